What follows belongs to an exercise in optimizing a design on an open flow for small area; a production flow would make more cautious choices.
The RTL was checked by simulation tests, not by an equivalence proof against the original design.
Order is by start time. A run may have started before the one above it ended, and the first run may already hold edits.
The series may have gaps, and a smaller design here may also do less where the tests do not look.

**flow/design.v**
```verilog
module Alarm_Clock_EE271 (
	clk, 
	pushBtn, 
	switches, 
	led,
	buzzer,
	ps,
	seg0, seg1, 
	seg2, seg3, 
	seg4, seg5,
	segDecimalPoint
);
input [9:0] switches;
input [1:0] pushBtn;
input clk;
output reg [9:0] led;
output reg buzzer;
output reg [3:0] ps;
output reg [7:0] seg0;
output reg [7:0] seg1;
output reg [7:0] seg2;
output reg [7:0] seg3;
output reg [6:0] seg4;
output reg [7:0] seg5;
output reg segDecimalPoint;
reg [1:0] currentState;
reg [24:0]counter_pressed, counter_not_pressed;
reg button_state;
reg alarmflag;
reg timerFlag;
reg buzzerFlag;
localparam [25:0] TICKS      = 26'd200;
localparam [25:0] HALF_TICKS = 26'd100;
localparam [24:0] DEBOUNCE   = 25'd8;
reg [25:0] count;
reg [7:0] hours;
reg [7:0] seconds;
reg [7:0] minutes;
reg [7:0] alarm_hours;
reg [7:0] alarm_minutes;  
reg [7:0] timer_hours;
reg [7:0] timer_minutes;
reg [7:0] timer_seconds;
reg [7:0] stopwatch_hours;
reg [7:0] stopwatch_minutes;
reg [7:0] stopwatch_seconds;
reg [7:0] display_hours;
reg [7:0] display_seconds;
reg [7:0] display_minutes;
reg switch_old;
always @ (posedge clk) begin
if(!pushBtn[1]) begin
	hours <= 0;
	minutes <= 0;
	seconds <= 0;
	alarm_hours <= 0;
	alarm_minutes <= 0;
	timer_hours <= 0;
	timer_minutes <= 0;
	timer_seconds <= 25'd2;
	stopwatch_hours <= 0;
	stopwatch_minutes <= 0;
	stopwatch_seconds <= 0;
	alarmflag = 0;
	timerFlag = 0;
	segDecimalPoint = 0;
	count <= 0;
	buzzer <= 0;
end
else begin
	if((switches[9] == 1'b0)) begin
		if(count == ( TICKS - 1'b1)) begin  
			count <= 0;  
			if(seconds == 6'd59) begin
				seconds <= 0;  
				if(minutes == 6'd59) begin
					minutes <= 0;  
					if(hours == 6'd23) begin  
						hours <= 0;  
					end
					else begin
						hours <= hours + 1;
					end
				end
				else begin
					minutes <= minutes + 1;
				end
			end
			else begin
				seconds <= seconds + 1;
			end
			if(timer_seconds == 6'd00 && timer_minutes != 0) begin
				timer_seconds <= 6'd59;
				if(timer_minutes == 6'd00) begin
					timer_minutes <= 0;
					if(timer_hours == 6'd00) begin 
						timer_hours <= 0;
					end
					else begin
						timer_hours <= timer_hours - 1;
					end
					end
				else begin
					timer_minutes <= timer_minutes - 1;
				end
			end
			else begin
			if (timer_seconds != 0) begin
				timer_seconds <= timer_seconds - 1;
				end
			end
			if (currentState ==3 && switches[0] == 1) begin
				if(stopwatch_seconds == 6'd00 && stopwatch_minutes != 0) begin
					stopwatch_seconds <= 6'd59;
					if(stopwatch_minutes == 6'd59) begin
						stopwatch_minutes <= 0;
						if(stopwatch_hours == 6'd23) begin 
							stopwatch_hours <= 0;
						end
						else begin
							stopwatch_hours <= stopwatch_hours + 1;
						end
					end
					else begin
						stopwatch_minutes <= stopwatch_minutes + 1;
					end
				end
				else begin
					stopwatch_seconds <= stopwatch_seconds + 1;
				end
			end
		end
		else begin
			count <= count + 1;
			if(count > HALF_TICKS) begin
				segDecimalPoint <= 1;
				if ((buzzerFlag && alarmflag) || (buzzerFlag && timerFlag)) begin
					buzzer <= 1;
				end 
				end
			else begin
				segDecimalPoint <= 0;
				buzzer <= 0;
			end
		end
	end
    if(currentState == 0 && switch_old != pushBtn[0] && !pushBtn[0]) begin
        if(switches[9] == 1'b1)
            if(switches[0] == 0 && switches[1] == 1) begin
                if(hours == 6'd23) begin
						hours <= 0;
					end
					else begin
						hours <= hours + 1;
					end
            end
            else if(switches[0] == 1 && switches[1] == 0) begin
                if(minutes == 6'd23) begin
						minutes <= 0;
					end
					else begin
						minutes <= minutes + 1;
					end
            end
    end
    else if(currentState == 1 && switch_old != pushBtn[0] && !pushBtn[0]) begin
        if(switches[9] == 1'b1)
            if(switches[0] == 0 && switches[1] == 1) begin
                if(alarm_hours == 6'd23) begin
						alarm_hours <= 0;
					end
					else begin
						alarm_hours <= alarm_hours + 1;
						alarmflag <=1;
					end
            end
            else if(switches[0] == 1 && switches[1] == 0) begin
                if(alarm_minutes == 6'd23) begin
						alarm_minutes <= 0;
					end
					else begin
						alarm_minutes <= alarm_minutes + 1;
						alarmflag <=1;
					end
            end
    end
	 else if(currentState == 2 && switch_old != pushBtn[0] && !pushBtn[0]) begin
        if(switches[9] == 1'b1)
            if(switches[0] == 0 && switches[1] == 1) begin
                if(timer_hours == 6'd23) begin
						timer_hours <= 0;
					end
					else begin
						timer_hours <= timer_hours + 1;
						timerFlag <= 1;
					end
            end
            else if(switches[0] == 1 && switches[1] == 0) begin
                if(timer_minutes == 6'd23) begin
						timer_minutes <= 0;
					end
					else begin
						timer_minutes <= timer_minutes + 1;
						timerFlag <= 1;
					end
            end
    end
end
switch_old  <= pushBtn[0];
end
always @ (posedge clk)
begin
	if(!pushBtn[1])
		begin
		currentState <= 2'b0;
		counter_pressed<= 25'b0;
		counter_not_pressed<= 25'b0;
		button_state <= 1'b1;
		end
	else
		begin
		if(!pushBtn[0] & !button_state)
			begin
			counter_pressed <= counter_pressed + 1'b1;
			end
		else
			begin
			counter_pressed <= 25'b0;
			end
		if(counter_pressed == DEBOUNCE)
			begin
			if (switches[9] == 1'b0) begin
				currentState = currentState + 1'b1;
				end
			counter_pressed <= 25'b0;
			button_state = 1'b1;
			end
		if(pushBtn[0] & button_state)
			begin
			counter_not_pressed <= counter_not_pressed + 1'b1;		
			end
		else
			begin
			counter_not_pressed <= 25'b0;
			end
		if(counter_not_pressed == DEBOUNCE)
			begin
			counter_not_pressed <= 25'b0;
			button_state = 1'b0;
			end
		end
end
always @ (posedge clk) begin
		if((hours == alarm_hours) && (minutes == alarm_minutes) && (alarmflag == 1) || (0 == timer_minutes) && (0 == timer_seconds) && (timerFlag == 1)) begin
			led = 10'b1111111111;
			buzzerFlag <= 1;
		end
		else begin
			led = 10'b0000000000;
			buzzerFlag <= 0; 
		end
end
always @ (*) begin
	case(currentState)
		0: begin 
			display_hours = hours;
			display_minutes = minutes;
			display_seconds = seconds;
			if (switches[9] == 1'b1) begin
				ps = {switches[0],switches[1], 1'b0,1'b0};
			end
			else begin
				ps = 4'b0000;
			end
			end
		1: begin 
			display_hours = alarm_hours;
			display_minutes = alarm_minutes;
			display_seconds = 0;
			if (switches[9] == 1'b1) begin
				ps = {switches[0],switches[1], 1'b0,1'b1};
			end
			else begin
				ps = 4'b0001;
			end
			end
		2: begin 
			display_hours = timer_hours;
			display_minutes = timer_minutes;
			display_seconds = timer_seconds;
			if (switches[9] == 1'b1) begin
				ps = {switches[0],switches[1], 1'b1,1'b0};
			end
			else begin
				ps = 4'b0010;
			end
			end
		3: begin 
			display_hours = stopwatch_hours;
			display_seconds = stopwatch_seconds;
			display_minutes = stopwatch_minutes;
			if (switches[0] == 1'b1) begin
				ps = {switches[0],switches[1], 1'b1,1'b1};
			end
			else begin
				ps = 4'b0011;
			end
			end
	endcase
end
always @ (*) begin
  case(display_hours)
		0: {seg5,seg4} =  {8'b11_00_00_00,7'b1_00_00_00};
		1: {seg5,seg4} =  {8'b11_00_00_00,7'b1_11_10_01};
		2: {seg5,seg4} =  {8'b11_00_00_00,7'b0_10_01_00};
		3: {seg5,seg4} =  {8'b11_00_00_00,7'b0_11_00_00};
		4: {seg5,seg4} =  {8'b11_00_00_00,7'b0_01_10_01};
		5: {seg5,seg4} =  {8'b11_00_00_00,7'b0_01_00_10};
		6: {seg5,seg4} =  {8'b11_00_00_00,7'b0_00_00_10};
		7: {seg5,seg4} =  {8'b11_00_00_00,7'b1_11_10_00};
		8: {seg5,seg4} =  {8'b11_00_00_00,7'b0_00_00_00};
		9: {seg5,seg4} =  {8'b11_00_00_00,7'b0_01_00_00};
		10: {seg5,seg4} = {8'b11_11_10_01,7'b1_00_00_00};
		11: {seg5,seg4} = {8'b11_11_10_01,7'b1_11_10_01};
		12: {seg5,seg4} = {8'b11_11_10_01,7'b0_10_01_00};
		13: {seg5,seg4} = {8'b11_11_10_01,7'b0_11_00_00};
		14: {seg5,seg4} = {8'b11_11_10_01,7'b0_01_10_01};
		15: {seg5,seg4} = {8'b11_11_10_01,7'b0_01_00_10};
		16: {seg5,seg4} = {8'b11_11_10_01,7'b0_00_00_10};
		17: {seg5,seg4} = {8'b11_11_10_01,7'b1_11_10_00};
		18: {seg5,seg4} = {8'b11_11_10_01,7'b0_00_00_00};
		19: {seg5,seg4} = {8'b11_11_10_01,7'b0_01_00_00};
		20: {seg5,seg4} = {8'b10_10_01_00,7'b1_00_00_00};
		21: {seg5,seg4} = {8'b10_10_01_00,7'b1_11_10_01};
		22: {seg5,seg4} = {8'b10_10_01_00,7'b0_10_01_00};
		23: {seg5,seg4} = {8'b10_10_01_00,7'b0_11_00_00};
		24: {seg5,seg4} = {8'b10_10_01_00,7'b0_01_10_01};
		default: {seg5,seg4} = {8'b11_11_11_11,7'b1_11_11_11};  
  endcase
  case(display_minutes)
		0: {seg3,seg2} =  {8'b11_00_00_00,8'b11_00_00_00};
		1: {seg3,seg2} =  {8'b11_00_00_00,8'b11_11_10_01};
		2: {seg3,seg2} =  {8'b11_00_00_00,8'b10_10_01_00};
		3: {seg3,seg2} =  {8'b11_00_00_00,8'b10_11_00_00};
		4: {seg3,seg2} =  {8'b11_00_00_00,8'b10_01_10_01};
		5: {seg3,seg2} =  {8'b11_00_00_00,8'b10_01_00_10};
		6: {seg3,seg2} =  {8'b11_00_00_00,8'b10_00_00_10};
		7: {seg3,seg2} =  {8'b11_00_00_00,8'b11_11_10_00};
		8: {seg3,seg2} =  {8'b11_00_00_00,8'b10_00_00_00};
		9: {seg3,seg2} =  {8'b11_00_00_00,8'b10_01_00_00};
		10: {seg3,seg2} = {8'b11_11_10_01,8'b11_00_00_00};
		11: {seg3,seg2} = {8'b11_11_10_01,8'b11_11_10_01};
		12: {seg3,seg2} = {8'b11_11_10_01,8'b10_10_01_00};
		13: {seg3,seg2} = {8'b11_11_10_01,8'b10_11_00_00};
		14: {seg3,seg2} = {8'b11_11_10_01,8'b10_01_10_01};
		15: {seg3,seg2} = {8'b11_11_10_01,8'b10_01_00_10};
		16: {seg3,seg2} = {8'b11_11_10_01,8'b10_00_00_10};
		17: {seg3,seg2} = {8'b11_11_10_01,8'b11_11_10_00};
		18: {seg3,seg2} = {8'b11_11_10_01,8'b10_00_00_00};
		19: {seg3,seg2} = {8'b11_11_10_01,8'b10_01_00_00};
		20: {seg3,seg2} = {8'b10_10_01_00,8'b11_00_00_00};
		21: {seg3,seg2} = {8'b10_10_01_00,8'b11_11_10_01};
		22: {seg3,seg2} = {8'b10_10_01_00,8'b10_10_01_00};
		23: {seg3,seg2} = {8'b10_10_01_00,8'b10_11_00_00};
		24: {seg3,seg2} = {8'b10_10_01_00,8'b10_01_10_01};
		25: {seg3,seg2} = {8'b10_10_01_00,8'b10_01_00_10};
		26: {seg3,seg2} = {8'b10_10_01_00,8'b10_00_00_10};
		27: {seg3,seg2} = {8'b10_10_01_00,8'b11_11_10_00};
		28: {seg3,seg2} = {8'b10_10_01_00,8'b10_00_00_00};
		29: {seg3,seg2} = {8'b10_10_01_00,8'b10_01_00_00};
		30: {seg3,seg2} = {8'b10_11_00_00,8'b11_00_00_00};
		31: {seg3,seg2} = {8'b10_11_00_00,8'b11_11_10_01};
		32: {seg3,seg2} = {8'b10_11_00_00,8'b10_10_01_00};
		33: {seg3,seg2} = {8'b10_11_00_00,8'b10_11_00_00};
		34: {seg3,seg2} = {8'b10_11_00_00,8'b10_01_10_01};
		35: {seg3,seg2} = {8'b10_11_00_00,8'b10_01_00_10};
		36: {seg3,seg2} = {8'b10_11_00_00,8'b10_00_00_10};
		37: {seg3,seg2} = {8'b10_11_00_00,8'b11_11_10_00};
		38: {seg3,seg2} = {8'b10_11_00_00,8'b10_00_00_00};
		39: {seg3,seg2} = {8'b10_11_00_00,8'b10_01_00_00};
		40: {seg3,seg2} = {8'b10_01_10_01,8'b11_00_00_00};
		41: {seg3,seg2} = {8'b10_01_10_01,8'b11_11_10_01};
		42: {seg3,seg2} = {8'b10_01_10_01,8'b10_10_01_00};
		43: {seg3,seg2} = {8'b10_01_10_01,8'b10_11_00_00};
		44: {seg3,seg2} = {8'b10_01_10_01,8'b10_01_10_01};
		45: {seg3,seg2} = {8'b10_01_10_01,8'b10_01_00_10};
		46: {seg3,seg2} = {8'b10_01_10_01,8'b10_00_00_10};
		47: {seg3,seg2} = {8'b10_01_10_01,8'b11_11_10_00};
		48: {seg3,seg2} = {8'b10_01_10_01,8'b10_00_00_00};
		49: {seg3,seg2} = {8'b10_01_10_01,8'b10_01_00_00};
		50: {seg3,seg2} = {8'b10_01_00_10,8'b11_00_00_00};
		51: {seg3,seg2} = {8'b10_01_00_10,8'b11_11_10_01};
		52: {seg3,seg2} = {8'b10_01_00_10,8'b10_10_01_00};
		53: {seg3,seg2} = {8'b10_01_00_10,8'b10_11_00_00};
		54: {seg3,seg2} = {8'b10_01_00_10,8'b10_01_10_01};
		55: {seg3,seg2} = {8'b10_01_00_10,8'b10_01_00_10};
		56: {seg3,seg2} = {8'b10_01_00_10,8'b10_00_00_10};
		57: {seg3,seg2} = {8'b10_01_00_10,8'b11_11_10_00};
		58: {seg3,seg2} = {8'b10_01_00_10,8'b10_00_00_00};
		59: {seg3,seg2} = {8'b10_01_00_10,8'b10_01_00_00};
		60: {seg3,seg2} = {8'b10_00_00_10,8'b11_00_00_00};
		default: {seg3,seg2} = {8'b11_11_11_11,8'b11_11_11_11};  
  endcase
  case(display_seconds)
		0: {seg1,seg0} =  {8'b11_00_00_00,8'b11_00_00_00};
		1: {seg1,seg0} =  {8'b11_00_00_00,8'b11_11_10_01};
		2: {seg1,seg0} =  {8'b11_00_00_00,8'b10_10_01_00};
		3: {seg1,seg0} =  {8'b11_00_00_00,8'b10_11_00_00};
		4: {seg1,seg0} =  {8'b11_00_00_00,8'b10_01_10_01};
		5: {seg1,seg0} =  {8'b11_00_00_00,8'b10_01_00_10};
		6: {seg1,seg0} =  {8'b11_00_00_00,8'b10_00_00_10};
		7: {seg1,seg0} =  {8'b11_00_00_00,8'b11_11_10_00};
		8: {seg1,seg0} =  {8'b11_00_00_00,8'b10_00_00_00};
		9: {seg1,seg0} =  {8'b11_00_00_00,8'b10_01_00_00};
		10: {seg1,seg0} = {8'b11_11_10_01,8'b11_00_00_00};
		11: {seg1,seg0} = {8'b11_11_10_01,8'b11_11_10_01};
		12: {seg1,seg0} = {8'b11_11_10_01,8'b10_10_01_00};
		13: {seg1,seg0} = {8'b11_11_10_01,8'b10_11_00_00};
		14: {seg1,seg0} = {8'b11_11_10_01,8'b10_01_10_01};
		15: {seg1,seg0} = {8'b11_11_10_01,8'b10_01_00_10};
		16: {seg1,seg0} = {8'b11_11_10_01,8'b10_00_00_10};
		17: {seg1,seg0} = {8'b11_11_10_01,8'b11_11_10_00};
		18: {seg1,seg0} = {8'b11_11_10_01,8'b10_00_00_00};
		19: {seg1,seg0} = {8'b11_11_10_01,8'b10_01_00_00};
		20: {seg1,seg0} = {8'b10_10_01_00,8'b11_00_00_00};
		21: {seg1,seg0} = {8'b10_10_01_00,8'b11_11_10_01};
		22: {seg1,seg0} = {8'b10_10_01_00,8'b10_10_01_00};
		23: {seg1,seg0} = {8'b10_10_01_00,8'b10_11_00_00};
		24: {seg1,seg0} = {8'b10_10_01_00,8'b10_01_10_01};
		25: {seg1,seg0} = {8'b10_10_01_00,8'b10_01_00_10};
		26: {seg1,seg0} = {8'b10_10_01_00,8'b10_00_00_10};
		27: {seg1,seg0} = {8'b10_10_01_00,8'b11_11_10_00};
		28: {seg1,seg0} = {8'b10_10_01_00,8'b10_00_00_00};
		29: {seg1,seg0} = {8'b10_10_01_00,8'b10_01_00_00};
		30: {seg1,seg0} = {8'b10_11_00_00,8'b11_00_00_00};
		31: {seg1,seg0} = {8'b10_11_00_00,8'b11_11_10_01};
		32: {seg1,seg0} = {8'b10_11_00_00,8'b10_10_01_00};
		33: {seg1,seg0} = {8'b10_11_00_00,8'b10_11_00_00};
		34: {seg1,seg0} = {8'b10_11_00_00,8'b10_01_10_01};
		35: {seg1,seg0} = {8'b10_11_00_00,8'b10_01_00_10};
		36: {seg1,seg0} = {8'b10_11_00_00,8'b10_00_00_10};
		37: {seg1,seg0} = {8'b10_11_00_00,8'b11_11_10_00};
		38: {seg1,seg0} = {8'b10_11_00_00,8'b10_00_00_00};
		39: {seg1,seg0} = {8'b10_11_00_00,8'b10_01_00_00};
		40: {seg1,seg0} = {8'b10_01_10_01,8'b11_00_00_00};
		41: {seg1,seg0} = {8'b10_01_10_01,8'b11_11_10_01};
		42: {seg1,seg0} = {8'b10_01_10_01,8'b10_10_01_00};
		43: {seg1,seg0} = {8'b10_01_10_01,8'b10_11_00_00};
		44: {seg1,seg0} = {8'b10_01_10_01,8'b10_01_10_01};
		45: {seg1,seg0} = {8'b10_01_10_01,8'b10_01_00_10};
		46: {seg1,seg0} = {8'b10_01_10_01,8'b10_00_00_10};
		47: {seg1,seg0} = {8'b10_01_10_01,8'b11_11_10_00};
		48: {seg1,seg0} = {8'b10_01_10_01,8'b10_00_00_00};
		49: {seg1,seg0} = {8'b10_01_10_01,8'b10_01_00_00};
		50: {seg1,seg0} = {8'b10_01_00_10,8'b11_00_00_00};
		51: {seg1,seg0} = {8'b10_01_00_10,8'b11_11_10_01};
		52: {seg1,seg0} = {8'b10_01_00_10,8'b10_10_01_00};
		53: {seg1,seg0} = {8'b10_01_00_10,8'b10_11_00_00};
		54: {seg1,seg0} = {8'b10_01_00_10,8'b10_01_10_01};
		55: {seg1,seg0} = {8'b10_01_00_10,8'b10_01_00_10};
		56: {seg1,seg0} = {8'b10_01_00_10,8'b10_00_00_10};
		57: {seg1,seg0} = {8'b10_01_00_10,8'b11_11_10_00};
		58: {seg1,seg0} = {8'b10_01_00_10,8'b10_00_00_00};
		59: {seg1,seg0} = {8'b10_01_00_10,8'b10_01_00_00};
		60: {seg1,seg0} = {8'b10_00_00_10,8'b11_00_00_00};
		default: {seg1,seg0} = {8'b11_11_11_11,8'b11_11_11_11};  
  endcase
end
endmodule 
```
**flow/run.sh**
```bash
#!/bin/bash
# synth_recipe.tcl (not shown) runs the flow's synth.tcl, then flattens the netlist and writes it again
# the make line also repeats each setting of config.mk as NAME=value (left out here)
make -C /OpenROAD-flow-scripts/flow DESIGN_CONFIG=/design/flow/config.mk WORK_HOME=/design/flow/orfs CLKGATE_MAP_FILE= SYNTH_SCRIPT=/design/flow/synth_recipe.tcl finish
```
**flow/config.mk**
```make
export PLATFORM = sky130hd
export DESIGN_NAME = Alarm_Clock_EE271
export DESIGN_NICKNAME = Alarm_Clock_EE271
export VERILOG_FILES = /design/flow/design.v
export SDC_FILE = /design/flow/constraint.sdc
export NUM_CORES = 4
export LEC_CHECK = 0
export CAP_MARGIN = 20
export CORE_MARGIN = 2
export CORE_UTILIZATION = 40
export PLACE_DENSITY = 0.6
export SLEW_MARGIN = 20
```
**flow/constraint.sdc**
```tcl
create_clock -name core_clock -period 10.0 [get_ports {clk}]
set_input_delay 2.0000 -clock core_clock [delete_from_list [all_inputs] [get_ports {clk}]]
set_output_delay 2.0000 -clock core_clock [all_outputs]
set_load 0.01 [all_outputs]
```
==> impl_metrics.prom, run 1 <==
# TYPE chip_impl_metric gauge
chip_impl_metric{name="number_of_synthesized_flops_with_an_enable_pin",unit=""} 0
chip_impl_metric{name="via_count",unit=""} 10800
chip_impl_metric{name="crit_fanout",unit=""} 26
chip_impl_metric{name="htree_num_levels",unit=""} 4
chip_impl_metric{name="first_iter_violations",unit=""} 760
chip_impl_metric{name="ctsResizeCount",unit=""} 0
chip_impl_metric{name="layout-area-overhead-vs-synth",unit="%"} 11.5
chip_impl_metric{name="buffer_ports.inserted",unit=""} 63
chip_impl_info{name="synth_top_flop_cell",value="dfxtp_1"} 1
chip_impl_metric{name="avgViaCountPerCell",unit=""} 5.68
chip_impl_metric{name="r2r_setup_slack",unit="ps"} 7200
chip_impl_metric{name="route.detailed.drc",unit=""} 0
chip_impl_info{name="timing.critical_path.from_type",value="flop"} 1
chip_impl_info{name="run_status",value="finished clean"} 1
chip_impl_metric{name="finalClockSkew",unit="ps"} 14.2
chip_impl_metric{name="finalHoldViolCount",unit=""} 0
chip_impl_metric{name="cts_made_buffers",unit=""} 17
chip_impl_info{name="synth.top_cells.by_count",value="184 x nor2_1, 173 x dfxtp_1, 148 x nand2_1"} 1
chip_impl_metric{name="antennaDiodeCount",unit=""} 0
chip_impl_info{name="yosysMostFrequentCell",value="nor2_1"} 1
chip_impl_metric{name="die_width",unit="um"} 175
chip_impl_metric{name="grt_pass1_vias",unit=""} 9859
chip_impl_info{name="r2r_end",value="timer_minutes[1]$_SDFF_PN0_"} 1
chip_impl_metric{name="layout_worst_path_cycle_share",unit=""} 0.659
chip_impl_metric{name="core.rowCount",unit=""} 62
chip_impl_metric{name="post_cts.repair.setup_buffers",unit=""} 0
chip_impl_metric{name="dp_hpwl",unit="mm"} 20.8
chip_impl_metric{name="finalSetupViolCount",unit=""} 0
chip_impl_info{name="worstSetupEndpoint",value="seg0[4]"} 1
chip_impl_metric{name="cp.required",unit="ps"} 8000
chip_impl_metric{name="cts_num_sinks",unit=""} 173
chip_impl_metric{name="cts_hold_repair.buffers",unit=""} 0
chip_impl_metric{name="ioPinCount",unit=""} 76
chip_impl_metric{name="avgSynthCellArea",unit="sq um"} 7.78
chip_impl_info{name="cts_tree",value="built"} 1
chip_impl_metric{name="ys_seq_area_frac",unit=""} 0.296
chip_impl_metric{name="number_of_flip_flops_under_the_largest_register_name",unit=""} 26
chip_impl_metric{name="tightestPinTransition",unit="ps"} 969
chip_impl_info{name="reg2reg_from",value="timer_seconds[2]$_SDFFE_PN0P_"} 1
chip_impl_metric{name="initial_core_util",unit=""} 0.406
chip_impl_metric{name="mappedNetlistArea",unit="sq um"} 11700
chip_impl_metric{name="insertion_delay",unit="ps"} 440
chip_impl_info{name="endpoint_kind",value="output pin"} 1
chip_impl_info{name="cell_accounting_for_the_most_synthesized_area",value="dfxtp_1"} 1
chip_impl_info{name="synth.area.top_cells",value="dfxtp_1 30%, nor2_1 5.9%, ha_1 5.7%, xor2_1 5.0%, nand2_1 4.8%"} 1
chip_impl_metric{name="fill_cells",unit=""} 2919
chip_impl_metric{name="maxCapViolCount",unit=""} 0
chip_impl_metric{name="core-area",unit="sq um"} 28800
chip_impl_metric{name="grt_util_all_layers",unit=""} 0.192
chip_impl_metric{name="postRouteAntennaNets",unit=""} 0
chip_impl_metric{name="globalplace.congestion",unit=""} 0.870
chip_impl_metric{name="grt_first_pass_wirelength",unit="mm"} 49.5
chip_impl_metric{name="dieArea",unit="sq um"} 30600
chip_impl_metric{name="post-synth-top-area-fraction",unit=""} 0.296
chip_impl_metric{name="maxSlewViolCount",unit=""} 0
chip_impl_metric{name="final_layout_size_suffix_gt1_frac",unit=""} 0.0587
chip_impl_info{name="clock-root-buffer",value="clkbuf_16"} 1
chip_impl_metric{name="setup-tns-final",unit="ps"} 0
chip_impl_metric{name="ys_ff_latch",unit=""} 173
chip_impl_metric{name="route.detailed.wl_per_inst",unit="um"} 15.5
chip_impl_info{name="rsz0062_at_grt",value="false"} 1
chip_impl_metric{name="ff2ff_path_depth",unit=""} 6
chip_impl_metric{name="post_synth_inst_count",unit=""} 1503
chip_impl_metric{name="synth_warnings",unit=""} 1
chip_impl_info{name="path_class",value="reg -> out"} 1
chip_impl_metric{name="clock_tree.buffer_depth",unit=""} 2
chip_impl_metric{name="max_slew_margin",unit=""} 0.350
chip_impl_metric{name="synth_async_sr_flop_share",unit=""} 0
chip_impl_info{name="cp-startpoint",value="currentState[0]$_SDFFE_PN0P_"} 1
chip_impl_metric{name="crit_arrival",unit="ps"} 4590
chip_impl_metric{name="worst_setup_hold_path_clk_slew",unit="ps"} 70
chip_impl_metric{name="layout.nets",unit=""} 1569
chip_impl_metric{name="period_minus_slack",unit="ps"} 6590
chip_impl_metric{name="first_drt_pass_iteration_count",unit=""} 8
chip_impl_metric{name="die_height",unit="um"} 175
chip_impl_metric{name="yosysUniqueCellTypes",unit=""} 88
chip_impl_metric{name="routed_wl",unit="mm"} 29.5
chip_impl_metric{name="antenna_found_initial",unit=""} 0
chip_impl_info{name="min_path_type",value="reg -> reg"} 1
chip_impl_metric{name="maximum_number_of_pins_on_one_net_before_global_route_repair",unit=""} 43
chip_impl_metric{name="clock.fmax",unit="GHz"} 0.152
chip_impl_info{name="top_register",value="count"} 1
chip_impl_metric{name="globalRoute.totalOverflow",unit=""} 0
-- kinds of logic after synthesis --
group | after synthesis | share of synthesized area
muxes | 33 | 0.0304
and+or+nand+nor | 656 | 0.287
buffers and inverters | 153 | 0.0585
DFF | 173 | 0.296
xor gates and xnor gates | 126 | 0.0944
other | 1 | 0.000321
adders and majority gates | 53 | 0.0567
AOI/OAI and AO/OA | 308 | 0.176
-- routing by layer --
layer | track usage | wire length (um) | vias up
met5 | 0 | 0 | -
met4 | 0.0458 | 308 | 0
met2 | 0.320 | 14100 | 214
met3 | 0.0283 | 1100 | 24
li1 | - | - | 5396
met1 | 0.261 | 14000 | 5151
-- stage by stage --
stage	cell area, sq um	instances	hold WS, ps	util	worst slack (ps)
finish	13000	1900	482	0.453	3410
global route	13000	1900	508	0.453	2990
CTS	13000	1900	486	0.453	3420
detailed placement	12400	1868	469	0.433	3910
global placement	12400	1868	456	0.433	3900
floorplan	11700	1507	437	-	5050
-- layout make-up --
cell class | count | area [sq um] | area share
Clock buffer | 17 | 425 | 0.0326
Tap cell | 384 | 480 | 0.0368
Timing Repair Buffer | 79 | 751 | 0.0575
Inverter | 51 | 191 | 0.0147
Multi-Input combinational cell | 1181 | 7560 | 0.580
Clock inverter | 15 | 171 | 0.0131
Sequential cell | 173 | 3460 | 0.265
-- worst max-delay path: stages, from the launching register on --
cell	delay, ps
dfxtp_1	400
inv_1	100
ha_1	200
buf_4	220
inv_2	450
mux2i_1	730
ha_1	420
inv_1	110
nor3_1	290
a21oi_1	70
o211ai_1	170
o21ai_0	110
a221o_1	380
clkdlybuf4s50_1	490
-- worst min-delay path by stage --
stage / startpoint / to / slack (ps) / cells past startpoint
floorplan: counter_pressed[0]$_SDFF_PP0_ / counter_pressed[0]$_SDFF_PP0_ / 440 / 1
global placement: counter_pressed[0]$_SDFF_PP0_ / counter_pressed[0]$_SDFF_PP0_ / 460 / 1
detailed placement: counter_not_pressed[0]$_SDFF_PP0_ / counter_not_pressed[0]$_SDFF_PP0_ / 470 / 1
CTS: counter_not_pressed[0]$_SDFF_PP0_ / counter_not_pressed[0]$_SDFF_PP0_ / 490 / 1
global route: counter_not_pressed[0]$_SDFF_PP0_ / counter_not_pressed[0]$_SDFF_PP0_ / 510 / 1
finish: counter_not_pressed[0]$_SDFF_PP0_ / counter_not_pressed[0]$_SDFF_PP0_ / 480 / 1
-- placed cells by master (no fill, tap or decap), drive strengths merged, types with 15 or more instances in the layout --
cell type,netlist,routed
clkbuf,62,17
nor3,34,34
a21oi,62,62
mux2i,25,25
o211ai,19,19
nand4,47,47
nor4,24,24
and3,34,34
nand3,87,87
xor2,67,67
buf,40,16
nor2,185,185
ha,53,53
o21ai,83,83
a211oi,15,15
clkdlybuf4s50,0,63
xnor2,59,59
dfxtp,173,173
inv,50,59
o31ai,16,16
nand2,148,148
Power of run 1 is not shown: the default activity estimate is doubtful for this run.
==> inputs of run 2 (changes only) <==
==> flow/design.v (replaced) <==
module Alarm_Clock_EE271 (
	clk,
	pushBtn,
	switches,
	led,
	buzzer,
	ps,
	seg0, seg1,
	seg2, seg3,
	seg4, seg5,
	segDecimalPoint
);
input [9:0] switches;
input [1:0] pushBtn;
input clk;
output [9:0] led;
output reg buzzer;
output [3:0] ps;
output [7:0] seg0;
output [7:0] seg1;
output [7:0] seg2;
output [7:0] seg3;
output [6:0] seg4;
output [7:0] seg5;
output reg segDecimalPoint;
wire rst  = ~pushBtn[1];
wire setm = switches[9];
reg [1:0] currentState;
reg [3:0] dcnt;         
reg       button_state;
reg       switch_old;
reg [7:0] count;        
reg [1:0] hr_t;  reg [3:0] hr_u;
reg [4:0] mn_t;  reg [3:0] mn_u;
reg [2:0] sc_t;  reg [3:0] sc_u;
reg [1:0] ah_t;  reg [3:0] ah_u;
reg [1:0] am_t;  reg [3:0] am_u;
reg [1:0] th_t;  reg [3:0] th_u;
reg [1:0] tm_t;  reg [3:0] tm_u;
reg [2:0] ts_t;  reg [3:0] ts_u;
reg [4:0] sw_t;  reg [3:0] sw_u;
reg alarmflag, timerFlag, ledFlag;
wire tick  = (count == 8'd199);
wire press = switch_old & ~pushBtn[0];
wire selH  = ~switches[0] &  switches[1];
wire selM  =  switches[0] & ~switches[1];
function [5:0] inc24;
	input [1:0] t; input [3:0] u;
	if (t == 2'd2 && u == 4'd3) inc24 = 6'd0;
	else if (u == 4'd9) inc24 = {t + 2'd1, 4'd0};
	else inc24 = {t, u + 4'd1};
endfunction
function [8:0] inc256;
	input [4:0] t; input [3:0] u;
	if (t == 5'd25 && u == 4'd5) inc256 = 9'd0;
	else if (u == 4'd9) inc256 = {t + 5'd1, 4'd0};
	else inc256 = {t, u + 4'd1};
endfunction
wire [5:0] hr_inc = inc24(hr_t, hr_u);
wire [8:0] mn_inc = inc256(mn_t, mn_u);
wire sc_59 = (sc_t == 3'd5) && (sc_u == 4'd9);
wire mn_59 = (mn_t == 5'd5) && (mn_u == 4'd9);
wire mn_23 = (mn_t == 5'd2) && (mn_u == 4'd3);
wire ah_23 = (ah_t == 2'd2) && (ah_u == 4'd3);
wire am_23 = (am_t == 2'd2) && (am_u == 4'd3);
wire th_23 = (th_t == 2'd2) && (th_u == 4'd3);
wire tm_23 = (tm_t == 2'd2) && (tm_u == 4'd3);
wire ts_0  = (ts_t == 3'd0) && (ts_u == 4'd0);
wire tm_0  = (tm_t == 2'd0) && (tm_u == 4'd0);
always @(posedge clk) begin
	switch_old <= pushBtn[0];
	if (rst) begin
		{hr_t, hr_u} <= 0;
		{mn_t, mn_u} <= 0;
		{sc_t, sc_u} <= 0;
		{ah_t, ah_u} <= 0;
		{am_t, am_u} <= 0;
		{th_t, th_u} <= 0;
		{tm_t, tm_u} <= 0;
		{ts_t, ts_u} <= {3'd0, 4'd2};
		{sw_t, sw_u} <= 0;
		alarmflag <= 0;
		timerFlag <= 0;
		segDecimalPoint <= 0;
		count <= 0;
		buzzer <= 0;
	end else begin
		if (!setm) begin
			if (tick) begin
				count <= 0;
				if (sc_59) begin
					{sc_t, sc_u} <= 0;
					if (mn_59) begin
						{mn_t, mn_u} <= 0;
						{hr_t, hr_u} <= hr_inc;
					end else
						{mn_t, mn_u} <= mn_inc;
				end else if (sc_u == 4'd9) begin
					sc_t <= sc_t + 3'd1;
					sc_u <= 4'd0;
				end else
					sc_u <= sc_u + 4'd1;
				if (ts_0) begin
					if (!tm_0) begin
						{ts_t, ts_u} <= {3'd5, 4'd9};
						if (tm_u == 4'd0) begin
							tm_t <= tm_t - 2'd1;
							tm_u <= 4'd9;
						end else
							tm_u <= tm_u - 4'd1;
					end
				end else if (ts_u == 4'd0) begin
					ts_t <= ts_t - 3'd1;
					ts_u <= 4'd9;
				end else
					ts_u <= ts_u - 4'd1;
				if (currentState == 2'd3 && switches[0])
					{sw_t, sw_u} <= inc256(sw_t, sw_u);
			end else begin
				count <= count + 8'd1;
				if (count > 8'd100) begin
					segDecimalPoint <= 1;
					if (ledFlag)
						buzzer <= 1;
				end else begin
					segDecimalPoint <= 0;
					buzzer <= 0;
				end
			end
		end else if (press) begin
			case (currentState)
			2'd0: begin
				if (selH) {hr_t, hr_u} <= hr_inc;
				else if (selM) {mn_t, mn_u} <= mn_23 ? 9'd0 : mn_inc;
			end
			2'd1: begin
				if (selH) begin
					{ah_t, ah_u} <= inc24(ah_t, ah_u);
					if (!ah_23) alarmflag <= 1;
				end else if (selM) begin
					{am_t, am_u} <= inc24(am_t, am_u);
					if (!am_23) alarmflag <= 1;
				end
			end
			2'd2: begin
				if (selH) begin
					{th_t, th_u} <= inc24(th_t, th_u);
					if (!th_23) timerFlag <= 1;
				end else if (selM) begin
					{tm_t, tm_u} <= inc24(tm_t, tm_u);
					if (!tm_23) timerFlag <= 1;
				end
			end
			default: ;
			endcase
		end
	end
end
wire dcnt_hit = dcnt[3];
wire dcnt_run = button_state ? pushBtn[0] : ~pushBtn[0];
always @(posedge clk) begin
	if (rst) begin
		currentState <= 2'd0;
		dcnt <= 4'd0;
		button_state <= 1'b1;
	end else if (dcnt_hit) begin
		dcnt <= {3'd0, ~button_state & pushBtn[0]};
		button_state <= ~button_state;
		if (!button_state && !setm)
			currentState <= currentState + 2'd1;
	end else begin
		dcnt <= dcnt_run ? dcnt + 4'd1 : 4'd0;
	end
end
always @(posedge clk)
	ledFlag <= ({hr_t, hr_u} == {ah_t, ah_u}) && ({mn_t, mn_u} == {3'd0, am_t, am_u}) && alarmflag ||
	           tm_0 && ts_0 && timerFlag;
assign led = {10{ledFlag}};
assign ps[1:0] = currentState;
assign ps[3] = (currentState == 2'd3) ? switches[0] : (setm & switches[0]);
assign ps[2] = (currentState == 2'd3) ? (switches[0] & switches[1]) : (setm & switches[1]);
reg [1:0] dh_t; reg [3:0] dh_u;
reg [4:0] dm_t; reg [3:0] dm_u;
reg [4:0] ds_t; reg [3:0] ds_u;
always @(*) begin
	case (currentState)
	2'd0: begin {dh_t, dh_u} = {hr_t, hr_u}; {dm_t, dm_u} = {mn_t, mn_u};       {ds_t, ds_u} = {2'd0, sc_t, sc_u}; end
	2'd1: begin {dh_t, dh_u} = {ah_t, ah_u}; {dm_t, dm_u} = {3'd0, am_t, am_u}; {ds_t, ds_u} = 9'd0; end
	2'd2: begin {dh_t, dh_u} = {th_t, th_u}; {dm_t, dm_u} = {3'd0, tm_t, tm_u}; {ds_t, ds_u} = {2'd0, ts_t, ts_u}; end
	default: begin {dh_t, dh_u} = 6'd0;      {dm_t, dm_u} = 9'd0;               {ds_t, ds_u} = {sw_t, sw_u}; end
	endcase
end
function [6:0] digit;
	input [3:0] d;
	case (d)
	4'd0: digit = 7'b100_0000;
	4'd1: digit = 7'b111_1001;
	4'd2: digit = 7'b010_0100;
	4'd3: digit = 7'b011_0000;
	4'd4: digit = 7'b001_1001;
	4'd5: digit = 7'b001_0010;
	4'd6: digit = 7'b000_0010;
	4'd7: digit = 7'b111_1000;
	4'd8: digit = 7'b000_0000;
	4'd9: digit = 7'b001_0000;
	default: digit = 7'bxxx_xxxx;
	endcase
endfunction
wire dm_blank = (dm_t > 5'd6) || (dm_t == 5'd6 && dm_u != 4'd0);
wire ds_blank = (ds_t > 5'd6) || (ds_t == 5'd6 && ds_u != 4'd0);
assign seg5 = {1'b1, digit({2'd0, dh_t})};
assign seg4 = digit(dh_u);
assign seg3 = {1'b1, dm_blank ? 7'h7f : digit(dm_t[3:0])};
assign seg2 = {1'b1, dm_blank ? 7'h7f : digit(dm_u)};
assign seg1 = {1'b1, ds_blank ? 7'h7f : digit(ds_t[3:0])};
assign seg0 = {1'b1, ds_blank ? 7'h7f : digit(ds_u)};
endmodule
==> impl_metrics.prom, run 2 <==
# TYPE chip_impl_metric gauge
chip_impl_metric{name="postRouteAntennaNets",unit=""} 0
chip_impl_metric{name="finalHoldViolCount",unit=""} 0
chip_impl_metric{name="die_height",unit="um"} 128
chip_impl_metric{name="cts_hold_repair.buffers",unit=""} 0
chip_impl_metric{name="buffer_ports.inserted",unit=""} 62
chip_impl_metric{name="insertion_delay",unit="ps"} 350
chip_impl_metric{name="cts_num_sinks",unit=""} 83
chip_impl_metric{name="core-area",unit="sq um"} 15100
chip_impl_info{name="rsz0062_at_grt",value="false"} 1
chip_impl_metric{name="core.rowCount",unit=""} 45
chip_impl_metric{name="crit_buf_inv",unit=""} 2
chip_impl_metric{name="worst_path_max_stage_delay",unit="ps"} 910
chip_impl_metric{name="routed_wl",unit="mm"} 15.7
chip_impl_metric{name="clock.fmax",unit="GHz"} 0.153
chip_impl_metric{name="synth_warnings",unit=""} 1
chip_impl_metric{name="grt_first_pass_wirelength",unit="mm"} 25.7
chip_impl_info{name="critPathTopFamily",value="adder cells"} 1
chip_impl_metric{name="finalWorstSetupSlack",unit="ps"} 3470
chip_impl_metric{name="clock_tree.buffer_depth",unit=""} 2
chip_impl_info{name="clock-root-buffer",value="clkbuf_16"} 1
chip_impl_metric{name="die_width",unit="um"} 128
chip_impl_info{name="min-delay-start",value="dcnt[2]$_SDFF_PP0_"} 1
chip_impl_metric{name="finalClockSkew",unit="ps"} 6.83
chip_impl_info{name="synth_top_flop_cell",value="dfxtp_1"} 1
chip_impl_metric{name="layout_worst_path_cycle_share",unit=""} 0.653
chip_impl_info{name="endpoint_kind",value="output pin"} 1
chip_impl_metric{name="first_drt_pass_iteration_count",unit=""} 5
chip_impl_info{name="cts_tree",value="built"} 1
chip_impl_metric{name="layout.nets",unit=""} 888
chip_impl_metric{name="final_layout_size_suffix_gt1_frac",unit=""} 0.0429
chip_impl_info{name="synth.top_cells.by_count",value="87 x nand2_1, 83 x dfxtp_1, 70 x nor2_1"} 1
chip_impl_metric{name="globalRoute.totalOverflow",unit=""} 0
chip_impl_info{name="mostFrequentLayoutCells",value="87 x nand2_1, 83 x dfxtp_1, 70 x nor2_1, 64 x ha_1, 62 x clkdlybuf4s50_1"} 1
chip_impl_metric{name="worst_setup_hold_path_clk_slew",unit="ps"} 70
chip_impl_metric{name="route.detailed.drc",unit=""} 0
chip_impl_metric{name="ctsResizeCount",unit=""} 0
chip_impl_metric{name="number_of_synthesized_flops_with_an_enable_pin",unit=""} 0
chip_impl_info{name="synth.area.top_cells",value="dfxtp_1 27%, ha_1 13%, nand2_1 5.3%, a21oi_1 4.4%, nor2_1 4.3%"} 1
chip_impl_info{name="mostFrequentLayoutCell",value="nand2_1"} 1
chip_impl_metric{name="ys_seq_area_frac",unit=""} 0.270
chip_impl_metric{name="period_minus_slack",unit="ps"} 6530
chip_impl_info{name="reg2reg_from",value="currentState[0]$_SDFFE_PN0P_"} 1
chip_impl_metric{name="cts_made_buffers",unit=""} 9
chip_impl_metric{name="via_count",unit=""} 5601
chip_impl_metric{name="grt_util_all_layers",unit=""} 0.196
chip_impl_metric{name="route.detailed.wl_per_inst",unit="um"} 15.6
chip_impl_info{name="cpMostUsedCell",value="ha_1"} 1
chip_impl_metric{name="avgViaCountPerCell",unit=""} 5.58
chip_impl_metric{name="ioPinCount",unit=""} 76
chip_impl_metric{name="utilization_after_layout",unit=""} 0.467
chip_impl_info{name="min_path_type",value="reg -> reg"} 1
chip_impl_metric{name="dp_hpwl",unit="mm"} 11.3
chip_impl_metric{name="avgSynthCellArea",unit="sq um"} 7.76
chip_impl_metric{name="post_synth_inst_count",unit=""} 792
chip_impl_info{name="crit_path_cell_trace",value="ha_1, inv_1, o21ai_0, ha_1, and2_1, and3b_1, o31a_1, o311ai_0, clkdlybuf4s50_1"} 1
chip_impl_metric{name="ys_ff_latch",unit=""} 83
chip_impl_metric{name="htree_num_levels",unit=""} 3
chip_impl_metric{name="antenna_found_initial",unit=""} 0
chip_impl_metric{name="max_slew_margin",unit=""} 0.282
chip_impl_metric{name="finalSetupViolCount",unit=""} 0
chip_impl_metric{name="globalplace.congestion",unit=""} 0.862
chip_impl_metric{name="synth_async_sr_flop_share",unit=""} 0
chip_impl_info{name="top_register",value="count"} 1
chip_impl_metric{name="crit_arrival",unit="ps"} 4530
chip_impl_metric{name="yosysUniqueCellTypes",unit=""} 70
chip_impl_metric{name="antennaDiodeCount",unit=""} 0
chip_impl_metric{name="r2r_setup_slack",unit="ps"} 7330
chip_impl_metric{name="dieArea",unit="sq um"} 16400
chip_impl_metric{name="first_iter_violations",unit=""} 404
chip_impl_metric{name="maximum_number_of_pins_on_one_net_before_global_route_repair",unit=""} 49
chip_impl_info{name="path_class",value="reg -> out"} 1
chip_impl_metric{name="cp.required",unit="ps"} 8000
chip_impl_metric{name="tightestPinTransition",unit="ps"} 1080
chip_impl_info{name="yosysMostFrequentCell",value="nand2_1"} 1
chip_impl_info{name="worst_path_cell_with_the_longest_stage_delay",value="ha_1"} 1
chip_impl_metric{name="number_of_flip_flops_under_the_largest_register_name",unit=""} 8
chip_impl_metric{name="grt_pass1_vias",unit=""} 5149
chip_impl_metric{name="post_cts.repair.setup_buffers",unit=""} 0
chip_impl_metric{name="maxSlewViolCount",unit=""} 0
chip_impl_metric{name="setup-tns-final",unit="ps"} 0
chip_impl_metric{name="dp_worst_setup_slack",unit="ps"} 3810
chip_impl_metric{name="crit_fanout",unit=""} 29
chip_impl_metric{name="maxCapViolCount",unit=""} 0
chip_impl_info{name="run_status",value="finished clean"} 1
chip_impl_info{name="cell_accounting_for_the_most_synthesized_area",value="dfxtp_1"} 1
chip_impl_metric{name="initial_core_util",unit=""} 0.407
chip_impl_metric{name="mappedNetlistArea",unit="sq um"} 6150
chip_impl_info{name="timing.critical_path.from_type",value="flop"} 1
chip_impl_metric{name="layout-area-overhead-vs-synth",unit="%"} 14.5
chip_impl_info{name="cp-startpoint",value="currentState[0]$_SDFFE_PN0P_"} 1
chip_impl_metric{name="post-synth-top-area-fraction",unit=""} 0.270
## run 2: cell types whose count changed after synthesis, sizes merged, moves of 17 or more
| cell | delta |
|---|---|
| and3 | -24 |
| buf | -17 |
| clkbuf | -24 |
| dfxtp | -90 |
| nand2 | -61 |
| nand3 | -68 |
| nand4 | -38 |
| nor2 | -115 |
| nor3 | -22 |
| o21ai | -32 |
| xnor2 | -42 |
| xor2 | -48 |
## run 2: layer usage
metal | up-vias | GRT usage | share of wire
li1 | 2817 | - | -
met1 | 2605 | 0.265 | 0.47
met2 | 157 | 0.310 | 0.45
met3 | 22 | 0.0334 | 0.059
met4 | 0 | 0.0860 | 0.019
met5 | - | 0 | 0
## run 2: worst min-delay path, delay by kind of cell, from the launching register on
kind	cells	cell delay, ps
DFF	1	320
and+or+nand+nor	2	110
## run 2: metrics by stage
stage | hold WS, ps | instances | area [sq um]
2_1_floorplan | 425 | 796 | 6160
3_3_place_gp | 446 | 988 | 6740
3_5_place_dp | 460 | 988 | 6740
4_1_cts | 480 | 1004 | 7040
5_1_grt | 495 | 1004 | 7040
6_report | 473 | 1004 | 7040
## run 2: final cells by class
class / instances / area [sq um]
fillers: 1472 / 8050
multi-input cells: 602 / 4010
flip-flops and latches: 83 / 1660
clock inverters: 7 / 76.3
clock buffers: 9 / 225
repair buffers: 65 / 643
inverters: 50 / 188
well taps: 188 / 235
## run 2: path summary, 6_finish.rpt
kind / endpoint / depth (start not counted)
worst max-delay path: seg0[4] / 9
worst min-delay path: dcnt[3]$_SDFF_PP0_ / 2
worst min register to register: dcnt[3]$_SDFF_PP0_ / 2
worst max register to register: th_u[3]$_SDFFE_PN0P_ / 6
## run 2: cell families after synthesis
kind of cell	after synthesis	share of synthesized area
simple gates	303	0.258
flops	83	0.270
mux	14	0.0232
other cells	2	0.00122
compound gates	179	0.186
fa+ha+maj	64	0.130
buf+inv	111	0.0798
xor+xnor	36	0.0513
Power of run 2 is not shown: the default activity estimate is doubtful for this run.
==> inputs of run 3 (changes only) <==
==> flow/design.v (replaced) <==
module Alarm_Clock_EE271 (
	clk,
	pushBtn,
	switches,
	led,
	buzzer,
	ps,
	seg0, seg1,
	seg2, seg3,
	seg4, seg5,
	segDecimalPoint
);
input [9:0] switches;
input [1:0] pushBtn;
input clk;
output [9:0] led;
output reg buzzer;
output [3:0] ps;
output [7:0] seg0;
output [7:0] seg1;
output [7:0] seg2;
output [7:0] seg3;
output [6:0] seg4;
output [7:0] seg5;
output reg segDecimalPoint;
wire rst  = ~pushBtn[1];
wire setm = switches[9];
reg [1:0] currentState;
reg [3:0] dcnt;         
reg       button_state;
reg       switch_old;
reg [7:0] count;        
reg [1:0] hr_t;  reg [3:0] hr_u;
reg [4:0] mn_t;  reg [3:0] mn_u;
reg [2:0] sc_t;  reg [3:0] sc_u;
reg [1:0] ah_t;  reg [3:0] ah_u;
reg [1:0] am_t;  reg [3:0] am_u;
reg [1:0] th_t;  reg [3:0] th_u;
reg [1:0] tm_t;  reg [3:0] tm_u;
reg [2:0] ts_t;  reg [3:0] ts_u;
reg [4:0] sw_t;  reg [3:0] sw_u;
reg alarmflag, timerFlag, ledFlag;
reg [1:0] dh_t; reg [3:0] dh_u;
reg [2:0] dm_t; reg [3:0] dm_u;
reg [2:0] ds_t; reg [3:0] ds_u;
always @(*) begin
	case (currentState)
	2'd0: begin {dh_t, dh_u} = {hr_t, hr_u}; {dm_t, dm_u} = {mn_t[2:0], mn_u}; {ds_t, ds_u} = {sc_t, sc_u}; end
	2'd1: begin {dh_t, dh_u} = {ah_t, ah_u}; {dm_t, dm_u} = {1'b0, am_t, am_u}; {ds_t, ds_u} = 7'd0; end
	2'd2: begin {dh_t, dh_u} = {th_t, th_u}; {dm_t, dm_u} = {1'b0, tm_t, tm_u}; {ds_t, ds_u} = {ts_t, ts_u}; end
	default: begin {dh_t, dh_u} = 6'd0;      {dm_t, dm_u} = 7'd0;               {ds_t, ds_u} = {sw_t[2:0], sw_u}; end
	endcase
end
wire mn_over = (mn_t[4:3] != 2'd0) || (mn_t[2:0] == 3'd7) || (mn_t[2:0] == 3'd6 && mn_u != 4'd0);
wire sw_over = (sw_t[4:3] != 2'd0) || (sw_t[2:0] == 3'd7) || (sw_t[2:0] == 3'd6 && sw_u != 4'd0);
wire dm_blank = (currentState == 2'd0) & mn_over;
wire ds_blank = (currentState == 2'd3) & sw_over;
wire tick  = count[7] & count[6] & count[2] & count[1] & count[0];    
wire press = switch_old & ~pushBtn[0];
wire selH  = ~switches[0] &  switches[1];
wire selM  =  switches[0] & ~switches[1];
function [3:0] u_inc;
	input [3:0] u;
	u_inc = {u[3] | (u[2] & u[1] & u[0]), u[2] ^ (u[1] & u[0]), u[1] ^ u[0], ~u[0]};
endfunction
function [3:0] u_dec;
	input [3:0] u;
	u_dec = {u[3] & u[0], (u[2] & (u[1] | u[0])) | (u[3] & ~u[0]),
	         (u[1] & u[0]) | (~u[1] & ~u[0] & (u[2] | u[3])), ~u[0]};
endfunction
function [5:0] inc24;
	input [1:0] t; input [3:0] u;
	if (t[1] & u[1] & u[0]) inc24 = 6'd0;
	else if (u[3] & u[0]) inc24 = {t[0], ~t[0], 4'd0};
	else inc24 = {t, u_inc(u)};
endfunction
function [8:0] inc256;
	input [4:0] t; input [3:0] u;
	if (t[4] & t[3] & t[0] & u[2] & ~u[1] & u[0]) inc256 = 9'd0;
	else if (u[3] & u[0]) inc256 = {t + 5'd1, 4'd0};
	else inc256 = {t, u_inc(u)};
endfunction
wire [5:0] hr_inc = inc24(hr_t, hr_u);
wire [8:0] mn_inc = inc256(mn_t, mn_u);
wire [8:0] sw_inc = inc256(sw_t, sw_u);
wire [3:0] sc_u_inc = u_inc(sc_u);
wire [3:0] tm_u_dec = u_dec(tm_u);
wire [3:0] ts_u_dec = u_dec(ts_u);
wire sc_u9 = sc_u[3] & sc_u[0];
wire sc_59 = sc_t[2] & sc_t[0] & sc_u9;
wire mn_59 = (mn_t == 5'd5) && mn_u[3] && mn_u[0];
wire mn_23 = (mn_t == 5'd2) && (mn_u[2:0] == 3'd3);
wire [5:0] dh_inc = inc24(dh_t, dh_u);
wire [5:0] dm_inc = inc24(dm_t[1:0], dm_u);
wire dh_23 = dh_t[1] & dh_u[1] & dh_u[0];
wire dm_23 = dm_t[1] & dm_u[1] & dm_u[0];
wire ts_0  = (ts_t == 3'd0) && (ts_u == 4'd0);
wire tm_0  = (tm_t == 2'd0) && (tm_u == 4'd0);
always @(posedge clk) begin
	switch_old <= pushBtn[0];
	if (rst) begin
		{hr_t, hr_u} <= 0;
		{mn_t, mn_u} <= 0;
		{sc_t, sc_u} <= 0;
		{ah_t, ah_u} <= 0;
		{am_t, am_u} <= 0;
		{th_t, th_u} <= 0;
		{tm_t, tm_u} <= 0;
		{ts_t, ts_u} <= {3'd0, 4'd2};
		{sw_t, sw_u} <= 0;
		alarmflag <= 0;
		timerFlag <= 0;
		segDecimalPoint <= 0;
		count <= 0;
		buzzer <= 0;
	end else begin
		if (!setm) begin
			if (tick) begin
				count <= 0;
				if (sc_59) begin
					{sc_t, sc_u} <= 0;
					if (mn_59) begin
						{mn_t, mn_u} <= 0;
						{hr_t, hr_u} <= hr_inc;
					end else
						{mn_t, mn_u} <= mn_inc;
				end else if (sc_u9) begin
					sc_t <= sc_t + 3'd1;
					sc_u <= 4'd0;
				end else
					sc_u <= sc_u_inc;
				if (ts_0) begin
					if (!tm_0) begin
						{ts_t, ts_u} <= {3'd5, 4'd9};
						if (tm_u == 4'd0) begin
							tm_t <= {1'b0, tm_t[1]};
							tm_u <= 4'd9;
						end else
							tm_u <= tm_u_dec;
					end
				end else if (ts_u == 4'd0) begin
					ts_t <= ts_t - 3'd1;
					ts_u <= 4'd9;
				end else
					ts_u <= ts_u_dec;
				if (currentState == 2'd3 && switches[0])
					{sw_t, sw_u} <= sw_inc;
			end else begin
				count <= count + 8'd1;
				if (count > 8'd100) begin
					segDecimalPoint <= 1;
					if (ledFlag)
						buzzer <= 1;
				end else begin
					segDecimalPoint <= 0;
					buzzer <= 0;
				end
			end
		end else if (press) begin
			case (currentState)
			2'd0: begin
				if (selH) {hr_t, hr_u} <= hr_inc;
				else if (selM) {mn_t, mn_u} <= mn_23 ? 9'd0 : mn_inc;
			end
			2'd1: begin
				if (selH) begin
					{ah_t, ah_u} <= dh_inc;
					if (!dh_23) alarmflag <= 1;
				end else if (selM) begin
					{am_t, am_u} <= dm_inc;
					if (!dm_23) alarmflag <= 1;
				end
			end
			2'd2: begin
				if (selH) begin
					{th_t, th_u} <= dh_inc;
					if (!dh_23) timerFlag <= 1;
				end else if (selM) begin
					{tm_t, tm_u} <= dm_inc;
					if (!dm_23) timerFlag <= 1;
				end
			end
			default: ;
			endcase
		end
	end
end
wire dcnt_hit = dcnt[3];
wire dcnt_run = button_state ? pushBtn[0] : ~pushBtn[0];
always @(posedge clk) begin
	if (rst) begin
		currentState <= 2'd0;
		dcnt <= 4'd0;
		button_state <= 1'b1;
	end else if (dcnt_hit) begin
		dcnt <= {3'd0, ~button_state & pushBtn[0]};
		button_state <= ~button_state;
		if (!button_state && !setm)
			currentState <= currentState + 2'd1;
	end else begin
		dcnt <= dcnt_run ? dcnt + 4'd1 : 4'd0;
	end
end
always @(posedge clk)
	ledFlag <= ({hr_t, hr_u} == {ah_t, ah_u}) && ({mn_t, mn_u} == {3'd0, am_t, am_u}) && alarmflag ||
	           tm_0 && ts_0 && timerFlag;
assign led = {10{ledFlag}};
assign ps[1:0] = currentState;
assign ps[3] = (currentState == 2'd3) ? switches[0] : (setm & switches[0]);
assign ps[2] = (currentState == 2'd3) ? (switches[0] & switches[1]) : (setm & switches[1]);
function [6:0] digit;
	input [3:0] d;
	case (d)
	4'd0: digit = 7'b100_0000;
	4'd1: digit = 7'b111_1001;
	4'd2: digit = 7'b010_0100;
	4'd3: digit = 7'b011_0000;
	4'd4: digit = 7'b001_1001;
	4'd5: digit = 7'b001_0010;
	4'd6: digit = 7'b000_0010;
	4'd7: digit = 7'b111_1000;
	4'd8: digit = 7'b000_0000;
	4'd9: digit = 7'b001_0000;
	default: digit = 7'b111_1111;
	endcase
endfunction
function [6:0] tens;
	input [2:0] d;
	case (d)
	3'd0: tens = 7'b100_0000;
	3'd1: tens = 7'b111_1001;
	3'd2: tens = 7'b010_0100;
	3'd3: tens = 7'b011_0000;
	3'd4: tens = 7'b001_1001;
	3'd5: tens = 7'b001_0010;
	3'd6: tens = 7'b000_0010;
	default: tens = 7'b111_1111;
	endcase
endfunction
assign seg5 = {1'b1, tens({1'b0, dh_t})};
assign seg4 = digit(dh_u);
assign seg3 = {1'b1, tens(dm_t | {3{dm_blank}})};
assign seg2 = {1'b1, digit(dm_u | {4{dm_blank}})};
assign seg1 = {1'b1, tens(ds_t | {3{ds_blank}})};
assign seg0 = {1'b1, digit(ds_u | {4{ds_blank}})};
endmodule
==> flow/flow/run.sh (new file) <==
#!/bin/bash
# Own layout flow: the standard layout (standard.sh, all steps), with these
# changes that only affect how the combinational logic and buffers are built:
#  - synthesis maps logic with an area-oriented ABC script (flow/synth_area.tcl
#    wraps synth_recipe.tcl and only swaps the ABC script) and without the
#    half/full-adder extraction (ADDER_MAP_FILE empty);
#  - port buffers are buf_1 cells (BUFFER_PORTS_ARGS);
#  - clock tree of clkbuf_8 cells without dummy loads (CTS_ARGS).
# Registers, their names and cell types are those of the standard synthesis.
set -euo pipefail
work=$(pwd)
export MY_ABC_SCRIPT="$work/flow/abc_area.script"
export MY_WORK="$work"
bash standard.sh \
  SYNTH_SCRIPT="$work/flow/synth_area.tcl" \
  ADDER_MAP_FILE= \
  "BUFFER_PORTS_ARGS=-buffer_cell sky130_fd_sc_hd__buf_1" \
  "CTS_ARGS=-sink_clustering_enable -repair_clock_nets -buf_list sky130_fd_sc_hd__clkbuf_8 -dont_use_dummy_load" \
  finish > "$work/flow_standard.log" 2>&1
==> flow/flow/abc_area.script (new file) <==
strash
&get -n
&fraig -x
&put
scorr
dc2
dretime
strash
&get -n
&dch -f
&nf -R 1000 -p -F 8 -A 4 -C 32
&put
topo
==> flow/flow/synth_area.tcl (new file) <==
# synth_recipe.tcl with the ABC mapping script replaced by an area-oriented one
proc abc {args} {
  set i [lsearch -exact $args -script]
  if {$i >= 0} { lset args [expr {$i + 1}] $::env(MY_ABC_SCRIPT) }
  yosys abc {*}$args
}
source [file join $::env(MY_WORK) synth_recipe.tcl]
==> flow/standard.sh (new file) <==
#!/bin/bash
# synth_recipe.tcl (not shown) runs the flow's synth.tcl, then flattens the netlist and writes it again
# the make line also repeats each setting of config.mk as NAME=value (left out here)
make -C /OpenROAD-flow-scripts/flow DESIGN_CONFIG=/design/flow/config.mk WORK_HOME=/design/flow/orfs CLKGATE_MAP_FILE= SYNTH_SCRIPT=/design/flow/synth_recipe.tcl "${@:-finish}"
removed: flow/run.sh
==> impl_metrics.prom, run 3 <==
# TYPE chip_impl_metric gauge
chip_impl_info{name="run_status",value="finished clean"} 1
chip_impl_metric{name="maxSlewViolCount",unit=""} 0
chip_impl_info{name="top_register",value="count"} 1
chip_impl_metric{name="finalHoldViolCount",unit=""} 0
chip_impl_metric{name="core-area",unit="sq um"} 10800
chip_impl_metric{name="initial_core_util",unit=""} 0.410
chip_impl_metric{name="post_synth_inst_count",unit=""} 593
chip_impl_metric{name="synth_warnings",unit=""} 1
chip_impl_info{name="mostFrequentLayoutCells",value="83 x dfxtp_1, 77 x nor2_1, 68 x a21oi_1, 66 x nand2_1"} 1
chip_impl_metric{name="finalWorstSetupSlack",unit="ps"} 4820
chip_impl_metric{name="die_width",unit="um"} 109
chip_impl_info{name="hold_path_end",value="buzzer$_SDFFE_PN0P_"} 1
chip_impl_info{name="timing.critical_path.from_type",value="input port"} 1
chip_impl_metric{name="post_synthesis_share_of_cell_area_spent_on_full_adders_half_adders_and_majority_gates",unit=""} 0
chip_impl_metric{name="ff2ff_path_depth",unit=""} 8
chip_impl_metric{name="number_of_synthesized_flops_with_an_enable_pin",unit=""} 0
chip_impl_info{name="endpoint_kind",value="output pin"} 1
chip_impl_metric{name="tightestPinTransition",unit="ps"} 1040
chip_impl_metric{name="postRouteAntennaNets",unit=""} 0
chip_impl_metric{name="dp_worst_setup_slack",unit="ps"} 4810
chip_impl_metric{name="grt_first_pass_wirelength",unit="mm"} 19.1
chip_impl_metric{name="htree_num_levels",unit=""} 3
chip_impl_info{name="clock-root-buffer",value="clkbuf_8"} 1
chip_impl_metric{name="ctsResizeCount",unit=""} 0
chip_impl_info{name="synth.top_cells.by_count",value="83 x dfxtp_1, 77 x nor2_1, 68 x a21oi_1"} 1
chip_impl_metric{name="setup-tns-final",unit="ps"} 0
chip_impl_metric{name="globalRoute.totalOverflow",unit=""} 0
chip_impl_metric{name="layout-area-overhead-vs-synth",unit="%"} 10.3
chip_impl_metric{name="synthMuxAreaShare",unit=""} 0.00506
chip_impl_metric{name="max_slew_margin",unit=""} 0.309
chip_impl_metric{name="crit_fanout",unit=""} 20
chip_impl_metric{name="synth_async_sr_flop_share",unit=""} 0
chip_impl_info{name="min-delay-start",value="buzzer$_SDFFE_PN0P_"} 1
chip_impl_metric{name="grt_pass1_vias",unit=""} 4021
chip_impl_metric{name="finalClockSkew",unit="ps"} 12.5
chip_impl_metric{name="cts_num_sinks",unit=""} 83
chip_impl_metric{name="number_of_flip_flops_under_the_largest_register_name",unit=""} 8
chip_impl_metric{name="antennaDiodeCount",unit=""} 0
chip_impl_metric{name="synth_compound_area_frac",unit=""} 0.259
chip_impl_info{name="synth.area.top_cells",value="dfxtp_1 37%, a21oi_1 7.7%, o21ai_0 6.9%, nor2_1 6.5%, nand2_1 5.6%"} 1
chip_impl_metric{name="cts_hold_repair.buffers",unit=""} 0
chip_impl_metric{name="grt_util_all_layers",unit=""} 0.200
chip_impl_metric{name="antenna_found_initial",unit=""} 0
chip_impl_metric{name="cp.required",unit="ps"} 8000
chip_impl_metric{name="ys_seq_area_frac",unit=""} 0.374
chip_impl_metric{name="dp_hpwl",unit="mm"} 8.27
chip_impl_metric{name="synth-xor-area-share",unit=""} 0.0394
chip_impl_metric{name="worst_setup_hold_path_clk_slew",unit="ps"} 60
chip_impl_metric{name="cts_made_buffers",unit=""} 9
chip_impl_metric{name="maxCapViolCount",unit=""} 0
chip_impl_metric{name="layout_worst_path_cycle_share",unit=""} 0.518
chip_impl_info{name="yosysMostFrequentCell",value="dfxtp_1"} 1
chip_impl_metric{name="mappedNetlistArea",unit="sq um"} 4450
chip_impl_metric{name="globalplace.congestion",unit=""} 0.838
chip_impl_info{name="cell_accounting_for_the_most_synthesized_area",value="dfxtp_1"} 1
chip_impl_info{name="reg2reg_from",value="currentState[0]$_SDFFE_PN0P_"} 1
chip_impl_info{name="path_class",value="in -> out"} 1
chip_impl_metric{name="maximum_number_of_pins_on_one_net_before_global_route_repair",unit=""} 51
chip_impl_metric{name="ys_ff_latch",unit=""} 83
chip_impl_metric{name="dieArea",unit="sq um"} 12000
chip_impl_metric{name="avgViaCountPerCell",unit=""} 5.60
chip_impl_metric{name="clock.fmax",unit="GHz"} 0.193
chip_impl_metric{name="first_iter_violations",unit=""} 308
chip_impl_metric{name="r2r_setup_slack",unit="ps"} 6850
chip_impl_metric{name="via_count",unit=""} 4461
chip_impl_metric{name="routed_wl",unit="mm"} 11.7
chip_impl_info{name="cp-startpoint",value="switches[9]"} 1
chip_impl_metric{name="utilization_after_layout",unit=""} 0.453
chip_impl_metric{name="buffer_ports.inserted",unit=""} 62
chip_impl_info{name="rsz0062_at_grt",value="false"} 1
chip_impl_info{name="mostFrequentLayoutCell",value="dfxtp_1"} 1
chip_impl_metric{name="post-synth-top-area-fraction",unit=""} 0.374
chip_impl_info{name="cts_tree",value="built"} 1
chip_impl_metric{name="hold_path_depth",unit=""} 2
chip_impl_info{name="synth_top_flop_cell",value="dfxtp_1"} 1
chip_impl_metric{name="first_drt_pass_iteration_count",unit=""} 5
chip_impl_metric{name="avgSynthCellArea",unit="sq um"} 7.50
chip_impl_metric{name="crit_arrival",unit="ps"} 3180
chip_impl_metric{name="finalSetupViolCount",unit=""} 0
chip_impl_metric{name="period_minus_slack",unit="ps"} 5180
chip_impl_metric{name="yosysUniqueCellTypes",unit=""} 48
chip_impl_metric{name="clock_tree.buffer_depth",unit=""} 2
chip_impl_metric{name="ioPinCount",unit=""} 76
chip_impl_metric{name="core.rowCount",unit=""} 38
chip_impl_metric{name="insertion_delay",unit="ps"} 360
chip_impl_metric{name="yosys.area_share.simple",unit=""} 0.271
chip_impl_metric{name="layout.nets",unit=""} 671
chip_impl_info{name="min_path_type",value="reg -> reg"} 1
chip_impl_metric{name="die_height",unit="um"} 109
chip_impl_metric{name="final_layout_size_suffix_gt1_frac",unit=""} 0.0259
chip_impl_metric{name="route.detailed.wl_per_inst",unit="um"} 14.7
chip_impl_info{name="r2r_end",value="tm_u[2]$_SDFFE_PN0P_"} 1
chip_impl_metric{name="route.detailed.drc",unit=""} 0
chip_impl_info{name="largest_family_of_logic_cells_by_synthesized_area",value="simple AND/OR/NAND/NOR gates"} 1
chip_impl_metric{name="post_cts.repair.setup_buffers",unit=""} 0
run 3: changes by cell type after synthesis, moves of 9 or more:
cell      previous run  this run
a21oi_1             54        68
and2_0               0         9
clkbuf_1            38         0
clkinv_1             0        21
ha_1                64         0
inv_1               50         0
mux2i_1             12         0
nand2_1             87        66
nor3_1              12        23
o21ai_0             46        61
or2_2                9         0
xnor2_1             17         5
run 3: worst max-delay path, cell delays in order:
cell and delay (ps):
buf_1 730, nor2_1 150, nor2b_1 140, buf_1 150
run 3: layer usage:
layer / global-route usage / wire, um / vias to the layer above
li1: - / - / 2247
met1: 0.262 / 5430 / 2080
met2: 0.330 / 5570 / 121
met3: 0.0356 / 533 / 13
met4: 0.0678 / 151 / 0
met5: 0 / 0 / -
run 3: logic make-up after synthesis:
family,Yosys count
AO/OA/AOI/OAI,189
XOR/XNOR,20
buffers and inverters,40
flip-flops,83
multiplexers,2
other,2
AND/OR/NAND/NOR,257
run 3: final cells by class:
| class | instances | area, sq um |
|---|---|---|
| Fill cell | 1122 | 5930 |
| Tap cell | 140 | 175 |
| Multi-Input combinational cell | 474 | 2580 |
| Sequential cell | 83 | 1660 |
| Inverter | 21 | 78.8 |
| Timing Repair Buffer | 69 | 287 |
| Clock buffer | 9 | 124 |
run 3: worst max-delay path by stage:
stage / end / cells past startpoint
after floorplan: seg1[3] / 8
after global placement: ps[3] / 4
after detailed placement: mn_t[2]$_SDFFE_PN0P_ / 11
after CTS: ps[3] / 4
after global routing: ps[2] / 4
final: ps[3] / 4
run 3: per-stage QoR:
stage | hold slack [ps] | instance area [sq um] | cells
global route | 508 | 4910 | 796
global placement | 449 | 4780 | 787
finish | 476 | 4910 | 796
CTS | 480 | 4910 | 796
floorplan | 434 | 4460 | 597
detailed placement | 465 | 4780 | 787
Power of run 3 is not shown: the default activity estimate is doubtful for this run.
==> inputs of run 4 (changes only) <==
==> flow/run.sh (new file) <==
#!/bin/bash
# synth_recipe.tcl (not shown) runs the flow's synth.tcl, then flattens the netlist and writes it again
# the make line also repeats each setting of config.mk as NAME=value (left out here)
make -C /OpenROAD-flow-scripts/flow DESIGN_CONFIG=/design/flow/config.mk WORK_HOME=/design/flow/orfs CLKGATE_MAP_FILE= SYNTH_SCRIPT=/design/flow/synth_recipe.tcl finish
removed: flow/flow/run.sh
removed: flow/flow/abc_area.script
removed: flow/flow/synth_area.tcl
removed: flow/standard.sh
==> impl_metrics.prom, run 4 <==
# TYPE chip_impl_metric gauge
chip_impl_info{name="run_status",value="finished clean"} 1
chip_impl_metric{name="finalHoldWorstSlack",unit="ps"} 450
chip_impl_info{name="mostFrequentLayoutCell",value="dfxtp_1"} 1
chip_impl_metric{name="max_slew_margin",unit=""} 0.316
chip_impl_metric{name="grt_util_all_layers",unit=""} 0.207
chip_impl_metric{name="cts_hold_repair.buffers",unit=""} 0
chip_impl_metric{name="buffer_ports.inserted",unit=""} 62
chip_impl_metric{name="synth_async_sr_flop_share",unit=""} 0
chip_impl_metric{name="globalplace.congestion",unit=""} 0.838
chip_impl_info{name="cell_accounting_for_the_most_synthesized_area",value="dfxtp_1"} 1
chip_impl_metric{name="crit_buf_inv",unit=""} 4
chip_impl_info{name="clock-root-buffer",value="clkbuf_16"} 1
chip_impl_info{name="mostFrequentLayoutCells",value="83 x dfxtp_1, 78 x nor2_1, 72 x nand2_1, 62 x clkdlybuf4s50_1, 58 x a21oi_1"} 1
chip_impl_metric{name="maximum_number_of_pins_on_one_net_before_global_route_repair",unit=""} 52
chip_impl_metric{name="crit_fanout",unit=""} 24
chip_impl_info{name="top_register",value="count"} 1
chip_impl_metric{name="first_iter_violations",unit=""} 415
chip_impl_metric{name="maxCapViolCount",unit=""} 0
chip_impl_info{name="min-delay-start",value="dcnt[2]$_SDFF_PP0_"} 1
chip_impl_metric{name="dieArea",unit="sq um"} 15300
chip_impl_metric{name="yosys.area_share.simple",unit=""} 0.235
chip_impl_metric{name="ctsResizeCount",unit=""} 0
chip_impl_info{name="critPathTopFamily",value="compound AO/OA/AOI/OAI gates"} 1
chip_impl_metric{name="initial_core_util",unit=""} 0.411
chip_impl_metric{name="cts_made_buffers",unit=""} 9
chip_impl_metric{name="crit_arrival",unit="ps"} 3850
chip_impl_metric{name="first_drt_pass_iteration_count",unit=""} 8
chip_impl_metric{name="post_synthesis_share_of_cell_area_spent_on_full_adders_half_adders_and_majority_gates",unit=""} 0.0962
chip_impl_info{name="min_path_type",value="reg -> reg"} 1
chip_impl_metric{name="worst_setup_hold_path_clk_slew",unit="ps"} 60
chip_impl_info{name="synth.area.top_cells",value="dfxtp_1 29%, ha_1 9.6%, nor2_1 5.1%, a21oi_1 5.1%, nand2_1 4.7%"} 1
chip_impl_info{name="synth_top_flop_cell",value="dfxtp_1"} 1
chip_impl_metric{name="number_of_flip_flops_under_the_largest_register_name",unit=""} 8
chip_impl_metric{name="routed_wl",unit="mm"} 15.4
chip_impl_info{name="path_class",value="reg -> out"} 1
chip_impl_metric{name="grt_pass1_vias",unit=""} 5102
chip_impl_metric{name="finalHoldViolCount",unit=""} 0
chip_impl_metric{name="die_width",unit="um"} 124
chip_impl_metric{name="multiInputGateArea",unit="sq um"} 3690
chip_impl_info{name="synth.top_cells.by_count",value="83 x dfxtp_1, 78 x nor2_1, 72 x nand2_1"} 1
chip_impl_metric{name="period_minus_slack",unit="ps"} 5850
chip_impl_metric{name="ioPinCount",unit=""} 76
chip_impl_info{name="hold_path_end",value="dcnt[3]$_SDFF_PP0_"} 1
chip_impl_metric{name="antennaDiodeCount",unit=""} 0
chip_impl_metric{name="ys_seq_area_frac",unit=""} 0.290
chip_impl_metric{name="hold_path_depth",unit=""} 2
chip_impl_metric{name="avgViaCountPerCell",unit=""} 5.72
chip_impl_metric{name="htree_num_levels",unit=""} 3
chip_impl_metric{name="grt_first_pass_wirelength",unit="mm"} 25.1
chip_impl_metric{name="worst_path_max_stage_delay",unit="ps"} 930
chip_impl_metric{name="setup-tns-final",unit="ps"} 0
chip_impl_metric{name="fill_cells",unit=""} 1375
chip_impl_info{name="timing.critical_path.from_type",value="flop"} 1
chip_impl_metric{name="seq_area",unit="sq um"} 1660
chip_impl_metric{name="layout-area-overhead-vs-synth",unit="%"} 17.5
chip_impl_metric{name="clock.fmax",unit="GHz"} 0.171
chip_impl_metric{name="die_height",unit="um"} 124
chip_impl_metric{name="ys_ff_latch",unit=""} 83
chip_impl_metric{name="core-area",unit="sq um"} 13900
chip_impl_metric{name="layout_worst_path_cycle_share",unit=""} 0.585
chip_impl_metric{name="post_layout_nonfiller_instances",unit=""} 958
chip_impl_metric{name="dp_hpwl",unit="mm"} 11.0
chip_impl_metric{name="antenna_found_initial",unit=""} 0
chip_impl_metric{name="post-synth-top-area-fraction",unit=""} 0.290
chip_impl_metric{name="synth_compound_area_frac",unit=""} 0.227
chip_impl_metric{name="finalClockSkew",unit="ps"} 4.84
chip_impl_metric{name="synth_warnings",unit=""} 1
chip_impl_metric{name="insertion_delay",unit="ps"} 350
chip_impl_info{name="yosysMostFrequentCell",value="dfxtp_1"} 1
chip_impl_metric{name="via_count",unit=""} 5477
chip_impl_metric{name="cp.required",unit="ps"} 8000
chip_impl_info{name="rsz0062_at_grt",value="false"} 1
chip_impl_metric{name="placed_cells_incl_taps",unit=""} 942
chip_impl_metric{name="synthMuxAreaShare",unit=""} 0.0284
chip_impl_metric{name="mappedNetlistArea",unit="sq um"} 5730
chip_impl_info{name="cts_tree",value="built"} 1
chip_impl_metric{name="yosysUniqueCellTypes",unit=""} 66
chip_impl_metric{name="maxSlewViolCount",unit=""} 0
chip_impl_metric{name="r2r_setup_slack",unit="ps"} 6620
chip_impl_metric{name="synth-xor-area-share",unit=""} 0.0490
chip_impl_metric{name="tightestPinTransition",unit="ps"} 1030
chip_impl_info{name="crit_path_cell_trace",value="inv_1, ha_1, buf_4, a222oi_1, nor2_1, inv_1, ha_1, o31a_1, clkdlybuf4s50_1"} 1
chip_impl_metric{name="layout.nets",unit=""} 830
chip_impl_metric{name="post_cts.repair.setup_buffers",unit=""} 0
chip_impl_info{name="r2r_end",value="th_u[2]$_SDFFE_PN0P_"} 1
chip_impl_metric{name="cts_num_sinks",unit=""} 83
chip_impl_metric{name="finalSetupViolCount",unit=""} 0
chip_impl_info{name="worst_path_cell_with_the_longest_stage_delay",value="a222oi_1"} 1
chip_impl_metric{name="number_of_synthesized_flops_with_an_enable_pin",unit=""} 0
chip_impl_metric{name="route.detailed.wl_per_inst",unit="um"} 16.1
chip_impl_metric{name="postRouteAntennaNets",unit=""} 0
chip_impl_metric{name="avgSynthCellArea",unit="sq um"} 7.73
chip_impl_metric{name="core.rowCount",unit=""} 43
chip_impl_info{name="largest_family_of_logic_cells_by_synthesized_area",value="simple AND/OR/NAND/NOR gates"} 1
chip_impl_info{name="endpoint_kind",value="output pin"} 1
chip_impl_metric{name="globalRoute.totalOverflow",unit=""} 0
chip_impl_info{name="reg2reg_from",value="currentState[0]$_SDFFE_PN0P_"} 1
chip_impl_metric{name="clock_tree.buffer_depth",unit=""} 2
chip_impl_metric{name="utilization_after_layout",unit=""} 0.483
chip_impl_metric{name="final_layout_size_suffix_gt1_frac",unit=""} 0.0501
chip_impl_metric{name="route.detailed.drc",unit=""} 0
chip_impl_metric{name="ff2ff_path_depth",unit=""} 10
chip_impl_metric{name="post_synth_inst_count",unit=""} 741
[run 4: worst max path at each step]
stage | depth (start not counted) | from | slack (ps) | endpoint
2_1_floorplan | 4 | switches[9] | 5190 | ps[3]
3_3_place_gp | 5 | switches[9] | 4430 | ps[2]
3_5_place_dp | 5 | switches[9] | 4430 | ps[2]
4_1_cts | 9 | currentState[0]$_SDFFE_PN0P_ | 4160 | seg4[3]
5_1_grt | 11 | currentState[0]$_SDFFE_PN0P_ | 3830 | seg4[1]
6_report | 9 | currentState[0]$_SDFFE_PN0P_ | 4150 | seg4[3]
[run 4: kinds of logic after synthesis]
| family | Yosys count |
|---|---|
| adder cells (fa/ha/maj) | 44 |
| AO/OA/AOI/OAI | 202 |
| flip-flops | 83 |
| XOR/XNOR | 32 |
| multiplexers | 16 |
| AND/OR/NAND/NOR | 271 |
| buffers and inverters | 91 |
| other | 2 |
[run 4: stage by stage]
stage / setup slack (ps) / instance area (sq um)
detailed placement: 4430 / 6400
CTS: 4160 / 6720
global placement: 4430 / 6400
global route: 3830 / 6730
finish: 4150 / 6730
floorplan: 5190 / 5740
[run 4: worst register-to-register path: stages (launching register included)]
cell,delay (ps)
dfxtp_1,440
inv_1,100
ha_1,200
buf_4,220
a222oi_1,950
nor2_1,330
ha_1,310
or3_1,340
a22oi_1,230
nand2_1,80
a21oi_1,120
[run 4: metal layers]
metal  up-vias  track usage  routed length, um
li1       2707            -                  -
met4         0       0.0682                217
met3        18       0.0316                699
met5         -            0                  0
met1      2609        0.282               7380
met2       143        0.334               7110
[run 4: cell type report]
class,count,area share
Clock buffer,10,0.0340
Clock inverter,6,0.0132
Inverter,35,0.0195
Multi-Input combinational cell,571,0.548
Sequential cell,83,0.247
Tap cell,180,0.0335
Timing Repair Buffer,73,0.105
Power of run 4 is not shown: the default activity estimate is doubtful for this run.
==> inputs of run 5 (changes only) <==
==> flow/flow/run.sh (new file) <==
#!/bin/bash
# Own layout flow: the standard layout (standard.sh, all steps), with these
# changes that only affect how the combinational logic and buffers are built:
#  - synthesis maps logic with an area-oriented ABC script (flow/synth_area.tcl
#    wraps synth_recipe.tcl and only swaps the ABC script) and without the
#    half/full-adder extraction (ADDER_MAP_FILE empty);
#  - port buffers are buf_1 cells (BUFFER_PORTS_ARGS);
#  - clock tree of clkbuf_8 cells without dummy loads (CTS_ARGS).
# Registers, their names and cell types are those of the standard synthesis.
set -euo pipefail
work=$(pwd)

export MY_WORK="$work"
bash standard.sh \
  SYNTH_SCRIPT="$work/flow/synth_area.tcl" \
  ADDER_MAP_FILE= \
  "BUFFER_PORTS_ARGS=-buffer_cell sky130_fd_sc_hd__buf_1" \
  "CTS_ARGS=-sink_clustering_enable -repair_clock_nets -buf_list sky130_fd_sc_hd__clkbuf_8 -dont_use_dummy_load" \
  finish > "$work/flow_standard.log" 2>&1
==> flow/flow/abc_area1.script (new file) <==
strash
&get -n
&fraig -x
&put
scorr
dc2
dretime
strash
&get -n
&dch -f
&nf -R 1000 -p -F 8 -A 4 -C 32
&put
topo
==> flow/flow/abc_area2.script (new file) <==
strash
&get -n
&fraig -x
&put
scorr
dc2
dretime
strash
&get -n
&deepsyn -T 25 -S 2
&put
strash
&get -n
&dch -f
&nf -R 1000 -p -F 8 -A 4 -C 32
&put
topo
==> flow/flow/abc_area3.script (new file) <==
strash
&get -n
&fraig -x
&put
scorr
dc2
dretime
strash
&get -n
&deepsyn -T 25 -S 3
&put
strash
&get -n
&dch -f
&nf -R 1000 -p -F 8 -A 4 -C 32
&put
topo
==> flow/flow/abc_area4.script (new file) <==
strash
&get -n
&fraig -x
&put
scorr
dc2
dretime
strash
&get -n
&deepsyn -T 25 -S 4
&put
strash
&get -n
&dch -f
&nf -R 1000 -p -F 8 -A 4 -C 32
&put
topo
==> flow/flow/synth_area.tcl (new file) <==
# synth_recipe.tcl with the ABC mapping step replaced: the logic is mapped
# several times with area-oriented ABC scripts (flow/abc_area*.script) and
# the smallest result is kept. Only combinational logic goes through ABC, so
# the registers stay exactly those of the standard synthesis.
proc abc_area_of_design {} {
  set lib_args {}
  foreach lib $::env(LIB_FILES) { lappend lib_args -liberty $lib }
  set s [tee -q -s result.string stat {*}$lib_args]
  if {[regexp {Chip area for [^:]*: +([0-9.eE+-]+)} $s -> a]} { return $a }
  return 1e99
}
proc abc {args} {
  set i [lsearch -exact $args -script]
  set scripts [lsort [glob -nocomplain [file join $::env(MY_WORK) flow abc_area*.script]]]
  if {$i < 0 || [llength $scripts] == 0} { yosys abc {*}$args; return }
  yosys design -save my_pre_abc
  set best 1e99
  set n 0
  foreach sc $scripts {
    yosys design -load my_pre_abc
    lset args [expr {$i + 1}] $sc
    yosys abc {*}$args
    set a [abc_area_of_design]
    puts "ABC script $sc: area $a"
    if {$a < $best} { set best $a; yosys design -save my_best_abc }
    incr n
  }
  yosys design -load my_best_abc
  puts "ABC best area $best of $n scripts"
}
source [file join $::env(MY_WORK) synth_recipe.tcl]
==> flow/standard.sh (new file) <==
#!/bin/bash
# synth_recipe.tcl (not shown) runs the flow's synth.tcl, then flattens the netlist and writes it again
# the make line also repeats each setting of config.mk as NAME=value (left out here)
make -C /OpenROAD-flow-scripts/flow DESIGN_CONFIG=/design/flow/config.mk WORK_HOME=/design/flow/orfs CLKGATE_MAP_FILE= SYNTH_SCRIPT=/design/flow/synth_recipe.tcl "${@:-finish}"
removed: flow/run.sh
==> impl_metrics.prom, run 5 <==
# TYPE chip_impl_metric gauge
chip_impl_info{name="run_status",value="finished clean"} 1
chip_impl_metric{name="crit_fanout",unit=""} 14
chip_impl_info{name="largest_family_of_logic_cells_by_synthesized_area",value="simple AND/OR/NAND/NOR gates"} 1
chip_impl_metric{name="post_layout_nonfiller_instances",unit=""} 745
chip_impl_metric{name="ioPinCount",unit=""} 76
chip_impl_metric{name="met2WireLength",unit="mm"} 4.91
chip_impl_metric{name="finalClockSkew",unit="ps"} 25.4
chip_impl_metric{name="number_of_flip_flops_under_the_largest_register_name",unit=""} 8
chip_impl_info{name="timing.critical_path.from_type",value="flop"} 1
chip_impl_metric{name="ctsResizeCount",unit=""} 0
chip_impl_metric{name="buffer_ports.inserted",unit=""} 62
chip_impl_metric{name="synth-xor-area-share",unit=""} 0.0289
chip_impl_info{name="min_path_type",value="reg -> reg"} 1
chip_impl_metric{name="setup-tns-final",unit="ps"} 0
chip_impl_info{name="rsz0062_at_grt",value="false"} 1
chip_impl_metric{name="synth_async_sr_flop_share",unit=""} 0
chip_impl_metric{name="grt_util_all_layers",unit=""} 0.195
chip_impl_metric{name="synth_warnings",unit=""} 1
chip_impl_metric{name="number_of_synthesized_flops_with_an_enable_pin",unit=""} 0
chip_impl_metric{name="finalHoldWorstSlack",unit="ps"} 476
chip_impl_metric{name="max_slew_margin",unit=""} 0.278
chip_impl_metric{name="core.rowCount",unit=""} 37
chip_impl_metric{name="maximum_number_of_pins_on_one_net_before_global_route_repair",unit=""} 35
chip_impl_metric{name="yosysUniqueCellTypes",unit=""} 49
chip_impl_metric{name="ys_seq_area_frac",unit=""} 0.392
chip_impl_metric{name="seq_area",unit="sq um"} 1660
chip_impl_metric{name="post-synth-top-area-fraction",unit=""} 0.392
chip_impl_info{name="mostFrequentLayoutCells",value="83 x dfxtp_1, 66 x nand2_1, 62 x buf_1, 61 x nor2_1, 45 x a21oi_1"} 1
chip_impl_metric{name="avgViaCountPerCell",unit=""} 5.63
chip_impl_metric{name="post_cts.repair.setup_buffers",unit=""} 0
chip_impl_info{name="synth.area.top_cells",value="dfxtp_1 39%, nand2_1 5.8%, nor2_1 5.4%, a21oi_1 5.3%, o21ai_0 5.1%"} 1
chip_impl_metric{name="layout-area-overhead-vs-synth",unit="%"} 10.1
chip_impl_metric{name="detail_route.wirelength.met1",unit="mm"} 5.23
chip_impl_metric{name="cts_num_sinks",unit=""} 83
chip_impl_metric{name="final_layout_size_suffix_gt1_frac",unit=""} 0.0213
chip_impl_metric{name="maxSlewViolCount",unit=""} 0
chip_impl_info{name="yosysMostFrequentCell",value="dfxtp_1"} 1
chip_impl_metric{name="cts_made_buffers",unit=""} 9
chip_impl_info{name="route.top_layer_used",value="met4"} 1
chip_impl_metric{name="dieArea",unit="sq um"} 11400
chip_impl_metric{name="htree_num_levels",unit=""} 3
chip_impl_metric{name="route.detailed.wl_per_inst",unit="um"} 14.5
chip_impl_info{name="clock-root-buffer",value="clkbuf_8"} 1
chip_impl_metric{name="maxCapViolCount",unit=""} 0
chip_impl_info{name="cell_accounting_for_the_most_synthesized_area",value="dfxtp_1"} 1
chip_impl_metric{name="core-area",unit="sq um"} 10300
chip_impl_metric{name="grt_first_pass_wirelength",unit="mm"} 18.0
chip_impl_metric{name="avgSynthCellArea",unit="sq um"} 7.71
chip_impl_info{name="path_class",value="reg -> out"} 1
chip_impl_metric{name="post_synthesis_share_of_cell_area_spent_on_full_adders_half_adders_and_majority_gates",unit=""} 0
chip_impl_metric{name="met3_length",unit="um"} 613
chip_impl_metric{name="ys_ff_latch",unit=""} 83
chip_impl_metric{name="cts_hold_repair.buffers",unit=""} 0
chip_impl_metric{name="antennaDiodeCount",unit=""} 0
chip_impl_metric{name="synthMuxAreaShare",unit=""} 0.00236
chip_impl_metric{name="globalplace.congestion",unit=""} 0.894
chip_impl_metric{name="fill_cells",unit=""} 1061
chip_impl_metric{name="grt_pass1_vias",unit=""} 3731
chip_impl_metric{name="insertion_delay",unit="ps"} 360
chip_impl_metric{name="globalRoute.totalOverflow",unit=""} 0
chip_impl_metric{name="layout_worst_path_cycle_share",unit=""} 0.542
chip_impl_info{name="synth.top_cells.by_count",value="83 x dfxtp_1, 66 x nand2_1, 61 x nor2_1"} 1
chip_impl_metric{name="cp.required",unit="ps"} 8000
chip_impl_metric{name="initial_core_util",unit=""} 0.411
chip_impl_metric{name="finalSetupViolCount",unit=""} 0
chip_impl_info{name="top_register",value="count"} 1
chip_impl_metric{name="die_height",unit="um"} 107
chip_impl_metric{name="post_synth_inst_count",unit=""} 550
chip_impl_metric{name="worst_setup_hold_path_clk_slew",unit="ps"} 90
chip_impl_metric{name="dp_hpwl",unit="mm"} 8.08
chip_impl_metric{name="clock.fmax",unit="GHz"} 0.184
chip_impl_metric{name="via_count",unit=""} 4195
chip_impl_metric{name="layout.nets",unit=""} 624
chip_impl_metric{name="die_width",unit="um"} 107
chip_impl_metric{name="postRouteAntennaNets",unit=""} 0
chip_impl_metric{name="placed_cells_incl_taps",unit=""} 736
chip_impl_info{name="mostFrequentLayoutCell",value="dfxtp_1"} 1
chip_impl_metric{name="clock_tree.buffer_depth",unit=""} 2
chip_impl_metric{name="synth_compound_area_frac",unit=""} 0.249
chip_impl_metric{name="mappedNetlistArea",unit="sq um"} 4240
chip_impl_metric{name="tightestPinTransition",unit="ps"} 1080
chip_impl_metric{name="antenna_found_initial",unit=""} 0
chip_impl_metric{name="crit_arrival",unit="ps"} 3420
chip_impl_metric{name="multiInputGateArea",unit="sq um"} 2350
chip_impl_info{name="synth_top_flop_cell",value="dfxtp_1"} 1
chip_impl_metric{name="finalHoldViolCount",unit=""} 0
chip_impl_metric{name="period_minus_slack",unit="ps"} 5420
chip_impl_metric{name="yosys.area_share.simple",unit=""} 0.267
chip_impl_metric{name="first_drt_pass_iteration_count",unit=""} 5
chip_impl_info{name="endpoint_kind",value="output pin"} 1
chip_impl_metric{name="route.detailed.drc",unit=""} 0
chip_impl_info{name="cts_tree",value="built"} 1
chip_impl_metric{name="first_iter_violations",unit=""} 334
chip_impl_metric{name="routed_wl",unit="mm"} 10.8
run 5: changes by cell type after synthesis, moves of 13 or more:
cell | before | now
ha_1 | 44 | 0
clkbuf_1 | 30 | 0
inv_1 | 34 | 0
nor2_1 | 78 | 61
clkinv_1 | 1 | 29
nor3_1 | 13 | 31
mux2i_1 | 14 | 1
a21oi_1 | 58 | 45
run 5: final cells by class:
cell class              count  area share
clock buffers               9      0.0265
inverters                  29      0.0233
multi-input cells         423       0.503
flip-flops and latches     83       0.356
well taps                 136      0.0364
repair buffers             65      0.0546
run 5: routing by layer:
layer  vias to the layer above  global-route usage
li1                       2114                   -
met1                      1935               0.262
met2                       139               0.317
met3                         7              0.0444
met4                         0              0.0501
met5                         -                   0
run 5: final timing paths:
path / depth (start not counted) / endpoint / slack (ps) / from
max reg2reg: 14 / hr_u[2]$_SDFFE_PN0P_ / 6540 / count[0]$_SDFFE_PN0N_
min: 2 / buzzer$_SDFFE_PN0P_ / 480 / buzzer$_SDFFE_PN0P_
min reg2reg: 2 / buzzer$_SDFFE_PN0P_ / 480 / buzzer$_SDFFE_PN0P_
max: 9 / seg4[1] / 4580 / currentState[0]$_SDFFE_PN0P_
run 5: metrics by stage:
stage                     cell area, sq um  setup slack (ps)   util
after floorplan                       4260              5390      -
after global placement                4540              4510  0.440
after detailed placement              4540              4510  0.440
after CTS                             4660              4580  0.452
after global routing                  4670              4200  0.452
final                                 4670              4580  0.452
run 5: cells by family (layout without fill, tap and decap cells):
group                     after synthesis  in the layout
other                                   2              6
DFF                                    83             83
muxes                                   1              1
and+or+nand+nor                       239            239
AOI/OAI and AO/OA                     163            163
xor gates and xnor gates               14             14
buffers and inverters                  48            103
run 5: worst max-delay path, stage by stage (launching register included):
cell and delay [ps]:
dfxtp_1 620, nor2_1 290, buf_4 270, a222oi_1 960, nor2b_1 280, nor2_1 90, a21o_1 190, o21ai_0 110
o21ai_0 110, buf_1 160
Power of run 5 is not shown: the default activity estimate is doubtful for this run.
==> inputs of run 6 (changes only) <==
--- a/flow/design.v
+++ b/flow/design.v
@@ -22,7 +22,7 @@
 output [7:0] seg3;
 output [6:0] seg4;
 output [7:0] seg5;
-output reg segDecimalPoint;
+output segDecimalPoint;
 wire rst  = ~pushBtn[1];
 wire setm = switches[9];
 reg [1:0] currentState;
@@ -56,6 +56,8 @@
 wire dm_blank = (currentState == 2'd0) & mn_over;
 wire ds_blank = (currentState == 2'd3) & sw_over;
 wire tick  = count[7] & count[6] & count[2] & count[1] & count[0];    
+wire c200  = count[7] & count[6] & count[3];
+assign segDecimalPoint = (count > 8'd101);
 wire press = switch_old & ~pushBtn[0];
 wire selH  = ~switches[0] &  switches[1];
 wire selM  =  switches[0] & ~switches[1];
@@ -110,13 +112,12 @@
 		{sw_t, sw_u} <= 0;
 		alarmflag <= 0;
 		timerFlag <= 0;
-		segDecimalPoint <= 0;
 		count <= 0;
 		buzzer <= 0;
 	end else begin
 		if (!setm) begin
+			count <= c200 ? 8'd1 : count + 8'd1;
 			if (tick) begin
-				count <= 0;
 				if (sc_59) begin
 					{sc_t, sc_u} <= 0;
 					if (mn_59) begin
@@ -145,16 +146,13 @@
 					ts_u <= ts_u_dec;
 				if (currentState == 2'd3 && switches[0])
 					{sw_t, sw_u} <= sw_inc;
-			end else begin
-				count <= count + 8'd1;
-				if (count > 8'd100) begin
-					segDecimalPoint <= 1;
+			end
+			if (!tick) begin
+				if (count > 8'd100 && !c200) begin
 					if (ledFlag)
 						buzzer <= 1;
-				end else begin
-					segDecimalPoint <= 0;
+				end else
 					buzzer <= 0;
-				end
 			end
 		end else if (press) begin
 			case (currentState)
==> flow/flow/abc_area5.script (new file) <==
strash
&get -n
&fraig -x
&put
scorr
dc2
dretime
strash
&get -n
&deepsyn -T 25 -S 5
&put
strash
&get -n
&dch -f
&nf -R 1000 -p -F 8 -A 4 -C 32
&put
topo
==> flow/flow/abc_area6.script (new file) <==
strash
&get -n
&fraig -x
&put
scorr
dc2
dretime
strash
&get -n
&deepsyn -T 25 -S 6
&put
strash
&get -n
&dch -f
&nf -R 1000 -p -F 8 -A 4 -C 32
&put
topo
==> flow/flow/abc_area7.script (new file) <==
strash
&get -n
&fraig -x
&put
scorr
dc2
dretime
strash
&get -n
&deepsyn -T 25 -S 7
&put
strash
&get -n
&dch -f
&nf -R 1000 -p -F 8 -A 4 -C 32
&put
topo
==> impl_metrics.prom, run 6 <==
# TYPE chip_impl_metric gauge
chip_impl_info{name="run_status",value="finished clean"} 1
chip_impl_info{name="cts_tree",value="built"} 1
chip_impl_info{name="r2r_end",value="hr_u[2]$_SDFFE_PN0P_"} 1
chip_impl_metric{name="synth_warnings",unit=""} 1
chip_impl_metric{name="finalWorstSetupSlack",unit="ps"} 4630
chip_impl_metric{name="first_iter_violations",unit=""} 262
chip_impl_metric{name="die_width",unit="um"} 107
chip_impl_metric{name="hold_path_depth",unit=""} 2
chip_impl_metric{name="worst_path_max_stage_delay",unit="ps"} 440
chip_impl_metric{name="post_synth_inst_count",unit=""} 553
chip_impl_metric{name="max_slew_margin",unit=""} 0.395
chip_impl_info{name="mostFrequentLayoutCells",value="82 x dfxtp_1, 74 x nand2_1, 62 x buf_1, 61 x nor2_1, 55 x a21oi_1"} 1
chip_impl_metric{name="grt_first_pass_wirelength",unit="mm"} 18.2
chip_impl_metric{name="finalClockSkew",unit="ps"} 39.0
chip_impl_metric{name="htree_num_levels",unit=""} 3
chip_impl_metric{name="layout.nets",unit=""} 628
chip_impl_metric{name="core.rowCount",unit=""} 37
chip_impl_metric{name="worst_setup_hold_path_clk_slew",unit="ps"} 70
chip_impl_info{name="cell_accounting_for_the_most_synthesized_area",value="dfxtp_1"} 1
chip_impl_metric{name="finalHoldViolCount",unit=""} 0
chip_impl_metric{name="cts_num_sinks",unit=""} 82
chip_impl_metric{name="routed_wl",unit="mm"} 10.9
chip_impl_metric{name="layout_worst_path_cycle_share",unit=""} 0.537
chip_impl_metric{name="route.detailed.wl_per_inst",unit="um"} 14.5
chip_impl_metric{name="avgSynthCellArea",unit="sq um"} 7.62
chip_impl_metric{name="crit_arrival",unit="ps"} 5650
chip_impl_metric{name="maxCapViolCount",unit=""} 0
chip_impl_metric{name="grt_pass1_vias",unit=""} 3862
chip_impl_metric{name="via_count",unit=""} 4212
chip_impl_metric{name="seq_area",unit="sq um"} 1640
chip_impl_metric{name="ys_ff_latch",unit=""} 82
chip_impl_metric{name="globalplace.congestion",unit=""} 0.903
chip_impl_metric{name="antennaDiodeCount",unit=""} 0
chip_impl_metric{name="layout-area-overhead-vs-synth",unit="%"} 10.2
chip_impl_metric{name="dp_hpwl",unit="mm"} 8.03
chip_impl_info{name="clock-root-buffer",value="clkbuf_8"} 1
chip_impl_metric{name="post-synth-top-area-fraction",unit=""} 0.390
chip_impl_metric{name="route.detailed.drc",unit=""} 0
chip_impl_metric{name="utilization_after_layout",unit=""} 0.452
chip_impl_metric{name="maxSlewViolCount",unit=""} 0
chip_impl_info{name="synth_top_flop_cell",value="dfxtp_1"} 1
chip_impl_metric{name="postRouteAntennaNets",unit=""} 0
chip_impl_metric{name="crit_fanout",unit=""} 13
chip_impl_metric{name="ioPinCount",unit=""} 76
chip_impl_info{name="mostFrequentLayoutCell",value="dfxtp_1"} 1
chip_impl_metric{name="fill_cells",unit=""} 1073
chip_impl_metric{name="finalSetupViolCount",unit=""} 0
chip_impl_metric{name="ff2ff_path_depth",unit=""} 13
chip_impl_info{name="timing.critical_path.from_type",value="input port"} 1
chip_impl_metric{name="core-area",unit="sq um"} 10300
chip_impl_metric{name="clock.fmax",unit="GHz"} 0.186
chip_impl_metric{name="globalRoute.totalOverflow",unit=""} 0
chip_impl_metric{name="dieArea",unit="sq um"} 11400
chip_impl_metric{name="mappedNetlistArea",unit="sq um"} 4210
chip_impl_metric{name="maximum_number_of_pins_on_one_net_before_global_route_repair",unit=""} 35
chip_impl_info{name="min_path_type",value="reg -> reg"} 1
chip_impl_info{name="synth.area.top_cells",value="dfxtp_1 39%, nand2_1 6.6%, a21oi_1 6.5%, nor2_1 5.4%, o21ai_0 4.0%"} 1
chip_impl_metric{name="synth_async_sr_flop_share",unit=""} 0
chip_impl_metric{name="tightestPinTransition",unit="ps"} 907
chip_impl_metric{name="post_cts.repair.setup_buffers",unit=""} 0
chip_impl_metric{name="avgViaCountPerCell",unit=""} 5.62
chip_impl_info{name="crit_path_cell_trace",value="buf_1, nor2b_1, and3_1, and3_1, nand2_1, nor3b_1, nand2_1, or3_1, a21boi_0, nor2_1, o21ai_0, nor4_1, nor2_1, a21oi_1"} 1
chip_impl_info{name="synth.top_cells.by_count",value="82 x dfxtp_1, 74 x nand2_1, 61 x nor2_1"} 1
chip_impl_metric{name="final_layout_size_suffix_gt1_frac",unit=""} 0.0212
chip_impl_metric{name="initial_core_util",unit=""} 0.410
chip_impl_info{name="min-delay-start",value="th_t[1]$_SDFFE_PN0P_"} 1
chip_impl_info{name="reg2reg_from",value="count[0]$_SDFFE_PN0N_"} 1
chip_impl_metric{name="number_of_flip_flops_under_the_largest_register_name",unit=""} 8
chip_impl_metric{name="clock_tree.buffer_depth",unit=""} 2
chip_impl_metric{name="dp_worst_setup_slack",unit="ps"} 4300
chip_impl_info{name="path_class",value="in -> reg"} 1
chip_impl_info{name="yosysMostFrequentCell",value="dfxtp_1"} 1
chip_impl_metric{name="grt_util_all_layers",unit=""} 0.196
chip_impl_info{name="endpoint_kind",value="flop"} 1
chip_impl_info{name="rsz0062_at_grt",value="false"} 1
chip_impl_metric{name="crit_buf_inv",unit=""} 1
chip_impl_metric{name="cts_hold_repair.buffers",unit=""} 0
chip_impl_metric{name="ctsResizeCount",unit=""} 0
chip_impl_info{name="hold_path_end",value="th_t[1]$_SDFFE_PN0P_"} 1
chip_impl_metric{name="buffer_ports.inserted",unit=""} 62
chip_impl_info{name="worst_path_cell_with_the_longest_stage_delay",value="nor3b_1"} 1
chip_impl_info{name="top_register",value="count"} 1
chip_impl_metric{name="insertion_delay",unit="ps"} 350
chip_impl_metric{name="setup-tns-final",unit="ps"} 0
chip_impl_metric{name="first_drt_pass_iteration_count",unit=""} 5
chip_impl_metric{name="cts_made_buffers",unit=""} 9
chip_impl_metric{name="yosysUniqueCellTypes",unit=""} 45
chip_impl_metric{name="multiInputGateArea",unit="sq um"} 2340
chip_impl_metric{name="period_minus_slack",unit="ps"} 5370
chip_impl_metric{name="ys_seq_area_frac",unit=""} 0.390
chip_impl_metric{name="number_of_synthesized_flops_with_an_enable_pin",unit=""} 0
chip_impl_metric{name="antenna_found_initial",unit=""} 0
chip_impl_metric{name="cp.required",unit="ps"} 10280
chip_impl_metric{name="die_height",unit="um"} 107
chip_impl_metric{name="r2r_setup_slack",unit="ps"} 6260
chip_impl_info{name="critPathTopFamily",value="simple AND/OR/NAND/NOR gates"} 1
-- run 6: changes by cell type in the layout (fill, tap and decap cells not counted), moves of 4 or more --
| cell | change |
|---|---|
| a21oi_1 | +10 |
| o21ai_0 | -9 |
| nand2_1 | +8 |
| nor3_1 | -8 |
| nand3_1 | +6 |
| a22oi_1 | +5 |
| a31oi_1 | -5 |
| o22ai_1 | +5 |
| and2_0 | -4 |
| or2_0 | +4 |
-- run 6: worst register-to-register path, cell delays in order (launching register included) --
cell and delay [ps]:
dfxtp_1 340, nor2b_1 290, and3_1 300, and3_1 420, nand2_1 130, nor3b_1 440
nand2_1 220, or3_1 440, a21boi_0 180, nor2_1 260, o21ai_0 160, nor4_1 310
nor2_1 70, a21oi_1 110
-- run 6: how the worst max path moves through the flow --
stage	startpoint	to	slack, ps	cells after the start
after global placement	switches[9]	hr_u[2]$_SDFFE_PN0P_	4360	14
after CTS	switches[9]	hr_u[2]$_SDFFE_PN0P_	4650	14
after global routing	switches[9]	mn_t[4]$_SDFFE_PN0P_	4210	15
final	switches[9]	hr_u[2]$_SDFFE_PN0P_	4630	14
after floorplan	switches[9]	hr_u[2]$_SDFFE_PN0P_	5260	13
after detailed placement	switches[9]	hr_u[2]$_SDFFE_PN0P_	4300	14
-- run 6: cell families (layout without fill, tap and decap cells) --
group | count (synthesis) | in the layout | synth area share
xor gates and xnor gates | 13 | 13 | 0.0270
other | 2 | 6 | 0.00178
and+or+nand+nor | 247 | 247 | 0.277
AOI/OAI and AO/OA | 159 | 159 | 0.239
DFF | 82 | 82 | 0.390
buffers and inverters | 47 | 103 | 0.0588
muxes | 3 | 3 | 0.00713
-- run 6: per-stage QoR --
step                      hold WS, ps  cell area (sq um)  std cells
final                             476               4640        749
after global routing              508               4640        749
after CTS                         479               4640        749
after detailed placement          465               4520        740
after global placement            448               4520        740
after floorplan                   424               4230        557
-- run 6: layer usage --
metal / global-route usage / routed length (um)
met1: 0.258 / 4880
met2: 0.331 / 5160
met3: 0.0347 / 706
met4: 0.0529 / 128
met5: 0 / 0
-- run 6: area by class of cell --
cell class / instances / area share
Timing Repair Buffer: 66 / 0.0566
Inverter: 28 / 0.0226
Clock buffer: 9 / 0.0267
Multi-Input combinational cell: 428 / 0.504
Tap cell: 136 / 0.0367
Sequential cell: 82 / 0.354
Power of run 6 is not shown: the default activity estimate is doubtful for this run.
==> inputs of run 7 (changes only) <==
--- a/flow/design.v
+++ b/flow/design.v
@@ -196,7 +196,7 @@
 		if (!button_state && !setm)
 			currentState <= currentState + 2'd1;
 	end else begin
-		dcnt <= dcnt_run ? dcnt + 4'd1 : 4'd0;
+		dcnt <= dcnt_run ? {dcnt[2] & dcnt[1] & dcnt[0], dcnt[2] ^ (dcnt[1] & dcnt[0]), dcnt[1] ^ dcnt[0], ~dcnt[0]} : 4'd0;
 	end
 end
 always @(posedge clk)
@@ -219,6 +219,11 @@
 	4'd7: digit = 7'b111_1000;
 	4'd8: digit = 7'b000_0000;
 	4'd9: digit = 7'b001_0000;
+	4'd10: digit = 7'b000_0100;
+	4'd11: digit = 7'b011_1100;
+	4'd12: digit = 7'b001_1001;
+	4'd13: digit = 7'b001_0011;
+	4'd14: digit = 7'b000_0111;
 	default: digit = 7'b111_1111;
 	endcase
 endfunction
@@ -235,7 +240,16 @@
 	default: tens = 7'b111_1111;
 	endcase
 endfunction
-assign seg5 = {1'b1, tens({1'b0, dh_t})};
+function [6:0] htens;
+	input [1:0] d;
+	case (d)
+	2'd0: htens = 7'b100_0000;
+	2'd1: htens = 7'b111_1001;
+	2'd2: htens = 7'b010_0100;
+	default: htens = 7'b011_1101;
+	endcase
+endfunction
+assign seg5 = {1'b1, htens(dh_t)};
 assign seg4 = digit(dh_u);
 assign seg3 = {1'b1, tens(dm_t | {3{dm_blank}})};
 assign seg2 = {1'b1, digit(dm_u | {4{dm_blank}})};
==> flow/flow/abc_area10.script (new file) <==
strash
&get -n
&fraig -x
&put
scorr
dc2
dretime
strash
&get -n
&deepsyn -T 25 -S 10
&put
strash
&get -n
&dch -f
&nf -R 1000 -p -F 8 -A 4 -C 32
&put
topo
==> flow/flow/abc_area8.script (new file) <==
strash
&get -n
&fraig -x
&put
scorr
dc2
dretime
strash
&get -n
&deepsyn -T 25 -S 8
&put
strash
&get -n
&dch -f
&nf -R 1000 -p -F 8 -A 4 -C 32
&put
topo
==> flow/flow/abc_area9.script (new file) <==
strash
&get -n
&fraig -x
&put
scorr
dc2
dretime
strash
&get -n
&deepsyn -T 25 -S 9
&put
strash
&get -n
&dch -f
&nf -R 1000 -p -F 8 -A 4 -C 32
&put
topo
==> impl_metrics.prom, run 7 <==
# TYPE chip_impl_metric gauge
chip_impl_metric{name="maxSlewViolCount",unit=""} 0
chip_impl_info{name="min_path_type",value="reg -> reg"} 1
chip_impl_metric{name="cts_hold_repair.buffers",unit=""} 0
chip_impl_metric{name="crit_fanout",unit=""} 12
chip_impl_metric{name="worst_setup_hold_path_clk_slew",unit="ps"} 80
chip_impl_info{name="synth.area.top_cells",value="dfxtp_1 39%, nand2_1 6.1%, a21oi_1 6.0%, o21ai_0 5.7%, nor2_1 4.4%"} 1
chip_impl_metric{name="maxCapViolCount",unit=""} 0
chip_impl_info{name="synth.top_cells.by_count",value="82 x dfxtp_1, 69 x nand2_1, 51 x a21oi_1"} 1
chip_impl_metric{name="post-synth-top-area-fraction",unit=""} 0.388
chip_impl_metric{name="period_minus_slack",unit="ps"} 5070
chip_impl_metric{name="clock.fmax",unit="GHz"} 0.197
chip_impl_info{name="yosysMostFrequentCell",value="dfxtp_1"} 1
chip_impl_info{name="path_class",value="reg -> out"} 1
chip_impl_metric{name="globalRoute.totalOverflow",unit=""} 0
chip_impl_info{name="timing.critical_path.from_type",value="flop"} 1
chip_impl_metric{name="insertion_delay",unit="ps"} 360
chip_impl_info{name="reg2reg_from",value="count[0]$_SDFFE_PN0N_"} 1
chip_impl_metric{name="grt_util_all_layers",unit=""} 0.201
chip_impl_metric{name="antenna_found_initial",unit=""} 0
chip_impl_metric{name="cts_made_buffers",unit=""} 9
chip_impl_metric{name="max_slew_margin",unit=""} 0.399
chip_impl_info{name="synth_top_flop_cell",value="dfxtp_1"} 1
chip_impl_metric{name="clock_tree.buffer_depth",unit=""} 2
chip_impl_metric{name="ff2ff_path_depth",unit=""} 11
chip_impl_metric{name="final_layout_size_suffix_gt1_frac",unit=""} 0.0232
chip_impl_metric{name="die_height",unit="um"} 107
chip_impl_metric{name="route.detailed.drc",unit=""} 0
chip_impl_metric{name="number_of_synthesized_flops_with_an_enable_pin",unit=""} 0
chip_impl_info{name="cts_tree",value="built"} 1
chip_impl_info{name="mostFrequentLayoutCell",value="dfxtp_1"} 1
chip_impl_metric{name="initial_core_util",unit=""} 0.411
chip_impl_info{name="clock-root-buffer",value="clkbuf_8"} 1
chip_impl_metric{name="cp.required",unit="ps"} 8000
chip_impl_info{name="mostFrequentLayoutCells",value="82 x dfxtp_1, 69 x nand2_1, 62 x buf_1, 51 x a21oi_1, 49 x nor2_1"} 1
chip_impl_metric{name="ys_seq_area_frac",unit=""} 0.388
chip_impl_metric{name="maximum_number_of_pins_on_one_net_before_global_route_repair",unit=""} 36
chip_impl_metric{name="grt_pass1_vias",unit=""} 3848
chip_impl_metric{name="finalClockSkew",unit="ps"} 18.4
chip_impl_metric{name="grt_first_pass_wirelength",unit="mm"} 18.4
chip_impl_metric{name="synth_async_sr_flop_share",unit=""} 0
chip_impl_info{name="rsz0062_at_grt",value="false"} 1
chip_impl_metric{name="tightestPinTransition",unit="ps"} 901
chip_impl_metric{name="htree_num_levels",unit=""} 3
chip_impl_metric{name="finalHoldViolCount",unit=""} 0
chip_impl_metric{name="hold_path_depth",unit=""} 2
chip_impl_metric{name="ioPinCount",unit=""} 76
chip_impl_metric{name="dieArea",unit="sq um"} 11400
chip_impl_metric{name="mappedNetlistArea",unit="sq um"} 4230
chip_impl_metric{name="first_iter_violations",unit=""} 338
chip_impl_metric{name="crit_arrival",unit="ps"} 3070
chip_impl_metric{name="buffer_ports.inserted",unit=""} 62
chip_impl_metric{name="avgSynthCellArea",unit="sq um"} 7.77
chip_impl_metric{name="core-area",unit="sq um"} 10300
chip_impl_info{name="run_status",value="finished clean"} 1
chip_impl_metric{name="layout.nets",unit=""} 619
chip_impl_metric{name="ctsResizeCount",unit=""} 0
chip_impl_metric{name="dp_hpwl",unit="mm"} 8.12
chip_impl_info{name="endpoint_kind",value="output pin"} 1
chip_impl_metric{name="route.detailed.wl_per_inst",unit="um"} 14.9
chip_impl_metric{name="post_synth_inst_count",unit=""} 544
chip_impl_metric{name="number_of_flip_flops_under_the_largest_register_name",unit=""} 8
chip_impl_info{name="hold_path_end",value="th_u[2]$_SDFFE_PN0P_"} 1
chip_impl_metric{name="layout-area-overhead-vs-synth",unit="%"} 10.2
chip_impl_metric{name="yosysUniqueCellTypes",unit=""} 47
chip_impl_metric{name="first_drt_pass_iteration_count",unit=""} 5
chip_impl_metric{name="core.rowCount",unit=""} 37
chip_impl_metric{name="setup-tns-final",unit="ps"} 0
chip_impl_info{name="cell_accounting_for_the_most_synthesized_area",value="dfxtp_1"} 1
chip_impl_metric{name="antennaDiodeCount",unit=""} 0
chip_impl_info{name="min-delay-start",value="th_u[2]$_SDFFE_PN0P_"} 1
chip_impl_metric{name="globalplace.congestion",unit=""} 0.823
chip_impl_metric{name="die_width",unit="um"} 107
chip_impl_info{name="top_register",value="count"} 1
chip_impl_metric{name="postRouteAntennaNets",unit=""} 0
chip_impl_metric{name="r2r_setup_slack",unit="ps"} 6800
chip_impl_metric{name="layout_worst_path_cycle_share",unit=""} 0.507
chip_impl_metric{name="post_cts.repair.setup_buffers",unit=""} 0
chip_impl_metric{name="cts_num_sinks",unit=""} 82
chip_impl_metric{name="ys_ff_latch",unit=""} 82
chip_impl_info{name="r2r_end",value="mn_t[1]$_SDFFE_PN0P_"} 1
chip_impl_metric{name="avgViaCountPerCell",unit=""} 5.65
chip_impl_metric{name="synth_warnings",unit=""} 1
chip_impl_metric{name="finalSetupViolCount",unit=""} 0
chip_impl_metric{name="via_count",unit=""} 4178
chip_impl_metric{name="routed_wl",unit="mm"} 11.0
## run 7: cell count changes in the layout (fill, tap and decap cells not counted), moves of 4 or more
cell,change
o21ai_0,+14
nor2_1,-12
o22ai_1,-6
and3_1,+5
nand2_1,-5
a21oi_1,-4
a22o_1,+4
nand3_1,-4
## run 7: stage by stage
step	setup slack (ps)	instances	instance area [sq um]	hold WS [ps]	util
finish	4930	740	4660	478	0.453
global route	4580	740	4660	504	0.453
CTS	4910	740	4660	477	0.453
detailed placement	4790	731	4530	453	0.441
global placement	4810	731	4530	441	0.441
floorplan	5560	548	4240	424	-
## run 7: worst max-delay path by stage
stage / start / end / slack [ps] / cells after the start
after floorplan: currentState[1]$_SDFFE_PN0P_ / seg4[1] / 5560 / 6
after global placement: switches[9] / mn_t[2]$_SDFFE_PN0P_ / 4810 / 12
after detailed placement: switches[9] / mn_t[1]$_SDFFE_PN0P_ / 4790 / 12
after CTS: currentState[0]$_SDFFE_PN0P_ / seg4[1] / 4910 / 8
after global routing: currentState[0]$_SDFFE_PN0P_ / seg4[1] / 4580 / 8
final: currentState[0]$_SDFFE_PN0P_ / seg2[3] / 4930 / 7
## run 7: logic make-up after synthesis
family,after synthesis,synth area share
buffers and inverters,47,0.0595
other,2,0.00178
xor gates and xnor gates,15,0.0311
AOI/OAI and AO/OA,174,0.263
and+or+nand+nor,224,0.256
DFF,82,0.388
## run 7: critical path, cell delays in order (launching register included)
cell,delay (ps)
dfxtp_1,590
nor2b_1,650
buf_4,270
a222oi_1,150
nor2_1,460
clkinv_1,220
o21ai_0,210
buf_1,170
## run 7: cell type report
class | instances | area, sq um
inverters | 27 | 101
well taps | 136 | 170
clock buffers | 9 | 124
fillers | 1061 | 5620
flip-flops and latches | 82 | 1640
multi-input cells | 419 | 2350
repair buffers | 67 | 270
## run 7: per-layer routing
layer	part of all wire	up-vias	global-route usage
met3	0.060	11	0.0419
met4	0.011	0	0.0566
met1	0.45	1941	0.257
met5	0	-	0
met2	0.48	124	0.343
li1	-	2102	-
Power of run 7 is not shown: the default activity estimate is doubtful for this run.
==> inputs of run 8 (changes only) <==
--- a/flow/design.v
+++ b/flow/design.v
@@ -30,27 +30,41 @@
 reg       button_state;
 reg       switch_old;
 reg [7:0] count;        
-reg [1:0] hr_t;  reg [3:0] hr_u;
+reg [4:0] hr;
 reg [4:0] mn_t;  reg [3:0] mn_u;
 reg [2:0] sc_t;  reg [3:0] sc_u;
-reg [1:0] ah_t;  reg [3:0] ah_u;
-reg [1:0] am_t;  reg [3:0] am_u;
-reg [1:0] th_t;  reg [3:0] th_u;
-reg [1:0] tm_t;  reg [3:0] tm_u;
+reg [4:0] ah;
+reg [4:0] am;
+reg [4:0] th;
+reg [4:0] tm;
 reg [2:0] ts_t;  reg [3:0] ts_u;
 reg [4:0] sw_t;  reg [3:0] sw_u;
 reg alarmflag, timerFlag, ledFlag;
-reg [1:0] dh_t; reg [3:0] dh_u;
-reg [2:0] dm_t; reg [3:0] dm_u;
+function [5:0] c24_digits;
+	input [4:0] c;
+	reg hi;
+	begin
+		hi = c[3] & (c[2] | c[1]);
+		c24_digits = {hi, c[4], hi ? {2'b00, c[2], c[0]} : c[3:0]};
+	end
+endfunction
+reg [4:0] dh;               
+reg [4:0] dmc;              
 reg [2:0] ds_t; reg [3:0] ds_u;
 always @(*) begin
 	case (currentState)
-	2'd0: begin {dh_t, dh_u} = {hr_t, hr_u}; {dm_t, dm_u} = {mn_t[2:0], mn_u}; {ds_t, ds_u} = {sc_t, sc_u}; end
-	2'd1: begin {dh_t, dh_u} = {ah_t, ah_u}; {dm_t, dm_u} = {1'b0, am_t, am_u}; {ds_t, ds_u} = 7'd0; end
-	2'd2: begin {dh_t, dh_u} = {th_t, th_u}; {dm_t, dm_u} = {1'b0, tm_t, tm_u}; {ds_t, ds_u} = {ts_t, ts_u}; end
-	default: begin {dh_t, dh_u} = 6'd0;      {dm_t, dm_u} = 7'd0;               {ds_t, ds_u} = {sw_t[2:0], sw_u}; end
+	2'd0: begin dh = hr; dmc = am; {ds_t, ds_u} = {sc_t, sc_u}; end
+	2'd1: begin dh = ah; dmc = am; {ds_t, ds_u} = 7'd0; end
+	2'd2: begin dh = th; dmc = tm; {ds_t, ds_u} = {ts_t, ts_u}; end
+	default: begin dh = 5'd0; dmc = tm; {ds_t, ds_u} = {sw_t[2:0], sw_u}; end
 	endcase
 end
+wire [5:0] dh_d  = c24_digits(dh);
+wire [5:0] dmc_d = c24_digits(dmc);
+wire [1:0] dh_t = dh_d[5:4];
+wire [3:0] dh_u = dh_d[3:0];
+wire [2:0] dm_t = (currentState == 2'd0) ? mn_t[2:0] : (currentState == 2'd3) ? 3'd0 : {1'b0, dmc_d[5:4]};
+wire [3:0] dm_u = (currentState == 2'd0) ? mn_u : (currentState == 2'd3) ? 4'd0 : dmc_d[3:0];
 wire mn_over = (mn_t[4:3] != 2'd0) || (mn_t[2:0] == 3'd7) || (mn_t[2:0] == 3'd6 && mn_u != 4'd0);
 wire sw_over = (sw_t[4:3] != 2'd0) || (sw_t[2:0] == 3'd7) || (sw_t[2:0] == 3'd6 && sw_u != 4'd0);
 wire dm_blank = (currentState == 2'd0) & mn_over;
@@ -70,11 +84,17 @@
 	u_dec = {u[3] & u[0], (u[2] & (u[1] | u[0])) | (u[3] & ~u[0]),
 	         (u[1] & u[0]) | (~u[1] & ~u[0] & (u[2] | u[3])), ~u[0]};
 endfunction
-function [5:0] inc24;
-	input [1:0] t; input [3:0] u;
-	if (t[1] & u[1] & u[0]) inc24 = 6'd0;
-	else if (u[3] & u[0]) inc24 = {t[0], ~t[0], 4'd0};
-	else inc24 = {t, u_inc(u)};
+function [4:0] c24_inc;
+	input [4:0] c;
+	if (c[3] & c[2] & c[0]) c24_inc = 5'd0;                                  
+	else if (c[3] & ~c[1] & c[0]) c24_inc = c[4] ? 5'b0_1010 : 5'b1_0000;    
+	else c24_inc = {c[4], u_inc(c[3:0])};
+endfunction
+function [4:0] c24_dec;
+	input [4:0] c;
+	if (~c[4] & c[3] & c[1] & ~c[0]) c24_dec = 5'b1_1001;                   
+	else if (c[4] & (c[3:0] == 4'd0)) c24_dec = 5'b0_1001;                  
+	else c24_dec = {c[4], c[3:0] - 4'd1};
 endfunction
 function [8:0] inc256;
 	input [4:0] t; input [3:0] u;
@@ -82,32 +102,31 @@
 	else if (u[3] & u[0]) inc256 = {t + 5'd1, 4'd0};
 	else inc256 = {t, u_inc(u)};
 endfunction
-wire [5:0] hr_inc = inc24(hr_t, hr_u);
+wire [4:0] hr_inc = c24_inc(hr);
 wire [8:0] mn_inc = inc256(mn_t, mn_u);
 wire [8:0] sw_inc = inc256(sw_t, sw_u);
 wire [3:0] sc_u_inc = u_inc(sc_u);
-wire [3:0] tm_u_dec = u_dec(tm_u);
 wire [3:0] ts_u_dec = u_dec(ts_u);
 wire sc_u9 = sc_u[3] & sc_u[0];
 wire sc_59 = sc_t[2] & sc_t[0] & sc_u9;
 wire mn_59 = (mn_t == 5'd5) && mn_u[3] && mn_u[0];
 wire mn_23 = (mn_t == 5'd2) && (mn_u[2:0] == 3'd3);
-wire [5:0] dh_inc = inc24(dh_t, dh_u);
-wire [5:0] dm_inc = inc24(dm_t[1:0], dm_u);
-wire dh_23 = dh_t[1] & dh_u[1] & dh_u[0];
-wire dm_23 = dm_t[1] & dm_u[1] & dm_u[0];
+wire [4:0] dh_inc = c24_inc(dh);
+wire [4:0] dm_inc = c24_inc(dmc);
+wire dh_23 = dh[3] & dh[2] & dh[0];
+wire dm_23 = dmc[3] & dmc[2] & dmc[0];
 wire ts_0  = (ts_t == 3'd0) && (ts_u == 4'd0);
-wire tm_0  = (tm_t == 2'd0) && (tm_u == 4'd0);
+wire tm_0  = (tm == 5'd0);
 always @(posedge clk) begin
 	switch_old <= pushBtn[0];
 	if (rst) begin
-		{hr_t, hr_u} <= 0;
+		hr <= 0;
 		{mn_t, mn_u} <= 0;
 		{sc_t, sc_u} <= 0;
-		{ah_t, ah_u} <= 0;
-		{am_t, am_u} <= 0;
-		{th_t, th_u} <= 0;
-		{tm_t, tm_u} <= 0;
+		ah <= 0;
+		am <= 0;
+		th <= 0;
+		tm <= 0;
 		{ts_t, ts_u} <= {3'd0, 4'd2};
 		{sw_t, sw_u} <= 0;
 		alarmflag <= 0;
@@ -122,7 +141,7 @@
 					{sc_t, sc_u} <= 0;
 					if (mn_59) begin
 						{mn_t, mn_u} <= 0;
-						{hr_t, hr_u} <= hr_inc;
+						hr <= hr_inc;
 					end else
 						{mn_t, mn_u} <= mn_inc;
 				end else if (sc_u9) begin
@@ -133,11 +152,7 @@
 				if (ts_0) begin
 					if (!tm_0) begin
 						{ts_t, ts_u} <= {3'd5, 4'd9};
-						if (tm_u == 4'd0) begin
-							tm_t <= {1'b0, tm_t[1]};
-							tm_u <= 4'd9;
-						end else
-							tm_u <= tm_u_dec;
+						tm <= c24_dec(tm);
 					end
 				end else if (ts_u == 4'd0) begin
 					ts_t <= ts_t - 3'd1;
@@ -157,24 +172,24 @@
 		end else if (press) begin
 			case (currentState)
 			2'd0: begin
-				if (selH) {hr_t, hr_u} <= hr_inc;
+				if (selH) hr <= hr_inc;
 				else if (selM) {mn_t, mn_u} <= mn_23 ? 9'd0 : mn_inc;
 			end
 			2'd1: begin
 				if (selH) begin
-					{ah_t, ah_u} <= dh_inc;
+					ah <= dh_inc;
 					if (!dh_23) alarmflag <= 1;
 				end else if (selM) begin
-					{am_t, am_u} <= dm_inc;
+					am <= dm_inc;
 					if (!dm_23) alarmflag <= 1;
 				end
 			end
 			2'd2: begin
 				if (selH) begin
-					{th_t, th_u} <= dh_inc;
+					th <= dh_inc;
 					if (!dh_23) timerFlag <= 1;
 				end else if (selM) begin
-					{tm_t, tm_u} <= dm_inc;
+					tm <= dm_inc;
 					if (!dm_23) timerFlag <= 1;
 				end
 			end
@@ -196,11 +211,12 @@
 		if (!button_state && !setm)
 			currentState <= currentState + 2'd1;
 	end else begin
-		dcnt <= dcnt_run ? {dcnt[2] & dcnt[1] & dcnt[0], dcnt[2] ^ (dcnt[1] & dcnt[0]), dcnt[1] ^ dcnt[0], ~dcnt[0]} : 4'd0;
+		dcnt <= dcnt_run ? dcnt + 4'd1 : 4'd0;
 	end
 end
+wire [5:0] am_d = c24_digits(am);
 always @(posedge clk)
-	ledFlag <= ({hr_t, hr_u} == {ah_t, ah_u}) && ({mn_t, mn_u} == {3'd0, am_t, am_u}) && alarmflag ||
+	ledFlag <= (hr == ah) && ({mn_t, mn_u} == {3'd0, am_d}) && alarmflag ||
 	           tm_0 && ts_0 && timerFlag;
 assign led = {10{ledFlag}};
 assign ps[1:0] = currentState;
@@ -219,11 +235,6 @@
 	4'd7: digit = 7'b111_1000;
 	4'd8: digit = 7'b000_0000;
 	4'd9: digit = 7'b001_0000;
-	4'd10: digit = 7'b000_0100;
-	4'd11: digit = 7'b011_1100;
-	4'd12: digit = 7'b001_1001;
-	4'd13: digit = 7'b001_0011;
-	4'd14: digit = 7'b000_0111;
 	default: digit = 7'b111_1111;
 	endcase
 endfunction
@@ -240,16 +251,7 @@
 	default: tens = 7'b111_1111;
 	endcase
 endfunction
-function [6:0] htens;
-	input [1:0] d;
-	case (d)
-	2'd0: htens = 7'b100_0000;
-	2'd1: htens = 7'b111_1001;
-	2'd2: htens = 7'b010_0100;
-	default: htens = 7'b011_1101;
-	endcase
-endfunction
-assign seg5 = {1'b1, htens(dh_t)};
+assign seg5 = {1'b1, tens({1'b0, dh_t})};
 assign seg4 = digit(dh_u);
 assign seg3 = {1'b1, tens(dm_t | {3{dm_blank}})};
 assign seg2 = {1'b1, digit(dm_u | {4{dm_blank}})};
==> impl_metrics.prom, run 8 <==
# TYPE chip_impl_metric gauge
chip_impl_info{name="run_status",value="finished clean"} 1
chip_impl_metric{name="ys_seq_area_frac",unit=""} 0.370
chip_impl_info{name="crit_path_cell_trace",value="nor2_1, buf_4, and2_0, a31oi_1, nand2b_1, o31ai_1, clkinv_1, o21ai_0, clkinv_1, buf_1"} 1
chip_impl_metric{name="worst_setup_hold_path_clk_slew",unit="ps"} 70
chip_impl_metric{name="grt_util_all_layers",unit=""} 0.195
chip_impl_info{name="cpMostUsedCell",value="clkinv_1"} 1
chip_impl_info{name="min_path_type",value="reg -> reg"} 1
chip_impl_metric{name="insertion_delay",unit="ps"} 370
chip_impl_info{name="clock-root-buffer",value="clkbuf_8"} 1
chip_impl_metric{name="finalSetupViolCount",unit=""} 0
chip_impl_metric{name="avgViaCountPerCell",unit=""} 5.50
chip_impl_metric{name="maxCapViolCount",unit=""} 0
chip_impl_metric{name="synth_async_sr_flop_share",unit=""} 0
chip_impl_metric{name="number_of_synthesized_flops_with_an_enable_pin",unit=""} 0
chip_impl_metric{name="fill_cells",unit=""} 1063
chip_impl_metric{name="cts_made_buffers",unit=""} 9
chip_impl_metric{name="number_of_flip_flops_under_the_largest_register_name",unit=""} 8
chip_impl_metric{name="maximum_number_of_pins_on_one_net_before_global_route_repair",unit=""} 29
chip_impl_metric{name="routed_wl",unit="mm"} 10.5
chip_impl_metric{name="cp.required",unit="ps"} 8000
chip_impl_metric{name="ctsResizeCount",unit=""} 0
chip_impl_metric{name="final_layout_size_suffix_gt1_frac",unit=""} 0.0231
chip_impl_metric{name="globalplace.congestion",unit=""} 0.844
chip_impl_metric{name="globalRoute.totalOverflow",unit=""} 0
chip_impl_metric{name="layout-area-overhead-vs-synth",unit="%"} 10.4
chip_impl_metric{name="ioPinCount",unit=""} 76
chip_impl_metric{name="route.detailed.wl_per_inst",unit="um"} 14.1
chip_impl_metric{name="buffer_ports.inserted",unit=""} 62
chip_impl_metric{name="first_drt_pass_iteration_count",unit=""} 5
chip_impl_info{name="yosysMostFrequentCell",value="dfxtp_1"} 1
chip_impl_metric{name="grt_util_met2",unit=""} 0.346
chip_impl_metric{name="core.rowCount",unit=""} 37
chip_impl_metric{name="via_count",unit=""} 4089
chip_impl_metric{name="cts_hold_repair.buffers",unit=""} 0
chip_impl_metric{name="initial_core_util",unit=""} 0.407
chip_impl_metric{name="post_cts.repair.setup_buffers",unit=""} 0
chip_impl_metric{name="cts_num_sinks",unit=""} 77
chip_impl_metric{name="setup-tns-final",unit="ps"} 0
chip_impl_info{name="rsz0062_at_grt",value="false"} 1
chip_impl_metric{name="clock_tree.buffer_depth",unit=""} 2
chip_impl_metric{name="yosysUniqueCellTypes",unit=""} 50
chip_impl_metric{name="post-synth-top-area-fraction",unit=""} 0.370
chip_impl_metric{name="period_minus_slack",unit="ps"} 5530
chip_impl_metric{name="max_slew_margin",unit=""} 0.464
chip_impl_info{name="cts_tree",value="built"} 1
chip_impl_metric{name="dp_hpwl",unit="mm"} 7.79
chip_impl_info{name="synth.area.top_cells",value="dfxtp_1 37%, nor2_1 6.5%, o21ai_0 6.0%, nand2_1 5.8%, a21oi_1 4.6%"} 1
chip_impl_metric{name="postRouteAntennaNets",unit=""} 0
chip_impl_metric{name="avgSynthCellArea",unit="sq um"} 7.62
chip_impl_metric{name="first_iter_violations",unit=""} 215
chip_impl_info{name="top_register",value="count"} 1
chip_impl_metric{name="worst_path_max_stage_delay",unit="ps"} 670
chip_impl_metric{name="met3_usage",unit=""} 0.0417
chip_impl_metric{name="grt_first_pass_wirelength",unit="mm"} 18.0
chip_impl_metric{name="r2r_setup_slack",unit="ps"} 6330
chip_impl_metric{name="antennaDiodeCount",unit=""} 0
chip_impl_info{name="synth_top_flop_cell",value="dfxtp_1"} 1
chip_impl_info{name="cell_accounting_for_the_most_synthesized_area",value="dfxtp_1"} 1
chip_impl_metric{name="dieArea",unit="sq um"} 11200
chip_impl_metric{name="route.detailed.drc",unit=""} 0
chip_impl_metric{name="die_width",unit="um"} 106
chip_impl_metric{name="grt_pass1_vias",unit=""} 3890
chip_impl_info{name="worst_path_cell_with_the_longest_stage_delay",value="dfxtp_1"} 1
chip_impl_metric{name="layout_worst_path_cycle_share",unit=""} 0.553
chip_impl_metric{name="crit_arrival",unit="ps"} 3530
chip_impl_metric{name="finalHoldViolCount",unit=""} 0
chip_impl_metric{name="clock.fmax",unit="GHz"} 0.181
chip_impl_info{name="global_route.peak_usage_layer",value="met2"} 1
chip_impl_metric{name="die_height",unit="um"} 106
chip_impl_info{name="timing.critical_path.from_type",value="flop"} 1
chip_impl_metric{name="synth_warnings",unit=""} 1
chip_impl_info{name="endpoint_kind",value="output pin"} 1
chip_impl_info{name="mostFrequentLayoutCells",value="77 x dfxtp_1, 72 x nor2_1, 64 x nand2_1, 62 x buf_1, 50 x o21ai_0"} 1
chip_impl_info{name="mostFrequentLayoutCell",value="dfxtp_1"} 1
chip_impl_metric{name="tightestPinTransition",unit="ps"} 804
chip_impl_info{name="path_class",value="reg -> out"} 1
chip_impl_metric{name="layout.nets",unit=""} 622
chip_impl_metric{name="ys_ff_latch",unit=""} 77
chip_impl_metric{name="crit_fanout",unit=""} 17
chip_impl_metric{name="finalClockSkew",unit="ps"} 40.3
chip_impl_metric{name="antenna_found_initial",unit=""} 0
chip_impl_metric{name="maxSlewViolCount",unit=""} 0
chip_impl_info{name="synth.top_cells.by_count",value="77 x dfxtp_1, 72 x nor2_1, 64 x nand2_1"} 1
chip_impl_metric{name="post_synth_inst_count",unit=""} 546
chip_impl_metric{name="mappedNetlistArea",unit="sq um"} 4160
chip_impl_metric{name="htree_num_levels",unit=""} 3
chip_impl_metric{name="core-area",unit="sq um"} 10200
chip_impl_metric{name="global_route.usage.met1",unit=""} 0.240
run 8: cell families after synthesis:
kind of cell | share of synthesized area
xor+xnor | 0.0526
other cells | 0.00180
mux | 0.00751
compound gates | 0.231
flops | 0.370
buf+inv | 0.0532
simple gates | 0.284
run 8: worst max-delay path, delay by kind of cell (launching register included):
kind | cells | cell delay [ps]
flip-flops | 1 | 670
AO/OA/AOI/OAI | 3 | 1230
buffers and inverters | 4 | 600
AND/OR/NAND/NOR | 3 | 670
run 8: path summary, 6_finish.rpt:
check / start / end / cells past startpoint
setup / recovery: currentState[1]$_SDFFE_PN0P_ / seg2[3] / 10
hold / removal: alarmflag$_SDFFE_PN0P_ / alarmflag$_SDFFE_PN0P_ / 1
setup reg to reg: count[0]$_SDFFE_PN0N_ / hr[4]$_SDFFE_PN0P_ / 12
hold reg to reg: alarmflag$_SDFFE_PN0P_ / alarmflag$_SDFFE_PN0P_ / 1
run 8: area by class of cell:
type,count,area [sq um],share of cell area
inverters,21,78.8,0.0171
well taps,136,170,0.0370
repair buffers,67,268,0.0582
flip-flops and latches,77,1540,0.335
clock buffers,9,124,0.0269
multi-input cells,433,2410,0.525
run 8: layer usage:
layer	routed length [um]	share of wire
met5	0	0
met4	93	0.0089
met3	475	0.045
met2	5200	0.50
met1	4730	0.45
run 8: per-stage QoR:
| step | cells | hold slack (ps) | setup WS (ps) | cell area, sq um | util |
|---|---|---|---|---|---|
| floorplan | 550 | 428 | 5060 | 4180 | - |
| global placement | 733 | 442 | 4530 | 4470 | 0.437 |
| detailed placement | 733 | 450 | 4420 | 4470 | 0.437 |
| CTS | 742 | 464 | 4540 | 4590 | 0.449 |
| global route | 743 | 495 | 4140 | 4600 | 0.449 |
| finish | 743 | 461 | 4470 | 4600 | 0.449 |
Power of run 8 is not shown: the default activity estimate is doubtful for this run.
==> inputs of run 9 (changes only) <==
--- a/flow/design.v
+++ b/flow/design.v
@@ -39,7 +39,10 @@
 reg [4:0] tm;
 reg [2:0] ts_t;  reg [3:0] ts_u;
 reg [4:0] sw_t;  reg [3:0] sw_u;
-reg alarmflag, timerFlag, ledFlag;
+reg ledFlag;
+localparam [4:0] OFF = 5'b1_1010;
+wire ah_off = ah[4] & ah[3] & ah[1];
+wire th_off = th[4] & th[3] & th[1];
 function [5:0] c24_digits;
 	input [4:0] c;
 	reg hi;
@@ -111,10 +114,8 @@
 wire sc_59 = sc_t[2] & sc_t[0] & sc_u9;
 wire mn_59 = (mn_t == 5'd5) && mn_u[3] && mn_u[0];
 wire mn_23 = (mn_t == 5'd2) && (mn_u[2:0] == 3'd3);
-wire [4:0] dh_inc = c24_inc(dh);
+wire [4:0] dh_inc = (dh[4] & dh[3] & dh[1]) ? 5'd1 : c24_inc(dh);    
 wire [4:0] dm_inc = c24_inc(dmc);
-wire dh_23 = dh[3] & dh[2] & dh[0];
-wire dm_23 = dmc[3] & dmc[2] & dmc[0];
 wire ts_0  = (ts_t == 3'd0) && (ts_u == 4'd0);
 wire tm_0  = (tm == 5'd0);
 always @(posedge clk) begin
@@ -123,14 +124,12 @@
 		hr <= 0;
 		{mn_t, mn_u} <= 0;
 		{sc_t, sc_u} <= 0;
-		ah <= 0;
+		ah <= OFF;
 		am <= 0;
-		th <= 0;
+		th <= OFF;
 		tm <= 0;
 		{ts_t, ts_u} <= {3'd0, 4'd2};
 		{sw_t, sw_u} <= 0;
-		alarmflag <= 0;
-		timerFlag <= 0;
 		count <= 0;
 		buzzer <= 0;
 	end else begin
@@ -176,21 +175,19 @@
 				else if (selM) {mn_t, mn_u} <= mn_23 ? 9'd0 : mn_inc;
 			end
 			2'd1: begin
-				if (selH) begin
+				if (selH)
 					ah <= dh_inc;
-					if (!dh_23) alarmflag <= 1;
-				end else if (selM) begin
+				else if (selM) begin
 					am <= dm_inc;
-					if (!dm_23) alarmflag <= 1;
+					if (ah_off) ah <= 5'd0;
 				end
 			end
 			2'd2: begin
-				if (selH) begin
+				if (selH)
 					th <= dh_inc;
-					if (!dh_23) timerFlag <= 1;
-				end else if (selM) begin
+				else if (selM) begin
 					tm <= dm_inc;
-					if (!dm_23) timerFlag <= 1;
+					if (th_off) th <= 5'd0;
 				end
 			end
 			default: ;
@@ -216,8 +213,8 @@
 end
 wire [5:0] am_d = c24_digits(am);
 always @(posedge clk)
-	ledFlag <= (hr == ah) && ({mn_t, mn_u} == {3'd0, am_d}) && alarmflag ||
-	           tm_0 && ts_0 && timerFlag;
+	ledFlag <= (hr == ah) && ({mn_t, mn_u} == {3'd0, am_d}) ||
+	           tm_0 && ts_0 && !th_off;
 assign led = {10{ledFlag}};
 assign ps[1:0] = currentState;
 assign ps[3] = (currentState == 2'd3) ? switches[0] : (setm & switches[0]);
@@ -251,7 +248,15 @@
 	default: tens = 7'b111_1111;
 	endcase
 endfunction
-assign seg5 = {1'b1, tens({1'b0, dh_t})};
+function [6:0] htens;
+	input [1:0] d;
+	case (d)
+	2'd1: htens = 7'b111_1001;
+	2'd2: htens = 7'b010_0100;
+	default: htens = 7'b100_0000;
+	endcase
+endfunction
+assign seg5 = {1'b1, htens(dh_t)};
 assign seg4 = digit(dh_u);
 assign seg3 = {1'b1, tens(dm_t | {3{dm_blank}})};
 assign seg2 = {1'b1, digit(dm_u | {4{dm_blank}})};
==> impl_metrics.prom, run 9 <==
# TYPE chip_impl_metric gauge
chip_impl_metric{name="cts_num_sinks",unit=""} 75
chip_impl_metric{name="number_of_flip_flops_under_the_largest_register_name",unit=""} 8
chip_impl_info{name="worst_path_cell_with_the_longest_stage_delay",value="dfxtp_1"} 1
chip_impl_info{name="min_path_type",value="reg -> reg"} 1
chip_impl_metric{name="layout.nets",unit=""} 619
chip_impl_metric{name="route.detailed.wl_per_inst",unit="um"} 14.1
chip_impl_metric{name="grt_util_all_layers",unit=""} 0.191
chip_impl_metric{name="tightestPinTransition",unit="ps"} 752
chip_impl_metric{name="finalClockSkew",unit="ps"} 23.8
chip_impl_metric{name="layout_worst_path_cycle_share",unit=""} 0.540
chip_impl_metric{name="postRouteAntennaNets",unit=""} 0
chip_impl_info{name="path_class",value="reg -> out"} 1
chip_impl_metric{name="grt_first_pass_wirelength",unit="mm"} 17.4
chip_impl_metric{name="synth_async_sr_flop_share",unit=""} 0
chip_impl_metric{name="die_height",unit="um"} 106
chip_impl_metric{name="cp.required",unit="ps"} 8000
chip_impl_metric{name="ctsResizeCount",unit=""} 0
chip_impl_metric{name="buffer_ports.inserted",unit=""} 62
chip_impl_info{name="mostFrequentLayoutCell",value="dfxtp_1"} 1
chip_impl_info{name="cts_tree",value="built"} 1
chip_impl_metric{name="ys_ff_latch",unit=""} 75
chip_impl_metric{name="global_route.usage.met1",unit=""} 0.252
chip_impl_metric{name="antennaDiodeCount",unit=""} 0
chip_impl_info{name="yosysMostFrequentCell",value="dfxtp_1"} 1
chip_impl_metric{name="mappedNetlistArea",unit="sq um"} 4130
chip_impl_metric{name="setup-tns-final",unit="ps"} 0
chip_impl_metric{name="worst_setup_hold_path_clk_slew",unit="ps"} 80
chip_impl_metric{name="maxSlewViolCount",unit=""} 0
chip_impl_metric{name="maximum_number_of_pins_on_one_net_before_global_route_repair",unit=""} 31
chip_impl_metric{name="grt_util_met2",unit=""} 0.312
chip_impl_metric{name="crit_fanout",unit=""} 15
chip_impl_metric{name="routed_wl",unit="mm"} 10.4
chip_impl_metric{name="first_iter_violations",unit=""} 176
chip_impl_metric{name="globalplace.congestion",unit=""} 0.863
chip_impl_metric{name="maxCapViolCount",unit=""} 0
chip_impl_metric{name="worst_path_max_stage_delay",unit="ps"} 720
chip_impl_metric{name="max_slew_margin",unit=""} 0.493
chip_impl_info{name="rsz0062_at_grt",value="false"} 1
chip_impl_metric{name="insertion_delay",unit="ps"} 350
chip_impl_metric{name="post_cts.repair.setup_buffers",unit=""} 0
chip_impl_metric{name="globalRoute.totalOverflow",unit=""} 0
chip_impl_metric{name="htree_num_levels",unit=""} 3
chip_impl_metric{name="clock.fmax",unit="GHz"} 0.185
chip_impl_metric{name="clock_tree.buffer_depth",unit=""} 2
chip_impl_metric{name="first_drt_pass_iteration_count",unit=""} 5
chip_impl_metric{name="layout-area-overhead-vs-synth",unit="%"} 10.4
chip_impl_metric{name="ioPinCount",unit=""} 76
chip_impl_metric{name="die_width",unit="um"} 106
chip_impl_info{name="cpMostUsedCell",value="a21oi_1"} 1
chip_impl_metric{name="grt_pass1_vias",unit=""} 3765
chip_impl_info{name="clock-root-buffer",value="clkbuf_8"} 1
chip_impl_info{name="synth.area.top_cells",value="dfxtp_1 36%, a21oi_1 7.3%, nor2_1 6.1%, nand2_1 5.4%, o21ai_0 5.3%"} 1
chip_impl_metric{name="ys_seq_area_frac",unit=""} 0.363
chip_impl_metric{name="post-synth-top-area-fraction",unit=""} 0.363
chip_impl_metric{name="finalWorstSetupSlack",unit="ps"} 4600
chip_impl_metric{name="avgViaCountPerCell",unit=""} 5.54
chip_impl_metric{name="cts_made_buffers",unit=""} 9
chip_impl_metric{name="core-area",unit="sq um"} 10200
chip_impl_metric{name="dp_hpwl",unit="mm"} 7.60
chip_impl_metric{name="post_synth_inst_count",unit=""} 544
chip_impl_metric{name="number_of_synthesized_flops_with_an_enable_pin",unit=""} 0
chip_impl_metric{name="synth_warnings",unit=""} 1
chip_impl_metric{name="antenna_found_initial",unit=""} 0
chip_impl_info{name="timing.critical_path.from_type",value="flop"} 1
chip_impl_info{name="synth.top_cells.by_count",value="75 x dfxtp_1, 67 x nor2_1, 60 x a21oi_1"} 1
chip_impl_info{name="top_register",value="count"} 1
chip_impl_info{name="endpoint_kind",value="output pin"} 1
chip_impl_metric{name="yosysUniqueCellTypes",unit=""} 53
chip_impl_metric{name="dp_worst_setup_slack",unit="ps"} 4520
chip_impl_metric{name="met3_usage",unit=""} 0.0445
chip_impl_info{name="cell_accounting_for_the_most_synthesized_area",value="dfxtp_1"} 1
chip_impl_metric{name="finalHoldViolCount",unit=""} 0
chip_impl_metric{name="avgSynthCellArea",unit="sq um"} 7.59
chip_impl_info{name="crit_path_cell_trace",value="nor2_1, buf_4, nand2_1, a21oi_1, a21oi_1, nor2b_1, a21boi_0, a21oi_1, nand2b_1, a22oi_1, buf_1"} 1
chip_impl_metric{name="core.rowCount",unit=""} 37
chip_impl_metric{name="period_minus_slack",unit="ps"} 5400
chip_impl_metric{name="route.detailed.drc",unit=""} 0
chip_impl_metric{name="dieArea",unit="sq um"} 11200
chip_impl_metric{name="crit_arrival",unit="ps"} 3400
chip_impl_info{name="global_route.peak_usage_layer",value="met2"} 1
chip_impl_metric{name="via_count",unit=""} 4101
chip_impl_info{name="run_status",value="finished clean"} 1
chip_impl_metric{name="cts_hold_repair.buffers",unit=""} 0
chip_impl_metric{name="finalSetupViolCount",unit=""} 0
chip_impl_info{name="synth_top_flop_cell",value="dfxtp_1"} 1
chip_impl_metric{name="fill_cells",unit=""} 1060
chip_impl_info{name="mostFrequentLayoutCells",value="75 x dfxtp_1, 67 x nor2_1, 62 x buf_1, 60 x a21oi_1, 59 x nand2_1"} 1
chip_impl_metric{name="final_layout_size_suffix_gt1_frac",unit=""} 0.0248
chip_impl_metric{name="initial_core_util",unit=""} 0.406
==> run 9: worst max-delay path, delay by kind of cell (launching register included) <==
kind	cells	cell delay, ps
AO/OA/AOI/OAI	5	980
AND/OR/NAND/NOR	4	910
flip-flops	1	720
buffers and inverters	2	450
==> run 9: kinds of logic after synthesis <==
family	count (synthesis)	share of synthesized area
compound gates	173	0.262
simple gates	232	0.269
other cells	2	0.00182
flops	75	0.363
xor+xnor	15	0.0318
buf+inv	40	0.0545
mux	7	0.0176
==> run 9: final cells by class <==
cell class | count | area (sq um) | share of cell area
multi-input combinational | 433 | 2420 | 0.531
clock buffer | 9 | 124 | 0.0271
inverter | 20 | 75.1 | 0.0165
tap | 136 | 170 | 0.0373
timing repair buffer | 67 | 270 | 0.0592
sequential | 75 | 1500 | 0.329
==> run 9: through the flow <==
step,util,hold slack (ps),cell area [sq um],std cells
3_3_place_gp,0.436,473,4440,731
6_report,0.448,491,4560,740
3_5_place_dp,0.436,473,4440,731
2_1_floorplan,-,446,4150,548
5_1_grt,0.448,528,4560,740
4_1_cts,0.448,491,4560,740
==> run 9: path summary, 6_finish.rpt <==
| path | startpoint | end | slack, ps | depth (start not counted) |
|---|---|---|---|---|
| setup reg to reg | currentState[1]$_SDFFE_PN0P_ | ah[4]$_SDFFE_PN1P_ | 6310 | 10 |
| setup / recovery | currentState[1]$_SDFFE_PN0P_ | seg2[6] | 4600 | 11 |
| hold / removal | dcnt[0]$_SDFF_PN0_ | dcnt[0]$_SDFF_PN0_ | 490 | 1 |
| hold reg to reg | dcnt[0]$_SDFF_PN0_ | dcnt[0]$_SDFF_PN0_ | 490 | 1 |
==> run 9: metal layers <==
metal / share of wire / vias up
met5: 0 / -
met4: 0.0067 / 0
met3: 0.050 / 7
met2: 0.48 / 80
met1: 0.46 / 1928
li1: - / 2086
Power of run 9 is not shown: the default activity estimate is doubtful for this run.
==> inputs of run 10 (changes only) <==
==> flow/flow/abc_area11.script (new file) <==
strash
&get -n
&fraig -x
&put
scorr
dc2
dretime
strash
&get -n
&deepsyn -T 25 -S 11
&put
strash
&get -n
&dch -f
&nf -R 1000 -p -F 8 -A 4 -C 32
&put
topo
==> flow/flow/abc_area12.script (new file) <==
strash
&get -n
&fraig -x
&put
scorr
dc2
dretime
strash
&get -n
&deepsyn -T 25 -S 12
&put
strash
&get -n
&dch -f
&nf -R 1000 -p -F 8 -A 4 -C 32
&put
topo
==> flow/flow/abc_area13.script (new file) <==
strash
&get -n
&fraig -x
&put
scorr
dc2
dretime
strash
&get -n
&deepsyn -T 25 -S 13
&put
strash
&get -n
&dch -f
&nf -R 1000 -p -F 8 -A 4 -C 32
&put
topo
==> flow/flow/abc_area14.script (new file) <==
strash
&get -n
&fraig -x
&put
scorr
dc2
dretime
strash
&get -n
&deepsyn -T 25 -S 14
&put
strash
&get -n
&dch -f
&nf -R 1000 -p -F 8 -A 4 -C 32
&put
topo
==> flow/flow/abc_area15.script (new file) <==
strash
&get -n
&fraig -x
&put
scorr
dc2
dretime
strash
&get -n
&deepsyn -T 25 -S 20
&put
strash
&get -n
&dch -f
&nf -R 1000 -p -F 8 -A 4 -C 32 -E 50
&put
topo
==> impl_metrics.prom, run 10 <==
# TYPE chip_impl_metric gauge
chip_impl_metric{name="ioPinCount",unit=""} 76
chip_impl_metric{name="die_width",unit="um"} 106
chip_impl_metric{name="clock.fmax",unit="GHz"} 0.185
chip_impl_metric{name="antenna_found_initial",unit=""} 0
chip_impl_metric{name="antennaDiodeCount",unit=""} 0
chip_impl_metric{name="grt_util_all_layers",unit=""} 0.191
chip_impl_metric{name="number_of_synthesized_flops_with_an_enable_pin",unit=""} 0
chip_impl_metric{name="grt_first_pass_wirelength",unit="mm"} 17.4
chip_impl_metric{name="yosysUniqueCellTypes",unit=""} 53
chip_impl_metric{name="ctsResizeCount",unit=""} 0
chip_impl_metric{name="route.detailed.drc",unit=""} 0
chip_impl_metric{name="period_minus_slack",unit="ps"} 5400
chip_impl_metric{name="globalRoute.totalOverflow",unit=""} 0
chip_impl_info{name="worstSetupEndpoint",value="seg2[6]"} 1
chip_impl_metric{name="ys_ff_latch",unit=""} 75
chip_impl_metric{name="mappedNetlistArea",unit="sq um"} 4130
chip_impl_metric{name="dieArea",unit="sq um"} 11200
chip_impl_metric{name="cp.required",unit="ps"} 8000
chip_impl_info{name="cell_accounting_for_the_most_synthesized_area",value="dfxtp_1"} 1
chip_impl_metric{name="crit_buf_inv",unit=""} 2
chip_impl_metric{name="layout-area-overhead-vs-synth",unit="%"} 10.4
chip_impl_metric{name="layout_worst_path_cycle_share",unit=""} 0.540
chip_impl_info{name="mostFrequentLayoutCell",value="dfxtp_1"} 1
chip_impl_metric{name="core-area",unit="sq um"} 10200
chip_impl_info{name="endpoint_kind",value="output pin"} 1
chip_impl_metric{name="cts_hold_repair.buffers",unit=""} 0
chip_impl_metric{name="initial_core_util",unit=""} 0.406
chip_impl_metric{name="post_synth_inst_count",unit=""} 544
chip_impl_metric{name="avgSynthCellArea",unit="sq um"} 7.59
chip_impl_metric{name="crit_fanout",unit=""} 15
chip_impl_info{name="rsz0062_at_grt",value="false"} 1
chip_impl_metric{name="maximum_number_of_pins_on_one_net_before_global_route_repair",unit=""} 31
chip_impl_info{name="cts_tree",value="built"} 1
chip_impl_info{name="clock-root-buffer",value="clkbuf_8"} 1
chip_impl_metric{name="max_slew_margin",unit=""} 0.493
chip_impl_info{name="cp-startpoint",value="currentState[1]$_SDFFE_PN0P_"} 1
chip_impl_metric{name="die_height",unit="um"} 106
chip_impl_metric{name="path_depth",unit=""} 11
chip_impl_metric{name="r2r_setup_slack",unit="ps"} 6310
chip_impl_metric{name="insertion_delay",unit="ps"} 350
chip_impl_info{name="reg2reg_from",value="currentState[1]$_SDFFE_PN0P_"} 1
chip_impl_metric{name="fill_cells",unit=""} 1060
chip_impl_info{name="synth_top_flop_cell",value="dfxtp_1"} 1
chip_impl_metric{name="clock_tree.buffer_depth",unit=""} 2
chip_impl_metric{name="tightestPinTransition",unit="ps"} 752
chip_impl_metric{name="core.rowCount",unit=""} 37
chip_impl_info{name="r2r_end",value="ah[4]$_SDFFE_PN1P_"} 1
chip_impl_metric{name="maxSlewViolCount",unit=""} 0
chip_impl_metric{name="dp_hpwl",unit="mm"} 7.60
chip_impl_info{name="top_register",value="count"} 1
chip_impl_info{name="run_status",value="finished clean"} 1
chip_impl_metric{name="avgViaCountPerCell",unit=""} 5.54
chip_impl_info{name="worst_path_cell_with_the_longest_stage_delay",value="dfxtp_1"} 1
chip_impl_metric{name="worst_setup_hold_path_clk_slew",unit="ps"} 80
chip_impl_metric{name="crit_arrival",unit="ps"} 3400
chip_impl_metric{name="ys_seq_area_frac",unit=""} 0.363
chip_impl_metric{name="placed_cells_incl_taps",unit=""} 731
chip_impl_metric{name="finalHoldViolCount",unit=""} 0
chip_impl_metric{name="first_drt_pass_iteration_count",unit=""} 5
chip_impl_info{name="synth.area.top_cells",value="dfxtp_1 36%, a21oi_1 7.3%, nor2_1 6.1%, nand2_1 5.4%, o21ai_0 5.3%"} 1
chip_impl_metric{name="setup-tns-final",unit="ps"} 0
chip_impl_metric{name="postRouteAntennaNets",unit=""} 0
chip_impl_metric{name="grt_pass1_vias",unit=""} 3765
chip_impl_metric{name="first_iter_violations",unit=""} 176
chip_impl_metric{name="maxCapViolCount",unit=""} 0
chip_impl_metric{name="buffer_ports.inserted",unit=""} 62
chip_impl_info{name="min_path_type",value="reg -> reg"} 1
chip_impl_metric{name="post-synth-top-area-fraction",unit=""} 0.363
chip_impl_metric{name="worst_path_max_stage_delay",unit="ps"} 720
chip_impl_metric{name="finalClockSkew",unit="ps"} 23.8
chip_impl_metric{name="cts_num_sinks",unit=""} 75
chip_impl_metric{name="dp_worst_setup_slack",unit="ps"} 4520
chip_impl_metric{name="route.detailed.wl_per_inst",unit="um"} 14.1
chip_impl_metric{name="synth_async_sr_flop_share",unit=""} 0
chip_impl_metric{name="routed_wl",unit="mm"} 10.4
chip_impl_metric{name="finalSetupViolCount",unit=""} 0
chip_impl_info{name="crit_path_cell_trace",value="nor2_1, buf_4, nand2_1, a21oi_1, a21oi_1, nor2b_1, a21boi_0, a21oi_1, nand2b_1, a22oi_1, buf_1"} 1
chip_impl_metric{name="final_layout_size_suffix_gt1_frac",unit=""} 0.0248
chip_impl_metric{name="ff2ff_path_depth",unit=""} 10
chip_impl_info{name="timing.critical_path.from_type",value="flop"} 1
chip_impl_metric{name="post_layout_nonfiller_instances",unit=""} 740
chip_impl_info{name="path_class",value="reg -> out"} 1
chip_impl_info{name="critPathTopFamily",value="compound AO/OA/AOI/OAI gates"} 1
chip_impl_info{name="mostFrequentLayoutCells",value="75 x dfxtp_1, 67 x nor2_1, 62 x buf_1, 60 x a21oi_1, 59 x nand2_1"} 1
chip_impl_metric{name="number_of_flip_flops_under_the_largest_register_name",unit=""} 8
chip_impl_info{name="cpMostUsedCell",value="a21oi_1"} 1
chip_impl_info{name="synth.top_cells.by_count",value="75 x dfxtp_1, 67 x nor2_1, 60 x a21oi_1"} 1
chip_impl_metric{name="htree_num_levels",unit=""} 3
chip_impl_metric{name="cts_made_buffers",unit=""} 9
chip_impl_metric{name="finalWorstSetupSlack",unit="ps"} 4600
chip_impl_metric{name="layout.nets",unit=""} 619
chip_impl_metric{name="post_cts.repair.setup_buffers",unit=""} 0
chip_impl_metric{name="synth_warnings",unit=""} 1
chip_impl_metric{name="via_count",unit=""} 4101
chip_impl_metric{name="utilization_after_layout",unit=""} 0.448
chip_impl_info{name="yosysMostFrequentCell",value="dfxtp_1"} 1
chip_impl_metric{name="globalplace.congestion",unit=""} 0.863
run 10: cell counts in the layout (fill, tap and decap cells not counted):
Identical to the previous run, type by type.
run 10: cells by family (layout without fill, tap and decap cells):
kind of cell              after synthesis  in the layout  synth area share
DFF                                    75             75             0.363
and+or+nand+nor                       232            232             0.269
xor gates and xnor gates               15             15            0.0318
muxes                                   7              7            0.0176
AOI/OAI and AO/OA                     173            173             0.262
other                                   2              6           0.00182
buffers and inverters                  40             96            0.0545
run 10: layer usage:
metal,GRT usage,share of wire,vias to the layer above
met4,0.0526,0.0067,0
met1,0.252,0.46,1928
met2,0.312,0.48,80
met5,0,0,-
met3,0.0445,0.050,7
li1,-,-,2086
run 10: final cells by class:
| cell class | instances | area [sq um] | share of cell area |
|---|---|---|---|
| inverter | 20 | 75.1 | 0.0165 |
| sequential | 75 | 1500 | 0.329 |
| clock buffer | 9 | 124 | 0.0271 |
| tap | 136 | 170 | 0.0373 |
| multi-input combinational | 433 | 2420 | 0.531 |
| timing repair buffer | 67 | 270 | 0.0592 |
run 10: worst min-delay path by stage:
stage / start / endpoint / slack, ps / cells after the start
3_3_place_gp: dcnt[0]$_SDFF_PN0_ / dcnt[0]$_SDFF_PN0_ / 470 / 1
3_5_place_dp: dcnt[0]$_SDFF_PN0_ / dcnt[0]$_SDFF_PN0_ / 470 / 1
2_1_floorplan: sc_u[2]$_SDFFE_PN0P_ / sc_u[2]$_SDFFE_PN0P_ / 450 / 1
5_1_grt: dcnt[2]$_SDFF_PP0_ / dcnt[3]$_SDFF_PP0_ / 530 / 1
4_1_cts: dcnt[0]$_SDFF_PN0_ / dcnt[0]$_SDFF_PN0_ / 490 / 1
6_report: dcnt[0]$_SDFF_PN0_ / dcnt[0]$_SDFF_PN0_ / 490 / 1
run 10: stage by stage:
step	cell area (sq um)	hold slack [ps]
floorplan	4150	446
global placement	4440	473
detailed placement	4440	473
CTS	4560	491
global route	4560	528
finish	4560	491
Power of run 10 is not shown: the default activity estimate is doubtful for this run.
==> inputs of run 11 (changes only) <==
==> flow/run.sh (new file) <==
#!/bin/bash
# synth_recipe.tcl (not shown) runs the flow's synth.tcl, then flattens the netlist and writes it again
# the make line also repeats each setting of config.mk as NAME=value (left out here)
make -C /OpenROAD-flow-scripts/flow DESIGN_CONFIG=/design/flow/config.mk WORK_HOME=/design/flow/orfs CLKGATE_MAP_FILE= SYNTH_SCRIPT=/design/flow/synth_recipe.tcl finish
removed: flow/flow/run.sh
removed: flow/flow/abc_area1.script
removed: flow/flow/abc_area10.script
removed: flow/flow/abc_area11.script
removed: flow/flow/abc_area12.script
removed: flow/flow/abc_area13.script
removed: flow/flow/abc_area14.script
removed: flow/flow/abc_area15.script
removed: flow/flow/abc_area2.script
removed: flow/flow/abc_area3.script
removed: flow/flow/abc_area4.script
removed: flow/flow/abc_area5.script
removed: flow/flow/abc_area6.script
removed: flow/flow/abc_area7.script
removed: flow/flow/abc_area8.script
removed: flow/flow/abc_area9.script
removed: flow/flow/synth_area.tcl
removed: flow/standard.sh
==> impl_metrics.prom, run 11 <==
# TYPE chip_impl_metric gauge
chip_impl_info{name="min-delay-start",value="dcnt[2]$_SDFF_PP0_"} 1
chip_impl_metric{name="grt_pass1_vias",unit=""} 5190
chip_impl_metric{name="grt_first_pass_wirelength",unit="mm"} 25.2
chip_impl_info{name="r2r_end",value="th[2]$_SDFFE_PN0P_"} 1
chip_impl_metric{name="yosys.area_share.simple",unit=""} 0.214
chip_impl_metric{name="number_of_flip_flops_under_the_largest_register_name",unit=""} 8
chip_impl_metric{name="via_count",unit=""} 5527
chip_impl_metric{name="maxCapViolCount",unit=""} 0
chip_impl_metric{name="post_synthesis_share_of_cell_area_spent_on_full_adders_half_adders_and_majority_gates",unit=""} 0.110
chip_impl_metric{name="dp_hpwl",unit="mm"} 11.2
chip_impl_metric{name="number_of_synthesized_flops_with_an_enable_pin",unit=""} 0
chip_impl_metric{name="synthMuxAreaShare",unit=""} 0.0337
chip_impl_metric{name="post_cts.repair.setup_buffers",unit=""} 0
chip_impl_info{name="reg2reg_from",value="currentState[0]$_SDFFE_PN0P_"} 1
chip_impl_metric{name="cp.required",unit="ps"} 8000
chip_impl_metric{name="grt_util_all_layers",unit=""} 0.192
chip_impl_metric{name="avgViaCountPerCell",unit=""} 5.74
chip_impl_metric{name="ys_seq_area_frac",unit=""} 0.256
chip_impl_metric{name="setup-tns-final",unit="ps"} 0
chip_impl_metric{name="die_width",unit="um"} 125
chip_impl_metric{name="clock.fmax",unit="GHz"} 0.171
chip_impl_metric{name="cts_made_buffers",unit=""} 9
chip_impl_metric{name="synth_compound_area_frac",unit=""} 0.254
chip_impl_info{name="synth.area.top_cells",value="dfxtp_1 26%, ha_1 11%, nand2_1 4.1%, nor2_1 4.0%, a21oi_1 3.8%"} 1
chip_impl_info{name="global_route.peak_usage_layer",value="met2"} 1
chip_impl_metric{name="layout_worst_path_cycle_share",unit=""} 0.586
chip_impl_metric{name="layout.nets",unit=""} 837
chip_impl_metric{name="first_iter_violations",unit=""} 465
chip_impl_metric{name="cts_num_sinks",unit=""} 75
chip_impl_metric{name="antennaDiodeCount",unit=""} 0
chip_impl_metric{name="core.rowCount",unit=""} 44
chip_impl_info{name="cell_accounting_for_the_most_synthesized_area",value="dfxtp_1"} 1
chip_impl_metric{name="clock_tree.buffer_depth",unit=""} 2
chip_impl_metric{name="ys_ff_latch",unit=""} 75
chip_impl_metric{name="crit_arrival",unit="ps"} 3860
chip_impl_metric{name="core-area",unit="sq um"} 14400
chip_impl_metric{name="globalRoute.totalOverflow",unit=""} 0
chip_impl_info{name="synth.top_cells.by_count",value="75 x dfxtp_1, 64 x nand2_1, 63 x nor2_1"} 1
chip_impl_metric{name="initial_core_util",unit=""} 0.406
chip_impl_metric{name="hold_path_depth",unit=""} 2
chip_impl_metric{name="ioPinCount",unit=""} 76
chip_impl_metric{name="period_minus_slack",unit="ps"} 5860
chip_impl_metric{name="synth_async_sr_flop_share",unit=""} 0
chip_impl_info{name="synth_top_flop_cell",value="dfxtp_1"} 1
chip_impl_metric{name="synth_warnings",unit=""} 1
chip_impl_metric{name="first_drt_pass_iteration_count",unit=""} 5
chip_impl_metric{name="ff2ff_path_depth",unit=""} 10
chip_impl_metric{name="route.detailed.drc",unit=""} 0
chip_impl_metric{name="post_synth_inst_count",unit=""} 750
chip_impl_metric{name="yosysUniqueCellTypes",unit=""} 80
chip_impl_metric{name="finalSetupViolCount",unit=""} 0
chip_impl_metric{name="tightestPinTransition",unit="ps"} 984
chip_impl_info{name="mostFrequentLayoutCell",value="dfxtp_1"} 1
chip_impl_metric{name="finalClockSkew",unit="ps"} 7.86
chip_impl_metric{name="dieArea",unit="sq um"} 15600
chip_impl_metric{name="mappedNetlistArea",unit="sq um"} 5860
chip_impl_info{name="clock-root-buffer",value="clkbuf_16"} 1
chip_impl_metric{name="htree_num_levels",unit=""} 3
chip_impl_metric{name="synth-xor-area-share",unit=""} 0.0433
chip_impl_metric{name="antenna_found_initial",unit=""} 0
chip_impl_metric{name="final_layout_size_suffix_gt1_frac",unit=""} 0.0616
chip_impl_info{name="cts_tree",value="built"} 1
chip_impl_metric{name="crit_fanout",unit=""} 23
chip_impl_metric{name="finalHoldViolCount",unit=""} 0
chip_impl_metric{name="maximum_number_of_pins_on_one_net_before_global_route_repair",unit=""} 38
chip_impl_metric{name="die_height",unit="um"} 125
chip_impl_metric{name="worst_setup_hold_path_clk_slew",unit="ps"} 60
chip_impl_metric{name="ctsResizeCount",unit=""} 0
chip_impl_metric{name="fill_cells",unit=""} 1412
chip_impl_info{name="top_register",value="count"} 1
chip_impl_metric{name="cts_hold_repair.buffers",unit=""} 0
chip_impl_info{name="mostFrequentLayoutCells",value="75 x dfxtp_1, 64 x nand2_1, 63 x nor2_1, 62 x clkdlybuf4s50_1, 50 x ha_1"} 1
chip_impl_metric{name="r2r_setup_slack",unit="ps"} 6680
chip_impl_metric{name="buffer_ports.inserted",unit=""} 62
chip_impl_info{name="path_class",value="in -> out"} 1
chip_impl_metric{name="globalplace.congestion",unit=""} 0.845
chip_impl_info{name="largest_family_of_logic_cells_by_synthesized_area",value="compound AO/OA/AOI/OAI gates"} 1
chip_impl_metric{name="layout-area-overhead-vs-synth",unit="%"} 14.9
chip_impl_metric{name="avgSynthCellArea",unit="sq um"} 7.81
chip_impl_metric{name="insertion_delay",unit="ps"} 340
chip_impl_metric{name="postRouteAntennaNets",unit=""} 0
chip_impl_metric{name="met3_usage",unit=""} 0.0304
chip_impl_metric{name="multiInputGateArea",unit="sq um"} 3860
chip_impl_metric{name="global_route.usage.met1",unit=""} 0.246
chip_impl_info{name="yosysMostFrequentCell",value="dfxtp_1"} 1
chip_impl_info{name="run_status",value="finished clean"} 1
chip_impl_info{name="endpoint_kind",value="output pin"} 1
chip_impl_metric{name="grt_util_met2",unit=""} 0.329
chip_impl_metric{name="maxSlewViolCount",unit=""} 0
chip_impl_metric{name="seq_area",unit="sq um"} 1500
chip_impl_metric{name="post-synth-top-area-fraction",unit=""} 0.256
chip_impl_metric{name="routed_wl",unit="mm"} 15.3
chip_impl_metric{name="max_slew_margin",unit=""} 0.344
chip_impl_info{name="rsz0062_at_grt",value="false"} 1
chip_impl_info{name="hold_path_end",value="dcnt[3]$_SDFF_PP0_"} 1
chip_impl_metric{name="route.detailed.wl_per_inst",unit="um"} 15.9
chip_impl_info{name="min_path_type",value="reg -> reg"} 1
chip_impl_info{name="timing.critical_path.from_type",value="input port"} 1
run 11: cell types whose count changed in the layout (fill, tap and decap cells not counted), moves of 9 or more:
cell,previous run,this run
a21oi_1,60,45
o211ai_1,2,12
clkinv_1,20,1
clkdlybuf4s50_1,0,62
inv_1,0,47
buf_1,62,0
clkbuf_16,0,9
ha_1,0,50
run 11: how the worst max path moves through the flow:
stage / startpoint / to / slack (ps)
global placement: switches[9] / ps[2] / 4120
finish: switches[9] / ps[2] / 4140
CTS: switches[9] / ps[2] / 4130
floorplan: switches[9] / ps[2] / 5140
global route: switches[9] / ps[2] / 3990
detailed placement: switches[9] / ps[2] / 4130
run 11: area by class of cell:
cell class                      count  area share
Multi-Input combinational cell    570       0.574
Clock inverter                      5     0.00558
Timing Repair Buffer               69       0.100
Tap cell                          184      0.0342
Inverter                           49      0.0273
Sequential cell                    75       0.223
Clock buffer                       11      0.0361
run 11: stage by stage:
step / std cells / utilization / setup slack (ps) / instance area (sq um) / hold slack (ps)
after CTS: 963 / 0.467 / 4130 / 6730 / 459
final: 963 / 0.467 / 4140 / 6730 / 457
after global placement: 947 / 0.447 / 4120 / 6450 / 438
after global routing: 963 / 0.467 / 3990 / 6730 / 491
after floorplan: 754 / - / 5140 / 5880 / 435
after detailed placement: 947 / 0.447 / 4130 / 6450 / 450
run 11: critical path, cell delays in order:
cell	delay, ps
clkdlybuf4s50_1	1010
nand2b_1	110
a21oi_1	180
clkdlybuf4s50_1	550
run 11: metal layers:
layer	share of wire	vias up
met1	0.45	2609
li1	-	2750
met4	0.016	0
met2	0.49	153
met3	0.046	15
met5	0	-
run 11: cell families after synthesis:
group	Yosys count
XOR/XNOR	29
AND/OR/NAND/NOR	247
other	2
multiplexers	19
adder cells (fa/ha/maj)	52
buffers and inverters	109
AO/OA/AOI/OAI	217
flip-flops	75
Power of run 11 is not shown: the default activity estimate is doubtful for this run.

-- re-timing with driven ports --
Ports are ideal in the flow. The routed layouts listed here were re-timed in OpenROAD.
Step 1, drivers: a clkbuf_16 drives clk and a buf_2 each remaining input, both assumed.
Step 2 also shifts input and output timing later by t, the mid clock arrival at the registers, as if the neighbouring blocks saw the same clock.
a / b / c = ideal ports / drivers / drivers and shift; a / b = the first two.
run	shift t [ns]	setup WS [ns]	worst setup path at the end	worst register clock-pin slew, ns	cell pins on the clock port's net
run 1	0.477	3.408 / 3.361 / 3.838	register to output	0.08 / 0.08	1
run 2	0.392	3.465 / 3.422 / 3.814	register to output	0.07 / 0.07	1
run 3	0.382	4.821 / 4.794 / 4.732	input to register	0.08 / 0.08	1
run 4	0.389	4.148 / 4.105 / 4.400	input to output	0.06 / 0.06	1
run 5	0.381	4.575 / 4.542 / 4.501	input to register	0.09 / 0.09	1
run 6	0.364	4.627 / 4.636 / 4.272	input to register	0.09 / 0.09	1
run 7	0.387	4.929 / 4.895 / 4.825	input to register	0.08 / 0.08	1
run 8	0.379	4.470 / 4.442 / 4.412	input to register	0.10 / 0.10	1
run 9	0.370	4.599 / 4.567 / 4.481	input to register	0.08 / 0.08	1
run 10	0.370	4.599 / 4.567 / 4.481	input to register	0.08 / 0.08	1
run 11	0.372	4.142 / 4.116 / 4.116	input to output	0.06 / 0.06	1
After both steps setup and hold are still met in every run listed. The setup slack of run 6, which loses most, moves by +0.009 ns with the drivers and by -0.355 ns with both steps.
